Context: an optimization exercise on an open-source flow, tuned for small area. The choices shown serve that exercise and are no tape-out recipe. At most, simulation tests tie the RTL to the original design; equivalence was not proved. The runs stand in the order in which they began. Some may have run side by side, so a run need not build on the results above it, and the first need not be the original design. Some runs may be left out. An edit can pass the tests and still lose a function that they never use. Only the layout flow was run in runs 2 and 10; the RTL was not checked for function there. In runs 8 to 17 the design's own scripts or RTL, not TritonCTS, make the clock network. The clock port is modelled as an ideal driver, which makes a skipped or thinned clock tree look cheaper than it is; a real chip needs a root buffer or a tree.

<file path="design/flow/config.mk">
export PLATFORM = sky130hd
export DESIGN_NAME = basys3_uart_alu
export DESIGN_NICKNAME = basys3_uart_alu
export VERILOG_FILES = /design/flow/design.v
export SDC_FILE = /design/flow/constraint.sdc
export NUM_CORES = 4
export LEC_CHECK = 0
export CAP_MARGIN = 20
export CORE_MARGIN = 2
export CORE_UTILIZATION = 40
export SLEW_MARGIN = 20
</file>
<file path="design/flow/constraint.sdc">
create_clock -name core_clock -period 10.0 [get_ports {clk100mhz}]
set_input_delay 2.0000 -clock core_clock [delete_from_list [all_inputs] [get_ports {clk100mhz}]]
set_output_delay 2.0000 -clock core_clock [all_outputs]
set_load 0.01 [all_outputs]
</file>
<file path="design/flow/design.v">
`timescale 1ns/1ps
`default_nettype none
module myALU #(
    parameter integer DATA_WIDTH   = 8,   
    parameter integer OPCODE_WIDTH = 6    
)(
    input  wire                   clk,     
    input  wire                   reset,   
    input  wire                   e1,      
    input  wire                   e2,      
    input  wire                   e3,      
    input  wire [DATA_WIDTH-1:0]  data,    
    output reg  [DATA_WIDTH-1:0]  result,  
    output wire                   zero,    
    output reg                    carry,   
    output reg                    overflow,  
    output wire                   neg      
);
    reg [DATA_WIDTH-1:0] A, B;
    reg [OPCODE_WIDTH-1:0] Op;
    localparam [OPCODE_WIDTH-1:0] OP_ADD = 6'b100000;  
    localparam [OPCODE_WIDTH-1:0] OP_SUB = 6'b100010;  
    localparam [OPCODE_WIDTH-1:0] OP_AND = 6'b100100;  
    localparam [OPCODE_WIDTH-1:0] OP_OR  = 6'b100101;  
    localparam [OPCODE_WIDTH-1:0] OP_XOR = 6'b100110;  
    localparam [OPCODE_WIDTH-1:0] OP_NOR = 6'b100111;  
    localparam [OPCODE_WIDTH-1:0] OP_SRL = 6'b000010;  
    localparam [OPCODE_WIDTH-1:0] OP_SRA = 6'b000011;  
    localparam integer SHAMT_WIDTH = 3; 
    wire [2:0] shamt = B[SHAMT_WIDTH-1:0];  
    reg [8:0] add9, sub9;
    always @(posedge clk) begin
        if (reset) begin
            A  <= 8'h00;
            B  <= 8'h00;
            Op <= OP_ADD;  
        end 
        else begin
            if (e1) A  <= data;                     
            if (e2) B  <= data;                     
            if (e3) Op <= data[OPCODE_WIDTH-1:0];   
        end
    end
    always @* begin
        result   = {DATA_WIDTH{1'b0}};
        carry    = 1'b0;
        overflow = 1'b0;
        add9     = 9'd0;
        sub9     = 9'd0;
        case (Op)
            OP_ADD: begin
                add9   = {1'b0, A} + {1'b0, B};    
                result = add9[DATA_WIDTH-1:0];     
                carry  = add9[DATA_WIDTH];         
                overflow = (~A[DATA_WIDTH-1] & ~B[DATA_WIDTH-1] &  result[DATA_WIDTH-1]) |
                           ( A[DATA_WIDTH-1] &  B[DATA_WIDTH-1] & ~result[DATA_WIDTH-1]);  
            end
            OP_SUB: begin
                sub9   = {1'b0, A} + {1'b0, ~B} + 9'd1;  
                result = sub9[DATA_WIDTH-1:0];
                carry  = sub9[DATA_WIDTH];  
                overflow = (~A[DATA_WIDTH-1] &  B[DATA_WIDTH-1] &  result[DATA_WIDTH-1]) |
                           ( A[DATA_WIDTH-1] & ~B[DATA_WIDTH-1] & ~result[DATA_WIDTH-1]);
            end
            OP_AND: result = A & B;              
            OP_OR : result = A | B;              
            OP_XOR: result = A ^ B;              
            OP_NOR: result = ~(A | B);           
            OP_SRL: result = A >>  shamt;        
            OP_SRA: result = $signed(A) >>> shamt;  
            default: result = {DATA_WIDTH{1'b0}};  
        endcase
    end
    assign zero = (result == {DATA_WIDTH{1'b0}});  
    assign neg  = result[DATA_WIDTH-1];            
endmodule
`timescale 1ns/1ps
`default_nettype none
module uart_baudgen #(
  parameter integer CLK_FREQ_HZ = 50_000_000,
  parameter integer BAUD        = 115200
)(
  input  wire clk,
  input  wire rst,
  output reg  tick16     
);
  localparam integer DIV_CALC = (CLK_FREQ_HZ / (BAUD * 16));
  localparam integer DIV      = (DIV_CALC < 1) ? 1 : DIV_CALC;
  localparam integer CNT_W = (DIV <= 1) ? 1 : $clog2(DIV);
  reg [CNT_W-1:0] cnt;
  always @(posedge clk or posedge rst) begin
    if (rst) begin
      cnt    <= 0;
      tick16 <= 1'b0;
    end else begin
      if (cnt == DIV-1) begin
        cnt    <= 0;
        tick16 <= 1'b1;
      end else begin
        cnt    <= cnt + 1'b1;
        tick16 <= 1'b0;
      end
    end
  end
endmodule
`default_nettype wire
`timescale 1ns/1ps
`default_nettype none
module uart_tx #(
  parameter integer DATA_BITS = 8
)(
  input  wire clk,
  input  wire rst,
  input  wire tick16,          
  input  wire start,           
  input  wire [DATA_BITS-1:0] data,
  output reg  tx,              
  output reg  busy             
);
  reg [3:0] sub;        
  wire bit_tick = tick16 && (sub == 4'd15);
  localparam [1:0] S_IDLE=0, S_START=1, S_DATA=2, S_STOP=3;
  reg [1:0] state;
  reg [DATA_BITS-1:0] shreg;
  reg [$clog2(DATA_BITS):0] bitcnt;
  always @(posedge clk or posedge rst) begin
    if (rst) begin
      tx     <= 1'b1;    
      busy   <= 1'b0;
      state  <= S_IDLE;
      sub    <= 4'd0;
      shreg  <= {DATA_BITS{1'b0}};
      bitcnt <= 0;
    end else begin
      if (tick16) sub <= sub + 4'd1;
      case (state)
        S_IDLE: begin
          tx   <= 1'b1;
          busy <= 1'b0;
          sub  <= 4'd0;
          if (start) begin
            busy   <= 1'b1;
            shreg  <= data;
            bitcnt <= 0;
            state  <= S_START;
            tx     <= 1'b0;  
          end
        end
        S_START: begin
          if (bit_tick) begin
            state <= S_DATA;
            tx    <= shreg[0];         
          end
        end
        S_DATA: begin
          if (bit_tick) begin
            shreg <= {1'b0, shreg[DATA_BITS-1:1]};
            bitcnt <= bitcnt + 1'b1;
            if (bitcnt == DATA_BITS-1) begin
              state <= S_STOP;
              tx    <= 1'b1;           
            end else begin
              tx    <= shreg[1];       
            end
          end
        end
        S_STOP: begin
          if (bit_tick) begin
            state <= S_IDLE;           
            tx    <= 1'b1;
            busy  <= 1'b0;
          end
        end
      endcase
    end
  end
endmodule
`default_nettype wire
`timescale 1ns/1ps
`default_nettype none
module uart_rx #(
  parameter integer DATA_BITS = 8
)(
  input  wire clk,
  input  wire rst,
  input  wire tick16,          
  input  wire rx,              
  output reg  [DATA_BITS-1:0] data,
  output reg  data_valid,      
  output reg  framing_error    
);
  localparam [1:0] S_IDLE=0, S_START=1, S_DATA=2, S_STOP=3;
  reg [1:0] state;
  reg [3:0] sub;  
  reg [$clog2(DATA_BITS):0] bitcnt;
  reg [DATA_BITS-1:0] shreg;
  reg rx_q1, rx_q2;
  always @(posedge clk) begin
    rx_q1 <= rx;
    rx_q2 <= rx_q1;
  end
  always @(posedge clk or posedge rst) begin
    if (rst) begin
      state         <= S_IDLE;
      sub           <= 4'd0;
      bitcnt        <= 0;
      shreg         <= {DATA_BITS{1'b0}};
      data          <= {DATA_BITS{1'b0}};
      data_valid    <= 1'b0;
      framing_error <= 1'b0;
    end else begin
      data_valid    <= 1'b0;  
      if (tick16) begin
        case (state)
          S_IDLE: begin
            framing_error <= 1'b0;
            if (rx_q2 == 1'b0) begin       
              state <= S_START;
              sub   <= 4'd0;
            end
          end
          S_START: begin
            sub <= sub + 4'd1;
            if (sub == 4'd7) begin         
              if (rx_q2 == 1'b0) begin
                sub    <= 4'd0;
                bitcnt <= 0;
                state  <= S_DATA;          
              end else begin
                state <= S_IDLE;           
              end
            end
          end
          S_DATA: begin
            sub <= sub + 4'd1;
            if (sub == 4'd15) begin        
              sub         <= 4'd0;
              shreg       <= {rx_q2, shreg[DATA_BITS-1:1]};  
              bitcnt      <= bitcnt + 1'b1;
              if (bitcnt == DATA_BITS-1) begin
                state <= S_STOP;
              end
            end
          end
          S_STOP: begin
            sub <= sub + 4'd1;
            if (sub == 4'd15) begin        
              sub <= 4'd0;
              data <= shreg;
              data_valid <= 1'b1;
              framing_error <= (rx_q2 != 1'b1);
              state <= S_IDLE;
            end
          end
        endcase
      end
    end
  end
endmodule
`default_nettype wire
`timescale 1ns/1ps
`default_nettype none
module uart #(
  parameter integer CLK_FREQ_HZ = 50_000_000,
  parameter integer BAUD        = 115200
)(
  input  wire clk,
  input  wire rst,
  input  wire        tx_start,
  input  wire [7:0]  tx_data,
  output wire        tx_busy,
  output wire        txd,
  input  wire        rxd,
  output wire [7:0]  rx_data,
  output wire        rx_valid,
  output wire        rx_ferr
);
  wire tick16;
  uart_baudgen #(
    .CLK_FREQ_HZ(CLK_FREQ_HZ),
    .BAUD(BAUD)
  ) u_baud (
    .clk(clk), .rst(rst),
    .tick16(tick16)
  );
  uart_tx #(.DATA_BITS(8)) u_tx (
    .clk(clk), .rst(rst),
    .tick16(tick16),
    .start(tx_start),
    .data(tx_data),
    .tx(txd),
    .busy(tx_busy)
  );
  uart_rx #(.DATA_BITS(8)) u_rx (
    .clk(clk), .rst(rst),
    .tick16(tick16),
    .rx(rxd),
    .data(rx_data),
    .data_valid(rx_valid),
    .framing_error(rx_ferr)
  );
endmodule
`default_nettype wire
`timescale 1ns/1ps
`default_nettype none
module basys3_uart_alu (
  input  wire clk100mhz,
  input  wire btn_reset,    
  input  wire uart_rxd,
  output wire uart_txd
);
  reg [1:0] rst_sync;
  always @(posedge clk100mhz or posedge btn_reset) begin
    if (btn_reset) rst_sync <= 2'b11;
    else           rst_sync <= {rst_sync[0], 1'b0};
  end
  wire rst = rst_sync[1];
  localparam integer CLK_FREQ_HZ = 100_000_000;
  localparam integer BAUD        = 115200;
  reg        tx_start;
  reg  [7:0] tx_data;
  wire       tx_busy;
  wire       txd;
  wire [7:0] rx_data;
  wire       rx_valid;
  wire       rx_ferr;
  uart #(
    .CLK_FREQ_HZ(CLK_FREQ_HZ),
    .BAUD(BAUD)
  ) u_uart (
    .clk     (clk100mhz),
    .rst     (rst),
    .tx_start(tx_start),
    .tx_data (tx_data),
    .tx_busy (tx_busy),
    .txd     (txd),
    .rxd     (uart_rxd),
    .rx_data (rx_data),
    .rx_valid(rx_valid),
    .rx_ferr (rx_ferr)
  );
  assign uart_txd = txd;
  reg        e1, e2, e3;
  reg  [7:0] data_bus;
  wire [7:0] alu_result;
  wire       alu_zero, alu_neg, alu_carry, alu_overflow;
  myALU u_alu (
    .clk      (clk100mhz),
    .reset    (rst),
    .e1       (e1),
    .e2       (e2),
    .e3       (e3),
    .data     (data_bus),
    .result   (alu_result),
    .zero     (alu_zero),
    .carry    (alu_carry),
    .overflow (alu_overflow),
    .neg      (alu_neg)
  );
  wire [7:0] flags_byte = {4'b0000, alu_overflow, alu_carry, alu_neg, alu_zero};
  localparam [7:0] HDR_IN  = 8'hAA;
  localparam [7:0] HDR_OUT = 8'h55;
  reg [7:0] op_reg, a_reg, b_reg;
  localparam [4:0]
    S_IDLE         = 5'd0,
    S_GET_OP       = 5'd1,
    S_GET_A        = 5'd2,
    S_GET_B        = 5'd3,
    S_LOAD_A       = 5'd4,
    S_LOAD_B       = 5'd5,
    S_LOAD_O       = 5'd6,
    S_SH_LOAD      = 5'd7,
    S_SH_WAITBUSY  = 5'd8,
    S_SH_WAITIDLE  = 5'd9,
    S_SR_LOAD      = 5'd10,
    S_SR_WAITBUSY  = 5'd11,
    S_SR_WAITIDLE  = 5'd12,
    S_SF_LOAD      = 5'd13,
    S_SF_WAITBUSY  = 5'd14,
    S_SF_WAITIDLE  = 5'd15;
  reg [4:0] st;
  always @(posedge clk100mhz or posedge rst) begin
    if (rst) begin
      st       <= S_IDLE;
      op_reg   <= 8'h00;
      a_reg    <= 8'h00;
      b_reg    <= 8'h00;
      data_bus <= 8'h00;
      e1       <= 1'b0;
      e2       <= 1'b0;
      e3       <= 1'b0;
      tx_start <= 1'b0;
      tx_data  <= 8'h00;
    end else begin
      e1 <= 1'b0; e2 <= 1'b0; e3 <= 1'b0;
      tx_start <= 1'b0;
      case (st)
        S_IDLE: begin
          if (rx_valid && !rx_ferr && rx_data == HDR_IN) st <= S_GET_OP;
        end
        S_GET_OP: if (rx_valid && !rx_ferr) begin
          if (rx_data == HDR_IN) st <= S_GET_OP;   
          else begin op_reg <= rx_data; st <= S_GET_A; end
        end
        S_GET_A: if (rx_valid && !rx_ferr) begin
          if (rx_data == HDR_IN) st <= S_GET_OP;
          else begin a_reg <= rx_data; st <= S_GET_B; end
        end
        S_GET_B: if (rx_valid && !rx_ferr) begin
          if (rx_data == HDR_IN) st <= S_GET_OP;
          else begin b_reg <= rx_data; st <= S_LOAD_A; end
        end
        S_LOAD_A: begin data_bus <= a_reg; e1 <= 1'b1; st <= S_LOAD_B; end
        S_LOAD_B: begin data_bus <= b_reg; e2 <= 1'b1; st <= S_LOAD_O; end
        S_LOAD_O: begin data_bus <= op_reg; e3 <= 1'b1; st <= S_SH_LOAD; end
        S_SH_LOAD:     begin if (!tx_busy) begin tx_data <= HDR_OUT; tx_start <= 1'b1; st <= S_SH_WAITBUSY; end end
        S_SH_WAITBUSY: begin if ( tx_busy) begin                     st <= S_SH_WAITIDLE; end end
        S_SH_WAITIDLE: begin if (!tx_busy) begin                               st <= S_SR_LOAD;    end end
        S_SR_LOAD:     begin if (!tx_busy) begin tx_data <= alu_result; tx_start <= 1'b1; st <= S_SR_WAITBUSY; end end
        S_SR_WAITBUSY: begin if ( tx_busy) begin                                   st <= S_SR_WAITIDLE; end end
        S_SR_WAITIDLE: begin if (!tx_busy) begin                                   st <= S_SF_LOAD;     end end
        S_SF_LOAD:     begin if (!tx_busy) begin tx_data <= flags_byte; tx_start <= 1'b1; st <= S_SF_WAITBUSY; end end
        S_SF_WAITBUSY: begin if ( tx_busy) begin                                   st <= S_SF_WAITIDLE; end end
        S_SF_WAITIDLE: begin if (!tx_busy) begin                                   st <= S_IDLE;        end end
        default: st <= S_IDLE;
      endcase
    end
  end
endmodule
`default_nettype wire
</file>
<file path="design/flow/run.sh">
#!/bin/bash
# synth_recipe.tcl (not shown) runs the flow's synth.tcl, then flattens the netlist and writes it again
# the make line also repeats each setting of config.mk as NAME=value (left out here)
make -C /OpenROAD-flow-scripts/flow DESIGN_CONFIG=/design/flow/config.mk WORK_HOME=/design/flow/orfs CLKGATE_MAP_FILE= SYNTH_SCRIPT=/design/flow/synth_recipe.tcl finish
</file>
==> out/qor.log, run 1 <==
qor: layout.num_antenna_cells 0
qor: clocking.hold_buffers 0
qor: worst_setup_path.r2r_setup_slack 6.43 ns
qor: sta.setup_repair_after_global_routing_missed_its_margin false
qor: place.detailedPlacementHpwl 10,700 um
qor: drt.wl_met3 433 um
qor: place.dp_worst_setup_slack 6.469 ns
qor: yosys.synthCells 734
qor: drt.total_routed_length 15,070 um
qor: sta.finalClockSkew 0.01248 ns
qor: grt.grt_start_max_net_pins 87
qor: layout.layout-drive-gt1-share 14.34%
qor: drt.wl_met1 7303 um
qor: status.run_status no timing/DRC/antenna violations
qor: clocking.tritoncts_buffers 17
qor: grt.grt_pass1_wl 26,260 um
qor: floorplan.design.die.area 0.01919 sq mm
qor: floorplan.fp.dieW 138.5 um
qor: worst_setup_path.path_buf_inv 1
qor: yosys.ys_top_cells_by_count sky130_fd_sc_hd__dfrtp_1 (102), sky130_fd_sc_hd__nor2_1 (69), sky130_fd_sc_hd__nand2_1 (62), sky130_fd_sc_hd__mux2_2 (52), sky130_fd_sc_hd__mux2i_1 (40)
qor: sta.layout_min_cycle_time 3.571 ns
qor: drt.drt_iter0_drcs 437
qor: sta.fmaxAchievable 0.2800 GHz
qor: floorplan.i_o_pins 4
qor: layout.fillCellCount 1,626
qor: worst_setup_path.crit_path_max_incr_delay 0.93 ns
qor: worst_setup_path.number_of_logic_stages_on_the_critical_path_including_buffering 10
qor: place.port_buffers 3
qor: layout.layout.cell_area.non_filler 0.007890 sq mm
qor: worst_setup_path.timing_worst_setup_path_type flip-flop to flip-flop
qor: yosys.synthDominantCellAreaShare 35.26%
qor: yosys.area_of_the_mapped_netlist 0.007238 sq mm
qor: grt.grt_overflow 0
qor: worst_setup_path.worst_path_dominant_cell_family compound AO/OA/AOI/OAI gates
qor: drt.vias_per_cell 5.488
qor: clocking.worstSkewPairLatency 0.41 ns
qor: layout.layoutNonFillerInstCount 961
qor: worst_setup_path.worst_ep_required_time 10.32 ns
qor: place.routabilityCongestion 0.8892
qor: sta.finalHoldViolations 0
qor: clocking.post_cts_resized 0
qor: clocking.cts_tree built
qor: sta.setup-violations-final 0
qor: layout.storage_element_area 0.003112 sq mm
qor: worst_setup_path.timing.reg2reg.worst_path_depth 10
qor: yosys.synth_enable_flop_cells 0
qor: drt.met2RoutedLength 7124 um
qor: yosys.ys_seq_elements 129
qor: worst_setup_path.worstSetupStartpointType flip-flop
qor: worst_setup_path.regToRegEndpoint tx_data[0]$_DFFE_PP0P_
qor: place.post_dp_cell_area 0.007366 sq mm
qor: sta.setup-tns-final 0 ns
qor: worst_setup_path.critPathSlowestCell sky130_fd_sc_hd__dfxtp_1
qor: yosys.synthesis.area_per_instance 9.861 sq um
qor: drt.route.detailed.drc 0
qor: worst_setup_path.rr_startpoint u_alu.B[1]$_SDFFE_PP0P_
qor: worst_setup_path.cp_data_arrival_time 3.89 ns
qor: grt.first_global_vias 5,221
qor: worst_setup_path.critical_path.endpoint tx_data[0]$_DFFE_PP0P_
qor: min_path.worst_hold_path_type flip-flop to flip-flop
qor: layout.areaGrowthSynthToFinish 9.006%
qor: sta.timing_max_transition_violations_final 0
qor: sta.worstMarginPinSlew 1.042 ns
qor: yosys.synth_seq_area_share 42.99%
qor: yosys.synth_top_flop_cell sky130_fd_sc_hd__dfrtp_1
qor: yosys.ys_async_sr_fraction 81.40%
qor: worst_setup_path.worst_setup_path_start u_alu.B[1]$_SDFFE_PP0P_
qor: yosys.cell_types_occupying_the_most_area_after_synthesis sky130_fd_sc_hd__dfrtp_1 (35%), sky130_fd_sc_hd__mux2_2 (8.1%), sky130_fd_sc_hd__dfxtp_1 (6.6%), sky130_fd_sc_hd__ha_1 (6.2%), sky130_fd_sc_hd__mux2i_1 (5.5%)
qor: layout.design.final.nets 760
qor: clocking.cts-htree-levels 4
qor: sta.final_clock_period_utilization_by_the_worst_path 35.71%
qor: yosys.synth_top_cell_by_area sky130_fd_sc_hd__dfrtp_1
qor: floorplan.design.core.area 0.01784 sq mm
qor: clocking.cts.root.buffer_cell sky130_fd_sc_hd__clkbuf_16
qor: yosys.ys_types 74
qor: drt.detail-route-antenna-nets 0
qor: clocking.postCtsSetupRepairBufs 0
qor: worst_setup_path.crit_path_max_fanout 23
qor: grt.overall_global_routing_usage 16.56%
qor: floorplan.floorplan.initialDensity 40.57%
qor: yosys.synth_most_common_cell sky130_fd_sc_hd__dfrtp_1
qor: worst_setup_path.cp_cell_sequence inv_1, ha_1, o21ba_2, or4_1, nand4b_1, o21ai_2, xnor2_1, a221o_1, o41a_1, a211oi_2
qor: yosys.ys.warnings.count 5
qor: job.maxCapViolCount 0
qor: grt.grt_antenna_before_repair 0
qor: place.placed_cells 929
qor: worst_setup_path.critPathCaptureType flip-flop
qor: clocking.cts.sink_count 129
qor: sta.worst_setup_slack_final 6.429 ns
qor: clocking.cts.clk_slew.worst_paths 0.06 ns
qor: drt.route.vias.total 5,274
qor: min_path.worstHoldStart u_uart.u_rx.rx_q1$_DFF_P_
qor: drt.wl_per_cell 15.68 um
qor: drt.dr.pass1.iters 5
qor: drt.route.top_layer_used met4
qor: sta.max_slew_margin 30.41%
qor: layout.multiInputGateArea 0.003770 sq mm
qor: floorplan.row_cnt 49
qor: clocking.clk_path_buf_depth 2
qor: yosys.synth_fp_nets 775
qor: floorplan.die_h 138.5 um
## metal layers
metal	track usage, %	vias up
met5	0	-
met4	5.532	0
met3	3.256	17
met2	26.42	88
met1	22.69	2604
li1	-	2565
## cell families (layout without fill, tap and decap cells)
logic type               Yosys count  in the layout  synth area share [%]
buffers and inverters             79             77                 5.099
multiplexers                      93             93                 13.78
AO/OA/AOI/OAI                    154            154                 14.16
XOR/XNOR                          27             27                 3.267
adder cells (fa/ha/maj)           38             38                 6.776
flip-flops                       129            129                 42.99
AND/OR/NAND/NOR                  213            213                 13.88
other                              1              1               0.05181
## worst min-delay path by stage
stage | slack, ns | to | cells after the start
2_1_floorplan | 0.31 | u_uart.u_rx.rx_q2$_DFF_P_ | 0
3_5_place_dp | 0.31 | u_uart.u_rx.rx_q2$_DFF_P_ | 0
3_3_place_gp | 0.31 | u_uart.u_rx.rx_q2$_DFF_P_ | 0
6_report | 0.33 | u_uart.u_rx.rx_q2$_DFF_P_ | 0
4_1_cts | 0.33 | u_uart.u_rx.rx_q2$_DFF_P_ | 0
5_1_grt | 0.35 | u_uart.u_rx.rx_q2$_DFF_P_ | 0
## layout make-up
type / instances / share of cell area [%]
Multi-Input combinational cell: 526 / 47.78
Sequential cell: 129 / 39.44
Clock buffer: 24 / 5.994
Tap cell: 229 / 3.631
Inverter: 38 / 1.840
Timing Repair Buffer: 7 / 0.8088
Clock inverter: 8 / 0.5075
## through the flow
step / utilization [%] / hold WS, ns
after floorplan: - / 0.3096
after global placement: 41.29 / 0.3102
after detailed placement: 41.29 / 0.3143
after CTS: 44.16 / 0.3279
after global routing: 44.22 / 0.3471
final: 44.22 / 0.3255
## worst register-to-register path, cell delays in order, from the launching register on
cell	delay, ns
sky130_fd_sc_hd__dfxtp_1	0.93
sky130_fd_sc_hd__inv_1	0.18
sky130_fd_sc_hd__ha_1	0.38
sky130_fd_sc_hd__o21ba_2	0.23
sky130_fd_sc_hd__or4_1	0.43
sky130_fd_sc_hd__nand4b_1	0.13
sky130_fd_sc_hd__o21ai_2	0.07
sky130_fd_sc_hd__xnor2_1	0.14
sky130_fd_sc_hd__a221o_1	0.38
sky130_fd_sc_hd__o41a_1	0.42
sky130_fd_sc_hd__a211oi_2	0.19
## cells in the final DEF, fill, tap and decap left out, types with 4 or more instances in the layout
| cell | instances |
|---|---|
| sky130_fd_sc_hd__a21oi_1 | 38 |
| sky130_fd_sc_hd__a22o_1 | 4 |
| sky130_fd_sc_hd__a31oi_1 | 7 |
| sky130_fd_sc_hd__and3_1 | 5 |
| sky130_fd_sc_hd__clkbuf_1 | 6 |
| sky130_fd_sc_hd__clkbuf_16 | 18 |
| sky130_fd_sc_hd__clkinv_2 | 8 |
| sky130_fd_sc_hd__dfrtp_1 | 102 |
| sky130_fd_sc_hd__dfxtp_1 | 24 |
| sky130_fd_sc_hd__ha_1 | 36 |
| sky130_fd_sc_hd__inv_1 | 35 |
| sky130_fd_sc_hd__mux2_2 | 52 |
| sky130_fd_sc_hd__mux2i_1 | 40 |
| sky130_fd_sc_hd__nand2_1 | 62 |
| sky130_fd_sc_hd__nand2b_1 | 6 |
| sky130_fd_sc_hd__nand3_1 | 18 |
| sky130_fd_sc_hd__nand3b_1 | 7 |
| sky130_fd_sc_hd__nand4_1 | 6 |
| sky130_fd_sc_hd__nor2_1 | 69 |
| sky130_fd_sc_hd__nor2b_1 | 5 |
| sky130_fd_sc_hd__nor3_1 | 13 |
| sky130_fd_sc_hd__o211ai_1 | 4 |
| sky130_fd_sc_hd__o21ai_0 | 33 |
| sky130_fd_sc_hd__o21ai_1 | 5 |
| sky130_fd_sc_hd__o221a_2 | 5 |
| sky130_fd_sc_hd__o22ai_1 | 16 |
| sky130_fd_sc_hd__or3_1 | 7 |
| sky130_fd_sc_hd__xnor2_1 | 17 |
| sky130_fd_sc_hd__xor2_1 | 10 |
Power of run 1 is not shown: the default activity estimate is doubtful for this run.
==> inputs of run 2 (changes only) <==
==> design/flow/design.v (replaced) <==
`timescale 1ns/1ps
`default_nettype none
module basys3_uart_alu (
  input  wire clk100mhz,
  input  wire btn_reset,    
  input  wire uart_rxd,
  output wire uart_txd
);
  wire clk = clk100mhz;
  wire rx  = uart_rxd;
  localparam [2:0] P_HDR = 3'd0, P_OP = 3'd1, P_A = 3'd2, P_B = 3'd3,
                   P_T0  = 3'd4, P_T1 = 3'd5, P_T2 = 3'd6;
  reg [2:0] ph;
  reg       busy;       
  reg [3:0] bc;         
  reg [9:0] t;          
  reg [7:0] A;          
  reg [5:0] op;
  reg       m;          
  reg       c;          
  reg       v;          
  wire tick  = &t;
  wire last  = (bc == 4'd9);
  wire data  = (bc != 4'd0) && !last;
  wire txph  = ph[2];
  always @(posedge clk) begin
    if (!busy)     t <= 10'd592;            
    else if (tick) t <= 10'd160;            
    else           t <= t + 10'd1;
  end
  always @(posedge clk or posedge btn_reset) begin
    if (btn_reset) begin
      ph   <= P_HDR;
      busy <= 1'b0;
      bc   <= 4'd0;
    end else begin
      if (!busy) begin
        if (!rx) busy <= 1'b1;
      end else if (tick) begin
        if (last) begin
          bc <= 4'd0;
          case (ph)
            P_T0: ph <= P_T1;
            P_T1: ph <= P_T2;
            P_T2: begin ph <= P_HDR; busy <= 1'b0; end
            default: begin
              busy <= 1'b0;
              if (rx) begin
                if (m)              ph <= P_OP;
                else if (ph == P_OP) ph <= P_A;
                else if (ph == P_A)  ph <= P_B;
                else if (ph == P_B) begin ph <= P_T0; busy <= 1'b1; end
              end
            end
          endcase
        end else begin
          bc <= bc + 4'd1;
        end
      end
    end
  end
  wire hi   = op[5] & ~op[4] & ~op[3];
  wire is_add = hi & ~op[2] & ~op[1] & ~op[0];
  wire is_sub = hi & ~op[2] &  op[1] & ~op[0];
  wire is_log = hi &  op[2];
  wire is_sh  = ~op[5] & ~op[4] & ~op[3] & ~op[2] & op[1];
  wire is_sra = is_sh & op[0];
  wire arith  = is_add | is_sub;
  wire a0 = A[0];
  wire bb = rx ^ is_sub;
  wire sum  = a0 ^ bb ^ c;
  wire cout = arith & ((a0 & bb) | (a0 & c) | (bb & c));
  reg  r;
  always @* begin
    r = 1'b0;
    if (arith) r = sum;
    else if (is_log) begin
      case (op[1:0])
        2'b00: r = a0 & rx;
        2'b01: r = a0 | rx;
        2'b10: r = a0 ^ rx;
        2'b11: r = ~(a0 | rx);
      endcase
    end
  end
  wire sh_win = (bc == 4'd1) ? tick :
                (bc == 4'd2) ? &t[9:1] :
                (bc == 4'd3) ? &t[9:2] : 1'b0;
  always @(posedge clk) begin
    if (!busy) begin
      m <= 1'b1;
      c <= is_sub;
    end
    if (busy && tick && data) begin
      m <= m & (rx ^ bc[0]);
      case (ph)
        P_OP: if (bc <= 4'd6) op <= {rx, op[5:1]};
        P_A:  A <= {rx, A[7:1]};
        P_B:  if (!is_sh) begin
                A <= {r, A[7:1]};
                c <= cout;
                if (bc == 4'd8) v <= c ^ cout;
              end
        P_T1: A <= {A[0], A[7:1]};
        default: ;
      endcase
    end
    if (busy && ph == P_B) begin
      if (is_sh && sh_win && rx) A <= {is_sra & A[7], A[7:1]};
      if (is_sh && tick && bc == 4'd8) v <= 1'b0;
    end
  end
  reg tbit;
  always @* begin
    case (ph)
      P_T0: tbit = bc[0];
      P_T1: tbit = A[0];
      default: case (bc)            
        4'd1: tbit = ~|A;
        4'd2: tbit = A[7];
        4'd3: tbit = c;
        4'd4: tbit = v;
        default: tbit = 1'b0;
      endcase
    endcase
  end
  assign uart_txd = !(busy && txph) ? 1'b1 :
                    (bc == 4'd0)    ? 1'b0 :
                    last            ? 1'b1 : tbit;
endmodule
`default_nettype wire
==> run 2 against run 1 <==
Net effect:
- synthesized area decreased by 72%
- global-route usage decreased by 0.31 points
- register-to-register slack improved by 0.94 ns
- fmax decreased by 17%
- clock-buffer cell count decreased by 17
- synthesized cell count decreased by 72%
- non-clock buffer count decreased by 4
- critical path type is now flip-flop to output port
- critical endpoint is now uart_txd
==> out/qor.log, run 2 <==
qor: status.run_status no timing/DRC/antenna violations
qor: clocking.tritoncts_buffers 5
qor: layout.mostFrequentLayoutCells sky130_fd_sc_hd__nand2_1 (23), sky130_fd_sc_hd__dfxtp_1 (20), sky130_fd_sc_hd__nor2_1 (12), sky130_fd_sc_hd__o21ai_0 (12), sky130_fd_sc_hd__nand3_1 (10)
qor: clocking.postCtsSetupRepairBufs 0
qor: worst_setup_path.rr_startpoint t[1]$_SDFF_PP0_
qor: sta.fmaxAchievable 0.2337 GHz
qor: layout.reg.largest.list t: 10 flops, A: 8 flops, op: 6 flops
qor: floorplan.row_cnt 25
qor: grt.grt_overflow 0
qor: grt.first_global_vias 1,386
qor: worst_setup_path.timing.reg2reg.worst_path_depth 4
qor: worst_setup_path.worstSetupStartpointType flip-flop
qor: min_path.min_path_cells 0
qor: floorplan.floorplan.initialDensity 41.83%
qor: layout.num_antenna_cells 0
qor: clocking.cts-htree-levels 2
qor: floorplan.design.die.area 0.005587 sq mm
qor: clocking.clk_path_buf_depth 2
qor: sta.max_slew_margin 27.80%
qor: layout.layoutNonFillerInstCount 275
qor: layout.areaGrowthSynthToFinish 7.625%
qor: worst_setup_path.r2r_setup_slack 7.37 ns
qor: yosys.synth_most_common_cell sky130_fd_sc_hd__nand2_1
qor: grt.grt_pass1_wl 6789 um
qor: clocking.cts.root.buffer_cell sky130_fd_sc_hd__clkbuf_8
qor: yosys.synth_fp_nets 212
qor: drt.route.vias.total 1,487
qor: yosys.ys_seq_elements 35
qor: yosys.ys.warnings.count 1
qor: job.maxCapViolCount 0
qor: worst_setup_path.timing_worst_setup_path_type flip-flop to output port
qor: min_path.worst_hold_path_type flip-flop to flip-flop
qor: floorplan.design.core.area 0.004786 sq mm
qor: yosys.ys_types 56
qor: drt.total_routed_length 3818 um
qor: grt.grt_start_max_net_pins 18
qor: place.placed_cells 267
qor: floorplan.die_h 74.75 um
qor: drt.wl_per_cell 13.88 um
qor: min_path.worstHoldStart op[3]$_DFFE_PP_
qor: sta.layout_min_cycle_time 4.278 ns
qor: floorplan.i_o_pins 4
qor: sta.setup-violations-final 0
qor: yosys.cell_types_occupying_the_most_area_after_synthesis sky130_fd_sc_hd__dfxtp_1 (20%), sky130_fd_sc_hd__edfxtp_1 (11%), sky130_fd_sc_hd__dfrtp_1 (10%), sky130_fd_sc_hd__mux2_4 (5.3%), sky130_fd_sc_hd__nand2_1 (4.3%)
qor: yosys.synth_top_flop_cell sky130_fd_sc_hd__dfxtp_1
qor: drt.drt_iter0_drcs 142
qor: yosys.synth_top_cell_by_area sky130_fd_sc_hd__dfxtp_1
qor: clocking.cts_tree built
qor: yosys.ys_async_sr_fraction 22.86%
qor: floorplan.fp.dieW 74.75 um
qor: clocking.hold_buffers 0
qor: yosys.ys_top_cells_by_count sky130_fd_sc_hd__nand2_1 (23), sky130_fd_sc_hd__dfxtp_1 (20), sky130_fd_sc_hd__nor2_1 (12), sky130_fd_sc_hd__o21ai_0 (12), sky130_fd_sc_hd__nand3_1 (10)
qor: min_path.min_to op[2]$_DFFE_PP_
qor: sta.worstMarginPinSlew 1.076 ns
qor: layout.largest_reg_flops 10
qor: grt.overall_global_routing_usage 16.25%
qor: sta.final_clock_period_utilization_by_the_worst_path 42.78%
qor: clocking.cts.sink_count 35
qor: drt.dr.pass1.iters 4
qor: layout.layout-drive-gt1-share 13.46%
qor: place.post_dp_cell_area 0.002073 sq mm
qor: place.routabilityCongestion 0.8345
qor: yosys.synth_seq_area_share 40.50%
qor: yosys.synthesis.area_per_instance 9.765 sq um
qor: place.port_buffers 3
qor: drt.detail-route-antenna-nets 0
qor: grt.grt_antenna_before_repair 0
qor: clocking.cts.clk_slew.worst_paths 0.07 ns
qor: worst_setup_path.regToRegEndpoint op[0]$_DFFE_PP_
qor: drt.route.detailed.drc 0
qor: yosys.synthCells 205
qor: layout.layout.cell_area.non_filler 0.002155 sq mm
qor: sta.setup-tns-final 0 ns
qor: place.detailedPlacementHpwl 2738 um
qor: yosys.area_of_the_mapped_netlist 0.002002 sq mm
qor: yosys.synth_enable_flop_cells 7
qor: worst_setup_path.cp_data_arrival_time 2.28 ns
qor: clocking.post_cts_resized 0
qor: worst_setup_path.worst_ep_required_time 8.00 ns
qor: worst_setup_path.critPathCaptureType output port
qor: sta.finalHoldViolations 0
qor: drt.vias_per_cell 5.407
qor: layout.biggest_register t
qor: worst_setup_path.crit_path_max_fanout 10
qor: layout.design.final.nets 214
qor: sta.timing_max_transition_violations_final 0
qor: sta.finalClockSkew 0.006290 ns
qor: layout.mostFrequentLayoutCell sky130_fd_sc_hd__nand2_1
qor: sta.setup_repair_after_global_routing_missed_its_margin false
qor: clocking.worstSkewPairLatency 0.29 ns
qor: yosys.synthDominantCellAreaShare 20.00%
==> run 2: how the worst max path moves through the flow <==
| stage | from | end | slack, ns | cells after the start |
|---|---|---|---|---|
| 2_1_floorplan | bc[1]$_DFFE_PP0P_ | uart_txd | 6.74 | 5 |
| 3_3_place_gp | uart_rxd | A[0]$_DFF_P_ | 5.97 | 6 |
| 5_1_grt | ph[1]$_DFFE_PP0P_ | uart_txd | 5.53 | 6 |
| 4_1_cts | ph[2]$_DFFE_PP0P_ | uart_txd | 5.71 | 6 |
| 3_5_place_dp | uart_rxd | A[3]$_DFF_P_ | 5.92 | 6 |
| 6_report | ph[2]$_DFFE_PP0P_ | uart_txd | 5.72 | 6 |
==> run 2: cells by family after synthesis <==
group	Yosys count	synth area share, %
flops	35	40.50
fa+ha+maj	4	2.875
simple gates	84	25.81
buf+inv	15	3.438
mux	11	7.375
xor+xnor	13	5.688
compound gates	43	14.31
==> run 2: metal layers <==
metal	up-vias	GRT usage (%)	share of wire [%]
met3	7	4.819	3.9
met1	700	22.95	51
met2	33	22.81	44
met4	0	7.540	1.8
met5	-	0	0
li1	747	-	-
==> run 2: worst max-delay path: stages, from the launching register on <==
cell and delay, ns:
sky130_fd_sc_hd__dfrtp_1 0.51, sky130_fd_sc_hd__nor2b_1 0.34, sky130_fd_sc_hd__nand2_1 0.18, sky130_fd_sc_hd__o21ai_0 0.19
sky130_fd_sc_hd__a221oi_1 0.10, sky130_fd_sc_hd__o31ai_1 0.09, sky130_fd_sc_hd__clkdlybuf4s50_1 0.58
==> run 2: cell type report <==
class                   count  area, sq um
fillers                   467         2631
multi-input cells         155         1122
flip-flops and latches     35        810.8
well taps                  67        83.83
clock buffers               7        76.32
repair buffers              3        30.03
inverters                   7        26.28
clock inverters             1        5.005
==> run 2: per-stage QoR <==
stage / hold slack [ns] / worst slack (ns) / util (%)
2_1_floorplan: 0.4417 / 6.736 / -
3_3_place_gp: 0.4585 / 5.969 / 43.32
3_5_place_dp: 0.4594 / 5.921 / 43.32
4_1_cts: 0.4770 / 5.710 / 45.02
5_1_grt: 0.5219 / 5.535 / 45.02
6_report: 0.4713 / 5.722 / 45.02
Power of run 2 is not shown: the default activity estimate is doubtful for this run.
==> inputs of run 3 (changes only) <==
==> design/flow/design.v (replaced) <==
`timescale 1ns/1ps
`default_nettype none
module basys3_uart_alu (
  input  wire clk100mhz,
  input  wire btn_reset,    
  input  wire uart_rxd,
  output wire uart_txd
);
  wire clk = clk100mhz;
  wire rx  = uart_rxd;
  localparam [2:0] P_HDR = 3'd0, P_OP = 3'd1, P_A = 3'd2, P_B = 3'd3,
                   P_T0  = 3'd4, P_T1 = 3'd5, P_T2 = 3'd6;
  reg [2:0] ph;
  reg       busy;       
  reg [3:0] bc;         
  reg [9:0] t;          
  reg [7:0] A;          
  reg [5:0] op;
  reg       m;          
  reg       c;          
  reg       v;          
  wire hit  = (t[8:0] == 9'h161);
  wire tick = busy & hit;
  always @(posedge clk)
    t <= {t[8:0], busy & (~(t[9] ^ t[6]) ^ hit)};
  wire w4 = (t[9:2] == 8'b10011011);
  wire w2 = w4 & t[1];
  wire last = bc[3] & bc[0];               
  wire data = (bc != 4'd0) && !last;
  wire txph = ph[2];
  always @(posedge clk or posedge btn_reset) begin
    if (btn_reset) begin
      ph   <= P_HDR;
      busy <= 1'b0;
    end else begin
      if (!busy) begin
        if (!rx) busy <= 1'b1;
      end else if (tick) begin
        if (ph == P_T2) begin
          if (bc == 4'd8) begin ph <= P_HDR; busy <= 1'b0; end   
        end else if (last) begin
          case (ph)
            P_T0: ph <= P_T1;
            P_T1: ph <= P_T2;
            default: begin
              busy <= 1'b0;
              if (rx) begin
                if (m)               ph <= P_OP;
                else if (ph == P_OP) ph <= P_A;
                else if (ph == P_A)  ph <= P_B;
                else if (ph == P_B) begin ph <= P_T0; busy <= 1'b1; end
              end
            end
          endcase
        end
      end
    end
  end
  always @(posedge clk) begin
    if (!busy || (tick && last)) bc <= 4'd0;
    else if (tick)               bc <= bc + 4'd1;
  end
  wire hi     = op[5] & ~op[4] & ~op[3];
  wire is_add = hi & ~op[2] & ~op[1] & ~op[0];
  wire is_sub = hi & ~op[2] &  op[1] & ~op[0];
  wire is_log = hi &  op[2];
  wire is_sh  = ~op[5] & ~op[4] & ~op[3] & ~op[2] & op[1];
  wire is_sra = is_sh & op[0];
  wire arith  = is_add | is_sub;
  wire a0   = A[0];
  wire bb   = rx ^ is_sub;
  wire sum  = a0 ^ bb ^ c;
  wire cout = arith & ((a0 & bb) | (a0 & c) | (bb & c));
  reg  r;
  always @* begin
    r = 1'b0;
    if (arith) r = sum;
    else if (is_log) begin
      case (op[1:0])
        2'b00: r = a0 & rx;
        2'b01: r = a0 | rx;
        2'b10: r = a0 ^ rx;
        2'b11: r = ~(a0 | rx);
      endcase
    end
  end
  wire sh_win = (bc == 4'd1) ? tick :
                (bc == 4'd2) ? w2 :
                (bc == 4'd3) ? w4 : 1'b0;
  always @(posedge clk) begin
    if (!busy) begin
      m <= 1'b1;
      c <= is_sub;
    end
    if (tick && data) begin
      m <= m & (rx ^ bc[0]);
      case (ph)
        P_OP: if (bc <= 4'd6) op <= {rx, op[5:1]};
        P_A:  A <= {rx, A[7:1]};
        P_B: begin
          if (!is_sh) A <= {r, A[7:1]};
          c <= cout;
          if (bc == 4'd8) v <= c ^ cout;
        end
        P_T1: A <= {A[0], A[7:1]};
        default: ;
      endcase
    end
    if (busy && ph == P_B && is_sh && sh_win && rx) A <= {is_sra & A[7], A[7:1]};
  end
  reg tbit;
  always @* begin
    case (ph)
      P_T0: tbit = bc[0];
      P_T1: tbit = A[0];
      default: case (bc)            
        4'd1: tbit = ~|A;
        4'd2: tbit = A[7];
        4'd3: tbit = c;
        4'd4: tbit = v;
        default: tbit = 1'b0;
      endcase
    endcase
  end
  assign uart_txd = !(busy && txph) ? 1'b1 :
                    (bc == 4'd0)    ? 1'b0 :
                    last            ? 1'b1 : tbit;
endmodule
`default_nettype wire
==> run 3 against run 2 <==
Net effect:
- worst setup slack got worse by 0.31 ns
- clock skew fell by 0.0022 ns
- first-iteration DRC count fell by 42%
- hold slack got worse by 0.13 ns
- critical path depth rose by 2
- critical path type unchanged
==> out/qor.log, run 3 <==
qor: status.run_status no timing/DRC/antenna violations
qor: yosys.synth_seq_area_share 50.36%
qor: layout.mostFrequentLayoutCells sky130_fd_sc_hd__edfxtp_1 (16), sky130_fd_sc_hd__dfxtp_1 (15), sky130_fd_sc_hd__o21ai_0 (12), sky130_fd_sc_hd__nand2_1 (11)
qor: worst_setup_path.cp_data_arrival_time 2.59 ns
qor: drt.route.detailed.drc 0
qor: drt.total_routed_length 3575 um
qor: worst_setup_path.crit_path_max_fanout 10
qor: clocking.cts.clk_slew.worst_paths 0.07 ns
qor: clocking.clk_path_buf_depth 2
qor: layout.multiInputGateArea 800.8 sq um
qor: place.port_buffers 3
qor: worst_setup_path.cp_cell_sequence inv_1, ha_1, a221o_1, a31oi_1, a2111oi_0, o21ai_0, nand3_1, clkdlybuf4s50_1
qor: worst_setup_path.path_buf_inv 2
qor: worst_setup_path.worst_path_dominant_cell_family compound AO/OA/AOI/OAI gates
qor: worst_setup_path.number_of_logic_stages_on_the_critical_path_including_buffering 8
qor: worst_setup_path.critPathSlowestCell sky130_fd_sc_hd__dfxtp_1
qor: drt.wl_met3 134 um
qor: grt.grt_antenna_before_repair 0
qor: layout.largest_reg_flops 10
qor: sta.worstMarginPinSlew 0.9376 ns
qor: layout.num_antenna_cells 0
qor: yosys.ys_types 52
qor: layout.design.final.nets 180
qor: yosys.ys_async_sr_fraction 11.43%
qor: sta.fmaxAchievable 0.2181 GHz
qor: yosys.synthesis.area_per_instance 10.47 sq um
qor: grt.overall_global_routing_usage 16.38%
qor: worst_setup_path.worstSetupStartpointType flip-flop
qor: yosys.synth_most_common_cell sky130_fd_sc_hd__edfxtp_1
qor: layout.layout-drive-gt1-share 9.357%
qor: floorplan.i_o_pins 4
qor: yosys.cell_types_occupying_the_most_area_after_synthesis sky130_fd_sc_hd__edfxtp_1 (27%), sky130_fd_sc_hd__dfxtp_1 (17%), sky130_fd_sc_hd__dfrtp_1 (5.7%), sky130_fd_sc_hd__ha_1 (4.3%), sky130_fd_sc_hd__o21ai_0 (3.7%)
qor: sta.finalClockSkew 0.004136 ns
qor: yosys.synth_fp_nets 177
qor: drt.route.vias.total 1,275
qor: grt.grt_pass1_wl 6299 um
qor: min_path.worst_hold_path_type flip-flop to flip-flop
qor: drt.route.top_layer_used met4
qor: yosys.synthCells 167
qor: clocking.hold_buffers 0
qor: clocking.cts.root.buffer_cell sky130_fd_sc_hd__clkbuf_8
qor: sta.timing_max_transition_violations_final 0
qor: sta.finalHoldViolations 0
qor: yosys.area_of_the_mapped_netlist 0.001749 sq mm
qor: worst_setup_path.critPathCaptureType output port
qor: floorplan.design.core.area 0.004294 sq mm
qor: floorplan.fp.dieW 70.13 um
qor: clocking.cts_tree built
qor: clocking.post_cts_resized 0
qor: worst_setup_path.timing.reg2reg.worst_path_depth 7
qor: yosys.synth_enable_flop_cells 16
qor: drt.dr.pass1.iters 4
qor: floorplan.floorplan.initialDensity 40.73%
qor: sta.setup_repair_after_global_routing_missed_its_margin false
qor: worst_setup_path.timing_worst_setup_path_type flip-flop to output port
qor: worst_setup_path.crit_path_max_incr_delay 0.57 ns
qor: yosys.ys_seq_elements 35
qor: floorplan.die_h 70.13 um
qor: sta.max_slew_margin 37.01%
qor: layout.reg.largest.list t: 10 flops, A: 8 flops, op: 6 flops
qor: clocking.cts-htree-levels 2
qor: clocking.postCtsSetupRepairBufs 0
qor: grt.first_global_vias 1,220
qor: yosys.ys_top_cells_by_count sky130_fd_sc_hd__edfxtp_1 (16), sky130_fd_sc_hd__dfxtp_1 (15), sky130_fd_sc_hd__o21ai_0 (13), sky130_fd_sc_hd__nand2_1 (11)
qor: place.routabilityCongestion 0.8708
qor: grt.grt_start_max_net_pins 21
qor: job.maxCapViolCount 0
qor: yosys.synthDominantCellAreaShare 27.47%
qor: sta.layout_min_cycle_time 4.586 ns
qor: yosys.synth_top_cell_by_area sky130_fd_sc_hd__edfxtp_1
qor: layout.fillCellCount 425
qor: drt.wl_per_cell 16.03 um
qor: drt.wl_met1 1812 um
qor: min_path.min_path_cells 0
qor: drt.met2RoutedLength 1570 um
qor: layout.areaGrowthSynthToFinish 9.657%
qor: drt.detail-route-antenna-nets 0
qor: drt.vias_per_cell 5.717
qor: grt.grt_overflow 0
qor: sta.setup-violations-final 0
qor: drt.drt_iter0_drcs 82
qor: floorplan.row_cnt 24
qor: sta.final_clock_period_utilization_by_the_worst_path 45.86%
qor: floorplan.design.die.area 0.004918 sq mm
qor: clocking.tritoncts_buffers 5
qor: yosys.ys.warnings.count 1
qor: layout.mostFrequentLayoutCell sky130_fd_sc_hd__edfxtp_1
qor: place.detailedPlacementHpwl 2565 um
qor: clocking.cts.sink_count 35
qor: layout.biggest_register t
qor: layout.storage_element_area 880.8 sq um
qor: worst_setup_path.worst_ep_required_time 8.00 ns
qor: yosys.synth_top_flop_cell sky130_fd_sc_hd__edfxtp_1
qor: sta.setup-tns-final 0 ns
qor: clocking.worstSkewPairLatency 0.28 ns
[run 3: cell types whose count changed after synthesis, sizes merged, moves of 5 or more]
cell / change
edfxtp: +9
mux2: -7
nor4: -5
nand2: -12
xor2: -5
dfxtp: -5
[run 3: metrics by stage]
step / worst slack (ns) / instances / util (%) / instance area, sq um / hold WS, ns
2_1_floorplan: 6.438 / 167 / - / 1749 / 0.3236
3_3_place_gp: 5.791 / 215 / 42.07 / 1807 / 0.3283
3_5_place_dp: 5.714 / 215 / 42.07 / 1807 / 0.3315
4_1_cts: 5.405 / 223 / 44.67 / 1918 / 0.3505
5_1_grt: 5.238 / 223 / 44.67 / 1918 / 0.3668
6_report: 5.414 / 223 / 44.67 / 1918 / 0.3450
[run 3: layout make-up]
class                      count  share of cell area, %
timing repair buffer           3                  1.566
sequential                    35                  45.92
tap                           52                  3.392
clock buffer                   6                  4.892
clock inverter                 2                 0.9132
multi-input combinational    117                  41.75
inverter                       8                  1.566
[run 3: worst register-to-register path, cell delays in order (launching register included)]
cell,delay (ns)
sky130_fd_sc_hd__dfxtp_1,0.57
sky130_fd_sc_hd__inv_1,0.16
sky130_fd_sc_hd__ha_1,0.27
sky130_fd_sc_hd__mux2_2,0.23
sky130_fd_sc_hd__nand4_1,0.09
sky130_fd_sc_hd__nor4b_1,0.35
sky130_fd_sc_hd__o2111ai_1,0.22
sky130_fd_sc_hd__o21ai_1,0.42
[run 3: worst paths after layout]
path	from	endpoint	slack (ns)
worst min register to register	t[7]$_DFF_P_	t[8]$_DFF_P_	0.35
worst max register to register	bc[0]$_SDFFE_PP0N_	A[5]$_DFFE_PP_	7.35
worst min-delay path	t[7]$_DFF_P_	t[8]$_DFF_P_	0.35
max in group asynchronous	btn_reset	ph[0]$_DFFE_PP0P_	7.96
min in group asynchronous	btn_reset	busy$_DFF_PP0_	1.89
worst max-delay path	bc[0]$_SDFFE_PP0N_	uart_txd	5.41
[run 3: per-layer routing]
layer,global-route usage (%),vias to the layer above
li1,-,629
met1,24.26,612
met2,22.12,28
met3,4.906,6
met4,6.624,0
met5,0,-
[run 3: cell families (layout without fill, tap and decap cells)]
family / Yosys count / count (layout) / synth area share (%)
buffers and inverters: 15 / 19 / 3.862
flip-flops: 35 / 35 / 50.36
adder cells (fa/ha/maj): 7 / 7 / 5.436
AO/OA/AOI/OAI: 42 / 42 / 15.74
AND/OR/NAND/NOR: 58 / 58 / 19.17
XOR/XNOR: 6 / 6 / 3.004
multiplexers: 4 / 4 / 2.432
Power of run 3 is not shown: the default activity estimate is doubtful for this run.
==> inputs of run 4 (changes only) <==
==> design/flow/flow/run.sh (new file) <==
#!/bin/bash
# Own layout flow: the standard layout, with an area-oriented ABC script
# in synthesis (registers are mapped before ABC, so they are the standard ones).
set -euo pipefail
W=$(pwd)
F=$W/flow
sed "s#SYNTH_SCRIPT=[^ ]*#SYNTH_SCRIPT=$F/synth.tcl#" standard.sh > my_standard.sh
bash my_standard.sh > make.log 2>&1 || { tail -50 make.log; exit 1; }
tail -5 make.log
==> design/flow/flow/area.abc (new file) <==
strash
dc2
dch -f
map -a
strash
dch -f
map -a
==> design/flow/flow/synth.tcl (new file) <==
# The standard flow's synthesis script, with ABC run on an area script of our own.
set ::own_abc_script [file join [file dirname [file normalize [info script]]] area.abc]
proc abc {args} {
  set i [lsearch -exact $args -script]
  if {$i >= 0} {
    set args [lreplace $args $i [expr {$i + 1}] -script $::own_abc_script]
  }
  yosys abc {*}$args
}
source [file join [file dirname [file dirname [file normalize [info script]]]] synth_recipe.tcl]
==> design/flow/standard.sh (new file) <==
#!/bin/bash
# synth_recipe.tcl (not shown) runs the flow's synth.tcl, then flattens the netlist and writes it again
# the make line also repeats each setting of config.mk as NAME=value (left out here)
make -C /OpenROAD-flow-scripts/flow DESIGN_CONFIG=/design/flow/config.mk WORK_HOME=/design/flow/orfs CLKGATE_MAP_FILE= SYNTH_SCRIPT=/design/flow/synth_recipe.tcl "${@:-finish}"
removed: design/flow/run.sh
==> run 4 against run 3 <==
Net effect:
- still clean on timing, DRC and antenna
- via count shrank 0.39%
- sequential share of layout area grew 3.1 points
- non-clock buffer count is the same
- sequential cell count is the same
- synthesized area shrank 7.2%
- die area shrank 6.8%
- critical endpoint unchanged
==> out/qor.log, run 4 <==
qor: status.run_status no timing/DRC/antenna violations
qor: drt.route.vias.total 1,270
qor: floorplan.floorplan.initialDensity 41.16%
qor: clocking.worstSkewPairLatency 0.29 ns
qor: sta.max_slew_margin 45.59%
qor: sta.setup-tns-final 0 ns
qor: drt.drt_iter0_drcs 135
qor: sta.timing_max_transition_violations_final 0
qor: layout.design.final.nets 196
qor: drt.wl_met1 1501 um
qor: clocking.cts.clk_slew.worst_paths 0.06 ns
qor: clocking.cts_tree built
qor: yosys.synthDominantCellAreaShare 29.61%
qor: yosys.synth.area.mux_share 0%
qor: clocking.cts.root.buffer_cell sky130_fd_sc_hd__clkbuf_8
qor: drt.detail-route-antenna-nets 0
qor: worst_setup_path.crit_path_max_incr_delay 0.49 ns
qor: floorplan.design.core.area 0.003943 sq mm
qor: floorplan.i_o_pins 4
qor: sta.finalClockSkew 0.01392 ns
qor: yosys.area_of_the_mapped_netlist 0.001623 sq mm
qor: grt.grt_start_max_net_pins 12
qor: drt.vias_per_cell 5.359
qor: layout.biggest_register t
qor: floorplan.row_cnt 23
qor: clocking.tritoncts_buffers 5
qor: yosys.synthesis.area_per_instance 9.220 sq um
qor: worst_setup_path.cp_cell_sequence clkinv_1, ha_1, a22oi_1, a311oi_1, o41ai_1, nand3_1, clkdlybuf4s50_1
qor: worst_setup_path.timing_worst_setup_path_type flip-flop to output port
qor: clocking.postCtsSetupRepairBufs 0
qor: worst_setup_path.cp_data_arrival_time 2.43 ns
qor: sta.worstMarginPinSlew 0.8099 ns
qor: worst_setup_path.worst_ep_required_time 8.00 ns
qor: worst_setup_path.critPathCaptureType output port
qor: drt.wl_met3 161 um
qor: yosys.yosys.area_share.simple 17.42%
qor: yosys.ys_top_cells_by_count sky130_fd_sc_hd__clkinv_1 (27), sky130_fd_sc_hd__nand2_1 (22), sky130_fd_sc_hd__nor2_1 (20), sky130_fd_sc_hd__edfxtp_1 (16), sky130_fd_sc_hd__dfxtp_1 (15)
qor: job.maxCapViolCount 0
qor: floorplan.fp.dieW 67.70 um
qor: clocking.cts-htree-levels 2
qor: drt.route.detailed.drc 0
qor: sta.fmaxAchievable 0.2260 GHz
qor: drt.total_routed_length 3174 um
qor: yosys.synth_fp_nets 186
qor: drt.dr.pass1.iters 4
qor: yosys.ys_types 27
qor: yosys.synth_top_cell_by_area sky130_fd_sc_hd__edfxtp_1
qor: place.port_buffers 3
qor: drt.met2RoutedLength 1431 um
qor: drt.wl_per_cell 13.39 um
qor: worst_setup_path.critPathSlowestCell sky130_fd_sc_hd__clkdlybuf4s50_1
qor: drt.route.top_layer_used met4
qor: sta.final_clock_period_utilization_by_the_worst_path 44.25%
qor: yosys.cell_types_occupying_the_most_area_after_synthesis sky130_fd_sc_hd__edfxtp_1 (30%), sky130_fd_sc_hd__dfxtp_1 (19%), sky130_fd_sc_hd__clkinv_1 (6.2%), sky130_fd_sc_hd__dfrtp_1 (6.2%), sky130_fd_sc_hd__nand2_1 (5.1%)
qor: yosys.ys.warnings.count 1
qor: yosys.ys_seq_elements 35
qor: clocking.post_cts_resized 0
qor: layout.largest_reg_flops 10
qor: layout.num_antenna_cells 0
qor: layout.areaGrowthSynthToFinish 10.72%
qor: layout.mostFrequentLayoutCells sky130_fd_sc_hd__clkinv_1 (28), sky130_fd_sc_hd__nand2_1 (22), sky130_fd_sc_hd__nor2_1 (20), sky130_fd_sc_hd__edfxtp_1 (16), sky130_fd_sc_hd__dfxtp_1 (15)
qor: yosys.synth_enable_flop_cells 16
qor: sta.setup-violations-final 0
qor: grt.grt_antenna_before_repair 0
qor: sta.setup_repair_after_global_routing_missed_its_margin false
qor: yosys.synthAdderAreaFrac 5.860%
qor: yosys.synth_most_common_cell sky130_fd_sc_hd__clkinv_1
qor: clocking.hold_buffers 0
qor: worst_setup_path.worstSetupStartpointType flip-flop
qor: place.routabilityCongestion 0.8544
qor: sta.layout_min_cycle_time 4.425 ns
qor: yosys.synth_top_flop_cell sky130_fd_sc_hd__edfxtp_1
qor: clocking.clk_path_buf_depth 2
qor: grt.grt_overflow 0
qor: layout.mostFrequentLayoutCell sky130_fd_sc_hd__clkinv_1
qor: place.detailedPlacementHpwl 2382 um
qor: yosys.synth_seq_area_share 54.28%
qor: sta.finalHoldViolations 0
qor: yosys.ys_async_sr_fraction 11.43%
qor: layout.layout-drive-gt1-share 3.209%
qor: layout.reg.largest.list t: 10 flops, A: 8 flops, op: 6 flops
qor: grt.overall_global_routing_usage 16.24%
qor: yosys.synthCells 176
qor: floorplan.die_h 67.70 um
qor: floorplan.design.die.area 0.004583 sq mm
qor: grt.first_global_vias 1,150
qor: grt.grt_pass1_wl 5347 um
qor: yosys.yosys.area_share.xor_xnor 2.159%
qor: yosys.combinational_family_with_the_most_area_after_synthesis simple AND/OR/NAND/NOR gates
qor: worst_setup_path.crit_path_max_fanout 7
qor: clocking.cts.sink_count 35
qor: yosys.synth_compound_area_share 14.03%
qor: min_path.worst_hold_path_type flip-flop to flip-flop
-- run 4: logic make-up after synthesis --
| kind of cell | Yosys count |
|---|---|
| xor gates and xnor gates | 4 |
| adders and majority gates | 7 |
| and+or+nand+nor | 65 |
| AOI/OAI and AO/OA | 38 |
| DFF | 35 |
| buffers and inverters | 27 |
-- run 4: worst paths after layout --
| kind | startpoint | endpoint | slack, ns | cells after the start |
|---|---|---|---|---|
| min | t[5]$_DFF_P_ | t[6]$_DFF_P_ | 0.35 | 0 |
| max reg2reg | op[4]$_DFFE_PP_ | A[7]$_DFFE_PP_ | 7.49 | 9 |
| min reg2reg | t[5]$_DFF_P_ | t[6]$_DFF_P_ | 0.35 | 0 |
| max | bc[0]$_SDFFE_PP0N_ | uart_txd | 5.57 | 7 |
| min in group asynchronous | btn_reset | busy$_DFF_PP0_ | 1.87 | 2 |
| max in group asynchronous | btn_reset | ph[0]$_DFFE_PP0P_ | 8.01 | 2 |
-- run 4: metrics by stage --
stage                     cell area, sq um  cells  worst slack [ns]  hold slack [ns]  util [%]
after global routing                  1797    237             5.377           0.3659     45.57
after CTS                             1797    237             5.576           0.3553     45.57
after global placement                1715    229             5.858           0.3408     43.51
after detailed placement              1715    229             5.895           0.3447     43.51
after floorplan                       1623    176             6.569           0.3306         -
final                                 1797    237             5.575           0.3534     45.57
-- run 4: layout make-up --
type                            instances  area (sq um)
Clock buffer                            6         72.57
Sequential cell                        35         880.8
Fill cell                             379          2146
Inverter                               27         101.3
Multi-Input combinational cell        114         640.6
Tap cell                               50         62.56
Clock inverter                          2         8.758
Timing Repair Buffer                    3         30.03
-- run 4: per-layer routing --
metal  up-vias  global-route usage (%)
met5         -                       0
met4         0                   9.439
met3        10                   4.667
met2        30                   23.53
met1       599                   21.47
li1        631                       -
-- run 4: critical path: cells and delay by family (launching register included) --
kind                       cells  cell delay (ns)
adders and majority gates      1             0.29
DFF                            1             0.47
and+or+nand+nor                1             0.12
AOI/OAI and AO/OA              3             0.55
buffers and inverters          2             0.71
Power of run 4 is not shown: the default activity estimate is doubtful for this run.
==> inputs of run 5 (changes only) <==
==> design/flow/flow/run.sh (replaced) <==
#!/bin/bash
# Own layout flow: the standard layout (standard.sh) with our synthesis
# script (synth.tcl) and small port buffers. Make's full output goes to make.log.
set -euo pipefail
W=$(pwd)
F=$W/flow
sed -e "s#SYNTH_SCRIPT=[^ ]*#SYNTH_SCRIPT=$F/synth.tcl BUFFER_PORTS_ARGS=-buffer_cell\\\\ sky130_fd_sc_hd__buf_1#" standard.sh > own_standard.sh
bash own_standard.sh > make.log 2>&1 || { tail -50 make.log; exit 1; }
tail -5 make.log
==> design/flow/flow/abc1.script (new file) <==
strash
dc2
dch -f
map -a
strash
dch -f
map -a
==> design/flow/flow/abc2.script (new file) <==
strash
dc2
dch -f
map -a
==> design/flow/flow/abc3.script (new file) <==
strash
dc2
dch -f
map -a
strash
dc2
dch -f
map -a
strash
dch -f
map -a
==> design/flow/flow/abc4.script (new file) <==
strash
&get -n
&dch -f
&nf -R 1000
&put
==> design/flow/flow/abc5.script (new file) <==
strash
dch
map -a
==> design/flow/flow/abc6.script (new file) <==
strash
dc2
dch -f
map -a
strash
balance -l
rewrite -l
refactor -l
balance -l
rewrite -l
rewrite -z -l
balance -l
refactor -z -l
rewrite -z -l
balance -l
dch -f
map -a
==> design/flow/flow/synth.tcl (replaced) <==
# The standard flow's synthesis script (synth_recipe.tcl in the work folder), with two changes
# to the combinational logic only; flip-flops are mapped before either applies:
#  - no extract_fa: half and full adders are left to ABC instead of fixed cells;
#  - ABC runs a generic pass first, then each area script abc*.script beside this
#    file, and the smallest mapped result is kept.
set ::own_dir [file dirname [file normalize [info script]]]
proc extract_fa {args} { puts "own flow: extract_fa skipped" }
proc abc {args} {
  set si [lsearch -exact $args -script]
  set lib [lindex $args [expr {[lsearch -exact $args -liberty] + 1}]]
  set stat $::env(LOG_DIR)/own_abc_stat.txt
  yosys design -save own_pre
  set best -1
  foreach k [lsort [glob $::own_dir/abc*.script]] {
    yosys design -load own_pre
    yosys abc -fast
    yosys abc {*}[lreplace $args $si [expr {$si + 1}] -script $k]
    yosys tee -q -o $stat stat -liberty $lib
    set fh [open $stat r]; set txt [read $fh]; close $fh
    regexp {Chip area for module[^:]*:\s*([0-9.]+)} $txt -> area
    puts "own flow: $k area $area"
    if {$best < 0 || $area < $best} {
      set best $area
      yosys design -save own_best
    }
  }
  yosys design -load own_best
  puts "own flow: kept area $best"
}
source [file join [file dirname $::own_dir] synth_recipe.tcl]
removed: design/flow/flow/area.abc
==> run 5 against run 4 <==
Net effect:
- highest routed layer unchanged
- register-to-register slack lost 0.51 ns
- final cell count fell by 5.9%
- global-route usage increased by 0.48 points
- wire length shrank 2.2%
- synthesized cell count shrank 7.4%
- utilization is 0.36 points higher
- synthesized area decreased by 6.6%
- worst setup slack better by 0.38 ns
- still clean
- first-iteration DRC count shrank 51%
- critical path type unchanged
- die area is 6.3% lower
==> out/qor.log, run 5 <==
qor: status.run_status no timing/DRC/antenna violations
qor: grt.overall_global_routing_usage 16.73%
qor: sta.finalHoldViolations 0
qor: worst_setup_path.path_buf_inv 3
qor: floorplan.die_h 65.55 um
qor: drt.vias_per_cell 5.345
qor: clocking.worstSkewPairLatency 0.29 ns
qor: worst_setup_path.r2r_setup_slack 6.98 ns
qor: worst_setup_path.worstSetupStartpointType flip-flop
qor: yosys.ys_async_sr_fraction 11.43%
qor: floorplan.fp.dieW 65.55 um
qor: worst_setup_path.worst_path_dominant_cell_family simple AND/OR/NAND/NOR gates
qor: sta.layout_min_cycle_time 4.049 ns
qor: clocking.postCtsSetupRepairBufs 0
qor: drt.dr.pass1.iters 4
qor: clocking.post_cts_resized 0
qor: floorplan.i_o_pins 4
qor: sta.setup-tns-final 0 ns
qor: layout.reg.largest.list t: 10 flops, A: 8 flops, op: 6 flops
qor: yosys.synth_top_cell_by_area sky130_fd_sc_hd__edfxtp_1
qor: yosys.synth_seq_area_share 58.13%
qor: worst_setup_path.critPathCaptureType output port
qor: clocking.tritoncts_buffers 5
qor: worst_setup_path.cp_cell_sequence clkinv_1, nor2_1, clkinv_1, nor2_1, nand2_1, a32o_1, nand3_1, buf_1
qor: worst_setup_path.crit_path_max_fanout 6
qor: layout.num_antenna_cells 0
qor: min_path.worst_hold_path_type flip-flop to flip-flop
qor: layout.layout-drive-gt1-share 6.286%
qor: drt.drt_iter0_drcs 66
qor: grt.grt_pass1_wl 5257 um
qor: layout.largest_reg_flops 10
qor: yosys.synthesis.area_per_instance 9.296 sq um
qor: grt.grt_start_max_net_pins 13
qor: clocking.hold_buffers 0
qor: drt.total_routed_length 3103 um
qor: place.detailedPlacementHpwl 2428 um
qor: floorplan.design.core.area 0.003661 sq mm
qor: worst_setup_path.regToRegEndpoint A[2]$_DFFE_PP_
qor: worst_setup_path.cp_data_arrival_time 2.05 ns
qor: drt.wl_per_cell 13.91 um
qor: yosys.synthDominantCellAreaShare 31.71%
qor: sta.worst_hold_slack 0.3550 ns
qor: clocking.cts.clk_slew.worst_paths 0.07 ns
qor: worst_setup_path.critical_path.endpoint uart_txd
qor: worst_setup_path.crit_path_max_incr_delay 0.45 ns
qor: sta.setup_repair_after_global_routing_missed_its_margin false
qor: grt.grt_antenna_before_repair 0
qor: worst_setup_path.rr_startpoint ph[0]$_DFFE_PP0P_
qor: floorplan.design.die.area 0.004296 sq mm
qor: sta.worstMarginPinSlew 0.7721 ns
qor: yosys.ys_seq_elements 35
qor: layout.mostFrequentLayoutCells sky130_fd_sc_hd__clkinv_1 (22), sky130_fd_sc_hd__nor2_1 (22), sky130_fd_sc_hd__nand2_1 (18), sky130_fd_sc_hd__edfxtp_1 (16), sky130_fd_sc_hd__dfxtp_1 (15)
qor: floorplan.row_cnt 22
qor: grt.first_global_vias 1,149
qor: job.maxCapViolCount 0
qor: clocking.cts_tree built
qor: clocking.cts.root.buffer_cell sky130_fd_sc_hd__clkbuf_8
qor: layout.areaGrowthSynthToFinish 10.98%
qor: drt.route.vias.total 1,192
qor: sta.setup-violations-final 0
qor: worst_setup_path.timing.reg2reg.worst_path_depth 7
qor: worst_setup_path.timing_worst_setup_path_type flip-flop to output port
qor: drt.route.detailed.drc 0
qor: sta.final_clock_period_utilization_by_the_worst_path 40.49%
qor: worst_setup_path.worst_setup_path_start ph[2]$_DFFE_PP0P_
qor: clocking.cts.sink_count 35
qor: floorplan.floorplan.initialDensity 41.39%
qor: yosys.synth_enable_flop_cells 16
qor: layout.design.final.nets 177
qor: min_path.worstHoldStart t[7]$_DFF_P_
qor: sta.finalClockSkew 0.003669 ns
qor: place.port_buffers 3
qor: yosys.ys.warnings.count 1
qor: sta.fmaxAchievable 0.2470 GHz
qor: yosys.synth_fp_nets 166
qor: worst_setup_path.number_of_logic_stages_on_the_critical_path_including_buffering 8
qor: yosys.ys_types 27
qor: yosys.ys_top_cells_by_count sky130_fd_sc_hd__clkinv_1 (22), sky130_fd_sc_hd__nor2_1 (22), sky130_fd_sc_hd__nand2_1 (18), sky130_fd_sc_hd__edfxtp_1 (16), sky130_fd_sc_hd__dfxtp_1 (15)
qor: sta.timing_max_transition_violations_final 0
qor: grt.grt_overflow 0
qor: worst_setup_path.critPathSlowestCell sky130_fd_sc_hd__dfrtp_1
qor: yosys.synthCells 163
qor: yosys.cell_types_occupying_the_most_area_after_synthesis sky130_fd_sc_hd__edfxtp_1 (32%), sky130_fd_sc_hd__dfxtp_1 (20%), sky130_fd_sc_hd__dfrtp_1 (6.6%), sky130_fd_sc_hd__clkinv_1 (5.5%), sky130_fd_sc_hd__nor2_1 (5.5%)
qor: yosys.area_of_the_mapped_netlist 0.001515 sq mm
qor: worst_setup_path.worst_ep_required_time 8.00 ns
qor: sta.max_slew_margin 47.19%
qor: yosys.synth_top_flop_cell sky130_fd_sc_hd__edfxtp_1
qor: clocking.cts-htree-levels 2
qor: place.routabilityCongestion 0.9112
qor: drt.detail-route-antenna-nets 0
qor: layout.biggest_register t
qor: clocking.clk_path_buf_depth 2
[run 5: cell types whose count changed in the layout (fill, tap and decap cells not counted), moves of 2 or more]
cell,change
sky130_fd_sc_hd__a211oi_1,-2
sky130_fd_sc_hd__buf_1,+3
sky130_fd_sc_hd__clkdlybuf4s50_1,-3
sky130_fd_sc_hd__clkinv_1,-6
sky130_fd_sc_hd__ha_1,-6
sky130_fd_sc_hd__nand2_1,-4
sky130_fd_sc_hd__nand3_1,+3
sky130_fd_sc_hd__nand4_1,-2
sky130_fd_sc_hd__nor2_1,+2
sky130_fd_sc_hd__nor3_1,-4
sky130_fd_sc_hd__nor4_1,+2
[run 5: cell type report]
cell class | instances | area, sq um
fill | 356 | 1979
clock buffer | 5 | 68.82
inverter | 22 | 82.58
multi-input combinational | 106 | 551.8
tap | 48 | 60.06
clock inverter | 3 | 18.77
sequential | 35 | 880.8
timing repair buffer | 4 | 18.77
[run 5: through the flow]
| step | setup slack, ns | util [%] | instance area, sq um | std cells |
|---|---|---|---|---|
| floorplan | 6.512 | - | 1515 | 163 |
| global placement | 6.048 | 43.54 | 1594 | 215 |
| detailed placement | 5.893 | 43.54 | 1594 | 215 |
| CTS | 5.950 | 45.93 | 1682 | 223 |
| global route | 5.680 | 45.93 | 1682 | 223 |
| finish | 5.951 | 45.93 | 1682 | 223 |
[run 5: logic make-up (layout without fill, tap and decap cells)]
| kind of cell | Yosys count | after routing | synth area share (%) |
|---|---|---|---|
| xor gates and xnor gates | 4 | 4 | 2.313 |
| DFF | 35 | 35 | 58.13 |
| AOI/OAI and AO/OA | 39 | 39 | 15.86 |
| and+or+nand+nor | 63 | 63 | 18.25 |
| buffers and inverters | 22 | 34 | 5.450 |
[run 5: how the worst min path moves through the flow]
| stage | to | depth (start not counted) |
|---|---|---|
| after detailed placement | t[8]$_DFF_P_ | 0 |
| after floorplan | t[6]$_DFF_P_ | 0 |
| after global routing | t[5]$_DFF_P_ | 0 |
| final | t[8]$_DFF_P_ | 0 |
| after CTS | t[8]$_DFF_P_ | 0 |
| after global placement | t[6]$_DFF_P_ | 0 |
[run 5: metal layers]
| metal | track usage (%) | wire length [um] |
|---|---|---|
| met1 | 20.24 | 1397 |
| met4 | 7.031 | 59 |
| met5 | 0 | 0 |
| met3 | 5.651 | 123 |
| met2 | 27.17 | 1523 |
[run 5: worst register-to-register path, cell delays in order (launching register included)]
cell	delay [ns]
sky130_fd_sc_hd__dfrtp_1	0.39
sky130_fd_sc_hd__clkinv_1	0.13
sky130_fd_sc_hd__nor3_1	0.57
sky130_fd_sc_hd__clkinv_1	0.20
sky130_fd_sc_hd__nor2_1	0.14
sky130_fd_sc_hd__clkinv_1	0.10
sky130_fd_sc_hd__a2111oi_0	0.69
sky130_fd_sc_hd__o21bai_1	0.44
Power of run 5 is not shown: the default activity estimate is doubtful for this run.
==> inputs of run 6 (changes only) <==
--- a/design/flow/config.mk
+++ b/design/flow/config.mk
@@ -8,4 +8,7 @@
 export CAP_MARGIN = 20
 export CORE_MARGIN = 2
 export CORE_UTILIZATION = 40
+export CTS_BUF_LIST = sky130_fd_sc_hd__clkbuf_8
+export CTS_CLUSTER_DIAMETER = 500
+export CTS_CLUSTER_SIZE = 50
 export SLEW_MARGIN = 20
==> run 6 against run 5 <==
Net effect:
- sequential cell count stayed put
- synthesized area stayed put
- global-route usage stayed put
- die area stayed put
- final area stayed put
- clock skew stayed put
- final cell count stayed put
- worst setup slack stayed put
- critical path depth stayed put
- via count stayed put
- critical path type unchanged
==> out/qor.log, run 6 <==
qor: status.run_status no timing/DRC/antenna violations
qor: drt.route.detailed.drc 0
qor: job.maxCapViolCount 0
qor: yosys.ys_seq_elements 35
qor: worst_setup_path.critPathCaptureType output port
qor: yosys.synth_top_cell_by_area sky130_fd_sc_hd__edfxtp_1
qor: yosys.synthAdderAreaFrac 0%
qor: drt.wl_per_cell 13.91 um
qor: layout.design.final.nets 177
qor: grt.overall_global_routing_usage 16.73%
qor: layout.areaGrowthSynthToFinish 10.98%
qor: worst_setup_path.crit_path_max_fanout 6
qor: clocking.postCtsSetupRepairBufs 0
qor: yosys.area_of_the_mapped_netlist 0.001515 sq mm
qor: floorplan.design.die.area 0.004296 sq mm
qor: yosys.synthesis.area_per_instance 9.296 sq um
qor: worst_setup_path.worstSetupStartpointType flip-flop
qor: yosys.ys_async_sr_fraction 11.43%
qor: sta.finalClockSkew 0.003669 ns
qor: sta.max_slew_margin 47.19%
qor: sta.fmaxAchievable 0.2470 GHz
qor: drt.route.vias.total 1,192
qor: floorplan.i_o_pins 4
qor: sta.layout_min_cycle_time 4.049 ns
qor: yosys.synth_fp_nets 166
qor: clocking.worstSkewPairLatency 0.29 ns
qor: floorplan.floorplan.initialDensity 41.39%
qor: yosys.combinational_family_with_the_most_area_after_synthesis simple AND/OR/NAND/NOR gates
qor: yosys.synth_seq_area_share 58.13%
qor: clocking.cts-htree-levels 2
qor: yosys.cell_types_occupying_the_most_area_after_synthesis sky130_fd_sc_hd__edfxtp_1 (32%), sky130_fd_sc_hd__dfxtp_1 (20%), sky130_fd_sc_hd__dfrtp_1 (6.6%), sky130_fd_sc_hd__clkinv_1 (5.5%), sky130_fd_sc_hd__nor2_1 (5.5%)
qor: worst_setup_path.cp_data_arrival_time 2.05 ns
qor: place.detailedPlacementHpwl 2428 um
qor: clocking.cts.clk_slew.worst_paths 0.07 ns
qor: floorplan.row_cnt 22
qor: drt.total_routed_length 3103 um
qor: place.placed_cells 215
qor: place.routabilityCongestion 0.9112
qor: clocking.cts.root.buffer_cell sky130_fd_sc_hd__clkbuf_8
qor: yosys.ys_top_cells_by_count sky130_fd_sc_hd__clkinv_1 (22), sky130_fd_sc_hd__nor2_1 (22), sky130_fd_sc_hd__nand2_1 (18), sky130_fd_sc_hd__edfxtp_1 (16), sky130_fd_sc_hd__dfxtp_1 (15)
qor: yosys.yosys.area_share.simple 18.25%
qor: layout.fillCellCount 356
qor: yosys.synthCells 163
qor: clocking.clk_path_buf_depth 2
qor: grt.first_global_vias 1,149
qor: sta.setup-tns-final 0 ns
qor: yosys.synth_compound_area_share 15.85%
qor: floorplan.fp.dieW 65.55 um
qor: sta.timing_max_transition_violations_final 0
qor: layout.mostFrequentLayoutCells sky130_fd_sc_hd__clkinv_1 (22), sky130_fd_sc_hd__nor2_1 (22), sky130_fd_sc_hd__nand2_1 (18), sky130_fd_sc_hd__edfxtp_1 (16), sky130_fd_sc_hd__dfxtp_1 (15)
qor: clocking.cts_tree built
qor: sta.setup-violations-final 0
qor: yosys.yosys.area_share.xor_xnor 2.312%
qor: drt.detail-route-antenna-nets 0
qor: yosys.ys_types 27
qor: sta.final_clock_period_utilization_by_the_worst_path 40.49%
qor: clocking.tritoncts_buffers 5
qor: layout.largest_reg_flops 10
qor: worst_setup_path.timing_worst_setup_path_type flip-flop to output port
qor: layout.biggest_register t
qor: grt.grt_pass1_wl 5257 um
qor: layout.layout-drive-gt1-share 6.286%
qor: place.port_buffers 3
qor: grt.grt_antenna_before_repair 0
qor: layout.num_antenna_cells 0
qor: min_path.worst_hold_path_type flip-flop to flip-flop
qor: floorplan.die_h 65.55 um
qor: worst_setup_path.worst_ep_required_time 8.00 ns
qor: layout.layoutNonFillerInstCount 223
qor: clocking.hold_buffers 0
qor: yosys.synthDominantCellAreaShare 31.71%
qor: yosys.synth.area.mux_share 0%
qor: drt.drt_iter0_drcs 66
qor: yosys.ys.warnings.count 1
qor: drt.vias_per_cell 5.345
qor: clocking.post_cts_resized 0
qor: yosys.synth_enable_flop_cells 16
qor: clocking.cts.sink_count 35
qor: floorplan.design.core.area 0.003661 sq mm
qor: yosys.synth_top_flop_cell sky130_fd_sc_hd__edfxtp_1
qor: sta.finalHoldViolations 0
qor: sta.setup_repair_after_global_routing_missed_its_margin false
qor: sta.worstMarginPinSlew 0.7721 ns
qor: layout.reg.largest.list t: 10 flops, A: 8 flops, op: 6 flops
qor: grt.grt_start_max_net_pins 13
qor: drt.dr.pass1.iters 4
qor: grt.grt_overflow 0
-- run 6: cell counts after synthesis --
Identical to the previous run, type by type.
-- run 6: cell type report --
cell class                 count  area, sq um  area share [%]
tap                           48        60.06           3.571
sequential                    35        880.8           52.38
inverter                      22        82.58           4.911
clock buffer                   5        68.82           4.092
timing repair buffer           4        18.77           1.116
clock inverter                 3        18.77           1.116
multi-input combinational    106        551.8           32.81
-- run 6: routing by layer --
metal | track usage [%] | vias to the layer above | part of all wire [%]
li1 | - | 606 | -
met1 | 20.24 | 561 | 45
met2 | 27.17 | 20 | 49
met3 | 5.651 | 5 | 4.0
met4 | 7.031 | 0 | 1.9
met5 | 0 | - | 0
-- run 6: through the flow --
stage	cell area (sq um)	utilization (%)	hold WS (ns)	worst slack, ns
floorplan	1515	-	0.3311	6.512
global placement	1594	43.54	0.3411	6.048
detailed placement	1594	43.54	0.3414	5.893
CTS	1682	45.93	0.3594	5.950
global route	1682	45.93	0.3650	5.680
finish	1682	45.93	0.3550	5.951
-- run 6: path summary, 6_finish.rpt --
| check | slack [ns] | end | start | depth (start not counted) |
|---|---|---|---|---|
| worst max-delay path | 5.95 | uart_txd | ph[2]$_DFFE_PP0P_ | 8 |
| worst min-delay path | 0.35 | t[8]$_DFF_P_ | t[7]$_DFF_P_ | 0 |
| worst max register to register | 6.98 | A[2]$_DFFE_PP_ | ph[0]$_DFFE_PP0P_ | 7 |
| worst min register to register | 0.35 | t[8]$_DFF_P_ | t[7]$_DFF_P_ | 0 |
| max in group asynchronous | 8.34 | ph[2]$_DFFE_PP0P_ | btn_reset | 2 |
| min in group asynchronous | 1.54 | busy$_DFF_PP0_ | btn_reset | 2 |
-- run 6: cell families (layout without fill, tap and decap cells) --
group / Yosys count / in the layout
buffers and inverters: 22 / 34
and+or+nand+nor: 63 / 63
DFF: 35 / 35
AOI/OAI and AO/OA: 39 / 39
xor gates and xnor gates: 4 / 4
-- run 6: worst max-delay path: stages, from the launching register on --
cell	delay, ns
sky130_fd_sc_hd__dfrtp_1	0.45
sky130_fd_sc_hd__clkinv_1	0.15
sky130_fd_sc_hd__nor2_1	0.16
sky130_fd_sc_hd__clkinv_1	0.16
sky130_fd_sc_hd__nor2_1	0.24
sky130_fd_sc_hd__nand2_1	0.12
sky130_fd_sc_hd__a32o_1	0.26
sky130_fd_sc_hd__nand3_1	0.06
sky130_fd_sc_hd__buf_1	0.15
Power of run 6 is not shown: the default activity estimate is doubtful for this run.
==> inputs of run 7 (changes only) <==
--- a/design/flow/config.mk
+++ b/design/flow/config.mk
@@ -8,7 +8,7 @@
 export CAP_MARGIN = 20
 export CORE_MARGIN = 2
 export CORE_UTILIZATION = 40
-export CTS_BUF_LIST = sky130_fd_sc_hd__clkbuf_8
+export CTS_BUF_LIST = sky130_fd_sc_hd__clkbuf_16
 export CTS_CLUSTER_DIAMETER = 500
 export CTS_CLUSTER_SIZE = 50
 export SLEW_MARGIN = 20
==> run 7 against run 6 <==
Net effect:
- hold slack got worse by 0.0022 ns
- wire length grew 1.2%
- utilization up 1.5 points
- critical path depth is the same
- synthesized area stayed put
- synthesized cell count is the same
- sequential cell count unchanged
- highest routed layer unchanged
- critical endpoint unchanged
- still clean on timing, DRC and antenna
- register-to-register slack about the same
- via count increased by 1.1%
- fmax increased by 0.16%
- clock skew up 0.0011 ns
==> out/qor.log, run 7 <==
qor: status.run_status no timing/DRC/antenna violations
qor: layout.layout-drive-gt1-share 6.286%
qor: clocking.hold_buffers 0
qor: sta.timing_max_transition_violations_final 0
qor: clocking.cts_tree built
qor: drt.total_routed_length 3140 um
qor: grt.grt_start_max_net_pins 13
qor: grt.grt_antenna_before_repair 0
qor: layout.reg.largest.list t: 10 flops, A: 8 flops, op: 6 flops
qor: yosys.synth_top_cell_by_area sky130_fd_sc_hd__edfxtp_1
qor: yosys.area_of_the_mapped_netlist 0.001515 sq mm
qor: clocking.clk_path_buf_depth 2
qor: sta.worst_hold_slack 0.3528 ns
qor: worst_setup_path.crit_path_max_fanout 6
qor: floorplan.fp.dieW 65.55 um
qor: yosys.ys_seq_elements 35
qor: sta.finalClockSkew 0.004770 ns
qor: drt.drt_iter0_drcs 97
qor: floorplan.design.core.area 0.003661 sq mm
qor: min_path.min_path_cells 0
qor: worst_setup_path.timing_worst_setup_path_type flip-flop to output port
qor: sta.final_clock_period_utilization_by_the_worst_path 40.43%
qor: drt.vias_per_cell 5.404
qor: sta.setup-violations-final 0
qor: worst_setup_path.cp_data_arrival_time 2.04 ns
qor: drt.route.detailed.drc 0
qor: floorplan.die_h 65.55 um
qor: worst_setup_path.worstSetupStartpointType flip-flop
qor: place.port_buffers 3
qor: drt.route.vias.total 1,205
qor: job.maxCapViolCount 0
qor: sta.fmaxAchievable 0.2474 GHz
qor: place.detailedPlacementHpwl 2428 um
qor: layout.layoutNonFillerInstCount 223
qor: yosys.ys_async_sr_fraction 11.43%
qor: place.placed_cells 215
qor: yosys.ys_top_cells_by_count sky130_fd_sc_hd__clkinv_1 (22), sky130_fd_sc_hd__nor2_1 (22), sky130_fd_sc_hd__nand2_1 (18), sky130_fd_sc_hd__edfxtp_1 (16), sky130_fd_sc_hd__dfxtp_1 (15)
qor: worst_setup_path.worst_setup_path_start ph[2]$_DFFE_PP0P_
qor: floorplan.floorplan.initialDensity 41.39%
qor: place.routabilityCongestion 0.9112
qor: clocking.cts.root.buffer_cell sky130_fd_sc_hd__clkbuf_16
qor: drt.dr.pass1.iters 4
qor: yosys.ys_types 27
qor: yosys.ys.warnings.count 1
qor: sta.setup-tns-final 0 ns
qor: sta.max_slew_margin 48.16%
qor: min_path.worst_hold_path_type flip-flop to flip-flop
qor: worst_setup_path.rr_startpoint ph[0]$_DFFE_PP0P_
qor: yosys.cell_types_occupying_the_most_area_after_synthesis sky130_fd_sc_hd__edfxtp_1 (32%), sky130_fd_sc_hd__dfxtp_1 (20%), sky130_fd_sc_hd__dfrtp_1 (6.6%), sky130_fd_sc_hd__clkinv_1 (5.5%), sky130_fd_sc_hd__nor2_1 (5.5%)
qor: floorplan.design.die.area 0.004296 sq mm
qor: grt.first_global_vias 1,161
qor: floorplan.i_o_pins 4
qor: sta.layout_min_cycle_time 4.043 ns
qor: clocking.post_cts_resized 0
qor: layout.fillCellCount 352
qor: grt.overall_global_routing_usage 17.13%
qor: layout.biggest_register t
qor: worst_setup_path.timing.reg2reg.worst_path_depth 7
qor: layout.mostFrequentLayoutCells sky130_fd_sc_hd__clkinv_1 (22), sky130_fd_sc_hd__nor2_1 (22), sky130_fd_sc_hd__nand2_1 (18), sky130_fd_sc_hd__edfxtp_1 (16), sky130_fd_sc_hd__dfxtp_1 (15)
qor: clocking.postCtsSetupRepairBufs 0
qor: worst_setup_path.worst_ep_required_time 8.00 ns
qor: yosys.synth_fp_nets 166
qor: yosys.synth_top_flop_cell sky130_fd_sc_hd__edfxtp_1
qor: layout.design.final.nets 177
qor: grt.grt_overflow 0
qor: yosys.synth_enable_flop_cells 16
qor: grt.grt_pass1_wl 5326 um
qor: layout.largest_reg_flops 10
qor: clocking.tritoncts_buffers 5
qor: floorplan.row_cnt 22
qor: clocking.cts.clk_slew.worst_paths 0.05 ns
qor: sta.worstMarginPinSlew 0.7579 ns
qor: worst_setup_path.critPathCaptureType output port
qor: drt.detail-route-antenna-nets 0
qor: clocking.cts-htree-levels 2
qor: yosys.synthCells 163
qor: yosys.synth_seq_area_share 58.13%
qor: clocking.cts.sink_count 35
qor: layout.areaGrowthSynthToFinish 14.70%
qor: sta.setup_repair_after_global_routing_missed_its_margin false
qor: layout.num_antenna_cells 0
qor: clocking.worstSkewPairLatency 0.28 ns
qor: min_path.worstHoldStart t[7]$_DFF_P_
qor: yosys.synthesis.area_per_instance 9.296 sq um
qor: drt.wl_per_cell 14.08 um
qor: yosys.synthDominantCellAreaShare 31.71%
qor: sta.finalHoldViolations 0
run 7: cell counts after synthesis:
Identical to the previous run, type by type.
run 7: cell families after synthesis:
kind of cell	count (synthesis)	synth area share [%]
buffers and inverters	22	5.450
DFF	35	58.13
AOI/OAI and AO/OA	39	15.86
xor gates and xnor gates	4	2.313
and+or+nand+nor	63	18.25
run 7: layout make-up:
type | instances | area (sq um) | area share, %
repair buffers | 4 | 18.77 | 1.080
multi-input cells | 106 | 551.8 | 31.75
well taps | 48 | 60.06 | 3.456
clock buffers | 5 | 125.1 | 7.199
inverters | 22 | 82.58 | 4.752
clock inverters | 3 | 18.77 | 1.080
flip-flops and latches | 35 | 880.8 | 50.68
run 7: path summary, 6_finish.rpt:
kind / to / slack (ns)
max: uart_txd / 5.96
min: t[8]$_DFF_P_ / 0.35
max reg2reg: A[2]$_DFFE_PP_ / 6.98
min reg2reg: t[8]$_DFF_P_ / 0.35
max in group asynchronous: ph[2]$_DFFE_PP0P_ / 8.33
min in group asynchronous: busy$_DFF_PP0_ / 1.55
run 7: per-layer routing:
layer	global-route usage, %	wire, um	up-vias	share of wire (%)
met3	5.137	107	7	3.4
met4	9.375	74	0	2.4
met5	0	0	-	0
li1	-	-	609	-
met1	20.68	1416	569	45
met2	27.30	1542	20	49
run 7: stage by stage:
stage	utilization (%)	worst slack, ns	area, sq um
floorplan	-	6.512	1515
global placement	43.54	6.048	1594
detailed placement	43.54	5.893	1594
CTS	47.47	5.965	1738
global route	47.47	5.703	1738
finish	47.47	5.957	1738
run 7: worst max-delay path, stage by stage, from the launching register on:
cell	delay (ns)
sky130_fd_sc_hd__dfrtp_1	0.45
sky130_fd_sc_hd__clkinv_1	0.15
sky130_fd_sc_hd__nor2_1	0.16
sky130_fd_sc_hd__clkinv_1	0.17
sky130_fd_sc_hd__nor2_1	0.24
sky130_fd_sc_hd__nand2_1	0.12
sky130_fd_sc_hd__a32o_1	0.26
sky130_fd_sc_hd__nand3_1	0.06
sky130_fd_sc_hd__buf_1	0.15
Power of run 7 is not shown: the default activity estimate is doubtful for this run.
==> inputs of run 8 (changes only) <==
==> design/flow/flow/run.sh (replaced) <==
#!/bin/bash
# Own layout flow: the standard layout (standard.sh) with
#  - our synthesis script (synth.tcl: no extract_fa, area-oriented ABC),
#  - buf_1 cells as the port buffers,
#  - a clock tree of one buffer (one_buf.tcl, run in place of TritonCTS).
# Make's full output goes to make.log; each step's log is under orfs/logs.
set -euo pipefail
W=$(pwd)
F=$W/flow
CLOCK_BUF=$(cat $F/clock_buf.txt)
sed -e "s#SYNTH_SCRIPT=[^ ]*#SYNTH_SCRIPT=$F/synth.tcl BUFFER_PORTS_ARGS=-buffer_cell\\\\ sky130_fd_sc_hd__buf_1 PRE_CTS_TCL=$F/one_buf.tcl OWN_CLOCK_PORT=clk100mhz OWN_CLOCK_BUF=$CLOCK_BUF#" standard.sh > own_standard.sh
bash own_standard.sh > make.log 2>&1 || { tail -50 make.log; exit 1; }
tail -5 make.log
==> design/flow/flow/clock_buf.txt (new file) <==
sky130_fd_sc_hd__clkbuf_16
==> design/flow/flow/one_buf.tcl (new file) <==
# Clock tree of one buffer: the clock port drives a single clock buffer placed
# at the centre of the flip-flops, which drives every flip-flop clock pin.
proc clock_tree_synthesis {args} {
  set block [ord::get_db_block]
  set n 0; set sx 0; set sy 0
  foreach inst [$block getInsts] {
    if {[[$inst getMaster] isSequential]} {
      set loc [$inst getLocation]
      set sx [expr {$sx + [lindex $loc 0]}]
      set sy [expr {$sy + [lindex $loc 1]}]
      incr n
    }
  }
  set dbu [$block getDbUnitsPerMicron]
  set x [expr {double($sx) / $n / $dbu}]
  set y [expr {double($sy) / $n / $dbu}]
  set clk_net [[[$block findBTerm $::env(OWN_CLOCK_PORT)] getNet] getName]
  puts "own flow: one $::env(OWN_CLOCK_BUF) for $n flip-flops at $x $y on $clk_net"
  insert_buffer -buffer_cell $::env(OWN_CLOCK_BUF) -net $clk_net -buffer_name clkbuf_root \
    -net_name clknet_root -location [list $x $y]
  set_propagated_clock [all_clocks]
}
--- a/design/flow/config.mk
+++ b/design/flow/config.mk
@@ -8,7 +8,4 @@
 export CAP_MARGIN = 20
 export CORE_MARGIN = 2
 export CORE_UTILIZATION = 40
-export CTS_BUF_LIST = sky130_fd_sc_hd__clkbuf_16
-export CTS_CLUSTER_DIAMETER = 500
-export CTS_CLUSTER_SIZE = 50
 export SLEW_MARGIN = 20
==> run 8 against run 7 <==
Net effect:
- via count fell by 2.3%
- utilization decreased by 3.2 points
- global-route usage decreased by 2.3 points
- sequential share of layout area up 3.7 points
- final cell count down 3.1%
- fmax is 2.0% higher
- largest cell class unchanged
==> out/qor.log, run 8 <==
qor: yosys.synth_fp_nets 166
qor: yosys.ys_top_cells_by_count sky130_fd_sc_hd__clkinv_1 (22), sky130_fd_sc_hd__nor2_1 (22), sky130_fd_sc_hd__nand2_1 (18), sky130_fd_sc_hd__edfxtp_1 (16), sky130_fd_sc_hd__dfxtp_1 (15)
qor: sta.fmaxAchievable 0.2524 GHz
qor: clocking.cts.clk_slew.worst_paths 0.12 ns
qor: grt.grt_overflow 0
qor: drt.wl_per_cell 14.05 um
qor: layout.biggest_register t
qor: floorplan.floorplan.initialDensity 41.39%
qor: layout.final_util 44.22%
qor: worst_setup_path.worst_ep_required_time 8.00 ns
qor: floorplan.row_cnt 22
qor: drt.detail-route-antenna-nets 0
qor: floorplan.die_h 65.55 um
qor: floorplan.i_o_pins 4
qor: job.maxCapViolCount 0
qor: yosys.ys.warnings.count 1
qor: yosys.synthCells 163
qor: drt.route.vias.total 1,177
qor: sta.layout_min_cycle_time 3.963 ns
qor: yosys.synth_top_flop_cell sky130_fd_sc_hd__edfxtp_1
qor: layout.design.final.nets 173
qor: worst_setup_path.timing_worst_setup_path_type flip-flop to output port
qor: yosys.cell_types_occupying_the_most_area_after_synthesis sky130_fd_sc_hd__edfxtp_1 (32%), sky130_fd_sc_hd__dfxtp_1 (20%), sky130_fd_sc_hd__dfrtp_1 (6.6%), sky130_fd_sc_hd__clkinv_1 (5.5%), sky130_fd_sc_hd__nor2_1 (5.5%)
qor: clocking.hold_buffers 0
qor: status.run_status no timing/DRC/antenna violations
qor: yosys.synthDominantCellAreaShare 31.71%
qor: yosys.synth_enable_flop_cells 16
qor: drt.route.detailed.drc 0
qor: drt.dr.pass1.iters 4
qor: yosys.ys_seq_elements 35
qor: drt.drt_iter0_drcs 88
qor: place.routabilityCongestion 0.9112
qor: sta.timing_max_transition_violations_final 0
qor: worst_setup_path.critPathCaptureType output port
qor: grt.grt_pass1_wl 5112 um
qor: layout.fillCellCount 364
qor: clocking.post_cts_resized 0
qor: yosys.synthesis.area_per_instance 9.296 sq um
qor: yosys.ys_types 27
qor: min_path.worst_hold_path_type flip-flop to flip-flop
qor: place.port_buffers 3
qor: grt.first_global_vias 1,112
qor: sta.setup-violations-final 0
qor: yosys.synth_seq_area_share 58.13%
qor: grt.grt_start_max_net_pins 36
qor: layout.mostFrequentLayoutCells sky130_fd_sc_hd__clkinv_1 (22), sky130_fd_sc_hd__nor2_1 (22), sky130_fd_sc_hd__nand2_1 (18), sky130_fd_sc_hd__edfxtp_1 (16), sky130_fd_sc_hd__dfxtp_1 (15)
qor: worst_setup_path.cp_data_arrival_time 1.96 ns
qor: floorplan.design.die.area 0.004296 sq mm
qor: sta.final_clock_period_utilization_by_the_worst_path 39.63%
qor: grt.overall_global_routing_usage 14.86%
qor: clocking.postCtsSetupRepairBufs 0
qor: sta.setup_repair_after_global_routing_missed_its_margin false
qor: yosys.ys_async_sr_fraction 11.43%
qor: drt.total_routed_length 3035 um
qor: floorplan.design.core.area 0.003661 sq mm
qor: sta.setup-tns-final 0 ns
qor: yosys.area_of_the_mapped_netlist 0.001515 sq mm
qor: grt.grt_antenna_before_repair 0
qor: worst_setup_path.worstSetupStartpointType flip-flop
qor: clocking.worstSkewPairLatency 0.18 ns
qor: floorplan.fp.dieW 65.55 um
qor: layout.reg.largest.list t: 10 flops, A: 8 flops, op: 6 flops
qor: sta.finalHoldViolations 0
qor: worst_setup_path.crit_path_max_fanout 6
qor: place.detailedPlacementHpwl 2428 um
qor: layout.areaGrowthSynthToFinish 6.854%
qor: sta.max_slew_margin 49.46%
qor: layout.largest_reg_flops 10
qor: layout.layout-drive-gt1-share 2.381%
qor: drt.vias_per_cell 5.449
qor: yosys.synth_top_cell_by_area sky130_fd_sc_hd__edfxtp_1
qor: sta.finalClockSkew 0.005294 ns
qor: layout.num_antenna_cells 0
qor: sta.worstMarginPinSlew 0.7391 ns
-- run 8: cell types whose count changed in the layout (fill, tap and decap cells not counted) --
| cell | previous run | this run |
|---|---|---|
| sky130_fd_sc_hd__clkbuf_16 | 5 | 1 |
| sky130_fd_sc_hd__inv_4 | 1 | 0 |
| sky130_fd_sc_hd__clkinvlp_4 | 1 | 0 |
| sky130_fd_sc_hd__clkinv_2 | 1 | 0 |
-- run 8: path summary, 6_finish.rpt --
kind                                        start  depth (start not counted)                 to  slack [ns]
worst max-delay path            ph[2]$_DFFE_PP0P_                          8           uart_txd        6.04
worst min-delay path                 t[7]$_DFF_P_                          0       t[8]$_DFF_P_        0.36
worst max register to register  ph[0]$_DFFE_PP0P_                          7     A[0]$_DFFE_PP_        6.98
worst min register to register       t[7]$_DFF_P_                          0       t[8]$_DFF_P_        0.36
max in group asynchronous               btn_reset                          2  ph[0]$_DFFE_PP0P_        8.24
min in group asynchronous               btn_reset                          2     busy$_DFF_PP0_        1.63
-- run 8: worst max-delay path, stage by stage (launching register included) --
cell and delay (ns):
sky130_fd_sc_hd__dfrtp_1 0.47, sky130_fd_sc_hd__clkinv_1 0.15, sky130_fd_sc_hd__nor2_1 0.16, sky130_fd_sc_hd__clkinv_1 0.17, sky130_fd_sc_hd__nor2_1 0.24, sky130_fd_sc_hd__nand2_1 0.12, sky130_fd_sc_hd__a32o_1 0.26, sky130_fd_sc_hd__nand3_1 0.06
sky130_fd_sc_hd__buf_1 0.15
-- run 8: through the flow --
step | worst slack, ns | hold WS (ns) | area [sq um] | std cells
final | 6.037 | 0.3624 | 1619 | 216
after global routing | 5.768 | 0.3726 | 1619 | 216
after detailed placement | 5.893 | 0.3414 | 1594 | 215
after global placement | 6.048 | 0.3411 | 1594 | 215
after floorplan | 6.512 | 0.3311 | 1515 | 163
after CTS | 6.039 | 0.3669 | 1619 | 216
-- run 8: metal layers --
layer,vias to the layer above,global-route usage (%),part of all wire [%]
met2,27,25.89,48
met3,6,0.5137,2.8
met4,0,2.344,1.8
li1,594,-,-
met5,-,0,0
met1,550,21.01,47
-- run 8: logic make-up (layout without fill, tap and decap cells) --
logic type / Yosys count / in the layout / share of synthesized area, %
compound gates: 39 / 39 / 15.86
xor+xnor: 4 / 4 / 2.313
buf+inv: 22 / 27 / 5.450
flops: 35 / 35 / 58.13
simple gates: 63 / 63 / 18.25
-- run 8: final cells by class, clock buffers not listed --
cell class	count	area [sq um]	area share [%]
repair buffers	4	18.77	1.159
multi-input cells	106	551.8	34.08
inverters	22	82.58	5.100
well taps	48	60.06	3.709
flip-flops and latches	35	880.8	54.41
Power of run 8 is not shown: the default activity estimate is doubtful for this run.
==> inputs of run 9 (changes only) <==
--- a/design/flow/config.mk
+++ b/design/flow/config.mk
@@ -7,5 +7,5 @@
 export LEC_CHECK = 0
 export CAP_MARGIN = 20
 export CORE_MARGIN = 2
-export CORE_UTILIZATION = 40
+export CORE_UTILIZATION = 70
 export SLEW_MARGIN = 20
==> run 9 against run 8 <==
Net effect:
- first-iteration DRC count up 2.3%
- synthesized area unchanged
- worst setup slack lost 0.053 ns
- register-to-register slack worse by 0.05 ns
- final cell count decreased by 10%
- wire length grew 3.9%
- global-route usage rose by 12 points
- synthesized cell count stayed put
- die area down 41%
- critical path depth unchanged
- via count grew 6.2%
- fmax is 1.3% lower
==> out/qor.log, run 9 <==
qor: status.run_status no timing/DRC/antenna violations
qor: min_path.worstHoldStart t[4]$_DFF_P_
qor: yosys.synth_top_flop_cell sky130_fd_sc_hd__edfxtp_1
qor: sta.timing_max_transition_violations_final 0
qor: yosys.synthCells 163
qor: sta.layout_min_cycle_time 4.015 ns
qor: yosys.synth_top_cell_by_area sky130_fd_sc_hd__edfxtp_1
qor: sta.setup-tns-final 0 ns
qor: floorplan.design.core.area 0.002002 sq mm
qor: floorplan.fp.dieW 50.53 um
qor: worst_setup_path.worstSetupStartpointType flip-flop
qor: yosys.cell_types_occupying_the_most_area_after_synthesis sky130_fd_sc_hd__edfxtp_1 (32%), sky130_fd_sc_hd__dfxtp_1 (20%), sky130_fd_sc_hd__dfrtp_1 (6.6%), sky130_fd_sc_hd__clkinv_1 (5.5%), sky130_fd_sc_hd__nor2_1 (5.5%)
qor: place.routabilityCongestion 0.9884
qor: drt.route.vias.total 1,250
qor: worst_setup_path.worst_ep_required_time 8.00 ns
qor: min_path.min_path_cells 0
qor: min_path.min_to t[5]$_DFF_P_
qor: drt.dr.pass1.iters 4
qor: floorplan.design.die.area 0.002553 sq mm
qor: worst_setup_path.regToRegEndpoint A[2]$_DFFE_PP_
qor: worst_setup_path.r2r_setup_slack 6.93 ns
qor: yosys.synthesis.area_per_instance 9.296 sq um
qor: floorplan.die_h 50.53 um
qor: clocking.post_cts_resized 0
qor: worst_setup_path.cp_data_arrival_time 2.02 ns
qor: worst_setup_path.timing_worst_setup_path_type flip-flop to output port
qor: drt.drt_iter0_drcs 90
qor: grt.grt_overflow 0
qor: layout.biggest_register t
qor: yosys.ys.warnings.count 1
qor: yosys.ys_top_cells_by_count sky130_fd_sc_hd__clkinv_1 (22), sky130_fd_sc_hd__nor2_1 (22), sky130_fd_sc_hd__nand2_1 (18), sky130_fd_sc_hd__edfxtp_1 (16), sky130_fd_sc_hd__dfxtp_1 (15)
qor: yosys.ys_async_sr_fraction 11.43%
qor: drt.vias_per_cell 6.443
qor: layout.areaGrowthSynthToFinish 5.037%
qor: grt.first_global_vias 1,162
qor: place.detailedPlacementHpwl 2379 um
qor: floorplan.floorplan.initialDensity 75.69%
qor: worst_setup_path.rr_startpoint ph[1]$_DFFE_PP0P_
qor: yosys.synth_enable_flop_cells 16
qor: yosys.ys_seq_elements 35
qor: drt.total_routed_length 3152 um
qor: layout.mostFrequentLayoutCells sky130_fd_sc_hd__clkinv_1 (22), sky130_fd_sc_hd__nor2_1 (22), sky130_fd_sc_hd__nand2_1 (18), sky130_fd_sc_hd__edfxtp_1 (16), sky130_fd_sc_hd__dfxtp_1 (15)
qor: min_path.worst_hold_path_type flip-flop to flip-flop
qor: sta.setup_repair_after_global_routing_missed_its_margin false
qor: clocking.worstSkewPairLatency 0.17 ns
qor: drt.route.detailed.drc 0
qor: grt.overall_global_routing_usage 26.40%
qor: clocking.hold_buffers 0
qor: sta.finalClockSkew 0.004994 ns
qor: sta.final_clock_period_utilization_by_the_worst_path 40.15%
qor: layout.largest_reg_flops 10
qor: place.port_buffers 3
qor: yosys.synth_fp_nets 166
qor: worst_setup_path.timing.reg2reg.worst_path_depth 7
qor: layout.design.final.nets 172
qor: sta.fmaxAchievable 0.2491 GHz
qor: layout.layout-drive-gt1-share 2.395%
qor: drt.wl_per_cell 16.25 um
qor: clocking.postCtsSetupRepairBufs 0
qor: sta.setup-violations-final 0
qor: layout.reg.largest.list t: 10 flops, A: 8 flops, op: 6 flops
qor: floorplan.row_cnt 16
qor: job.maxCapViolCount 0
qor: sta.max_slew_margin 50.28%
qor: worst_setup_path.crit_path_max_fanout 6
qor: worst_setup_path.critPathCaptureType output port
qor: sta.worstMarginPinSlew 0.7443 ns
qor: yosys.area_of_the_mapped_netlist 0.001515 sq mm
qor: drt.detail-route-antenna-nets 0
qor: floorplan.i_o_pins 4
qor: grt.grt_pass1_wl 5244 um
qor: yosys.synth_seq_area_share 58.13%
qor: grt.grt_start_max_net_pins 36
qor: sta.finalHoldViolations 0
qor: grt.grt_antenna_before_repair 0
qor: yosys.synthDominantCellAreaShare 31.71%
qor: clocking.cts.clk_slew.worst_paths 0.12 ns
qor: layout.num_antenna_cells 0
qor: yosys.ys_types 27
run 9: worst max-delay path, stage by stage, from the launching register on:
cell and delay, ns:
sky130_fd_sc_hd__dfrtp_1 0.46, sky130_fd_sc_hd__clkinv_1 0.14, sky130_fd_sc_hd__nor2_1 0.15, sky130_fd_sc_hd__clkinv_1 0.17, sky130_fd_sc_hd__nor2_1 0.28, sky130_fd_sc_hd__nand2_1 0.14
sky130_fd_sc_hd__a32o_1 0.28, sky130_fd_sc_hd__nand3_1 0.07, sky130_fd_sc_hd__buf_1 0.16
run 9: layout make-up, clock buffers not listed:
cell class                 instances  area (sq um)
timing repair buffer               3         11.26
fill                             135         410.4
sequential                        35         880.8
inverter                          22         82.58
multi-input combinational        106         558.0
tap                               27         33.78
run 9: cell families after synthesis:
group                  synth area share, %
flip-flops                           58.13
XOR/XNOR                             2.313
buffers and inverters                5.450
AO/OA/AOI/OAI                        15.86
AND/OR/NAND/NOR                      18.25
run 9: worst max path at each step:
stage	slack, ns	end	from	cells past startpoint
final	5.98	uart_txd	ph[2]$_DFFE_PP0P_	8
after global routing	5.80	uart_txd	ph[2]$_DFFE_PP0P_	8
after CTS	6.03	uart_txd	ph[2]$_DFFE_PP0P_	8
after detailed placement	5.98	A[4]$_DFFE_PP_	uart_rxd	5
after global placement	6.07	A[0]$_DFFE_PP_	uart_rxd	5
after floorplan	6.51	A[0]$_DFFE_PP_	uart_rxd	4
run 9: layer usage:
layer	global-route usage, %	up-vias	wire length, um
met5	0	-	0
met4	3.604	0	52
met3	0.8929	8	238
met2	46.27	70	1514
met1	37.93	582	1347
li1	-	590	-
run 9: stage by stage:
stage / area [sq um] / hold slack [ns] / instances / util, % / setup slack [ns]
CTS: 1585 / 0.3613 / 194 / 79.19 / 6.030
finish: 1592 / 0.3627 / 194 / 79.50 / 5.985
global route: 1592 / 0.3652 / 194 / 79.50 / 5.796
detailed placement: 1560 / 0.3393 / 193 / 77.94 / 5.976
global placement: 1560 / 0.3359 / 193 / 77.94 / 6.071
floorplan: 1515 / 0.3311 / 163 / - / 6.512
Power of run 9 is not shown: the default activity estimate is doubtful for this run.
==> inputs of run 10 (changes only) <==
--- a/design/flow/design.v
+++ b/design/flow/design.v
@@ -15,14 +15,12 @@
   reg [3:0] bc;         
   reg [9:0] t;          
   reg [7:0] A;          
-  reg [5:0] op;
+  reg [3:0] q;          
   reg       m;          
   reg       c;          
-  reg       v;          
-  wire hit  = (t[8:0] == 9'h161);
-  wire tick = busy & hit;
+  wire tick = (t[8:0] == 9'h161);
   always @(posedge clk)
-    t <= {t[8:0], busy & (~(t[9] ^ t[6]) ^ hit)};
+    t <= {t[8:0], busy & (~(t[9] ^ t[6]) ^ tick)};
   wire w4 = (t[9:2] == 8'b10011011);
   wire w2 = w4 & t[1];
   wire last = bc[3] & bc[0];               
@@ -60,13 +58,16 @@
     if (!busy || (tick && last)) bc <= 4'd0;
     else if (tick)               bc <= bc + 4'd1;
   end
-  wire hi     = op[5] & ~op[4] & ~op[3];
-  wire is_add = hi & ~op[2] & ~op[1] & ~op[0];
-  wire is_sub = hi & ~op[2] &  op[1] & ~op[0];
-  wire is_log = hi &  op[2];
-  wire is_sh  = ~op[5] & ~op[4] & ~op[3] & ~op[2] & op[1];
-  wire is_sra = is_sh & op[0];
-  wire arith  = is_add | is_sub;
+  wire op_lo  = ~A[4] & ~A[3];
+  wire q_ari  = op_lo & A[5] & ~A[2] & ~A[0];
+  wire q_log  = op_lo & A[5] &  A[2];
+  wire q_sh   = op_lo & ~A[5] & ~A[2] & A[1];
+  wire [3:0] q_new = {q_log | q_sh, q_ari | q_sh, A[1:0]};
+  wire arith  = ~q[3] &  q[2];
+  wire is_sub = arith & q[1];
+  wire is_log =  q[3] & ~q[2];
+  wire is_sh  =  q[3] &  q[2];
+  wire is_sra = is_sh & q[0];
   wire a0   = A[0];
   wire bb   = rx ^ is_sub;
   wire sum  = a0 ^ bb ^ c;
@@ -76,7 +77,7 @@
     r = 1'b0;
     if (arith) r = sum;
     else if (is_log) begin
-      case (op[1:0])
+      case (q[1:0])
         2'b00: r = a0 & rx;
         2'b01: r = a0 | rx;
         2'b10: r = a0 ^ rx;
@@ -87,6 +88,16 @@
   wire sh_win = (bc == 4'd1) ? tick :
                 (bc == 4'd2) ? w2 :
                 (bc == 4'd3) ? w4 : 1'b0;
+  reg fl;
+  always @* begin
+    case (bc)
+      4'd1: fl = ~|A;
+      4'd2: fl = A[6];
+      4'd3: fl = c;
+      4'd4: fl = q[0];
+      default: fl = 1'b0;
+    endcase
+  end
   always @(posedge clk) begin
     if (!busy) begin
       m <= 1'b1;
@@ -95,35 +106,22 @@
     if (tick && data) begin
       m <= m & (rx ^ bc[0]);
       case (ph)
-        P_OP: if (bc <= 4'd6) op <= {rx, op[5:1]};
-        P_A:  A <= {rx, A[7:1]};
+        P_HDR, P_OP, P_A: A <= {rx, A[7:1]};
         P_B: begin
           if (!is_sh) A <= {r, A[7:1]};
           c <= cout;
-          if (bc == 4'd8) v <= c ^ cout;
+          if (bc == 4'd8) q[0] <= c ^ cout;    
         end
-        P_T1: A <= {A[0], A[7:1]};
+        P_T1, P_T2: A <= {fl, A[7:1]};
         default: ;
       endcase
     end
-    if (busy && ph == P_B && is_sh && sh_win && rx) A <= {is_sra & A[7], A[7:1]};
+    if (tick && last && ph == P_OP) q <= q_new;
+    if (ph == P_B && is_sh && sh_win && rx) A <= {is_sra & A[7], A[7:1]};
   end
-  reg tbit;
-  always @* begin
-    case (ph)
-      P_T0: tbit = bc[0];
-      P_T1: tbit = A[0];
-      default: case (bc)            
-        4'd1: tbit = ~|A;
-        4'd2: tbit = A[7];
-        4'd3: tbit = c;
-        4'd4: tbit = v;
-        default: tbit = 1'b0;
-      endcase
-    endcase
-  end
-  assign uart_txd = !(busy && txph) ? 1'b1 :
-                    (bc == 4'd0)    ? 1'b0 :
-                    last            ? 1'b1 : tbit;
+  assign uart_txd = !txph         ? 1'b1 :
+                    (ph == P_T0)  ? bc[0] :
+                    (bc == 4'd0)  ? 1'b0 :
+                    last | A[0];
 endmodule
 `default_nettype wire
==> design/flow/flow/run.sh (replaced) <==
#!/bin/bash
# Own layout flow: the standard layout (standard.sh) with
#  - our synthesis script (synth.tcl: no extract_fa, area-oriented ABC),
#  - buf_1 cells as the port buffers,
#  - a one-level clock tree of two buffers (clock_bufs.tcl, in place of TritonCTS).
# Make's full output goes to make.log; each step's log is under orfs/logs.
set -euo pipefail
W=$(pwd)
F=$W/flow

sed -e "s#SYNTH_SCRIPT=[^ ]*#SYNTH_SCRIPT=$F/synth.tcl BUFFER_PORTS_ARGS=-buffer_cell\\\\ sky130_fd_sc_hd__buf_1 PRE_CTS_TCL=$F/clock_bufs.tcl OWN_CLOCK_PORT=clk100mhz OWN_CLOCK_BUF=sky130_fd_sc_hd__clkbuf_8 OWN_CLOCK_GROUPS=2#" standard.sh > own_standard.sh
bash own_standard.sh > make.log 2>&1 || { tail -50 make.log; exit 1; }
tail -5 make.log
==> design/flow/flow/clock_bufs.tcl (new file) <==
# A clock tree of one level, run in place of TritonCTS: the flip-flops are split
# into OWN_CLOCK_GROUPS groups by position (sorted along x, equal sizes), and
# each group gets one OWN_CLOCK_BUF buffer at its centre, driven by the clock port.
proc clock_tree_synthesis {args} {
  set block [ord::get_db_block]
  set port_net [[$block findBTerm $::env(OWN_CLOCK_PORT)] getNet]
  set sinks {}
  foreach p [get_pins -of_objects [get_nets [$port_net getName]]] {
    set it [sta::sta_to_db_pin $p]
    if {$it == "NULL"} { continue }
    if {[$it getIoType] != "INPUT"} { continue }
    set loc [[$it getInst] getLocation]
    lappend sinks [list [lindex $loc 0] [lindex $loc 1] $p]
  }
  set sinks [lsort -integer -index 0 $sinks]
  set n [llength $sinks]
  set k $::env(OWN_CLOCK_GROUPS)
  set dbu [$block getDbUnitsPerMicron]
  for {set g 0} {$g < $k} {incr g} {
    set lo [expr {($g * $n) / $k}]
    set hi [expr {(($g + 1) * $n) / $k - 1}]
    set pins {}; set sx 0.0; set sy 0.0
    foreach s [lrange $sinks $lo $hi] {
      lappend pins [lindex $s 2]
      set sx [expr {$sx + [lindex $s 0]}]
      set sy [expr {$sy + [lindex $s 1]}]
    }
    set m [llength $pins]
    set x [expr {$sx / $m / $dbu}]
    set y [expr {$sy / $m / $dbu}]
    puts "own flow: clock buffer $g ($::env(OWN_CLOCK_BUF)) for $m flip-flops at $x $y"
    insert_buffer -buffer_cell $::env(OWN_CLOCK_BUF) -net [$port_net getName] \
      -load_pins $pins -buffer_name clkbuf_$g -net_name clknet_$g -location [list $x $y]
  }
  set_propagated_clock [all_clocks]
}
removed: design/flow/flow/clock_buf.txt
removed: design/flow/flow/one_buf.tcl
==> run 10 against run 9 <==
Net effect:
- still clean
- register-to-register slack gained 0.77 ns
- clock skew grew 0.011 ns
- synthesized area shrank 4.7%
- via count shrank 4.8%
- worst setup slack gained 0.39 ns
- sequential cell count shrank 3
- synthesized cell count shrank 7.4%
- largest cell class unchanged
==> out/qor.log, run 10 <==
qor: worst_setup_path.critPathSlowestCell sky130_fd_sc_hd__buf_1
qor: place.detailedPlacementHpwl 2112 um
qor: yosys.synth_most_common_cell sky130_fd_sc_hd__nand2_1
qor: drt.route.detailed.drc 0
qor: yosys.synthDominantCellAreaShare 27.04%
qor: sta.finalHoldViolations 0
qor: drt.detail-route-antenna-nets 0
qor: min_path.worst_hold_path_type flip-flop to flip-flop
qor: floorplan.design.die.area 0.002442 sq mm
qor: clocking.postCtsSetupRepairBufs 0
qor: sta.max_slew_margin 32.20%
qor: yosys.ys_seq_elements 32
qor: worst_setup_path.cp_data_arrival_time 3.54 ns
qor: floorplan.die_h 49.42 um
qor: status.run_status no timing/DRC/antenna violations
qor: yosys.ys.warnings.count 1
qor: worst_setup_path.timing_worst_setup_path_type input port to flip-flop
qor: yosys.area_of_the_mapped_netlist 0.001444 sq mm
qor: sta.setup-tns-final 0 ns
qor: yosys.cell_types_occupying_the_most_area_after_synthesis sky130_fd_sc_hd__edfxtp_1 (27%), sky130_fd_sc_hd__dfxtp_1 (21%), sky130_fd_sc_hd__dfrtp_1 (6.9%), sky130_fd_sc_hd__o21ai_0 (5.2%), sky130_fd_sc_hd__a21oi_1 (4.9%)
qor: worst_setup_path.critPathCaptureType flip-flop
qor: layout.design.final.nets 161
qor: place.routabilityCongestion 0.9132
qor: floorplan.floorplan.initialDensity 73.60%
qor: layout.biggest_register t
qor: yosys.ys_types 34
qor: layout.mostFrequentLayoutCell sky130_fd_sc_hd__nand2_1
qor: clocking.post_cts_resized 0
qor: yosys.synthesis.area_per_instance 9.562 sq um
qor: worst_setup_path.cp_cell_sequence buf_1, xor2_1, or3_1, a31oi_1, o22ai_1, a311oi_1, a21oi_1
qor: sta.worstMarginPinSlew 1.008 ns
qor: layout.areaGrowthSynthToFinish 5.026%
qor: grt.grt_start_max_net_pins 17
qor: drt.drt_iter0_drcs 44
qor: sta.setup_repair_after_global_routing_missed_its_margin false
qor: grt.grt_pass1_wl 4788 um
qor: layout.layout-drive-gt1-share 1.282%
qor: worst_setup_path.crit_path_max_fanout 11
qor: yosys.synth_top_flop_cell sky130_fd_sc_hd__dfxtp_1
qor: floorplan.row_cnt 16
qor: layout.reg.largest.list t: 10 flops, A: 8 flops
qor: drt.route.vias.total 1,190
qor: worst_setup_path.worst_path_dominant_cell_family compound AO/OA/AOI/OAI gates
qor: sta.finalClockSkew 0.01568 ns
qor: drt.dr.pass1.iters 4
qor: floorplan.i_o_pins 4
qor: layout.fillCellCount 158
qor: layout.mostFrequentLayoutCells sky130_fd_sc_hd__nand2_1 (18), sky130_fd_sc_hd__nor2_1 (15), sky130_fd_sc_hd__o21ai_0 (15), sky130_fd_sc_hd__dfxtp_1 (15), sky130_fd_sc_hd__a21oi_1 (14)
qor: yosys.ys_top_cells_by_count sky130_fd_sc_hd__nand2_1 (18), sky130_fd_sc_hd__dfxtp_1 (15), sky130_fd_sc_hd__nor2_1 (15), sky130_fd_sc_hd__o21ai_0 (15), sky130_fd_sc_hd__a21oi_1 (14)
qor: worst_setup_path.path_buf_inv 1
qor: drt.vias_per_cell 6.503
qor: yosys.synth_enable_flop_cells 13
qor: place.port_buffers 3
qor: sta.layout_min_cycle_time 3.628 ns
qor: yosys.synth_top_cell_by_area sky130_fd_sc_hd__edfxtp_1
qor: grt.grt_overflow 0
qor: sta.fmaxAchievable 0.2756 GHz
qor: layout.num_antenna_cells 0
qor: drt.wl_per_cell 15.52 um
qor: layout.largest_reg_flops 10
qor: yosys.synth_fp_nets 154
qor: drt.total_routed_length 2840 um
qor: grt.overall_global_routing_usage 24.41%
qor: clocking.cts.clk_slew.worst_paths 0.10 ns
qor: clocking.hold_buffers 0
qor: job.maxCapViolCount 0
qor: sta.timing_max_transition_violations_final 0
qor: clocking.worstSkewPairLatency 0.16 ns
qor: sta.setup-violations-final 0
qor: yosys.synth_seq_area_share 54.77%
qor: grt.first_global_vias 1,075
qor: worst_setup_path.worstSetupStartpointType input port
qor: floorplan.design.core.area 0.001962 sq mm
qor: grt.grt_antenna_before_repair 0
qor: floorplan.fp.dieW 49.42 um
qor: yosys.ys_async_sr_fraction 12.50%
qor: yosys.synthCells 151
qor: worst_setup_path.crit_path_max_incr_delay 0.36 ns
qor: sta.final_clock_period_utilization_by_the_worst_path 36.28%
qor: worst_setup_path.worst_ep_required_time 9.91 ns
[run 10: final timing paths]
path                              start                end  slack [ns]  cells past startpoint
max                            uart_rxd     A[7]$_DFFE_PP_        6.37                      7
min                        t[4]$_DFF_P_       t[5]$_DFF_P_        0.36                      0
max reg2reg                t[6]$_DFF_P_     q[0]$_DFFE_PP_        7.70                      5
min reg2reg                t[4]$_DFF_P_       t[5]$_DFF_P_        0.36                      0
max in group asynchronous     btn_reset  ph[2]$_DFFE_PP0P_        8.22                      2
min in group asynchronous     btn_reset  ph[0]$_DFFE_PP0P_        1.65                      2
[run 10: metal layers]
layer  vias to the layer above  track usage, %  routed length (um)
met5                         -               0                   0
met4                         0           2.315                  24
met3                         4           2.454                 195
met2                        41           43.92                1429
met1                       568           33.13                1190
li1                        577               -                   -
[run 10: final cells by class, clock buffers not listed]
cell class	count	area (sq um)	share of cell area, %
Tap cell	27	33.78	2.228
Sequential cell	32	790.8	52.15
Multi-Input combinational cell	117	645.6	42.57
Inverter	2	7.507	0.4951
Timing Repair Buffer	3	11.26	0.7426
[run 10: logic make-up after synthesis]
kind of cell,count (synthesis),share of synthesized area [%]
AO/OA/AOI/OAI,42,16.90
buffers and inverters,2,0.5201
XOR/XNOR,4,2.427
AND/OR/NAND/NOR,71,25.39
flip-flops,32,54.77
[run 10: through the flow]
stage	cells	util (%)	hold slack, ns	worst slack [ns]	area (sq um)
after detailed placement	181	75.89	0.3450	6.255	1489
after global routing	183	77.30	0.3677	6.232	1516
after CTS	183	77.30	0.3641	6.382	1516
after global placement	181	75.89	0.3406	6.381	1489
after floorplan	151	-	0.3311	6.725	1444
final	183	77.30	0.3630	6.372	1516
Power of run 10 is not shown: the default activity estimate is doubtful for this run.
==> inputs of run 11 (changes only) <==
==> design/flow/design.v (replaced) <==
`timescale 1ns/1ps
`default_nettype none
module basys3_uart_alu (
  input  wire clk100mhz,
  input  wire btn_reset,    
  input  wire uart_rxd,
  output wire uart_txd
);
  wire clk = clk100mhz;
  wire rx  = uart_rxd;
  reg       tx;
  reg [1:0] p;
  reg       busy;       
  reg [3:0] bc;         
  reg [9:0] t;          
  reg [7:0] A;          
  reg [3:0] q;          
  reg       m;          
  reg       c;          
  wire tick = (t[8:0] == 9'h161);
  always @(posedge clk)
    t <= {t[8:0], busy & (~(t[9] ^ t[6]) ^ tick)};
  wire w4 = (t[9:2] == 8'b10011011);
  wire w2 = w4 & t[1];
  wire last = bc[3] & bc[0];               
  wire data = (bc != 4'd0) && !last;       
  wire fe   = tick & last;                 
  always @(posedge clk or posedge btn_reset) begin
    if (btn_reset) begin
      tx   <= 1'b0;
      p    <= 2'd0;
      busy <= 1'b0;
    end else if (!busy) begin
      if (!rx) busy <= 1'b1;
    end else if (fe) begin
      if (tx) begin
        p <= {p[1] & p[0], p[1] & ~p[0]};
        if (p == 2'd1) begin tx <= 1'b0; busy <= 1'b0; end
      end else begin
        busy <= 1'b0;
        if (rx) begin                           
          p <= {~m & (p[1] | p[0]), m | p[1]};
          if (!m && p == 2'd3) begin tx <= 1'b1; busy <= 1'b1; end
        end
      end
    end
  end
  always @(posedge clk) begin
    if (!busy || (tick && last)) bc <= 4'd0;
    else if (tick)               bc <= bc + 4'd1;
  end
  wire op_lo  = ~A[4] & ~A[3];
  wire q_ari  = op_lo & A[5] & ~A[2] & ~A[0];
  wire q_log  = op_lo & A[5] &  A[2];
  wire q_sh   = op_lo & ~A[5] & ~A[2] & A[1];
  wire [3:0] q_new = {q_log | q_sh, q_ari | q_sh, A[1:0]};
  wire arith  = ~q[3] &  q[2];
  wire is_sub = arith & q[1];
  wire is_log =  q[3] & ~q[2];
  wire is_sh  =  q[3] &  q[2];
  wire is_sra = is_sh & q[0];
  wire a0   = A[0];
  wire bb   = rx ^ is_sub;
  wire sum  = a0 ^ bb ^ c;
  wire cout = arith & ((a0 & bb) | (a0 & c) | (bb & c));
  reg  r;
  always @* begin
    r = 1'b0;
    if (arith) r = sum;
    else if (is_log) begin
      case (q[1:0])
        2'b00: r = a0 & rx;
        2'b01: r = a0 | rx;
        2'b10: r = a0 ^ rx;
        2'b11: r = ~(a0 | rx);
      endcase
    end
  end
  wire sh_win = (bc == 4'd1) ? tick :
                (bc == 4'd2) ? w2 :
                (bc == 4'd3) ? w4 : 1'b0;
  reg fl;
  always @* begin
    case (bc)
      4'd2: fl = ~|A;
      4'd3: fl = A[6];
      4'd4: fl = c;
      4'd5: fl = q[0];
      default: fl = 1'b0;
    endcase
  end
  always @(posedge clk) begin
    if (!busy) begin
      m <= 1'b1;
      c <= is_sub;
    end
    if (tick && data) m <= m & (rx ^ bc[0]);
    if (tick && data && !tx) begin
      case (p)
        2'd0, 2'd1, 2'd2: A <= {rx, A[7:1]};
        2'd3: begin
          if (!is_sh) A <= {r, A[7:1]};
          c <= cout;
          if (bc == 4'd8) q[0] <= c ^ cout;    
        end
      endcase
    end
    if (tick && tx && p != 2'd3 && bc[3:1] != 3'd0) A <= {fl, A[7:1]};
    if (fe && !tx && p == 2'd1) q <= q_new;
    if (!tx && p == 2'd3 && is_sh && sh_win && rx) A <= {is_sra & A[7], A[7:1]};
  end
  assign uart_txd = !tx ? 1'b1 :
                    (p == 2'd3 || bc[3:1] == 3'd0) ? ~bc[0] : A[0];
endmodule
`default_nettype wire
--- a/design/flow/config.mk
+++ b/design/flow/config.mk
@@ -6,6 +6,6 @@
 export NUM_CORES = 4
 export LEC_CHECK = 0
 export CAP_MARGIN = 20
-export CORE_MARGIN = 2
-export CORE_UTILIZATION = 70
+export CORE_AREA = 3 3 63 63
+export DIE_AREA = 0 0 66 66
 export SLEW_MARGIN = 20
==> run 11 against run 10 <==
Net effect:
- critical path depth unchanged
- utilization fell by 33 points
- synthesized cell count increased by 6.0%
- wire length decreased by 2.6%
- sequential cell count unchanged
- highest routed layer unchanged
- die area increased by 78%
- critical path type is now flip-flop to output port
- via count fell by 6.7%
==> out/qor.log, run 11 <==
qor: status.run_status no timing/DRC/antenna violations
qor: layout.layout.cell_area.non_filler 0.001504 sq mm
qor: worst_setup_path.critPathSlowestCell sky130_fd_sc_hd__dfrtp_1
qor: sta.finalHoldViolations 0
qor: grt.overall_global_routing_usage 13.07%
qor: worst_setup_path.worst_ep_required_time 8.00 ns
qor: sta.worstMarginPinSlew 0.9252 ns
qor: sta.fmaxAchievable 0.2810 GHz
qor: yosys.combinational_family_with_the_most_area_after_synthesis simple AND/OR/NAND/NOR gates
qor: drt.detail-route-antenna-nets 0
qor: grt.grt_pass1_wl 4643 um
qor: grt.grtUsageMet2 22.90%
qor: job.maxCapViolCount 0
qor: layout.fillCellCount 352
qor: sta.worst_setup_slack_final 6.441 ns
qor: grt.grt_use_met3 0.8503%
qor: yosys.ys.warnings.count 1
qor: layout.design.final.nets 170
qor: floorplan.design.core.area 0.003390 sq mm
qor: yosys.ys_top_cells_by_count sky130_fd_sc_hd__clkinv_1 (23), sky130_fd_sc_hd__nand2_1 (23), sky130_fd_sc_hd__nor2_1 (19), sky130_fd_sc_hd__a21oi_1 (16), sky130_fd_sc_hd__dfxtp_1 (15)
qor: floorplan.i_o_pins 4
qor: clocking.post_cts_resized 0
qor: clocking.postCtsSetupRepairBufs 0
qor: min_path.min_path_cells 0
qor: yosys.synth_compound_area_share 16.27%
qor: place.dp_worst_setup_slack 6.383 ns
qor: layout.multiInputGateArea 530.5 sq um
qor: sta.setup-tns-final 0 ns
qor: layout.layout-drive-gt1-share 1.818%
qor: min_path.worst_hold_path_type flip-flop to flip-flop
qor: layout.reg.largest.list t: 10 flops, A: 8 flops
qor: worst_setup_path.critPathCaptureType output port
qor: drt.drt_iter0_drcs 63
qor: place.port_buffers 3
qor: drt.route.detailed.drc 0
qor: yosys.synthAdderAreaFrac 0%
qor: worst_setup_path.timing.reg2reg.worst_path_depth 9
qor: yosys.synth_seq_area_share 56.18%
qor: yosys.yosys.area_share.simple 18.93%
qor: floorplan.floorplan.initialDensity 41.53%
qor: drt.dr.pass1.iters 4
qor: yosys.synthesis.area_per_instance 8.798 sq um
qor: drt.total_routed_length 2765 um
qor: yosys.synthDominantCellAreaShare 27.73%
qor: yosys.ys_seq_elements 32
qor: grt.gr-max-usage-layer met2
qor: yosys.synthCells 160
qor: place.routabilityCongestion 0.8187
qor: yosys.ys_async_sr_fraction 12.50%
qor: grt.first_global_vias 1,039
qor: sta.layout_min_cycle_time 3.559 ns
qor: yosys.cell_types_occupying_the_most_area_after_synthesis sky130_fd_sc_hd__edfxtp_1 (28%), sky130_fd_sc_hd__dfxtp_1 (21%), sky130_fd_sc_hd__dfrtp_1 (7.1%), sky130_fd_sc_hd__clkinv_1 (6.1%), sky130_fd_sc_hd__nand2_1 (6.1%)
qor: sta.worst_hold_slack 0.3606 ns
qor: grt.grt_overflow 0
qor: floorplan.row_cnt 21
qor: grt.global_route.usage.met1 18.26%
qor: sta.max_slew_margin 37.75%
qor: layout.areaGrowthSynthToFinish 6.844%
qor: min_path.min_to t[5]$_DFF_P_
qor: worst_setup_path.cp_cell_sequence clkinv_1, nor2_1, a21oi_1, clkinv_1, a21oi_1, o21ai_0, buf_1
qor: min_path.worstHoldStart t[4]$_DFF_P_
qor: grt.grt_antenna_before_repair 0
qor: worst_setup_path.worstSetupStartpointType flip-flop
qor: yosys.area_of_the_mapped_netlist 0.001408 sq mm
qor: grt.grt_start_max_net_pins 17
qor: worst_setup_path.cp_data_arrival_time 1.56 ns
qor: clocking.hold_buffers 0
qor: yosys.ys_types 24
qor: worst_setup_path.rr_startpoint t[6]$_DFF_P_
qor: floorplan.design.die.area 0.004356 sq mm
qor: yosys.synth_enable_flop_cells 13
qor: worst_setup_path.regToRegEndpoint q[0]$_DFFE_PP_
qor: worst_setup_path.crit_path_max_fanout 6
qor: sta.final_clock_period_utilization_by_the_worst_path 35.59%
qor: place.detailedPlacementHpwl 2162 um
qor: worst_setup_path.r2r_setup_slack 7.38 ns
qor: layout.mostFrequentLayoutCells sky130_fd_sc_hd__clkinv_1 (23), sky130_fd_sc_hd__nand2_1 (23), sky130_fd_sc_hd__nor2_1 (19), sky130_fd_sc_hd__a21oi_1 (16), sky130_fd_sc_hd__dfxtp_1 (15)
qor: clocking.worstSkewPairLatency 0.16 ns
qor: sta.timing_max_transition_violations_final 0
qor: yosys.synth_top_cell_by_area sky130_fd_sc_hd__edfxtp_1
qor: sta.finalClockSkew 0.01003 ns
qor: sta.setup_repair_after_global_routing_missed_its_margin false
qor: clocking.cts.clk_slew.worst_paths 0.10 ns
qor: yosys.synth_top_flop_cell sky130_fd_sc_hd__dfxtp_1
qor: floorplan.fp.dieW 66 um
qor: drt.vias_per_cell 5.261
qor: sta.setup-violations-final 0
qor: layout.largest_reg_flops 10
qor: place.post_dp_cell_area 0.001476 sq mm
qor: worst_setup_path.timing_worst_setup_path_type flip-flop to output port
qor: layout.num_antenna_cells 0
qor: yosys.synth.area.mux_share 0%
qor: yosys.synth_fp_nets 163
qor: yosys.yosys.area_share.xor_xnor 2.489%
qor: layout.biggest_register t
qor: layout.storage_element_area 790.8 sq um
qor: floorplan.die_h 66 um
qor: drt.route.vias.total 1,110
qor: worst_setup_path.crit_path_max_incr_delay 0.42 ns
qor: drt.wl_per_cell 13.10 um
[run 11: changes by cell type in the layout (fill, tap and decap cells not counted), sizes merged, moves of 3 or more]
cell / delta
nor2: +4
nand2b: -5
nor3: +3
nand4b: -3
a21o: -3
and3: -3
clkinv: +21
nor2b: -3
nand2: +5
[run 11: final cells by class, clock buffers not listed]
cell class	instances	area share (%)
Timing Repair Buffer	3	0.7488
Multi-Input combinational cell	105	35.27
Inverter	23	5.740
Tap cell	46	3.827
Sequential cell	32	52.58
[run 11: how the worst max path moves through the flow]
stage                           startpoint              to  slack [ns]  depth (start not counted)
after detailed placement          uart_rxd  A[7]$_DFFE_PP_        6.38                         10
after floorplan                   uart_rxd  A[7]$_DFFE_PP_        6.86                          9
after CTS                 p[1]$_DFFE_PP0P_        uart_txd        6.46                          7
after global placement            uart_rxd  A[7]$_DFFE_PP_        6.47                         10
final                     p[1]$_DFFE_PP0P_        uart_txd        6.44                          7
after global routing      p[1]$_DFFE_PP0P_        uart_txd        6.24                          7
[run 11: per-stage QoR]
stage | std cells | utilization, %
floorplan | 160 | -
global placement | 209 | 43.56
detailed placement | 209 | 43.56
CTS | 211 | 44.37
global route | 211 | 44.37
finish | 211 | 44.37
[run 11: layer usage]
| layer | routed length [um] | vias to the layer above |
|---|---|---|
| met5 | 0 | - |
| met4 | 28 | 0 |
| met3 | 134 | 4 |
| met2 | 1291 | 28 |
| met1 | 1310 | 506 |
| li1 | - | 572 |
[run 11: kinds of logic after synthesis]
| family | Yosys count |
|---|---|
| compound gates | 39 |
| xor+xnor | 4 |
| buf+inv | 23 |
| flops | 32 |
| simple gates | 62 |
[run 11: worst max-delay path, delay by kind of cell (launching register included)]
family / cells / cell delay [ns]
buf+inv: 3 / 0.39
simple gates: 1 / 0.35
compound gates: 3 / 0.23
flops: 1 / 0.42
Power of run 11 is not shown: the default activity estimate is doubtful for this run.
==> inputs of run 12 (changes only) <==
==> design/flow/flow/synth.tcl (replaced) <==
# The standard flow's synthesis script (synth_recipe.tcl in the work folder), with two changes
# to the combinational logic only; flip-flops are mapped before either applies:
#  - no extract_fa: half and full adders are left to ABC instead of fixed cells;
#  - ABC runs a generic pass first, then each of the area scripts below, and the
#    smallest mapped result is kept. The deepsyn runs are deterministic: a fixed
#    seed (-S) and a stop after J steps without improvement, no time limit.
set ::own_scripts {
  "strash; dc2; dch -f; map -a; strash; dch -f; map -a"
  "strash; dc2; dch -f; map -a"
  "strash; dc2; dch -f; map -a; strash; dc2; dch -f; map -a; strash; dch -f; map -a"
  "strash; &get -n; &dch -f; &nf -R 1000; &put"
  "strash; dch; map -a"
}
foreach s {1 2 3 4 5 6 7 8 9 10 11 12 13 14 15 16} {
  lappend ::own_scripts "strash; &get -n; &deepsyn -J 50 -S $s; &put; dc2; dch -f; map -a; strash; dch -f; map -a"
}
proc extract_fa {args} { puts "own flow: extract_fa skipped" }
proc abc {args} {
  set si [lsearch -exact $args -script]
  set lib [lindex $args [expr {[lsearch -exact $args -liberty] + 1}]]
  set stat $::env(LOG_DIR)/own_abc_stat.txt
  yosys design -save own_pre
  set best -1
  set i 0
  foreach s $::own_scripts {
    incr i
    set f $::env(LOG_DIR)/own_abc_$i.script
    set fh [open $f w]; puts $fh [join [split $s ";"] "\n"]; close $fh
    yosys design -load own_pre
    yosys abc -fast
    yosys abc {*}[lreplace $args $si [expr {$si + 1}] -script $f]
    yosys tee -q -o $stat stat -liberty $lib
    set fh [open $stat r]; set txt [read $fh]; close $fh
    regexp {Chip area for module[^:]*:\s*([0-9.]+)} $txt -> area
    puts "own flow: script $i ($s) area $area"
    if {$best < 0 || $area < $best} {
      set best $area
      yosys design -save own_best
    }
  }
  yosys design -load own_best
  puts "own flow: kept area $best"
}
source [file join [file dirname [file dirname [file normalize [info script]]]] synth_recipe.tcl]
removed: design/flow/flow/abc1.script
removed: design/flow/flow/abc2.script
removed: design/flow/flow/abc3.script
removed: design/flow/flow/abc4.script
removed: design/flow/flow/abc5.script
removed: design/flow/flow/abc6.script
==> run 12 against run 11 <==
Net effect:
- via count fell by 5.1%
- final area fell by 2.1%
- wire length fell by 12%
- sequential cell count did not move
- register-to-register slack got worse by 0.06 ns
- global-route usage fell by 0.84 points
- still clean on timing, DRC and antenna
- largest cell class unchanged
- sequential share of layout area rose by 1.1 points
- hold slack got worse by 0.0068 ns
- critical endpoint is now q[0]$_DFFE_PP_
- final cell count fell by 3.3%
==> out/qor.log, run 12 <==
qor: yosys.ys_seq_elements 32
qor: layout.reg.largest.list t: 10 flops, A: 8 flops
qor: drt.route.detailed.drc 0
qor: floorplan.die_h 66 um
qor: sta.timing_max_transition_violations_final 0
qor: sta.finalHoldViolations 0
qor: drt.route.vias.total 1,053
qor: worst_setup_path.worst_ep_required_time 9.89 ns
qor: drt.vias_per_cell 5.162
qor: yosys.ys_async_sr_fraction 12.50%
qor: yosys.cell_types_occupying_the_most_area_after_synthesis sky130_fd_sc_hd__edfxtp_1 (29%), sky130_fd_sc_hd__dfxtp_1 (22%), sky130_fd_sc_hd__dfrtp_1 (7.3%), sky130_fd_sc_hd__nor2_1 (6.6%), sky130_fd_sc_hd__clkinv_1 (6.0%)
qor: grt.grt_pass1_wl 4457 um
qor: yosys.synth_enable_flop_cells 13
qor: yosys.ys_types 22
qor: yosys.synth_seq_area_share 57.77%
qor: drt.detail-route-antenna-nets 0
qor: floorplan.design.die.area 0.004356 sq mm
qor: worst_setup_path.worstSetupStartpointType input port
qor: sta.worst_hold_slack 0.3538 ns
qor: yosys.synth_top_cell_by_area sky130_fd_sc_hd__edfxtp_1
qor: clocking.hold_buffers 0
qor: clocking.cts.clk_slew.worst_paths 0.10 ns
qor: floorplan.row_cnt 21
qor: layout.layoutNonFillerInstCount 204
qor: worst_setup_path.critPathCaptureType flip-flop
qor: grt.grt_overflow 0
qor: layout.areaGrowthSynthToFinish 7.587%
qor: yosys.synthCells 153
qor: yosys.synthDominantCellAreaShare 28.52%
qor: yosys.ys.warnings.count 1
qor: sta.layout_min_cycle_time 3.409 ns
qor: worst_setup_path.crit_path_max_fanout 7
qor: sta.worstMarginPinSlew 0.7217 ns
qor: sta.setup-violations-final 0
qor: sta.setup_repair_after_global_routing_missed_its_margin false
qor: layout.layout-drive-gt1-share 2.532%
qor: clocking.post_cts_resized 0
qor: place.placed_cells 202
qor: place.routabilityCongestion 0.8602
qor: yosys.synthesis.area_per_instance 8.946 sq um
qor: yosys.area_of_the_mapped_netlist 0.001369 sq mm
qor: worst_setup_path.timing_worst_setup_path_type input port to flip-flop
qor: worst_setup_path.cp_data_arrival_time 3.29 ns
qor: layout.biggest_register t
qor: layout.mostFrequentLayoutCells sky130_fd_sc_hd__nor2_1 (24), sky130_fd_sc_hd__clkinv_1 (22), sky130_fd_sc_hd__nand2_1 (18), sky130_fd_sc_hd__dfxtp_1 (15), sky130_fd_sc_hd__o21ai_0 (14)
qor: layout.mostFrequentLayoutCell sky130_fd_sc_hd__nor2_1
qor: grt.grt_start_max_net_pins 17
qor: floorplan.floorplan.initialDensity 40.38%
qor: clocking.postCtsSetupRepairBufs 0
qor: grt.grt_antenna_before_repair 0
qor: floorplan.fp.dieW 66 um
qor: layout.design.final.nets 163
qor: grt.first_global_vias 983
qor: sta.final_clock_period_utilization_by_the_worst_path 34.09%
qor: floorplan.design.core.area 0.003390 sq mm
qor: job.maxCapViolCount 0
qor: drt.total_routed_length 2442 um
qor: status.run_status no timing/DRC/antenna violations
qor: yosys.synth_top_flop_cell sky130_fd_sc_hd__dfxtp_1
qor: sta.setup-tns-final 0 ns
qor: layout.largest_reg_flops 10
qor: sta.finalClockSkew 0.01394 ns
qor: min_path.worst_hold_path_type flip-flop to flip-flop
qor: floorplan.i_o_pins 4
qor: place.detailedPlacementHpwl 1904 um
qor: yosys.ys_top_cells_by_count sky130_fd_sc_hd__nor2_1 (24), sky130_fd_sc_hd__clkinv_1 (22), sky130_fd_sc_hd__nand2_1 (18), sky130_fd_sc_hd__dfxtp_1 (15), sky130_fd_sc_hd__o21ai_0 (14)
qor: sta.fmaxAchievable 0.2934 GHz
qor: drt.dr.pass1.iters 4
qor: grt.overall_global_routing_usage 12.24%
qor: place.port_buffers 3
qor: sta.max_slew_margin 51.52%
qor: clocking.worstSkewPairLatency 0.16 ns
qor: drt.drt_iter0_drcs 96
qor: drt.wl_per_cell 11.97 um
qor: yosys.synth_most_common_cell sky130_fd_sc_hd__nor2_1
qor: yosys.synth_fp_nets 156
qor: layout.num_antenna_cells 0
==> run 12: final timing paths <==
path / start / endpoint / slack, ns / cells after the start
worst max register to register: t[6]$_DFF_P_ / q[0]$_DFFE_PP_ / 7.32 / 11
worst max-delay path: uart_rxd / q[0]$_DFFE_PP_ / 6.59 / 8
worst min-delay path: t[0]$_DFF_P_ / t[1]$_DFF_P_ / 0.35 / 0
worst min register to register: t[0]$_DFF_P_ / t[1]$_DFF_P_ / 0.35 / 0
max in group asynchronous: btn_reset / busy$_DFF_PP0_ / 8.23 / 2
min in group asynchronous: btn_reset / tx$_DFFE_PP0P_ / 1.65 / 2
==> run 12: cell families (layout without fill, tap and decap cells) <==
family | Yosys count | count (layout) | synth area share (%)
and+or+nand+nor | 59 | 59 | 18.10
AOI/OAI and AO/OA | 36 | 36 | 15.54
DFF | 32 | 32 | 57.77
buffers and inverters | 22 | 27 | 6.033
xor gates and xnor gates | 4 | 4 | 2.560
==> run 12: final cells by class, clock buffers not listed <==
type / instances / area (sq um)
fill: 322 / 1917
sequential: 32 / 790.8
multi-input combinational: 99 / 503.0
inverter: 22 / 82.58
tap: 46 / 57.56
timing repair buffer: 3 / 11.26
==> run 12: stage by stage <==
step | worst slack, ns | utilization [%] | instance area [sq um]
2_1_floorplan | 6.797 | - | 1369
6_report | 6.591 | 43.45 | 1473
3_5_place_dp | 6.415 | 42.41 | 1438
5_1_grt | 6.363 | 43.45 | 1473
4_1_cts | 6.563 | 43.23 | 1465
3_3_place_gp | 6.471 | 42.41 | 1438
==> run 12: worst max-delay path: stages <==
cell	delay (ns)
sky130_fd_sc_hd__buf_1	0.22
sky130_fd_sc_hd__clkinv_1	0.22
sky130_fd_sc_hd__xor2_1	0.21
sky130_fd_sc_hd__clkinv_1	0.07
sky130_fd_sc_hd__nor2_1	0.04
sky130_fd_sc_hd__o21ai_0	0.26
sky130_fd_sc_hd__xor2_1	0.18
sky130_fd_sc_hd__o21ai_0	0.10
==> run 12: layer usage <==
metal  up-vias  part of all wire, %  global-route usage, %
li1        541                    -                      -
met1       492                   48                  17.77
met2        16                   47                  20.53
met3         4                  3.6                  1.020
met4         0                  1.1                  1.269
met5         -                    0                      0
Power of run 12 is not shown: the default activity estimate is doubtful for this run.
==> inputs of run 13 (changes only) <==
--- a/design/flow/design.v
+++ b/design/flow/design.v
@@ -25,7 +25,7 @@
   wire last = bc[3] & bc[0];               
   wire data = (bc != 4'd0) && !last;       
   wire fe   = tick & last;                 
-  always @(posedge clk or posedge btn_reset) begin
+  always @(posedge clk) begin
     if (btn_reset) begin
       tx   <= 1'b0;
       p    <= 2'd0;
==> run 13 against run 12 <==
Net effect:
- still clean
- sequential cell count stayed put
- worst setup slack worse by 0.00074 ns
- fmax hardly changed
- final cell count is 0.98% lower
- critical path type is now flip-flop to output port
- largest cell class unchanged
==> out/qor.log, run 13 <==
qor: yosys.ys_async_sr_fraction 0%
qor: layout.mostFrequentLayoutCells sky130_fd_sc_hd__clkinv_1 (22), sky130_fd_sc_hd__nor2_1 (20), sky130_fd_sc_hd__dfxtp_1 (19), sky130_fd_sc_hd__nand2_1 (16), sky130_fd_sc_hd__a21oi_1 (14)
qor: yosys.synthesis.area_per_instance 8.974 sq um
qor: drt.drt_iter0_drcs 57
qor: yosys.synth_seq_area_share 56.88%
qor: job.maxCapViolCount 0
qor: worst_setup_path.worst_ep_required_time 8.00 ns
qor: floorplan.row_cnt 21
qor: yosys.ys_seq_elements 32
qor: worst_setup_path.timing.reg2reg.worst_path_depth 7
qor: yosys.synth_top_flop_cell sky130_fd_sc_hd__dfxtp_1
qor: yosys.cell_types_occupying_the_most_area_after_synthesis sky130_fd_sc_hd__edfxtp_1 (29%), sky130_fd_sc_hd__dfxtp_1 (28%), sky130_fd_sc_hd__clkinv_1 (6.1%), sky130_fd_sc_hd__nor2_1 (5.5%), sky130_fd_sc_hd__a21oi_1 (5.2%)
qor: layout.reg.largest.list t: 10 flops, A: 8 flops
qor: worst_setup_path.cpMostUsedCell sky130_fd_sc_hd__nor2_1
qor: layout.areaGrowthSynthToFinish 7.664%
qor: worst_setup_path.worstSetupStartpointType flip-flop
qor: worst_setup_path.crit_path_max_incr_delay 0.39 ns
qor: floorplan.design.core.area 0.003390 sq mm
qor: layout.mostFrequentLayoutCell sky130_fd_sc_hd__clkinv_1
qor: place.port_buffers 3
qor: worst_setup_path.rr_startpoint t[3]$_DFF_P_
qor: sta.setup-tns-final 0 ns
qor: worst_setup_path.critPathCaptureType output port
qor: yosys.combinational_family_with_the_most_area_after_synthesis simple AND/OR/NAND/NOR gates
qor: clocking.cts.clk_slew.worst_paths 0.09 ns
qor: yosys.ys_top_cells_by_count sky130_fd_sc_hd__clkinv_1 (22), sky130_fd_sc_hd__nor2_1 (20), sky130_fd_sc_hd__dfxtp_1 (19), sky130_fd_sc_hd__nand2_1 (16), sky130_fd_sc_hd__a21oi_1 (14)
qor: clocking.worstSkewPairLatency 0.15 ns
qor: layout.biggest_register t
qor: grt.grt_pass1_wl 4409 um
qor: sta.finalHoldViolations 0
qor: yosys.synthDominantCellAreaShare 28.81%
qor: grt.grt_start_max_net_pins 17
qor: yosys.synth_top_cell_by_area sky130_fd_sc_hd__edfxtp_1
qor: drt.detail-route-antenna-nets 0
qor: grt.first_global_vias 982
qor: yosys.yosys.area_share.simple 18.10%
qor: grt.overall_global_routing_usage 12.39%
qor: sta.final_clock_period_utilization_by_the_worst_path 34.09%
qor: floorplan.fp.dieW 66 um
qor: yosys.synth.area.mux_share 0%
qor: clocking.post_cts_resized 0
qor: grt.grt_antenna_before_repair 0
qor: place.detailedPlacementHpwl 2003 um
qor: clocking.postCtsSetupRepairBufs 0
qor: floorplan.i_o_pins 4
qor: layout.layout-drive-gt1-share 3.205%
qor: min_path.worst_hold_path_type flip-flop to flip-flop
qor: worst_setup_path.r2r_setup_slack 7.38 ns
qor: worst_setup_path.worst_setup_path_start p[0]$_SDFFE_PP0P_
qor: worst_setup_path.cp_data_arrival_time 1.41 ns
qor: yosys.synthCells 151
qor: drt.route.vias.total 1,051
qor: place.placed_cells 200
qor: yosys.synth_most_common_cell sky130_fd_sc_hd__clkinv_1
qor: layout.num_antenna_cells 0
qor: floorplan.floorplan.initialDensity 39.98%
qor: clocking.hold_buffers 0
qor: place.routabilityCongestion 0.8290
qor: floorplan.die_h 66 um
qor: sta.fmaxAchievable 0.2933 GHz
qor: worst_setup_path.regToRegEndpoint A[5]$_DFFE_PP_
qor: layout.design.final.nets 161
qor: status.run_status no timing/DRC/antenna violations
qor: drt.wl_per_cell 12.43 um
qor: worst_setup_path.cp_cell_sequence clkinv_1, nor2_1, nor2_1, a21oi_1, o21ai_0, buf_1
qor: sta.setup-violations-final 0
qor: sta.timing_max_transition_violations_final 0
qor: yosys.area_of_the_mapped_netlist 0.001355 sq mm
qor: sta.finalClockSkew 0.006269 ns
qor: sta.setup_repair_after_global_routing_missed_its_margin false
qor: sta.worstMarginPinSlew 0.7016 ns
qor: layout.fillCellCount 331
qor: layout.largest_reg_flops 10
qor: floorplan.design.die.area 0.004356 sq mm
qor: grt.grt_overflow 0
qor: yosys.ys_types 21
qor: layout.layout.cell_area.non_filler 0.001459 sq mm
qor: yosys.synthAdderAreaFrac 0%
qor: yosys.yosys.area_share.xor_xnor 1.939%
qor: yosys.ys.warnings.count 1
qor: drt.dr.pass1.iters 4
qor: yosys.synth_compound_area_share 16.99%
qor: sta.max_slew_margin 53.15%
qor: yosys.synth_enable_flop_cells 13
qor: sta.worst_hold_slack 0.3559 ns
qor: drt.vias_per_cell 5.203
qor: sta.layout_min_cycle_time 3.409 ns
qor: drt.route.detailed.drc 0
qor: worst_setup_path.timing_worst_setup_path_type flip-flop to output port
qor: place.post_dp_cell_area 0.001424 sq mm
qor: worst_setup_path.critical_path.endpoint uart_txd
qor: drt.total_routed_length 2510 um
qor: worst_setup_path.crit_path_max_fanout 5
qor: worst_setup_path.critPathSlowestCell sky130_fd_sc_hd__dfxtp_1
qor: layout.layoutNonFillerInstCount 202
qor: yosys.synth_fp_nets 154
## run 13: critical path: cells and delay by family (launching register included)
| kind | cells | cell delay, ns |
|---|---|---|
| compound gates | 2 | 0.23 |
| flops | 1 | 0.39 |
| simple gates | 2 | 0.37 |
| buf+inv | 2 | 0.28 |
## run 13: cell type report, clock buffers not listed
| type | instances | area [sq um] | area share (%) |
|---|---|---|---|
| flip-flops and latches | 32 | 770.7 | 52.83 |
| multi-input cells | 97 | 509.2 | 34.91 |
| inverters | 22 | 82.58 | 5.660 |
| well taps | 46 | 57.56 | 3.945 |
| repair buffers | 3 | 11.26 | 0.7719 |
## run 13: per-stage QoR
stage / utilization [%] / setup WS [ns]
floorplan: - / 6.871
global placement: 42.01 / 6.457
detailed placement: 42.01 / 6.432
CTS: 42.82 / 6.594
global route: 43.04 / 6.435
finish: 43.04 / 6.591
## run 13: worst min path at each step
stage | startpoint | depth (start not counted) | to
6_report | t[5]$_DFF_P_ | 0 | t[6]$_DFF_P_
5_1_grt | t[7]$_DFF_P_ | 0 | t[8]$_DFF_P_
4_1_cts | t[5]$_DFF_P_ | 0 | t[6]$_DFF_P_
3_5_place_dp | t[5]$_DFF_P_ | 0 | t[6]$_DFF_P_
3_3_place_gp | t[5]$_DFF_P_ | 0 | t[6]$_DFF_P_
2_1_floorplan | t[0]$_DFF_P_ | 0 | t[1]$_DFF_P_
## run 13: cells by family after synthesis
logic type	count (synthesis)
AOI/OAI and AO/OA	39
xor gates and xnor gates	3
buffers and inverters	22
DFF	32
and+or+nand+nor	55
## run 13: per-layer routing
layer / part of all wire [%] / GRT usage [%]
met3: 4.7 / 0.8503
met5: 0 / 0
met2: 46 / 21.15
met4: 0.68 / 1.015
met1: 48 / 17.94
Power of run 13 is not shown: the default activity estimate is doubtful for this run.
==> inputs of run 14 (changes only) <==
--- a/design/flow/config.mk
+++ b/design/flow/config.mk
@@ -5,7 +5,7 @@
 export SDC_FILE = /design/flow/constraint.sdc
 export NUM_CORES = 4
 export LEC_CHECK = 0
-export CAP_MARGIN = 20
+export CAP_MARGIN = 0
 export CORE_AREA = 3 3 63 63
 export DIE_AREA = 0 0 66 66
-export SLEW_MARGIN = 20
+export SLEW_MARGIN = 0
==> run 14 against run 13 <==
Net effect:
- sequential share of layout area is 0.27 points higher
- still clean on timing, DRC and antenna
- final area is 0.51% lower
- via count is 0.67% lower
- clock skew is 0.00054 ns higher
==> out/qor.log, run 14 <==
qor: status.run_status no timing/DRC/antenna violations
qor: sta.worst_hold_slack 0.3559 ns
qor: sta.max_slew_margin 24.17%
qor: sta.finalClockSkew 0.006808 ns
qor: layout.mostFrequentLayoutCell sky130_fd_sc_hd__clkinv_1
qor: sta.fmaxAchievable 0.2930 GHz
qor: sta.timing_max_transition_violations_final 0
qor: grt.grt_start_max_net_pins 17
qor: floorplan.die_h 66 um
qor: drt.dr.pass1.iters 4
qor: drt.route.vias.total 1,044
qor: min_path.worst_hold_path_type flip-flop to flip-flop
qor: grt.overall_global_routing_usage 12.39%
qor: drt.total_routed_length 2509 um
qor: drt.route.detailed.drc 0
qor: drt.wl_per_cell 12.42 um
qor: layout.mostFrequentLayoutCells sky130_fd_sc_hd__clkinv_1 (22), sky130_fd_sc_hd__nor2_1 (20), sky130_fd_sc_hd__dfxtp_1 (19), sky130_fd_sc_hd__nand2_1 (16), sky130_fd_sc_hd__a21oi_1 (14)
qor: drt.drt_iter0_drcs 87
qor: layout.storage_element_area 770.7 sq um
qor: place.detailedPlacementHpwl 2003 um
qor: yosys.synth_fp_nets 154
qor: yosys.synthDominantCellAreaShare 28.81%
qor: worst_setup_path.crit_path_max_fanout 5
qor: clocking.postCtsSetupRepairBufs 0
qor: place.dp_worst_setup_slack 6.432 ns
qor: job.maxCapViolCount 0
qor: sta.layout_min_cycle_time 3.413 ns
qor: sta.finalHoldViolations 0
qor: worst_setup_path.critPathSlowestCell sky130_fd_sc_hd__dfxtp_1
qor: grt.grt_pass1_wl 4409 um
qor: layout.num_antenna_cells 0
qor: worst_setup_path.worst_ep_required_time 8.00 ns
qor: sta.worstMarginPinSlew 1.120 ns
qor: worst_setup_path.worstSetupStartpointType flip-flop
qor: floorplan.i_o_pins 4
qor: grt.first_global_vias 982
qor: worst_setup_path.cp_cell_sequence clkinv_1, nor2_1, nor2_1, a21oi_1, o21ai_0, buf_1
qor: layout.reg.largest.list t: 10 flops, A: 8 flops
qor: floorplan.row_cnt 21
qor: layout.layout-drive-gt1-share 2.564%
qor: clocking.hold_buffers 0
qor: worst_setup_path.critPathCaptureType output port
qor: layout.fillCellCount 333
qor: floorplan.fp.dieW 66 um
qor: layout.biggest_register t
qor: clocking.worstSkewPairLatency 0.15 ns
qor: sta.final_clock_period_utilization_by_the_worst_path 34.13%
qor: layout.largest_reg_flops 10
qor: sta.setup-tns-final 0 ns
qor: place.port_buffers 3
qor: drt.detail-route-antenna-nets 0
qor: sta.setup_repair_after_global_routing_missed_its_margin false
qor: sta.setup-violations-final 0
qor: yosys.synthCells 151
qor: yosys.synthesis.area_per_instance 8.974 sq um
qor: min_path.min_path_cells 0
qor: yosys.ys_seq_elements 32
qor: floorplan.design.core.area 0.003390 sq mm
qor: worst_setup_path.timing.reg2reg.worst_path_depth 7
qor: yosys.synth_enable_flop_cells 13
qor: layout.areaGrowthSynthToFinish 7.110%
qor: worst_setup_path.timing_worst_setup_path_type flip-flop to output port
qor: yosys.ys_async_sr_fraction 0%
qor: yosys.synth_most_common_cell sky130_fd_sc_hd__clkinv_1
qor: yosys.synth_top_flop_cell sky130_fd_sc_hd__dfxtp_1
qor: drt.vias_per_cell 5.168
qor: place.routabilityCongestion 0.8290
qor: layout.multiInputGateArea 501.7 sq um
qor: clocking.post_cts_resized 0
qor: worst_setup_path.cpMostUsedCell sky130_fd_sc_hd__nor2_1
qor: floorplan.design.die.area 0.004356 sq mm
qor: grt.grt_overflow 0
qor: sta.worst_setup_slack_final 6.587 ns
qor: worst_setup_path.crit_path_max_incr_delay 0.39 ns
qor: yosys.synth_seq_area_share 56.88%
qor: grt.grt_antenna_before_repair 0
qor: yosys.ys_types 21
qor: clocking.cts.clk_slew.worst_paths 0.10 ns
qor: yosys.synth_top_cell_by_area sky130_fd_sc_hd__edfxtp_1
qor: yosys.ys_top_cells_by_count sky130_fd_sc_hd__clkinv_1 (22), sky130_fd_sc_hd__nor2_1 (20), sky130_fd_sc_hd__dfxtp_1 (19), sky130_fd_sc_hd__nand2_1 (16), sky130_fd_sc_hd__a21oi_1 (14)
qor: yosys.area_of_the_mapped_netlist 0.001355 sq mm
qor: layout.design.final.nets 161
qor: floorplan.floorplan.initialDensity 39.98%
qor: yosys.ys.warnings.count 1
qor: yosys.cell_types_occupying_the_most_area_after_synthesis sky130_fd_sc_hd__edfxtp_1 (29%), sky130_fd_sc_hd__dfxtp_1 (28%), sky130_fd_sc_hd__clkinv_1 (6.1%), sky130_fd_sc_hd__nor2_1 (5.5%), sky130_fd_sc_hd__a21oi_1 (5.2%)
qor: worst_setup_path.cp_data_arrival_time 1.41 ns
-- run 14: cell count changes in the layout (fill, tap and decap cells not counted) --
cell and delta:
sky130_fd_sc_hd__o311ai_1 +1, sky130_fd_sc_hd__o311ai_2 -1
-- run 14: worst max-delay path, delay by kind of cell, from the launching register on --
kind                   cells  cell delay, ns
AOI/OAI and AO/OA          2            0.23
buffers and inverters      2            0.28
DFF                        1            0.39
and+or+nand+nor            2            0.37
-- run 14: layout make-up, clock buffers not listed --
class                   count  area share, %
inverters                  22          5.690
well taps                  46          3.966
multi-input cells          97          34.57
repair buffers              3         0.7759
flip-flops and latches     32          53.10
-- run 14: cell families (layout without fill, tap and decap cells) --
group | Yosys count | after routing | synth area share [%]
AOI/OAI and AO/OA | 39 | 39 | 16.99
xor gates and xnor gates | 3 | 3 | 1.939
buffers and inverters | 22 | 27 | 6.094
DFF | 32 | 32 | 56.88
and+or+nand+nor | 55 | 55 | 18.10
-- run 14: stage by stage --
step | utilization, % | cell area [sq um] | std cells
after floorplan | - | 1355 | 151
after global placement | 42.01 | 1424 | 200
after detailed placement | 42.01 | 1424 | 200
after CTS | 42.82 | 1451 | 202
after global routing | 42.82 | 1451 | 202
final | 42.82 | 1451 | 202
-- run 14: path summary, 6_finish.rpt --
path	slack, ns	endpoint	from
worst min register to register	0.36	t[6]$_DFF_P_	t[5]$_DFF_P_
worst max-delay path	6.59	uart_txd	p[0]$_SDFFE_PP0P_
worst min-delay path	0.36	t[6]$_DFF_P_	t[5]$_DFF_P_
worst max register to register	7.06	A[5]$_DFFE_PP_	t[3]$_DFF_P_
-- run 14: layer usage --
metal | part of all wire, % | global-route usage (%) | wire, um
met5 | 0 | 0 | 0
met2 | 46 | 21.15 | 1161
met3 | 4.1 | 0.8503 | 102
met1 | 49 | 17.94 | 1227
met4 | 0.68 | 1.015 | 17
Power of run 14 is not shown: the default activity estimate is doubtful for this run.
==> inputs of run 15 (changes only) <==
--- a/design/flow/flow/run.sh
+++ b/design/flow/flow/run.sh
@@ -8,6 +8,6 @@
 W=$(pwd)
 F=$W/flow
 
-sed -e "s#SYNTH_SCRIPT=[^ ]*#SYNTH_SCRIPT=$F/synth.tcl BUFFER_PORTS_ARGS=-buffer_cell\\\\ sky130_fd_sc_hd__buf_1 PRE_CTS_TCL=$F/clock_bufs.tcl OWN_CLOCK_PORT=clk100mhz OWN_CLOCK_BUF=sky130_fd_sc_hd__clkbuf_8 OWN_CLOCK_GROUPS=2#" standard.sh > own_standard.sh
+sed -e "s#SYNTH_SCRIPT=[^ ]*#SYNTH_SCRIPT=$F/synth.tcl BUFFER_PORTS_ARGS=-buffer_cell\\\\ sky130_fd_sc_hd__buf_1 PRE_CTS_TCL=$F/clock_bufs.tcl OWN_CLOCK_PORT=clk100mhz OWN_CLOCK_BUF=sky130_fd_sc_hd__clkbuf_4 OWN_CLOCK_GROUPS=3#" standard.sh > own_standard.sh
 bash own_standard.sh > make.log 2>&1 || { tail -50 make.log; exit 1; }
 tail -5 make.log
==> run 15 against run 14 <==
Net effect:
- critical path depth unchanged
- register-to-register slack got worse by 0.03 ns
- wire length increased by 1.5%
- utilization shrank 0.15 points
- final cell count grew 0.50%
- critical path type unchanged
- largest cell class unchanged
- highest routed layer unchanged
==> out/qor.log, run 15 <==
qor: yosys.synth_seq_area_share 56.88%
qor: yosys.synth_fp_nets 154
qor: worst_setup_path.timing_worst_setup_path_type flip-flop to output port
qor: sta.fmaxAchievable 0.2905 GHz
qor: drt.vias_per_cell 5.187
qor: place.routabilityCongestion 0.8290
qor: sta.worstMarginPinSlew 1.124 ns
qor: drt.route.vias.total 1,053
qor: worst_setup_path.worst_ep_required_time 8.00 ns
qor: status.run_status no timing/DRC/antenna violations
qor: clocking.hold_buffers 0
qor: sta.timing_max_transition_violations_final 0
qor: layout.mostFrequentLayoutCells sky130_fd_sc_hd__clkinv_1 (22), sky130_fd_sc_hd__nor2_1 (20), sky130_fd_sc_hd__dfxtp_1 (19), sky130_fd_sc_hd__nand2_1 (16), sky130_fd_sc_hd__a21oi_1 (14)
qor: worst_setup_path.cp_cell_sequence clkinv_1, nor2_1, nor2_1, a21oi_1, o21ai_0, buf_1
qor: worst_setup_path.crit_path_max_fanout 5
qor: worst_setup_path.cp_data_arrival_time 1.44 ns
qor: layout.design.final.nets 162
qor: floorplan.fp.dieW 66 um
qor: yosys.ys_top_cells_by_count sky130_fd_sc_hd__clkinv_1 (22), sky130_fd_sc_hd__nor2_1 (20), sky130_fd_sc_hd__dfxtp_1 (19), sky130_fd_sc_hd__nand2_1 (16), sky130_fd_sc_hd__a21oi_1 (14)
qor: sta.finalClockSkew 0.02918 ns
qor: layout.biggest_register t
qor: yosys.synthDominantCellAreaShare 28.81%
qor: worst_setup_path.path_buf_inv 2
qor: min_path.worst_hold_path_type flip-flop to flip-flop
qor: worst_setup_path.worst_setup_path_start p[0]$_SDFFE_PP0P_
qor: yosys.ys_seq_elements 32
qor: yosys.ys_async_sr_fraction 0%
qor: drt.total_routed_length 2547 um
qor: clocking.post_cts_resized 0
qor: job.maxCapViolCount 0
qor: place.post_dp_cell_area 0.001424 sq mm
qor: yosys.synth_most_common_cell sky130_fd_sc_hd__clkinv_1
qor: yosys.synthCells 151
qor: drt.wl_per_cell 12.55 um
qor: floorplan.i_o_pins 4
qor: grt.grt_overflow 0
qor: worst_setup_path.critPathSlowestCell sky130_fd_sc_hd__dfxtp_1
qor: layout.mostFrequentLayoutCell sky130_fd_sc_hd__clkinv_1
qor: min_path.worstHoldStart t[2]$_DFF_P_
qor: layout.largest_reg_flops 10
qor: yosys.ys_types 21
qor: layout.layout.cell_area.non_filler 0.001446 sq mm
qor: grt.grt_pass1_wl 4485 um
qor: place.port_buffers 3
qor: worst_setup_path.worstSetupStartpointType flip-flop
qor: worst_setup_path.worst_path_dominant_cell_family flip-flops
qor: clocking.cts.clk_slew.worst_paths 0.12 ns
qor: clocking.worstSkewPairLatency 0.18 ns
qor: layout.num_antenna_cells 0
qor: floorplan.die_h 66 um
qor: layout.fillCellCount 336
qor: drt.dr.pass1.iters 4
qor: worst_setup_path.crit_path_max_incr_delay 0.40 ns
qor: yosys.area_of_the_mapped_netlist 0.001355 sq mm
qor: sta.setup-tns-final 0 ns
qor: layout.areaGrowthSynthToFinish 6.741%
qor: worst_setup_path.critPathCaptureType output port
qor: worst_setup_path.rr_startpoint t[3]$_DFF_P_
qor: yosys.synthesis.area_per_instance 8.974 sq um
qor: worst_setup_path.cpMostUsedCell sky130_fd_sc_hd__nor2_1
qor: grt.overall_global_routing_usage 12.61%
qor: sta.max_slew_margin 23.86%
qor: drt.detail-route-antenna-nets 0
qor: sta.setup-violations-final 0
qor: place.detailedPlacementHpwl 2003 um
qor: yosys.ys.warnings.count 1
qor: layout.layout-drive-gt1-share 3.185%
qor: layout.reg.largest.list t: 10 flops, A: 8 flops
qor: grt.grt_antenna_before_repair 0
qor: floorplan.row_cnt 21
qor: grt.first_global_vias 998
qor: sta.layout_min_cycle_time 3.443 ns
qor: sta.setup_repair_after_global_routing_missed_its_margin false
qor: sta.finalHoldViolations 0
qor: yosys.synth_enable_flop_cells 13
qor: floorplan.floorplan.initialDensity 39.98%
qor: yosys.synth_top_flop_cell sky130_fd_sc_hd__dfxtp_1
qor: drt.route.detailed.drc 0
qor: yosys.synth_top_cell_by_area sky130_fd_sc_hd__edfxtp_1
qor: drt.drt_iter0_drcs 76
qor: clocking.postCtsSetupRepairBufs 0
qor: grt.grt_start_max_net_pins 12
qor: floorplan.design.die.area 0.004356 sq mm
qor: sta.final_clock_period_utilization_by_the_worst_path 34.43%
qor: floorplan.design.core.area 0.003390 sq mm
qor: yosys.cell_types_occupying_the_most_area_after_synthesis sky130_fd_sc_hd__edfxtp_1 (29%), sky130_fd_sc_hd__dfxtp_1 (28%), sky130_fd_sc_hd__clkinv_1 (6.1%), sky130_fd_sc_hd__nor2_1 (5.5%), sky130_fd_sc_hd__a21oi_1 (5.2%)
[run 15: per-stage QoR]
| stage | utilization [%] | cells | hold WS (ns) | setup slack [ns] |
|---|---|---|---|---|
| final | 42.67 | 203 | 0.3453 | 6.557 |
| after global routing | 42.67 | 203 | 0.3587 | 6.428 |
| after CTS | 42.67 | 203 | 0.3522 | 6.560 |
| after detailed placement | 42.01 | 200 | 0.3404 | 6.432 |
| after global placement | 42.01 | 200 | 0.3400 | 6.457 |
| after floorplan | - | 151 | 0.3306 | 6.871 |
[run 15: area by class of cell, clock buffers not listed]
| type | count | area (sq um) | area share [%] |
|---|---|---|---|
| Timing Repair Buffer | 3 | 11.26 | 0.7785 |
| Sequential cell | 32 | 770.7 | 53.29 |
| Tap cell | 46 | 57.56 | 3.979 |
| Inverter | 22 | 82.58 | 5.709 |
| Multi-Input combinational cell | 97 | 501.7 | 34.69 |
[run 15: kinds of logic after synthesis]
kind of cell	share of synthesized area, %
AO/OA/AOI/OAI	16.99
XOR/XNOR	1.939
buffers and inverters	6.094
flip-flops	56.88
AND/OR/NAND/NOR	18.10
[run 15: path summary, 6_finish.rpt]
check | depth (start not counted) | slack, ns | endpoint
worst max-delay path | 6 | 6.56 | uart_txd
worst min-delay path | 0 | 0.35 | t[3]$_DFF_P_
worst max register to register | 7 | 7.03 | A[4]$_DFFE_PP_
worst min register to register | 0 | 0.35 | t[3]$_DFF_P_
[run 15: metal layers]
metal	wire, um	vias up	share of wire [%]	track usage (%)
met3	129	2	5.1	1.020
li1	-	546	-	-
met1	1212	487	48	18.05
met4	18	0	0.71	1.015
met2	1187	18	47	21.65
met5	0	-	0	0
Power of run 15 is not shown: the default activity estimate is doubtful for this run.
==> inputs of run 16 (changes only) <==
--- a/design/flow/flow/run.sh
+++ b/design/flow/flow/run.sh
@@ -8,6 +8,6 @@
 W=$(pwd)
 F=$W/flow
 
-sed -e "s#SYNTH_SCRIPT=[^ ]*#SYNTH_SCRIPT=$F/synth.tcl BUFFER_PORTS_ARGS=-buffer_cell\\\\ sky130_fd_sc_hd__buf_1 PRE_CTS_TCL=$F/clock_bufs.tcl OWN_CLOCK_PORT=clk100mhz OWN_CLOCK_BUF=sky130_fd_sc_hd__clkbuf_4 OWN_CLOCK_GROUPS=3#" standard.sh > own_standard.sh
+sed -e "s#SYNTH_SCRIPT=[^ ]*#SYNTH_SCRIPT=$F/synth.tcl BUFFER_PORTS_ARGS=-buffer_cell\\\\ sky130_fd_sc_hd__buf_1 PRE_CTS_TCL=$F/clock_bufs.tcl OWN_CLOCK_PORT=clk100mhz OWN_CLOCK_BUF=sky130_fd_sc_hd__clkbuf_8 OWN_CLOCK_GROUPS=2#" standard.sh > own_standard.sh
 bash own_standard.sh > make.log 2>&1 || { tail -50 make.log; exit 1; }
 tail -5 make.log
--- a/design/flow/flow/synth.tcl
+++ b/design/flow/flow/synth.tcl
@@ -13,6 +13,7 @@
 }
 foreach s {1 2 3 4 5 6 7 8 9 10 11 12 13 14 15 16} {
   lappend ::own_scripts "strash; &get -n; &deepsyn -J 50 -S $s; &put; dc2; dch -f; map -a; strash; dch -f; map -a"
+  lappend ::own_scripts "strash; &get -n; &deepsyn -J 50 -S $s; &put; &get -n; &dch -f; &nf -a -R 1000; &put"
 }
 proc extract_fa {args} { puts "own flow: extract_fa skipped" }
 proc abc {args} {
==> run 16 against run 15 <==
Net effect:
- synthesized area fell by 2.3%
- hold slack gained 0.011 ns
- clock skew fell by 0.012 ns
- via count fell by 3.1%
- final area down 1.8%
- first-iteration DRC count grew 120%
- utilization is 0.78 points lower
- sequential cell count unchanged
- sequential share of layout area grew 0.99 points
- register-to-register slack gained 0.40 ns
==> out/qor.log, run 16 <==
qor: worst_setup_path.worstSetupStartpointType input port
qor: status.run_status no timing/DRC/antenna violations
qor: layout.reg.largest.list t: 10 flops, A: 8 flops
qor: place.detailedPlacementHpwl 1816 um
qor: yosys.ys_seq_elements 32
qor: place.routabilityCongestion 0.8401
qor: drt.drt_iter0_drcs 168
qor: yosys.synthCells 134
qor: job.maxCapViolCount 0
qor: sta.timing_max_transition_violations_final 0
qor: grt.grt_pass1_wl 4367 um
qor: yosys.yosys.area_share.simple 18.62%
qor: layout.layout-drive-gt1-share 1.439%
qor: floorplan.die_h 66 um
qor: layout.largest_reg_flops 10
qor: yosys.combinational_family_with_the_most_area_after_synthesis simple AND/OR/NAND/NOR gates
qor: worst_setup_path.r2r_setup_slack 7.43 ns
qor: yosys.synthesis.area_per_instance 9.879 sq um
qor: sta.worstMarginPinSlew 0.8203 ns
qor: worst_setup_path.timing_worst_setup_path_type input port to flip-flop
qor: grt.first_global_vias 954
qor: worst_setup_path.timing.reg2reg.worst_path_depth 7
qor: worst_setup_path.crit_path_max_fanout 11
qor: clocking.worstSkewPairLatency 0.16 ns
qor: yosys.ys_types 32
qor: yosys.synth_top_cell_by_area sky130_fd_sc_hd__edfxtp_1
qor: worst_setup_path.critPathCaptureType flip-flop
qor: drt.detail-route-antenna-nets 0
qor: sta.fmaxAchievable 0.2881 GHz
qor: layout.biggest_register t
qor: floorplan.fp.dieW 66 um
qor: sta.setup-tns-final 0 ns
qor: grt.grt_start_max_net_pins 17
qor: layout.mostFrequentLayoutCell sky130_fd_sc_hd__dfxtp_1
qor: yosys.area_of_the_mapped_netlist 0.001324 sq mm
qor: drt.total_routed_length 2502 um
qor: drt.vias_per_cell 5.514
qor: worst_setup_path.regToRegEndpoint q[0]$_DFFE_PP_
qor: sta.final_clock_period_utilization_by_the_worst_path 34.71%
qor: drt.dr.pass1.iters 4
qor: drt.route.vias.total 1,020
qor: floorplan.floorplan.initialDensity 39.06%
qor: grt.grt_antenna_before_repair 0
qor: sta.layout_min_cycle_time 3.471 ns
qor: yosys.synth_enable_flop_cells 13
qor: drt.wl_per_cell 13.52 um
qor: clocking.cts.clk_slew.worst_paths 0.11 ns
qor: yosys.synth_most_common_cell sky130_fd_sc_hd__dfxtp_1
qor: layout.areaGrowthSynthToFinish 7.278%
qor: yosys.synth_compound_area_share 16.35%
qor: yosys.synth_fp_nets 137
qor: place.dp_worst_setup_slack 6.428 ns
qor: sta.max_slew_margin 44.89%
qor: worst_setup_path.critical_path.endpoint A[7]$_DFFE_PP_
qor: yosys.synth_seq_area_share 58.22%
qor: floorplan.row_cnt 21
qor: floorplan.design.die.area 0.004356 sq mm
qor: yosys.cell_types_occupying_the_most_area_after_synthesis sky130_fd_sc_hd__edfxtp_1 (29%), sky130_fd_sc_hd__dfxtp_1 (29%), sky130_fd_sc_hd__nand2_1 (4.0%), sky130_fd_sc_hd__a21oi_1 (3.8%), sky130_fd_sc_hd__o21ai_0 (3.8%)
qor: worst_setup_path.rr_startpoint t[3]$_DFF_P_
qor: sta.finalClockSkew 0.01714 ns
qor: sta.setup-violations-final 0
qor: yosys.ys_async_sr_fraction 0%
qor: sta.finalHoldViolations 0
qor: grt.overall_global_routing_usage 12.13%
qor: yosys.ys.warnings.count 1
qor: floorplan.i_o_pins 4
qor: clocking.postCtsSetupRepairBufs 0
qor: layout.mostFrequentLayoutCells sky130_fd_sc_hd__dfxtp_1 (19), sky130_fd_sc_hd__nand2_1 (14), sky130_fd_sc_hd__edfxtp_1 (13), sky130_fd_sc_hd__nor2_1 (13)
qor: yosys.synthAdderAreaFrac 0.7561%
qor: floorplan.design.core.area 0.003390 sq mm
qor: layout.design.final.nets 144
qor: layout.final_util 41.90%
qor: yosys.synth.area.mux_share 0.7561%
qor: yosys.ys_top_cells_by_count sky130_fd_sc_hd__dfxtp_1 (19), sky130_fd_sc_hd__nand2_1 (14), sky130_fd_sc_hd__edfxtp_1 (13), sky130_fd_sc_hd__nor2_1 (13)
qor: sta.setup_repair_after_global_routing_missed_its_margin false
qor: worst_setup_path.worst_ep_required_time 10.04 ns
qor: worst_setup_path.worst_setup_path_start uart_rxd
qor: yosys.synth_top_flop_cell sky130_fd_sc_hd__dfxtp_1
qor: yosys.synthDominantCellAreaShare 29.49%
qor: worst_setup_path.cp_data_arrival_time 3.51 ns
qor: clocking.hold_buffers 0
qor: clocking.post_cts_resized 0
qor: place.port_buffers 3
qor: min_path.worst_hold_path_type flip-flop to flip-flop
qor: yosys.yosys.area_share.xor_xnor 3.308%
qor: sta.worst_setup_slack_final 6.529 ns
qor: grt.grt_overflow 0
qor: layout.num_antenna_cells 0
qor: drt.route.detailed.drc 0
==> run 16: worst min-delay path by stage <==
stage | from | to | slack (ns) | cells past startpoint
2_1_floorplan | t[0]$_DFF_P_ | t[1]$_DFF_P_ | 0.33 | 0
3_3_place_gp | t[7]$_DFF_P_ | t[8]$_DFF_P_ | 0.34 | 0
3_5_place_dp | t[7]$_DFF_P_ | t[8]$_DFF_P_ | 0.34 | 0
4_1_cts | t[7]$_DFF_P_ | t[8]$_DFF_P_ | 0.36 | 0
5_1_grt | t[7]$_DFF_P_ | t[8]$_DFF_P_ | 0.37 | 0
6_report | t[7]$_DFF_P_ | t[8]$_DFF_P_ | 0.36 | 0
==> run 16: worst max-delay path, cell delays in order <==
cell and delay, ns:
sky130_fd_sc_hd__buf_1 0.36, sky130_fd_sc_hd__o21ai_0 0.21, sky130_fd_sc_hd__a2111oi_0 0.46, sky130_fd_sc_hd__o21ai_0 0.16, sky130_fd_sc_hd__o211ai_1 0.14, sky130_fd_sc_hd__o211ai_1 0.11, sky130_fd_sc_hd__nand2_1 0.07
==> run 16: area by class of cell, clock buffers not listed <==
cell class / count / area (sq um)
fillers: 339 / 1969
flip-flops and latches: 32 / 770.7
multi-input cells: 95 / 526.8
well taps: 46 / 57.56
inverters: 7 / 26.28
repair buffers: 3 / 11.26
==> run 16: logic make-up (layout without fill, tap and decap cells) <==
group | after synthesis | after routing
fa+ha+maj | 1 | 1
xor+xnor | 5 | 5
flops | 32 | 32
mux | 1 | 1
simple gates | 53 | 53
buf+inv | 7 | 12
compound gates | 35 | 35
==> run 16: through the flow <==
step	cells	cell area, sq um	hold WS, ns
final	185	1420	0.3558
after detailed placement	183	1393	0.3389
after CTS	185	1420	0.3564
after global routing	185	1420	0.3688
after floorplan	134	1324	0.3304
after global placement	183	1393	0.3358
==> run 16: routing by layer <==
metal	GRT usage, %	wire, um	share of wire, %
met5	0	0	0
met4	2.792	46	1.8
met1	18.22	1210	48
met3	1.361	149	6.0
met2	18.65	1096	44
Power of run 16 is not shown: the default activity estimate is doubtful for this run.
==> inputs of run 17 (changes only) <==
--- a/design/flow/design.v
+++ b/design/flow/design.v
@@ -10,13 +10,13 @@
   wire rx  = uart_rxd;
   reg       tx;
   reg [1:0] p;
-  reg       busy;       
   reg [3:0] bc;         
   reg [9:0] t;          
   reg [7:0] A;          
   reg [3:0] q;          
   reg       m;          
   reg       c;          
+  wire      busy = ~(bc[3] & bc[1]);       
   wire tick = (t[8:0] == 9'h161);
   always @(posedge clk)
     t <= {t[8:0], busy & (~(t[9] ^ t[6]) ^ tick)};
@@ -25,29 +25,26 @@
   wire last = bc[3] & bc[0];               
   wire data = (bc != 4'd0) && !last;       
   wire fe   = tick & last;                 
+  wire cont = tx ? (p != 2'd1) : (rx & ~m & (p == 2'd3));
   always @(posedge clk) begin
     if (btn_reset) begin
-      tx   <= 1'b0;
-      p    <= 2'd0;
-      busy <= 1'b0;
-    end else if (!busy) begin
-      if (!rx) busy <= 1'b1;
+      tx <= 1'b0;
+      p  <= 2'd0;
     end else if (fe) begin
       if (tx) begin
         p <= {p[1] & p[0], p[1] & ~p[0]};
-        if (p == 2'd1) begin tx <= 1'b0; busy <= 1'b0; end
-      end else begin
-        busy <= 1'b0;
-        if (rx) begin                           
-          p <= {~m & (p[1] | p[0]), m | p[1]};
-          if (!m && p == 2'd3) begin tx <= 1'b1; busy <= 1'b1; end
-        end
+        if (p == 2'd1) tx <= 1'b0;
+      end else if (rx) begin                    
+        p <= {~m & (p[1] | p[0]), m | p[1]};
+        if (!m && p == 2'd3) tx <= 1'b1;
       end
     end
   end
   always @(posedge clk) begin
-    if (!busy || (tick && last)) bc <= 4'd0;
-    else if (tick)               bc <= bc + 4'd1;
+    if (btn_reset)     bc <= 4'd10;
+    else if (!busy)    bc <= rx ? 4'd10 : 4'd0;    
+    else if (fe)       bc <= cont ? 4'd0 : 4'd10;
+    else if (tick)     bc <= bc + 4'd1;
   end
   wire op_lo  = ~A[4] & ~A[3];
   wire q_ari  = op_lo & A[5] & ~A[2] & ~A[0];
==> run 17 against run 16 <==
Net effect:
- sequential share of layout area is 1.0 points lower
- fmax is 3.3% lower
- via count is 1.8% higher
- first-iteration DRC count is 25% lower
- register-to-register slack better by 0.08 ns
- utilization is 0.30 points lower
- die area stayed put
- clock skew is 0.00079 ns higher
- still clean
- synthesized area is 0.76% lower
==> out/qor.log, run 17 <==
qor: status.run_status no timing/DRC/antenna violations
qor: drt.vias_per_cell 5.351
qor: clocking.postCtsSetupRepairBufs 0
qor: floorplan.row_cnt 21
qor: clocking.worstSkewPairLatency 0.16 ns
qor: job.maxCapViolCount 0
qor: sta.layout_min_cycle_time 3.590 ns
qor: sta.max_slew_margin 71.82%
qor: yosys.ys_seq_elements 31
qor: grt.first_global_vias 999
qor: layout.design.final.nets 153
qor: yosys.synth_top_flop_cell sky130_fd_sc_hd__dfxtp_1
qor: floorplan.design.core.area 0.003390 sq mm
qor: place.dp_worst_setup_slack 6.272 ns
qor: floorplan.floorplan.initialDensity 38.76%
qor: yosys.synthCells 143
qor: grt.grt_antenna_before_repair 0
qor: yosys.ys_async_sr_fraction 0%
qor: layout.final_util 41.60%
qor: drt.route.vias.total 1,038
qor: yosys.cell_types_occupying_the_most_area_after_synthesis sky130_fd_sc_hd__edfxtp_1 (30%), sky130_fd_sc_hd__dfxtp_1 (27%), sky130_fd_sc_hd__o21ai_0 (6.1%), sky130_fd_sc_hd__nor2_1 (5.1%), sky130_fd_sc_hd__clkinv_1 (4.9%)
qor: layout.storage_element_area 750.7 sq um
qor: floorplan.design.die.area 0.004356 sq mm
qor: worst_setup_path.worstSetupStartpointType input port
qor: floorplan.fp.dieW 66 um
qor: drt.route.detailed.drc 0
qor: layout.fillCellCount 335
qor: yosys.synth_enable_flop_cells 13
qor: sta.finalHoldViolations 0
qor: clocking.post_cts_resized 0
qor: grt.grt_pass1_wl 4567 um
qor: clocking.cts.clk_slew.worst_paths 0.08 ns
qor: layout.areaGrowthSynthToFinish 7.333%
qor: yosys.synth_seq_area_share 57.14%
qor: layout.multiInputGateArea 499.2 sq um
qor: sta.fmaxAchievable 0.2786 GHz
qor: yosys.ys.warnings.count 1
qor: grt.overall_global_routing_usage 12.68%
qor: worst_setup_path.cp_cell_sequence buf_1, nand3_1, or4_2, nand2_1
qor: floorplan.die_h 66 um
qor: yosys.area_of_the_mapped_netlist 0.001314 sq mm
qor: yosys.synthDominantCellAreaShare 29.71%
qor: sta.setup-tns-final 0 ns
qor: clocking.hold_buffers 0
qor: layout.mostFrequentLayoutCells sky130_fd_sc_hd__nor2_1 (18), sky130_fd_sc_hd__dfxtp_1 (18), sky130_fd_sc_hd__clkinv_1 (17), sky130_fd_sc_hd__o21ai_0 (16), sky130_fd_sc_hd__nand2_1 (14)
qor: worst_setup_path.timing_worst_setup_path_type input port to flip-flop
qor: place.detailedPlacementHpwl 1896 um
qor: worst_setup_path.cp_data_arrival_time 3.41 ns
qor: min_path.worst_hold_path_type flip-flop to flip-flop
qor: worst_setup_path.crit_path_max_incr_delay 0.67 ns
qor: grt.grt_overflow 0
qor: sta.final_clock_period_utilization_by_the_worst_path 35.90%
qor: worst_setup_path.crit_path_max_fanout 9
qor: drt.total_routed_length 2483 um
qor: sta.setup_repair_after_global_routing_missed_its_margin false
qor: layout.largest_reg_flops 10
qor: place.routabilityCongestion 0.8176
qor: sta.worstMarginPinSlew 0.4227 ns
qor: drt.detail-route-antenna-nets 0
qor: grt.grt_start_max_net_pins 17
qor: layout.biggest_register t
qor: layout.layout-drive-gt1-share 2.027%
qor: drt.drt_iter0_drcs 126
qor: sta.setup-violations-final 0
qor: layout.layout.cell_area.non_filler 0.001410 sq mm
qor: layout.num_antenna_cells 0
qor: sta.worst_setup_slack_final 6.410 ns
qor: worst_setup_path.critPathCaptureType flip-flop
qor: worst_setup_path.worst_ep_required_time 9.82 ns
qor: layout.reg.largest.list t: 10 flops, A: 8 flops
qor: worst_setup_path.r2r_setup_slack 7.51 ns
qor: place.port_buffers 3
qor: yosys.synth_fp_nets 146
qor: sta.timing_max_transition_violations_final 0
qor: floorplan.i_o_pins 4
qor: drt.wl_per_cell 12.80 um
qor: yosys.synthesis.area_per_instance 9.187 sq um
qor: sta.finalClockSkew 0.01793 ns
qor: yosys.synth_top_cell_by_area sky130_fd_sc_hd__edfxtp_1
qor: worst_setup_path.critPathSlowestCell sky130_fd_sc_hd__or4_2
qor: yosys.ys_types 26
qor: drt.dr.pass1.iters 4
qor: yosys.ys_top_cells_by_count sky130_fd_sc_hd__dfxtp_1 (18), sky130_fd_sc_hd__nor2_1 (18), sky130_fd_sc_hd__clkinv_1 (17), sky130_fd_sc_hd__o21ai_0 (16), sky130_fd_sc_hd__nand2_1 (14)
qor: place.post_dp_cell_area 0.001383 sq mm
run 17: changes by cell type after synthesis, sizes merged, moves of 2 or more:
cell	before	now
a21oi	10	12
o21ai	10	16
nor2	13	18
o31ai	0	2
nand3	9	7
a211oi	2	0
clkinv	7	17
and3	2	0
run 17: cell type report, clock buffers not listed:
class | instances | share of cell area, %
Inverter | 17 | 4.525
Multi-Input combinational cell | 95 | 35.40
Sequential cell | 31 | 53.24
Tap cell | 46 | 4.082
Timing Repair Buffer | 3 | 0.7986
run 17: critical path, delay by kind of cell:
family                 cells  cell delay [ns]
buffers and inverters      1             0.33
AND/OR/NAND/NOR            3             1.08
run 17: kinds of logic (layout without fill, tap and decap cells):
group / Yosys count / after routing / share of synthesized area [%]
flops: 31 / 31 / 57.14
simple gates: 50 / 50 / 16.67
buf+inv: 17 / 22 / 4.857
compound gates: 42 / 42 / 19.33
xor+xnor: 3 / 3 / 2.000
run 17: path summary, 6_finish.rpt:
| path | from | end | depth (start not counted) |
|---|---|---|---|
| worst min register to register | t[0]$_DFF_P_ | t[1]$_DFF_P_ | 0 |
| worst max register to register | t[6]$_DFF_P_ | A[4]$_DFFE_PP_ | 7 |
| worst max-delay path | uart_rxd | A[4]$_DFFE_PP_ | 4 |
| worst min-delay path | t[0]$_DFF_P_ | t[1]$_DFF_P_ | 0 |
run 17: routing by layer:
layer  wire length [um]  GRT usage (%)  up-vias
li1                   -              -      530
met1               1203          19.62      484
met2               1139          19.90       22
met3                117          1.190        2
met4                 23          1.015        0
met5                  0              0        -
run 17: stage by stage:
stage / std cells / hold slack (ns)
4_1_cts: 194 / 0.3575
2_1_floorplan: 143 / 0.3311
6_report: 194 / 0.3550
3_3_place_gp: 192 / 0.3381
5_1_grt: 194 / 0.3640
3_5_place_dp: 192 / 0.3404
Power of run 17 is not shown: the default activity estimate is doubtful for this run.

re-timing with driven ports:
How much do the figures lean on ideal ports? The routed layouts below were timed once more, with nothing changed but the port constraints. Step 1 (the two cells are an assumption about what drives the block):
set clk [get_ports {clk100mhz}]
set_driving_cell -lib_cell sky130_fd_sc_hd__clkbuf_16 $clk
set_driving_cell -lib_cell sky130_fd_sc_hd__buf_2 [delete_from_list [all_inputs] $clk]
Step 2 moves the port delays by t, midway between the first and last clock arrival at a register: inputs arrive t later, outputs are due t later. That takes back most of the time a late clock gives input paths. a / b / c = ideal ports / drivers / drivers and shift; a / b = the first two.
run | t, ns | setup slack, ns | latest minus earliest clock arrival (ns) | worst data-port slew with drivers (ns) | pins driven straight from the clock port
run 1 | 0.449 | 6.429 / 6.429 / 6.429 | 0.013 / 0.013 | 0.03 | 1
run 2 | 0.309 | 5.722 / 5.696 / 5.901 | 0.007 / 0.006 | 0.03 | 1
run 3 | 0.311 | 5.414 / 5.386 / 5.697 | 0.005 / 0.004 | 0.03 | 1
run 4 | 0.312 | 5.575 / 5.549 / 5.861 | 0.014 / 0.013 | 0.03 | 1
run 5 | 0.314 | 5.951 / 5.923 / 5.880 | 0.004 / 0.004 | 0.03 | 1
run 6 | 0.314 | 5.951 / 5.923 / 5.880 | 0.004 / 0.004 | 0.03 | 1
run 7 | 0.311 | 5.957 / 5.925 / 5.877 | 0.005 / 0.005 | 0.03 | 1
run 8 | 0.203 | 6.037 / 6.009 / 5.920 | 0.005 / 0.005 | 0.03 | 1
run 9 | 0.200 | 5.985 / 5.958 / 5.925 | 0.005 / 0.005 | 0.03 | 1
run 10 | 0.181 | 6.372 / 6.379 / 6.198 | 0.016 / 0.016 | 0.03 | 2
run 11 | 0.186 | 6.441 / 6.407 / 6.394 | 0.011 / 0.010 | 0.03 | 2
run 12 | 0.184 | 6.591 / 6.584 / 6.411 | 0.014 / 0.014 | 0.03 | 2
run 13 | 0.182 | 6.591 / 6.558 / 6.424 | 0.006 / 0.006 | 0.03 | 2
run 14 | 0.182 | 6.587 / 6.554 / 6.415 | 0.007 / 0.006 | 0.03 | 2
run 15 | 0.196 | 6.557 / 6.525 / 6.436 | 0.029 / 0.029 | 0.03 | 3
run 16 | 0.188 | 6.529 / 6.537 / 6.349 | 0.017 / 0.017 | 0.03 | 2
run 17 | 0.182 | 6.410 / 6.414 / 6.232 | 0.018 / 0.018 | 0.03 | 2
After both steps every run listed still meets setup and hold.
